Background: an optimization exercise with open tools, aiming at small area. Do not read the settings as production practice.
RTL that was checked went through simulation tests only; none was proved equivalent to the original.
Order is by start time. A run may have started before the one above it ended, and the first run may already hold edits.
The series may have gaps, and a smaller design here may also do less where the tests do not look.
No functional check of the RTL was part of run 10.
Power is estimated from default activity; no workload was simulated.

==> design/flow/run.sh <==
#!/bin/bash
# synth_recipe.tcl (not shown) runs the flow's synth.tcl, then flattens the netlist and writes it again
# the make line also repeats each setting of config.mk as NAME=value (left out here)
make -C /OpenROAD-flow-scripts/flow DESIGN_CONFIG=/design/flow/config.mk WORK_HOME=/design/flow/orfs CLKGATE_MAP_FILE= SYNTH_SCRIPT=/design/flow/synth_recipe.tcl finish
==> design/flow/config.mk <==
export PLATFORM = sky130hd
export DESIGN_NAME = SnakeTop
export DESIGN_NICKNAME = SnakeTop
export VERILOG_FILES = /design/flow/design.v
export SDC_FILE = /design/flow/constraint.sdc
export NUM_CORES = 4
export LEC_CHECK = 0
export CAP_MARGIN = 40
export CORE_MARGIN = 2
export CORE_UTILIZATION = 40
export PLACE_DENSITY = 0.6
export SLEW_MARGIN = 30
==> design/flow/constraint.sdc <==
create_clock -name core_clock -period 10.0 [get_ports {clk}]
set_input_delay 2.0000 -clock core_clock [delete_from_list [all_inputs] [get_ports {clk}]]
set_output_delay 2.0000 -clock core_clock [all_outputs]
set_load 0.01 [all_outputs]
==> design/flow/design.v <==
`timescale 1ns/10ps
module FA(a, b, ci, sum, co);
  input   a, b, ci;
  output  sum, co;
  wire axb;
  assign axb = a^b;
  assign sum = axb ^ ci;
  assign co = (a&b) | (a&ci) | (b&ci); 
endmodule
`timescale 1ns/10ps
module CSA(a, b, ci, sum, co);
    parameter N=4;
    parameter K = N >> 1;
    input [N-1:0] a;
    input [N-1:0] b;
    input ci;
    output [N-1:0] sum;
    output co;
	generate
	   if (N==1) begin
	       FA fa_inst (.a(a[0]),.b(b[0]),.ci(ci),.sum(sum[0]),.co(co));
	   end else begin
	       wire [K-1:0] sum_low;
	       wire co_low;
	       wire [N-K-1:0] sum_high_0, sum_high_1;
	       wire co_high_0, co_high_1;
	       CSA #(.N(K))csa_low (.a(a[K-1:0]),.b(b[K-1:0]),.ci(ci),.sum(sum_low),.co(co_low));  
	       CSA #(.N(N-K))csa_high_0 (.a(a[N-1:K]),.b(b[N-1:K]),.ci(1'b0),.sum(sum_high_0),.co(co_high_0));  
	       CSA #(.N(N-K))csa_high_1 (.a(a[N-1:K]),.b(b[N-1:K]),.ci(1'b1),.sum(sum_high_1),.co(co_high_1));  
	       assign sum[K-1:0] = sum_low;
	       assign sum[N-1:K] = co_low ? sum_high_1 : sum_high_0;
	       assign co = co_low ? co_high_1 : co_high_0;
	       end
           endgenerate
endmodule
`timescale 1ns/10ps
module Lim_Inc(a, ci, sum, co);
    parameter L = 10;
    parameter N = $clog2(L);
    input [N-1:0] a;
    input ci;
    output [N-1:0] sum;
    output co;
    wire [N-1:0] sum_csa;
    wire co_csa;
   CSA #(.N(N)) csa_inst (
            .a(a),
            .b({N{1'b0}}),
            .ci(ci),
            .sum(sum_csa),
            .co(co_csa)
        );
    wire [N:0] result = {co_csa,sum_csa};
    assign co = (result >= L ) ? 1'b1 : 1'b0;
    assign sum = (co) ? {N{1'b0}} : sum_csa;
endmodule
`timescale 1ns/10ps
module Debouncer(clk, input_unstable, output_stable);
   input clk, input_unstable;
   output reg output_stable;
   parameter COUNTER_BITS = 7;
   reg [COUNTER_BITS-1:0] counter;  
   reg [COUNTER_BITS-1:0] prev_counter;     
   always @(posedge clk)
     begin
        prev_counter <= counter;  
        if (input_unstable == 1)
            counter <= (counter < {COUNTER_BITS{1'b1}}) ? counter  + 1 : counter;
        else
            counter <= (counter > {COUNTER_BITS{1'b0}}) ? counter  - 1 : counter;
        output_stable <= (counter == {COUNTER_BITS{1'b1}} && prev_counter != {COUNTER_BITS{1'b1}});  
     end
endmodule
module Ps2_Interface (
    input  wire       PS2Clk,       
    input  wire       clk,          
    input  wire       rstn,         
    input  wire       PS2Data,      
    output reg  [7:0] scancode,     
    output reg        keyPressed    
);
    reg  [3:0]  bit_count;       
    reg  [9:0]  shift_reg;        
    reg         got_make;         
    reg         skip_next;        
    reg         ps2_pulse;        
    wire [7:0] data_byte = shift_reg[8:1];
    reg ps2c_s1, ps2c_s2, ps2c_s3;
    reg ps2d_s1, ps2d_s2;
    always @(posedge clk) begin
        if (!rstn) begin
            ps2c_s1 <= 1'b1;
            ps2c_s2 <= 1'b1;
            ps2c_s3 <= 1'b1;
            ps2d_s1 <= 1'b1;
            ps2d_s2 <= 1'b1;
        end else begin
            ps2c_s1 <= PS2Clk;
            ps2c_s2 <= ps2c_s1;
            ps2c_s3 <= ps2c_s2;
            ps2d_s1 <= PS2Data;
            ps2d_s2 <= ps2d_s1;
        end
    end
    wire ps2_fall = ps2c_s3 & ~ps2c_s2;
    always @(posedge clk) begin
        if (!rstn) begin
            bit_count   <= 4'd0;
            shift_reg   <= 10'd0;
            got_make    <= 1'b0;
            skip_next   <= 1'b0;
            ps2_pulse   <= 1'b0;
            scancode    <= 8'd0;
        end else begin
            ps2_pulse <= 1'b0;   
            if (ps2_fall) begin
            if (bit_count == 4'd10) begin
                if      (data_byte == 8'hE0) begin
                end else if (data_byte == 8'hF0) begin
                    skip_next <= 1'b1;
                    got_make  <= 1'b0;
                end else if (skip_next) begin
                    skip_next <= 1'b0;
                end else if (!got_make || data_byte != scancode) begin
                         scancode  <= data_byte;
                         ps2_pulse <= 1'b1;
                         got_make  <= 1'b1;
                         end
                         end
            shift_reg <= { ps2d_s2, shift_reg[9:1] };
            bit_count <= (bit_count == 4'd10) ? 4'd0
                                              : bit_count + 4'd1;
            end
        end
    end
    reg sync1, sync2;
    always @(posedge clk) begin
        if (!rstn) begin
            sync1      <= 1'b0;
            sync2      <= 1'b0;
            keyPressed <= 1'b0;
        end else begin
            sync1      <= ps2_pulse;
            sync2      <= sync1;
            keyPressed <= sync1 & ~sync2;
        end
    end
endmodule
module Direction_Decoder (
    input  wire       clk,     
    input  wire       rstn,   
    input  wire [7:0] scancode,  
    input  wire       scancode_valid, 
    output reg  [1:0] direction   
);
    localparam UP    = 2'b00;
    localparam RIGHT = 2'b01;
    localparam DOWN  = 2'b10;
    localparam LEFT  = 2'b11;
    localparam SC_8 = 8'h75;
    localparam SC_6 = 8'h74;
    localparam SC_5 = 8'h73;
    localparam SC_4 = 8'h6B;
    reg [1:0] next_direction;
    always @(*) begin
        next_direction = direction;   
        if (scancode_valid) begin
            case (scancode)
                SC_8: next_direction = UP;
                SC_6: next_direction = RIGHT;
                SC_5: next_direction = DOWN;
                SC_4: next_direction = LEFT;
                default: ;
            endcase
            case (direction)
                UP:    if (next_direction == DOWN)  next_direction = direction;
                DOWN:  if (next_direction == UP)    next_direction = direction;
                LEFT:  if (next_direction == RIGHT) next_direction = direction;
                RIGHT: if (next_direction == LEFT)  next_direction = direction;
            endcase
        end
    end
    always @(posedge clk) begin
        if (!rstn)
            direction <= UP;              
        else
            direction <= next_direction;
    end
endmodule
module Game_FSM (
    input  wire       clk,
    input  wire       rstn,              
    input  wire [1:0] direction_in,      
    input  wire       food_eaten,        
    input  wire       collision,         
    output reg        frame_tick,        
    output reg        update_snake,      
    output reg        score_inc,         
    output reg        reset_game,        
    output reg [1:0]  direction_out      
);
  localparam IDLE     = 2'b00;
  localparam RUN      = 2'b01;
  localparam GAMEOVER = 2'b10;
  reg [1:0] state, next_state;
  parameter [24:0] TICKS_PER_FRAME = 25'd20_000_000;
  reg  [24:0] tick_counter;
  reg eaten_latched;
  always @(posedge clk) begin
    if (!rstn) begin
      tick_counter   <= 0;
      frame_tick     <= 0;
      eaten_latched  <= 0;
    end else begin
      if (tick_counter == TICKS_PER_FRAME-1) begin
        tick_counter <= 0;
        frame_tick   <= 1;
      end else begin
        tick_counter <= tick_counter + 1;
        frame_tick   <= 0;
      end
      if (food_eaten)
        eaten_latched <= 1;
      else if (frame_tick)
        eaten_latched <= 0;
    end
  end
  always @(posedge clk) begin
    if (!rstn)
      state <= IDLE;
    else
      state <= next_state;
  end
  always @(*) begin
    next_state    = state;
    update_snake  = 0;
    score_inc     = 0;
    reset_game    = 0;
    direction_out = direction_in;
    case (state)
      IDLE: begin
        if (rstn)
          next_state = RUN;
      end
      RUN: begin
        if (frame_tick) begin
          update_snake = 1;
          if (eaten_latched)
            score_inc = 1;
          if (collision)
            next_state = GAMEOVER;
        end
      end
      GAMEOVER: begin
        reset_game = 1;
        if (!rstn)
          next_state = IDLE;
      end
      default: next_state = IDLE;
    endcase
  end
endmodule
`timescale 1ns/1ps
module Snake_Logic #(
  parameter GRID_W   = 100,     
  parameter GRID_H   = 75,      
  parameter MAX_LEN  = 64,      
  parameter INIT_LEN = 4,       
  parameter POS_BITS = 13       
)(
  input  wire                   clk,
  input  wire                   rstn,           
  input  wire                   update_snake,   
  input  wire                   food_eaten,     
  input  wire [1:0]             direction_in,   
  output reg  [POS_BITS-1:0]    snake_head,     
  output reg  [$clog2(MAX_LEN):0] snake_length,  
  output wire [POS_BITS*MAX_LEN-1:0] snake_body_flat
);
  reg [POS_BITS-1:0] snake_body [0:MAX_LEN-1];
  reg [POS_BITS-1:0] new_head;          
  reg [6:0]          head_x, head_y;    
  reg                upd_s1, eat_s1;    
  reg                grow_req;          
  integer            i;
  always @(posedge clk) begin
    if (!rstn) begin
      head_x <= GRID_W/2;
      head_y <= GRID_H/2;
      upd_s1 <= 1'b0;
      eat_s1 <= 1'b0;
    end else begin
      upd_s1 <= update_snake;
      eat_s1 <= food_eaten;
      if (update_snake) begin
        case (direction_in)
          2'b00: head_y <= (head_y == 0        ? GRID_H-1 : head_y-1);
          2'b01: head_x <= (head_x == GRID_W-1 ? 0        : head_x+1);
          2'b10: head_y <= (head_y == GRID_H-1 ? 0        : head_y+1);
          2'b11: head_x <= (head_x == 0        ? GRID_W-1 : head_x-1);
        endcase
      end
    end
  end
  always @(posedge clk) begin
    if (!rstn) begin
      snake_length <= INIT_LEN;
      snake_head   <= (GRID_H/2)*GRID_W + (GRID_W/2);
      grow_req     <= 1'b0;
      for (i = 0; i < INIT_LEN;  i = i + 1)
        snake_body[i] <= (GRID_H/2)*GRID_W + ((GRID_W/2) - i);
      for (i = INIT_LEN; i < MAX_LEN; i = i + 1)
        snake_body[i] <= {POS_BITS{1'b0}};
    end else begin
      if      (eat_s1)    grow_req <= 1'b1;
      else if (upd_s1)    grow_req <= 1'b0;
      if (upd_s1) begin
        new_head = head_y * GRID_W + head_x;
        for (i = MAX_LEN-1; i > 0; i = i - 1)
          snake_body[i] <= snake_body[i-1];
        snake_body[0] <= new_head;
        if (grow_req && (snake_length < MAX_LEN))
          snake_length <= snake_length + 1;
        snake_head <= new_head;
      end
    end
  end
  genvar idx;
  generate
    for (idx = 0; idx < MAX_LEN; idx = idx + 1) begin : FLATTEN
      assign snake_body_flat[idx*POS_BITS +: POS_BITS] = snake_body[idx];
    end
  endgenerate
endmodule
`timescale 1ns/1ps
module Food_Generator #(
    parameter integer GRID_W     = 100,
    parameter integer GRID_H     = 75,
    parameter integer MAX_LEN    = 64,
    parameter integer POS_BITS   = 13
)(
    input  wire                         clk,
    input  wire                         rstn,
    input  wire                         food_eaten,         
    input  wire [POS_BITS*MAX_LEN-1:0]  snake_body_flat,    
    input  wire [$clog2(MAX_LEN):0]     snake_length,
    output reg  [POS_BITS-1:0]          food_pos            
);
    localparam integer TOTAL_CELLS = GRID_W * GRID_H;
    localparam S_IDLE   = 1'b0;
    localparam S_SEARCH = 1'b1;
    reg  [POS_BITS-1:0] lfsr_q;   
    wire feedback = lfsr_q[12] ^ lfsr_q[3] ^ lfsr_q[2] ^ lfsr_q[0];
    wire [POS_BITS-1:0] lfsr_nxt = {lfsr_q[11:0], feedback};
    reg state_q, state_d;
    reg [POS_BITS-1:0] cand_idx;
    function automatic collides;
        input [POS_BITS-1:0] idx;
        integer i;
        begin
            collides = 1'b0;
            for (i = 0; i < MAX_LEN; i = i + 1) begin : OCC
                if (i < snake_length) begin
                    if (snake_body_flat[i*POS_BITS +: POS_BITS] == idx)
                        collides = 1'b1;
                end
            end
        end
    endfunction
    always @(posedge clk) begin
        if (!rstn) begin
            state_q <= S_IDLE;
            lfsr_q  <= 13'h1;
            food_pos<= 0;                
        end else begin
            state_q <= state_d;
            lfsr_q  <= lfsr_nxt;
            if (state_q == S_SEARCH && state_d == S_IDLE) begin
                food_pos <= cand_idx;
            end
        end
    end
    always @* begin
        state_d  = state_q;    
        cand_idx = food_pos;   
        case (state_q)
            S_IDLE: begin
                if (food_eaten) begin
                    state_d = S_SEARCH;
                end
            end
            S_SEARCH: begin
                if (lfsr_nxt < TOTAL_CELLS && !collides(lfsr_nxt)) begin
                    cand_idx = lfsr_nxt;
                    state_d  = S_IDLE;    
                end else begin
                    state_d  = S_SEARCH;  
                end
            end
        endcase
    end
endmodule
`timescale 1ns/1ps
module Collision_Detector #(
    parameter MAX_LEN   = 64,     
    parameter POS_BITS  = 13,     
    parameter GRID_W    = 100,    
    parameter GRID_H    = 75      
)(
    input  wire [POS_BITS-1:0]        snake_head,
    input  wire [POS_BITS*MAX_LEN-1:0] snake_body_flat,
    input  wire [6:0]                 snake_length,
    input  wire [POS_BITS-1:0]        food_pos,
    input  wire [1:0]                 direction_in,
    output wire                       food_eaten,  
    output wire                       collision  
);
    assign food_eaten = (snake_head == food_pos);
    wire [6:0] head_x = snake_head % GRID_W;
    wire [6:0] head_y = snake_head / GRID_W;
    wire hit_left  = (direction_in == 2'b11) && (head_x == 0);
    wire hit_right = (direction_in == 2'b01) && (head_x == GRID_W-1);
    wire hit_up    = (direction_in == 2'b00) && (head_y == 0);
    wire hit_down  = (direction_in == 2'b10) && (head_y == GRID_H-1);
    wire wall_collision = hit_left || hit_right || hit_up || hit_down;
    reg col_self;
    integer i;
    always @(*) begin
        col_self = 0;
        for (i = 1; i < MAX_LEN; i = i + 1) begin
            if (i < snake_length) begin
                if (snake_head == snake_body_flat[i*POS_BITS +: POS_BITS]) begin
                    col_self = 1;
                end
            end
        end
    end
    assign collision = col_self || wall_collision;
endmodule
`timescale 1ns/1ps
module Score_Counter (
    input  wire        clk,         
    input  wire        rstn,        
    input  wire        score_inc,   
    output reg  [15:0] score        
);
    wire [3:0] ones_next, tens_next, hundreds_next, thousands_next;
    wire       c1, c2, c3, c4;
    Lim_Inc #(.L(10)) inc0 (
        .a   (score[3:0]),
        .ci  (score_inc),
        .sum (ones_next),
        .co  (c1)
    );
    Lim_Inc #(.L(10)) inc1 (
        .a   (score[7:4]),
        .ci  (c1),
        .sum (tens_next),
        .co  (c2)
    );
    Lim_Inc #(.L(10)) inc2 (
        .a   (score[11:8]),
        .ci  (c2),
        .sum (hundreds_next),
        .co  (c3)
    );
    Lim_Inc #(.L(10)) inc3 (
        .a   (score[15:12]),
        .ci  (c3),
        .sum (thousands_next),
        .co  (c4)
    );
    always @(posedge clk) begin
        if (!rstn)
            score <= 16'd0;
        else if (score_inc)
            score <= {thousands_next, hundreds_next, tens_next, ones_next};
    end
endmodule
`timescale 1ns/10ps
module Seg_7_Display(
	input [15:0] x,
    input clk,
    input clr,
    output reg [6:0] a_to_g,
    output reg [3:0] an,
    output wire dp 
	 );
    wire [1:0] s;	 
    reg [3:0] digit;
    reg [19:0] clkdiv;
    assign s = clkdiv[19:18];  
   assign dp = (s == 2'b10) ? 0 : 1;            
   always @(posedge clk) 
       case(s)
           0:digit = x[3:0];  
           1:digit = x[7:4];  
           2:digit = x[11:8];  
           3:digit = x[15:12];  
           default:digit = x[3:0];
       endcase
   always @(*)
       case(digit)
           0:a_to_g = 7'b1000000; 
           1:a_to_g = 7'b1111001; 
           2:a_to_g = 7'b0100100; 
           3:a_to_g = 7'b0110000; 
           4:a_to_g = 7'b0011001; 
           5:a_to_g = 7'b0010010; 
           6:a_to_g = 7'b0000010; 
           7:a_to_g = 7'b1111000; 
           8:a_to_g = 7'b0000000; 
           9:a_to_g = 7'b0010000; 
           'hA:a_to_g = 7'b0111111;  
           'hB:a_to_g = 7'b1111111;  
           'hC:a_to_g = 7'b1110111;
           default: a_to_g = 7'b0000000;  
   endcase
   always @(*)begin
       an=4'b1111;
       an[s] = 0;
   end
   always @(posedge clk) begin
       if ( clr == 1)
           clkdiv <= 0;
       else
           clkdiv <= clkdiv+1;
   end
endmodule
module VGA_Interface (
    input  wire        clk,           
    input  wire        rstn,          
    input  wire [11:0] pixel_color,  
    output reg  [3:0]  vgaRed,
    output reg  [3:0]  vgaGreen,
    output reg  [3:0]  vgaBlue,
    output reg         Hsync,
    output reg         Vsync,
    output reg  [10:0] XCoord,        
    output reg  [10:0] YCoord         
);
  localparam H_TOTAL    = 1040;
  localparam H_SYNC_START = 856;
  localparam H_SYNC_END   =  976;
  localparam H_VISIBLE  =  800;
  localparam V_TOTAL    =  666;
  localparam V_SYNC_START =  637;
  localparam V_SYNC_END   =  643;
  localparam V_VISIBLE  =  600;
  reg pix_clk_div;
  always @(posedge clk) begin
    if (!rstn)
      pix_clk_div <= 1'b0;
    else
      pix_clk_div <= ~pix_clk_div;
  end
  wire pix_en = ~pix_clk_div;
  reg [10:0] hcount;
  reg [9:0]  vcount;
  always @(posedge clk) begin
    if (!rstn) begin
      hcount <= 0;
      vcount <= 0;
    end else if (pix_en) begin
      if (hcount == H_TOTAL-1) begin
        hcount <= 0;
        if (vcount == V_TOTAL-1)
          vcount <= 0;
        else
          vcount <= vcount + 1;
      end else
        hcount <= hcount + 1;
    end
  end
  wire in_hsync = (hcount >= H_SYNC_START) && (hcount < H_SYNC_END);
  wire in_vsync = (vcount >= V_SYNC_START) && (vcount < V_SYNC_END);
  wire visible  = (hcount < H_VISIBLE)   && (vcount < V_VISIBLE);
  always @(posedge clk) begin
    if (!rstn) begin
      Hsync   <= 1'b1; 
      Vsync   <= 1'b1;
      vgaRed   <= 4'h0;
      vgaGreen <= 4'h0;
      vgaBlue  <= 4'h0;
      XCoord   <= 0;
      YCoord   <= 0;
    end else if (pix_en) begin
      Hsync <= ~in_hsync;  
      Vsync <= ~in_vsync;
      if (visible) begin
        vgaRed   <= pixel_color[11:8];
        vgaGreen <= pixel_color[7:4];
        vgaBlue  <= pixel_color[3:0];
      end else begin
        vgaRed   <= 4'h0;
        vgaGreen <= 4'h0;
        vgaBlue  <= 4'h0;
      end
      XCoord <= hcount >> 3;
      YCoord <= vcount >> 3;
    end
  end
endmodule
`timescale 1ns/1ps
module Font_ROM (
  input  wire [3:0] char_idx,    
  input  wire [2:0] row_idx,     
  output reg  [7:0] bits         
);
always @(*) begin
  case (char_idx)
    4'd0:  
      case (row_idx)
        3'd0: bits = 8'b00111100;
        3'd1: bits = 8'b01000010;
        3'd2: bits = 8'b01000000;
        3'd3: bits = 8'b01001110;
        3'd4: bits = 8'b01000010;
        3'd5: bits = 8'b01000010;
        3'd6: bits = 8'b01000110;
        3'd7: bits = 8'b00111000;
      endcase
    4'd1:  
      case (row_idx)
        3'd0: bits = 8'b00011000;
        3'd1: bits = 8'b00100100;
        3'd2: bits = 8'b01000010;
        3'd3: bits = 8'b01000010;
        3'd4: bits = 8'b01111110;
        3'd5: bits = 8'b01000010;
        3'd6: bits = 8'b01000010;
        3'd7: bits = 8'b01000010;
      endcase
    4'd2:  
      case (row_idx)
        3'd0: bits = 8'b01000010;
        3'd1: bits = 8'b01100110;
        3'd2: bits = 8'b01011010;
        3'd3: bits = 8'b01000010;
        3'd4: bits = 8'b01000010;
        3'd5: bits = 8'b01000010;
        3'd6: bits = 8'b01000010;
        3'd7: bits = 8'b01000010;
      endcase
    4'd3:  
      case (row_idx)
        3'd0: bits = 8'b01111110;
        3'd1: bits = 8'b01000000;
        3'd2: bits = 8'b01000000;
        3'd3: bits = 8'b01111100;
        3'd4: bits = 8'b01000000;
        3'd5: bits = 8'b01000000;
        3'd6: bits = 8'b01000000;
        3'd7: bits = 8'b01111110;
      endcase
    4'd4:  
      bits = 8'b00000000;
    4'd5:  
      case (row_idx)
        3'd0: bits = 8'b00111100;
        3'd1: bits = 8'b01000010;
        3'd2: bits = 8'b01000010;
        3'd3: bits = 8'b01000010;
        3'd4: bits = 8'b01000010;
        3'd5: bits = 8'b01000010;
        3'd6: bits = 8'b01000010;
        3'd7: bits = 8'b00111100;
      endcase
    4'd6:  
      case (row_idx)
        3'd0: bits = 8'b01000010;
        3'd1: bits = 8'b01000010;
        3'd2: bits = 8'b01000010;
        3'd3: bits = 8'b01000010;
        3'd4: bits = 8'b01000010;
        3'd5: bits = 8'b00100100;
        3'd6: bits = 8'b00100100;
        3'd7: bits = 8'b00011000;
      endcase
    4'd7:  
      case (row_idx)
        3'd0: bits = 8'b01111110;
        3'd1: bits = 8'b01000000;
        3'd2: bits = 8'b01000000;
        3'd3: bits = 8'b01111100;
        3'd4: bits = 8'b01000000;
        3'd5: bits = 8'b01000000;
        3'd6: bits = 8'b01000000;
        3'd7: bits = 8'b01111110;
      endcase
    4'd8:  
      case (row_idx)
        3'd0: bits = 8'b01111100;
        3'd1: bits = 8'b01000010;
        3'd2: bits = 8'b01000010;
        3'd3: bits = 8'b01111100;
        3'd4: bits = 8'b01010000;
        3'd5: bits = 8'b01001000;
        3'd6: bits = 8'b01000100;
        3'd7: bits = 8'b01000010;
      endcase
    default:
      bits = 8'b00000000;
  endcase
end
endmodule
`timescale 1ns/1ps
module Snake_Renderer #(
  parameter GRID_W    = 100,     
  parameter GRID_H    = 75,      
  parameter MAX_LEN   = 64,      
  parameter POS_BITS  = 13       
)(
  input  wire                     clk,
  input  wire                     rstn,           
  input  wire [10:0]              XCoord,          
  input  wire [10:0]              YCoord,          
  input  wire [POS_BITS*MAX_LEN-1:0] snake_body_flat,  
  input  wire [$clog2(MAX_LEN+1)-1:0] snake_length,    
  input  wire [POS_BITS-1:0]      food_pos,        
  input  wire                     game_over,       
  output reg  [3:0]               pixel_red,
  output reg  [3:0]               pixel_green,
  output reg  [3:0]               pixel_blue
);
  localparam CHAR_W     = 8;                     
  localparam CHAR_H     = 8;                     
  localparam TEXT_CHARS = 9;                     
  localparam TEXT_W     = CHAR_W * TEXT_CHARS;   
  localparam TEXT_H     = CHAR_H;                
  localparam X0         = (GRID_W - TEXT_W) / 2;  
  localparam Y0         = (GRID_H - TEXT_H) / 2;  
  localparam WIDTH = 27;
  reg [WIDTH-1:0] free_counter;
  always @(posedge clk) begin
    if (!rstn)
      free_counter <= 0;
    else
      free_counter <= free_counter + 1;
  end
    wire [3:0] fade = free_counter[26:23];
  integer i;
  reg [POS_BITS-1:0] cur_pos;
  reg snake_pixel;
  always @(*) begin
    cur_pos     = YCoord * GRID_W + XCoord;
    snake_pixel = 1'b0;
    for (i = 0; i < MAX_LEN; i = i + 1) begin
      if (i < snake_length && snake_body_flat[i*POS_BITS +: POS_BITS] == cur_pos)
        snake_pixel = 1'b1;
    end
  end
  reg [11:0] bg_color;
  reg [11:0] txt_color;
  reg  [3:0] char_idx;
  reg  [2:0] row_idx;
  reg  [2:0] bit_idx;
  wire [7:0] font_bits;
  Font_ROM font_rom (
    .char_idx(char_idx),
    .row_idx (row_idx),
    .bits    (font_bits)
  );
  always @(*) begin
    char_idx  = 4'd0;
    row_idx   = 3'd0;
    bit_idx   = 3'd0;
    txt_color = 12'h000;
    bg_color  = 12'h000;
    if (game_over) begin
        txt_color = {fade, fade, fade}; 
        bg_color  = ~txt_color;
      if (XCoord >= X0 && XCoord < X0 + TEXT_W &&
          YCoord >= Y0 && YCoord < Y0 + TEXT_H) begin
        char_idx = (XCoord - X0) / CHAR_W;
        row_idx  = (YCoord - Y0);
        bit_idx  = 3'd7 - ((XCoord - X0) % CHAR_W);
        if (font_bits[bit_idx])
          {pixel_red, pixel_green, pixel_blue} = txt_color;
        else
          {pixel_red, pixel_green, pixel_blue} = bg_color;
      end else begin
        {pixel_red, pixel_green, pixel_blue} = bg_color;
      end
    end else begin
      if (snake_pixel) begin
        pixel_red   = 4'h0;
        pixel_green = 4'hF;
        pixel_blue  = 4'h0;
      end else if (cur_pos == food_pos) begin
        pixel_red   = 4'hF;
        pixel_green = 4'h0;
        pixel_blue  = 4'h0;
      end else begin
        pixel_red   = 4'h0;
        pixel_green = 4'h0;
        pixel_blue  = 4'h0;
      end
    end
  end
endmodule
`timescale 1ns/1ps
module SnakeTop (
  input  wire        clk,        
  input  wire        btnC,       
  input  wire        PS2Clk,
  input  wire        PS2Data,
  output wire [6:0]  seg,
  output wire [3:0]  an,
  output wire        dp,
  output wire [3:0]  vgaRed,
  output wire [3:0]  vgaGreen,
  output wire [3:0]  vgaBlue,
  output wire        Hsync,
  output wire        Vsync
);
  localparam GRID_W   = 100;
  localparam GRID_H   = 75;
  localparam MAX_LEN  = 100;
  localparam POS_BITS = 13;
  wire db_btnC;
  Debouncer db_rst (
    .clk(clk),
    .input_unstable(btnC),
    .output_stable(db_btnC)
  );
  wire rstn = ~db_btnC;    
  wire [7:0]  scancode;
  wire        keyPressed;
  Ps2_Interface ps2_intf (
    .PS2Clk     (PS2Clk),
    .clk        (clk),
    .rstn       (rstn),
    .PS2Data    (PS2Data),
    .scancode   (scancode),
    .keyPressed (keyPressed)
  );
  wire [1:0] direction;
  Direction_Decoder dir_dec (
    .clk            (clk),
    .rstn           (rstn),
    .scancode       (scancode),
    .scancode_valid (keyPressed),
    .direction      (direction)
  );
  wire        collision;
  wire        food_eaten;
  wire        frame_tick;
  wire        update_snake;
  wire        score_inc;
  wire        reset_game;
  wire [1:0]  direction_out;
  Game_FSM #(
    .TICKS_PER_FRAME(25'd500)
  ) fsm (
    .clk           (clk),
    .rstn          (rstn),
    .direction_in  (direction),
    .food_eaten    (food_eaten),
    .collision     (collision),
    .frame_tick    (frame_tick),
    .update_snake  (update_snake),
    .score_inc     (score_inc),
    .reset_game    (reset_game),
    .direction_out (direction_out)
  );
  wire [POS_BITS-1:0]           snake_head;
  wire [POS_BITS*MAX_LEN-1:0]   snake_body_flat;
  wire [6:0]                    snake_length;
  Snake_Logic #(
    .GRID_W   (GRID_W),
    .GRID_H   (GRID_H),
    .MAX_LEN  (MAX_LEN),
    .INIT_LEN (4),
    .POS_BITS (POS_BITS)
  ) snake (
    .clk             (clk),
    .rstn            (rstn),
    .update_snake    (update_snake),
    .direction_in    (direction_out),
    .food_eaten      (food_eaten),
    .snake_head      (snake_head),
    .snake_body_flat (snake_body_flat),
    .snake_length    (snake_length)
  );
  wire [POS_BITS-1:0] food_pos;
  Food_Generator #(
    .GRID_W   (GRID_W),
    .GRID_H   (GRID_H),
    .MAX_LEN  (MAX_LEN),
    .POS_BITS (POS_BITS)
  ) food_gen (
    .clk             (clk),
    .rstn            (rstn),
    .food_eaten      (food_eaten),
    .snake_body_flat (snake_body_flat),
    .snake_length    (snake_length),
    .food_pos        (food_pos)
  );
  Collision_Detector #(
    .MAX_LEN  (MAX_LEN),
    .POS_BITS (POS_BITS),
    .GRID_W   (GRID_W),
    .GRID_H   (GRID_H)
  ) coll (
    .snake_head      (snake_head),
    .snake_body_flat (snake_body_flat),
    .snake_length    (snake_length),
    .food_pos        (food_pos),
    .direction_in    (direction_out),
    .food_eaten      (food_eaten),
    .collision       (collision)
  );
  wire [15:0] score;
  Score_Counter score_ctr (
    .clk       (clk),
    .rstn      (rstn),
    .score_inc (score_inc),
    .score     (score)
  );
  Seg_7_Display seg7 (
    .x   (score),
    .clk (clk),
    .clr (~rstn),
    .a_to_g(seg),
    .an  (an),
    .dp  (dp)
  );
  wire [3:0] pixel_red, pixel_green, pixel_blue;
  wire [11:0] pixel_color = {pixel_red, pixel_green, pixel_blue};
  wire        video_on;
  wire [10:0] XCoord, YCoord;
  VGA_Interface vga_if (
    .clk         (clk),
    .rstn        (rstn),
    .pixel_color (pixel_color),
    .vgaRed      (vgaRed),
    .vgaGreen    (vgaGreen),
    .vgaBlue     (vgaBlue),
    .Hsync       (Hsync),
    .Vsync       (Vsync),
    .XCoord      (XCoord),
    .YCoord      (YCoord)
  );
  Snake_Renderer #(
    .GRID_W   (GRID_W),
    .GRID_H   (GRID_H),
    .MAX_LEN  (MAX_LEN),
    .POS_BITS (POS_BITS)
  ) disp (
    .clk             (clk),
    .rstn            (rstn),
    .XCoord          (XCoord),
    .YCoord          (YCoord),
    .snake_body_flat (snake_body_flat),
    .snake_length    (snake_length),
    .food_pos        (food_pos),
    .game_over       (reset_game),
    .pixel_red       (pixel_red),
    .pixel_green     (pixel_green),
    .pixel_blue      (pixel_blue)
  );
endmodule
==> summary.md, run 1 <==
| Metric | Value |
|---|---|
| Routed len/inst | between 30 and 40 um |
| Clock sink count | roughly 1600 |
| Sequential fraction of the synthesis area | between 20% and 30% |
| Placer Congestion | 1.09 |
| Chip width | about 530 um |
| Unique cell type count in the Yosys netlist | 105 |
| Fin nets | ~12000 |
| Period utilization | 80.3% |
| Max-capacitance violation count | 0 |
| Top flop regs | snake.snake_body: 1287 flops, disp.free_counter: 27 flops, fsm.tick_counter: 25 flops |
| Layout Cells excl Fill | roughly 16000 |
| TritonCTS clock tree | done |
| Hold crit path type | reg2reg |
| Crit-path leading delay family | simple AND/OR/NAND/NOR gates |
| Critical path peak fanout | between 70 and 80 |
| CTS root buf | clkbuf_16 |
| Area growth, synth to finish | 6.97% |
| Unrepaired setup endpoints after global routing | no |
| Number of global-route vias before repair | between 80000 and 90000 |
| Number of post-CTS setup repair buffers | 0 |
| Initial antenna violation count | 25 |
| Post-Syn Area | 111000 sq um |
| # fillers | between 20000 and 30000 |
| PostCTS Resize Cnt | 0 |
| Met2 Track Usage GR | a little under half |
| Largest net degree at the start of global routing | about 180 |
| Post-route minimum period | about 8 ns |
| Power Dens Cells | 395 nW/um^2 |
| Average cell area after synthesis | around 8.4 sq um |
| Worst path cell trace | inv_1, ha_1, ha_1, inv_1, fa_1, inv_1, ha_1, a21o_1, a21oi_1, xnor2_2, nand3_1, nor3b_2, buf_4, xnor2_2, buf_12, xor2_1, nand4_1, o22ai_1, a221o_1, or3_1, nor4_1, o221ai_2, o21ai_0, o21ai_0 |
| DR iter-0 viols | around 13000 |
| Slowest cell on the critical path | xnor2_2 |
| Post-Syn Nets | 13300 |
| Placed wire-length estimate | 331 mm |
| First-pass DRT Iterations | 6 |
| Gr busiest metal | met2 |
| IO buf count | 29 |
| Vias | 94400 |
| Synth Instances | 13200 |
| Clk buf depth | 4 |
| Startpoint types | register |
| Setup_tns | 0 ns |
| H-tree levels | 4 |
| Place WS | 1.87 ns |
| Core area | about 280000 sq um |
| P_leak | 40.5 nW |
| Final setup fails | 0 |
| Drt total wl | approximately 480 mm |
| Share of layout cells above drive strength 1 | approximately 6.1% |
| Most flops, register | snake.snake_body |
| CP peak stage delay | ~0.73 ns |
| Final Max Slew Viols | 0 |
| # DRC | 0 |
| Slew Limit Headroom | around a fifth |
| Overflow left after global routing | 0 |
| Die H | between 500 and 600 um |
| Post-synth ARST share | 0% |
| Vias per cell | approximately 6.0 |
| Synthesis Warnings | 15 |
| Yosys reg bits | 1551 |
| Setup ws final | between 1.5 and 2 ns |
| Clk slew on worst S/H paths | 0.06 ns |
| Most numerous cell in the Yosys netlist | xnor2_1 |
| Post-synth top flop | dfxtp_1 |
| EDFF count, synth | 7 |
| CTS Buf Count | 191 |
| Hold buffer count at cts | 0 |
| Status | complete, no violations |
| Synth area leaders | dfxtp_1 28%, xnor2_1 17%, xor2_1 14% |
| Achievable Freq | 124 MHz |
| CP Capture Type | register |
| Max FFs per register | between 1000 and 1500 |
| Post-synth top cells | 2088 x xnor2_1, 1753 x xor2_1, 1553 x nor2_1 |
| Setup CP Type | reg2reg |
| Clock Skew | about 0.089 ns |
| Grt met3 use | ~10% |
| Peak supply drop | ~0.27 mV |
| Global Route Usage Sum | 32.8% |
| Arr. time, crit path | about 8.8 ns |
| Post-synth top area share | ~28% |
| Cell taking the most area after synthesis | dfxtp_1 |
| Routed Antenna Nets | 0 |
| Worst slew pin tran | 1.22 ns |
| Met1 GRT Util | between 40% and 50% |
| IO Pins | 30 |
| Placed cells | between 15000 and 20000 |
| First-pass GRT wire length | 673 mm |
| Worst-Skew Late Latency | slightly above 0.9 ns |
| CP Data Required Time | between 10 and 15 ns |
| Die ar. | around 280000 sq um |
| CP bufs+invs | 5 |
| Pwr Total | 46.8 mW |
| Hold Fails Final Rpt | 0 |
| # rows | just under 200 |
| Initial Utilization | around two fifths |
[layout make-up]
cell class / count / area, sq um / share of cell area, %
diodes: 24 / 60.1 / 0.0507
inverters: 215 / 808 / 0.682
multi-input cells: 9580 / 72000 / 60.8
repair buffers: 333 / 3300 / 2.78
clock buffers: 270 / 5560 / 4.69
flip-flops and latches: 1551 / 31200 / 26.4
clock inverters: 68 / 870 / 0.734
well taps: 3705 / 4640 / 3.91
[through the flow]
step                area (sq um)  util [%]  hold slack [ns]
floorplan                 111000         -            0.367
global placement          111000      40.3            0.374
detailed placement        112000      40.5            0.384
CTS                       118000      42.8            0.395
global route              118000      42.9            0.399
finish                    118000      42.9            0.389
[placed cells by master (no fill, tap or decap), drive strengths merged, types with 170 or more instances in the layout]
cell type	instances
nand2	237
nand4	574
nor3	180
a21oi	170
dfxtp	1544
nor2	1553
xnor2	2088
clkbuf	274
mux2i	1332
nor4	484
inv	219
xor2	1753
buf	292
nand3	203
[layer usage]
layer | up-vias | share of wire (%) | wire [um]
met4 | 16 | 8.7 | 41500
met3 | 1773 | 12 | 59500
met5 | - | 0.026 | 124
met2 | 6008 | 40 | 190000
met1 | 45600 | 39 | 186000
li1 | 41000 | - | -
[power by group]
part           internal, mW  switching (mW)
sequential             9.31            8.10
combinational          10.0            12.1
clock                  4.28            3.00
total                  23.6            23.2
[cell families (layout without fill, tap and decap cells)]
family | Yosys count | after routing | share of synthesized area, %
adders and majority gates | 122 | 122 | 1.43
buffers and inverters | 2086 | 886 | 7.18
and+or+nand+nor | 3552 | 3552 | 15.9
AOI/OAI and AO/OA | 691 | 691 | 4.24
xor gates and xnor gates | 3871 | 3871 | 31.0
muxes | 1344 | 1344 | 12.2
DFF | 1551 | 1551 | 28.1
other | 0 | 24 | 0
[worst paths after layout]
kind               startpoint             endpoint  slack [ns]  depth (start not counted)
min            ps2_intf.sync2  ps2_intf.keyPressed        0.39                          1
max reg2reg  vga_if.YCoord[2]   vga_if.vgaGreen[2]        1.97                         24
min reg2reg    ps2_intf.sync2  ps2_intf.keyPressed        0.39                          1
max          vga_if.YCoord[2]   vga_if.vgaGreen[2]        1.97                         24
==> run 2, diff against run 1 <==
==> design/flow/design.v (replaced) <==
`timescale 1ns/1ps
module Font_ROM (
  input  wire [3:0] char_idx,    
  input  wire [2:0] row_idx,     
  output reg  [7:0] bits         
);
always @(*) begin
  case (char_idx)
    4'd0:  
      case (row_idx)
        3'd0: bits = 8'b00111100;
        3'd1: bits = 8'b01000010;
        3'd2: bits = 8'b01000000;
        3'd3: bits = 8'b01001110;
        3'd4: bits = 8'b01000010;
        3'd5: bits = 8'b01000010;
        3'd6: bits = 8'b01000110;
        3'd7: bits = 8'b00111000;
      endcase
    4'd1:  
      case (row_idx)
        3'd0: bits = 8'b00011000;
        3'd1: bits = 8'b00100100;
        3'd2: bits = 8'b01000010;
        3'd3: bits = 8'b01000010;
        3'd4: bits = 8'b01111110;
        3'd5: bits = 8'b01000010;
        3'd6: bits = 8'b01000010;
        3'd7: bits = 8'b01000010;
      endcase
    4'd2:  
      case (row_idx)
        3'd0: bits = 8'b01000010;
        3'd1: bits = 8'b01100110;
        3'd2: bits = 8'b01011010;
        3'd3: bits = 8'b01000010;
        3'd4: bits = 8'b01000010;
        3'd5: bits = 8'b01000010;
        3'd6: bits = 8'b01000010;
        3'd7: bits = 8'b01000010;
      endcase
    4'd3:  
      case (row_idx)
        3'd0: bits = 8'b01111110;
        3'd1: bits = 8'b01000000;
        3'd2: bits = 8'b01000000;
        3'd3: bits = 8'b01111100;
        3'd4: bits = 8'b01000000;
        3'd5: bits = 8'b01000000;
        3'd6: bits = 8'b01000000;
        3'd7: bits = 8'b01111110;
      endcase
    4'd4:  
      bits = 8'b00000000;
    4'd5:  
      case (row_idx)
        3'd0: bits = 8'b00111100;
        3'd1: bits = 8'b01000010;
        3'd2: bits = 8'b01000010;
        3'd3: bits = 8'b01000010;
        3'd4: bits = 8'b01000010;
        3'd5: bits = 8'b01000010;
        3'd6: bits = 8'b01000010;
        3'd7: bits = 8'b00111100;
      endcase
    4'd6:  
      case (row_idx)
        3'd0: bits = 8'b01000010;
        3'd1: bits = 8'b01000010;
        3'd2: bits = 8'b01000010;
        3'd3: bits = 8'b01000010;
        3'd4: bits = 8'b01000010;
        3'd5: bits = 8'b00100100;
        3'd6: bits = 8'b00100100;
        3'd7: bits = 8'b00011000;
      endcase
    4'd7:  
      case (row_idx)
        3'd0: bits = 8'b01111110;
        3'd1: bits = 8'b01000000;
        3'd2: bits = 8'b01000000;
        3'd3: bits = 8'b01111100;
        3'd4: bits = 8'b01000000;
        3'd5: bits = 8'b01000000;
        3'd6: bits = 8'b01000000;
        3'd7: bits = 8'b01111110;
      endcase
    4'd8:  
      case (row_idx)
        3'd0: bits = 8'b01111100;
        3'd1: bits = 8'b01000010;
        3'd2: bits = 8'b01000010;
        3'd3: bits = 8'b01111100;
        3'd4: bits = 8'b01010000;
        3'd5: bits = 8'b01001000;
        3'd6: bits = 8'b01000100;
        3'd7: bits = 8'b01000010;
      endcase
    default:
      bits = 8'b00000000;
  endcase
end
endmodule
`timescale 1ns/1ps
module SnakeTop (
  input  wire        clk,
  input  wire        btnC,
  input  wire        PS2Clk,
  input  wire        PS2Data,
  output wire [6:0]  seg,
  output wire [3:0]  an,
  output wire        dp,
  output reg  [3:0]  vgaRed,
  output reg  [3:0]  vgaGreen,
  output reg  [3:0]  vgaBlue,
  output reg         Hsync,
  output reg         Vsync
);
  reg [6:0] db_cnt;
  reg       db_max_q;
  reg       rst;
  wire      db_max = (db_cnt == 7'h7f);
  always @(posedge clk) begin
    db_max_q <= db_max;
    if (btnC) begin
      if (!db_max) db_cnt <= db_cnt + 7'd1;
    end else begin
      if (db_cnt != 7'd0) db_cnt <= db_cnt - 7'd1;
    end
    rst <= db_max & ~db_max_q;
  end
  reg       ps2c_s1, ps2c_s2, ps2c_s3, ps2d_s1, ps2d_s2;
  always @(posedge clk) begin
    if (rst) begin
      ps2c_s1 <= 1'b1; ps2c_s2 <= 1'b1; ps2c_s3 <= 1'b1;
      ps2d_s1 <= 1'b1; ps2d_s2 <= 1'b1;
    end else begin
      ps2c_s1 <= PS2Clk; ps2c_s2 <= ps2c_s1; ps2c_s3 <= ps2c_s2;
      ps2d_s1 <= PS2Data; ps2d_s2 <= ps2d_s1;
    end
  end
  wire ps2_fall = ps2c_s3 & ~ps2c_s2;
  reg [3:0] bit_count;
  reg [9:1] shift_reg;
  reg       got_make, skip_next, ps2_pulse, sync1, keyPressed;
  reg [7:0] scancode;
  wire [7:0] data_byte = shift_reg[8:1];
  always @(posedge clk) begin
    if (rst) begin
      bit_count <= 4'd0;
      shift_reg <= 9'd0;
      got_make  <= 1'b0;
      skip_next <= 1'b0;
      ps2_pulse <= 1'b0;
      scancode  <= 8'd0;
      sync1     <= 1'b0;
      keyPressed <= 1'b0;
    end else begin
      ps2_pulse  <= 1'b0;
      sync1      <= ps2_pulse;
      keyPressed <= sync1;
      if (ps2_fall) begin
        if (bit_count == 4'd10) begin
          if (data_byte == 8'hE0) begin
          end else if (data_byte == 8'hF0) begin
            skip_next <= 1'b1;
            got_make  <= 1'b0;
          end else if (skip_next) begin
            skip_next <= 1'b0;
          end else if (!got_make || data_byte != scancode) begin
            scancode  <= data_byte;
            ps2_pulse <= 1'b1;
            got_make  <= 1'b1;
          end
        end
        shift_reg <= {ps2d_s2, shift_reg[9:2]};
        bit_count <= (bit_count == 4'd10) ? 4'd0 : bit_count + 4'd1;
      end
    end
  end
  reg [1:0] direction;
  reg [1:0] nd;
  always @(*) begin
    nd = direction;
    if (keyPressed) begin
      case (scancode)
        8'h75: nd = 2'd0;
        8'h74: nd = 2'd1;
        8'h73: nd = 2'd2;
        8'h6B: nd = 2'd3;
        default: ;
      endcase
      if (nd == (direction ^ 2'b10)) nd = direction;
    end
  end
  always @(posedge clk) begin
    if (rst) direction <= 2'd0;
    else     direction <= nd;
  end
  reg [8:0] tick;
  reg       frame_tick, eaten_latched, gameover;
  wire      food_eaten;
  wire      collision;
  wire      update = frame_tick & ~gameover;
  always @(posedge clk) begin
    if (rst) begin
      tick <= 9'd0;
      frame_tick <= 1'b0;
      eaten_latched <= 1'b0;
      gameover <= 1'b0;
    end else begin
      if (tick == 9'd499) begin
        tick <= 9'd0;
        frame_tick <= 1'b1;
      end else begin
        tick <= tick + 9'd1;
        frame_tick <= 1'b0;
      end
      if (food_eaten) eaten_latched <= 1'b1;
      else if (frame_tick) eaten_latched <= 1'b0;
      if (update & collision) gameover <= 1'b1;
    end
  end
  wire score_inc = update & eaten_latched;
  reg        upd_s1, upd_s2, eat_s1, grow_req;
  reg [6:0]  len;
  reg [12:0] snake_head;
  wire       grow = grow_req & (len != 7'd100);
  reg [6:0]  px, py;
  reg [12:0] pf;
  reg [6:0]  tx, ty;            
  reg [1:0]  D [1:99];
  wire [1:0] d99 = D[99];
  reg        walking, pass2, rowwalk, rowpend;
  reg [6:0]  k;
  reg        coll_flag;
  reg [15:0] hit;               
  wire       k_live = (k < len);
  wire       rotate = walking & (k != 7'd0);
  wire       walk_move = walking & (k != 7'd0) & k_live;
  wire       proc = walking & pass2 & k_live;
  reg [12:0] la;                
  reg [27:0] W;
  wire       la_fb = la[12] ^ la[3] ^ la[2] ^ la[0];
  wire start_walk = ~walking & ((tick == 9'd32) |
                                (rowpend & (tick >= 9'd32) & (tick <= 9'd300)));
  reg [1:0] dsel;
  always @(*) begin
    if (update)      dsel = direction;
    else if (pass2)  dsel = d99;
    else             dsel = d99 ^ 2'b10;
  end
  reg [6:0]  nx, ny;
  reg [12:0] nf;
  always @(*) begin
    nx = px; ny = py;
    case (dsel)
      2'd0: begin ny = py - 7'd1; nf = pf - 13'd100; end
      2'd1: begin nx = px + 7'd1; nf = pf + 13'd1;   end
      2'd2: begin ny = py + 7'd1; nf = pf + 13'd100; end
      default: begin nx = px - 7'd1; nf = pf - 13'd1; end
    endcase
  end
  integer i;
  always @(posedge clk) begin
    if (update | rotate) begin
      for (i = 99; i > 1; i = i - 1) D[i] <= D[i-1];
      D[1] <= update ? direction : d99;
    end
    if (rst) begin
      D[1] <= 2'd1; D[2] <= 2'd1; D[3] <= 2'd1;
    end
  end
  always @(posedge clk) begin
    if (rst) begin
      upd_s1 <= 1'b0; upd_s2 <= 1'b0; eat_s1 <= 1'b0; grow_req <= 1'b0;
      len <= 7'd4;
      snake_head <= 13'd3750;
      px <= 7'd50; py <= 7'd37; pf <= 13'd3750;
      tx <= 7'd47; ty <= 7'd37;
      walking <= 1'b0; pass2 <= 1'b0; rowwalk <= 1'b0;
      k <= 7'd0;
      coll_flag <= 1'b0;
    end else begin
      upd_s1 <= update;
      upd_s2 <= upd_s1;
      eat_s1 <= food_eaten;
      if (eat_s1) grow_req <= 1'b1;
      else if (upd_s1) grow_req <= 1'b0;
      if (upd_s1) begin
        if (grow) len <= len + 7'd1;
        snake_head <= pf;
      end
      if (update | walk_move) begin
        px <= nx; py <= ny; pf <= nf;
      end
      if (start_walk) begin
        walking <= 1'b1;
        pass2 <= 1'b0;
        k <= 7'd99;
        rowwalk <= rowpend;
        coll_flag <= 1'b0;
      end else if (walking) begin
        if (!pass2) begin
          if (k == 7'd1) begin pass2 <= 1'b1; k <= 7'd99; end
          else k <= k - 7'd1;
        end else begin
          if (k == 7'd99) begin tx <= px; ty <= py; end
          if (k == 7'd0) walking <= 1'b0;
          else k <= k - 7'd1;
          if (proc && k != 7'd0 && pf == snake_head) coll_flag <= 1'b1;
        end
      end
    end
  end
  wire hit_en = proc & ((k != len - 7'd1) | grow);
  integer j;
  always @(posedge clk) begin
    for (j = 0; j < 16; j = j + 1) begin
      if (start_walk)
        hit[(j+3)%16] <= 1'b0;
      else if ((hit_en | (tick == 9'd2)) && pf == W[27-j -: 13])
        hit[(j+3)%16] <= 1'b1;
    end
  end
  always @(posedge clk) begin
    if (rst) la <= 13'h9d3;
    else     la <= {la[11:0], la_fb};
    if (tick >= 9'd3 && tick <= 9'd30) W <= {W[26:0], la_fb};
  end
  wire wall = (direction == 2'd3 && px == 7'd0) || (direction == 2'd1 && px == 7'd99) ||
              (direction == 2'd0 && py == 7'd0) || (direction == 2'd2 && py == 7'd74);
  assign collision = coll_flag | wall;
  reg        fsearch;
  reg [12:0] food_pos;
  wire [12:0] wtop = W[27:15];
  assign food_eaten = (snake_head == food_pos);
  wire accept = fsearch & ((tick >= 9'd19) | (~hit[tick[3:0]] & (wtop < 13'd7500)));
  always @(posedge clk) begin
    if (rst) begin
      fsearch <= 1'b0;
      food_pos <= 13'd0;
    end else begin
      if (!fsearch) begin
        if (food_eaten) fsearch <= 1'b1;
      end else if (accept) begin
        fsearch <= 1'b0;
        food_pos <= wtop;
      end
    end
  end
  reg [15:0] score;
  always @(posedge clk) begin
    if (rst) score <= 16'd0;
    else if (score_inc) begin
      if (score[3:0] != 4'd9) score[3:0] <= score[3:0] + 4'd1;
      else begin
        score[3:0] <= 4'd0;
        if (score[7:4] != 4'd9) score[7:4] <= score[7:4] + 4'd1;
        else begin
          score[7:4] <= 4'd0;
          if (score[11:8] != 4'd9) score[11:8] <= score[11:8] + 4'd1;
          else begin
            score[11:8] <= 4'd0;
            if (score[15:12] != 4'd9) score[15:12] <= score[15:12] + 4'd1;
            else score[15:12] <= 4'd0;
          end
        end
      end
    end
  end
  reg [19:0] clkdiv;
  reg [3:0]  digit;
  reg [6:0]  a_to_g;
  wire [1:0] s = clkdiv[19:18];
  always @(posedge clk) begin
    if (rst) clkdiv <= 20'd0;
    else     clkdiv <= clkdiv + 20'd1;
    case (s)
      2'd0: digit <= score[3:0];
      2'd1: digit <= score[7:4];
      2'd2: digit <= score[11:8];
      default: digit <= score[15:12];
    endcase
  end
  always @(*) begin
    case (digit)
      4'd0: a_to_g = 7'b1000000;
      4'd1: a_to_g = 7'b1111001;
      4'd2: a_to_g = 7'b0100100;
      4'd3: a_to_g = 7'b0110000;
      4'd4: a_to_g = 7'b0011001;
      4'd5: a_to_g = 7'b0010010;
      4'd6: a_to_g = 7'b0000010;
      4'd7: a_to_g = 7'b1111000;
      4'd8: a_to_g = 7'b0000000;
      4'd9: a_to_g = 7'b0010000;
      4'hA: a_to_g = 7'b0111111;
      4'hB: a_to_g = 7'b1111111;
      4'hC: a_to_g = 7'b1110111;
      default: a_to_g = 7'b0000000;
    endcase
  end
  assign seg = a_to_g;
  assign an  = ~(4'b0001 << s);
  assign dp  = ~(s == 2'd2);
  reg        pix_div;
  reg [10:0] hcount;
  reg [9:0]  vcount;
  reg [7:0]  XCoord;
  reg [6:0]  YCoord;
  wire       pix_en = ~pix_div;
  wire       visible = (hcount < 11'd800) && (vcount < 10'd600);
  reg [3:0]  pr, pg, pb;
  always @(posedge clk) begin
    if (rst) begin
      pix_div <= 1'b0;
      hcount <= 11'd0; vcount <= 10'd0;
      Hsync <= 1'b1; Vsync <= 1'b1;
      vgaRed <= 4'h0; vgaGreen <= 4'h0; vgaBlue <= 4'h0;
      XCoord <= 8'd0; YCoord <= 7'd0;
    end else begin
      pix_div <= ~pix_div;
      if (pix_en) begin
        if (hcount == 11'd1039) begin
          hcount <= 11'd0;
          if (vcount == 10'd665) vcount <= 10'd0;
          else vcount <= vcount + 10'd1;
        end else
          hcount <= hcount + 11'd1;
        Hsync <= ~((hcount >= 11'd856) && (hcount < 11'd976));
        Vsync <= ~((vcount >= 10'd637) && (vcount < 10'd643));
        if (visible) begin
          vgaRed <= pr; vgaGreen <= pg; vgaBlue <= pb;
        end else begin
          vgaRed <= 4'h0; vgaGreen <= 4'h0; vgaBlue <= 4'h0;
        end
        XCoord <= hcount[10:3];
        YCoord <= vcount[9:3];
      end
    end
  end
  reg [99:0] M;           
  reg        S1;          
  reg        S0;          
  reg [6:0]  Rm;
  wire row_trig = pix_en && (hcount == 11'd799) &&
                  (((vcount[2:0] == 3'd7) && (vcount < 10'd600)) || (vcount == 10'd665));
  wire [6:0] row_tgt = (vcount == 10'd665) ? 7'd0 : (vcount[9:3] + 7'd1);
  wire       tail_clr = upd_s1 & ~grow;
  wire       wp_en  = (proc & rowwalk) | tail_clr | upd_s2;
  wire       wp_val = ~tail_clr;
  wire [6:0] wx = tail_clr ? tx : px;
  wire [6:0] wy = tail_clr ? ty : py;
  wire       w_row = wp_en & (wy == Rm);
  wire       clr_mask = start_walk & rowpend;
  always @(posedge clk) begin
    if (rst) begin
      M <= 100'd0;
      S1 <= 1'b0;
      S0 <= 1'b0;
      Rm <= 7'd0;
      rowpend <= 1'b0;
    end else begin
      if (row_trig) begin
        rowpend <= 1'b1;
        Rm <= row_tgt;
      end else if (start_walk) rowpend <= 1'b0;
      if (clr_mask) begin
        M <= 100'd0;
        S1 <= 1'b0;
        S0 <= 1'b0;
      end else begin
        for (i = 0; i < 100; i = i + 1)
          if (w_row && wx == i) M[i] <= wp_val;
        if (wp_en && wx == 7'd29 && wy == Rm + 7'd1) S1 <= wp_val;
        if (wp_en && wx == 7'd37 && wy == 7'd2) S0 <= wp_val;
      end
    end
  end
  reg [26:0] free_counter;
  always @(posedge clk) begin
    if (rst) free_counter <= 27'd0;
    else     free_counter <= free_counter + 27'd1;
  end
  wire [3:0] fade = free_counter[26:23];
  wire [12:0] cur_pos = YCoord * 7'd100 + XCoord;
  wire special = (XCoord == 8'd129);
  wire mbit = special ? ((YCoord == 7'd83) ? S0 : ((YCoord + 7'd1 == Rm) ? M[29] : S1))
                      : M[XCoord[6:0]];
  wire snake_pixel = mbit | (cur_pos == snake_head);
  wire food_pixel  = (cur_pos == food_pos);
  wire       in_text = (XCoord >= 8'd14) && (XCoord < 8'd86) && (YCoord >= 7'd33) && (YCoord < 7'd41);
  wire [7:0] xo = XCoord - 8'd14;
  wire [6:0] yo = YCoord - 7'd33;
  wire [7:0] font_bits;
  Font_ROM font_rom (
    .char_idx(in_text ? xo[6:3] : 4'd0),
    .row_idx (in_text ? yo[2:0] : 3'd0),
    .bits    (font_bits)
  );
  wire txt_on = in_text & font_bits[~xo[2:0]];
  always @(*) begin
    if (gameover) begin
      pr = txt_on ? fade : ~fade;
      pg = pr;
      pb = pr;
    end else if (snake_pixel) begin
      pr = 4'h0; pg = 4'hF; pb = 4'h0;
    end else if (food_pixel) begin
      pr = 4'hF; pg = 4'h0; pb = 4'h0;
    end else begin
      pr = 4'h0; pg = 4'h0; pb = 4'h0;
    end
  end
endmodule
==> summary.md, run 2 <==
| Metric | Value |
|---|---|
| IO buf count | 29 (unchanged) |
| Setup CP Type | reg2reg |
| Startpoint types | register |
| Unrepaired setup endpoints after global routing | no |
| Die H | 286 um (-46%) |
| Cell taking the most area after synthesis | dfxtp_1 |
| Final setup fails | 0 (unchanged) |
| R2R setup slack | 4.92 ns (+2.95 ns) |
| Hold crit path type | reg2reg |
| Synth Instances | 3217 (-76%) |
| Vias | 22600 (-76%) |
| First-pass GRT wire length | 117 mm (-83%) |
| FF+latch area | 14900 sq um (-52%) |
| # rows | 103 (-47%) |
| Arr. time, crit path | 5.61 ns (-3.18 ns) |
| Sequential fraction of the synthesis area | 46.8% (+19 points) |
| Number of post-CTS setup repair buffers | 0 (unchanged) |
| Worst-Skew Late Latency | 0.64 ns (-0.29 ns) |
| Largest net degree at the start of global routing | 103 (-44%) |
| Number of global-route vias before repair | 21300 (-76%) |
| Post-Syn Nets | 3341 (-75%) |
| Die ar. | 81800 sq um (-71%) |
| CTS root buf | clkbuf_16 |
| Routed Antenna Nets | 0 (unchanged) |
| DR iter-0 viols | 1772 (-86%) |
| Fin nets | 3302 (-72%) |
| Post-Syn Area | 31800 sq um (-71%) |
| First-pass DRT Iterations | 7 (+1) |
| Drt total wl | 71.7 mm (-85%) |
| Hold buffer count at cts | 0 (unchanged) |
| Worst slew pin tran | 0.857 ns (-0.361 ns) |
| # fillers | 7487 (-73%) |
| Setup_tns | 0 ns (unchanged) |
| Unique cell type count in the Yosys netlist | 80 (-24%) |
| Initial antenna violation count | 0 (-100%) |
| Most frequent cells in the layout | 434 x nor2_1, 400 x dfxtp_1, 227 x edfxtp_1 |
| Synthesis Warnings | 3 (-12) |
| Global Route Usage Sum | 17.4% (-15 points) |
| Worst r2r src | YCoord[2] |
| Chip width | 286 um (-46%) |
| Overflow left after global routing | 0 (unchanged) |
| Status | complete, no violations |
| Most frequent CP cell | ha_1 |
| Routed len/inst | 16.7 um (-45%) |
| Post-route minimum period | 5.08 ns (-2.95 ns) |
| H-tree levels | 3 (-1) |
| Post-synth top area share | 25.4% (-2.5 points) |
| Core area | 78900 sq um (-71%) |
| Placer Congestion | 0.887 (-19%) |
| # DRC | 0 (unchanged) |
| Most common cell after layout, fill and taps aside | nor2_1 |
| PostCTS Resize Cnt | 0 (unchanged) |
| CP Capture Type | register |
| Top flop regs | D: 198 flops, M: 100 flops, W: 28 flops |
| Critical path peak fanout | 13 (-82%) |
| Initial Utilization | 40.3% (+0.21 points) |
| Period utilization | 50.8% (-30 points) |
| CP endpoint | vgaGreen[2] |
| Clock Skew | 0.0251 ns (-0.0643 ns) |
| Post-synth ARST share | 0% (unchanged) |
| Share of layout cells above drive strength 1 | 8.60% (+2.5 points) |
| Vias per cell | 5.27 (-12%) |
| Most numerous cell in the Yosys netlist | nor2_1 |
| EDFF count, synth | 227 (+220) |
| Area of the multi-input gates | 15900 sq um (-78%) |
| R2R cell count | 18 (-25%) |
| Max-capacitance violation count | 0 (unchanged) |
| Hold Fails Final Rpt | 0 (unchanged) |
| CTS Buf Count | 71 (-63%) |
| IO Pins | 30 (unchanged) |
| Area growth, synth to finish | 12.3% |
| Worst path cell trace | inv_1, ha_1, ha_1, ha_1, inv_1, fa_1, inv_1, ha_1, nor2_1, nor2_1, nand3_1, or4_1, xor2_1, xnor2_1, or4_1, a21o_1, a21boi_0, o22ai_1 |
| CP peak stage delay | 0.53 ns (-0.20 ns) |
| RR Endpoint | vgaGreen[2] |
| Synth area leaders | dfxtp_1 25%, edfxtp_1 21%, xor2_1 6.0% |
| CP Data Required Time | 10.53 ns (-0.23 ns) |
| Clk buf depth | 3 (-1) |
| Max FFs per register | 198 (-85%) |
| Slowest cell on the critical path | dfxtp_1 |
| Achievable Freq | 197 MHz (+58%) |
| TritonCTS clock tree | done |
| Most flops, register | D |
| Post-synth top flop | dfxtp_1 |
| Post-synth top cells | 435 x nor2_1, 403 x dfxtp_1, 227 x edfxtp_1 |
| Worst Setup SP | YCoord[2] |
| Yosys reg bits | 630 (-59%) |
| Slew Limit Headroom | 41.9% (+23 points) |
| Clk slew on worst S/H paths | 0.07 ns (about the same) |
| Final Max Slew Viols | 0 (unchanged) |
| Average cell area after synthesis | 9.89 sq um (+18%) |
| Placed wire-length estimate | 46.0 mm (-86%) |
| Clock sink count | 630 (-59%) |
==> run 2: changes by cell type after synthesis, moves of 510 or more <==
cell,delta
nand4_1,-510
dfxtp_1,-1141
mux2i_1,-1270
xnor2_1,-1873
nor2_1,-1118
clkbuf_1,-1363
xor2_1,-1536
==> run 2: how the worst min path moves through the flow <==
stage	start	to	slack (ns)	cells after the start
detailed placement	db_max_q	rst	0.37	1
global placement	db_max_q	rst	0.36	1
global route	db_max_q	rst	0.38	1
finish	db_max_q	rst	0.37	1
floorplan	db_max_q	rst	0.37	1
CTS	db_max_q	rst	0.38	1
==> run 2: through the flow <==
| stage | area [sq um] | hold WS (ns) | setup slack, ns | utilization [%] | std cells |
|---|---|---|---|---|---|
| after CTS | 35600 | 0.382 | 4.99 | 45.1 | 4274 |
| after global placement | 33000 | 0.362 | 5.07 | 41.8 | 4140 |
| final | 35700 | 0.373 | 4.92 | 45.3 | 4284 |
| after global routing | 35700 | 0.383 | 4.60 | 45.3 | 4283 |
| after detailed placement | 33000 | 0.368 | 5.03 | 41.9 | 4146 |
| after floorplan | 31800 | 0.367 | 3.80 | - | 3217 |
==> run 2: per-layer routing <==
layer | part of all wire (%) | track usage, % | vias to the layer above
met3 | 4.4 | 2.46 | 101
met4 | 1.7 | 4.53 | 0
met5 | 0 | 0 | -
met1 | 50 | 25.8 | 10800
li1 | - | - | 11300
met2 | 44 | 26.5 | 443
==> run 2: layout make-up <==
class | count | area share, %
repair buffers | 83 | 2.16
clock inverters | 37 | 1.60
flip-flops and latches | 630 | 41.7
clock buffers | 91 | 5.50
multi-input cells | 2312 | 44.5
diodes | 1 | 0.00701
well taps | 1050 | 3.68
inverters | 80 | 0.841
==> run 2: kinds of logic after synthesis <==
group	after synthesis	share of synthesized area [%]
buf+inv	275	3.30
compound gates	528	11.1
simple gates	1125	17.0
mux	104	4.75
xor+xnor	435	12.1
flops	630	46.8
fa+ha+maj	120	4.91
==> run 2: worst max-delay path, delay by kind of cell (launching register included) <==
kind / cells / cell delay (ns)
xor gates and xnor gates: 2 / 0.45
DFF: 1 / 0.53
adders and majority gates: 5 / 1.96
buffers and inverters: 3 / 0.25
and+or+nand+nor: 5 / 1.22
AOI/OAI and AO/OA: 3 / 0.58
Power of run 2 is not shown: the default activity estimate is doubtful for this run.
==> run 3, diff against run 2 <==
--- a/design/flow/design.v
+++ b/design/flow/design.v
@@ -229,27 +229,39 @@
   reg [6:0]  px, py;
-  reg [12:0] pf;
-  reg [6:0]  tx, ty;            
-  reg [1:0]  D [1:99];
-  wire [1:0] d99 = D[99];
-  reg        walking, pass2, rowwalk, rowpend;
-  reg [6:0]  k;
+  wire [12:0] pf = py * 7'd100 + px;
+  reg [6:0]  tx, ty;
+  reg [1:0]  tdir;
+  reg [1:0]  Q [0:99];
+  wire [1:0] tap = Q[99];
+  reg [6:0]  kk;
+  reg        ins_pend;
+  reg [1:0]  d_pend;
+  wire       insert = ins_pend & (kk == 7'd0);
+  reg        walking, stepwalk, rowwalk, rowpend, steppend;
   reg        coll_flag;
-  reg [15:0] hit;               
-  wire       k_live = (k < len);
-  wire       rotate = walking & (k != 7'd0);
-  wire       walk_move = walking & (k != 7'd0) & k_live;
-  wire       proc = walking & pass2 & k_live;
+  reg [17:0] hit;               
+  reg [1:0]  widx;              
+  wire       k_live = (kk < len);
+  wire       proc = walking & k_live;
+  reg [12:0] lf;                
   reg [12:0] la;                
-  reg [27:0] W;
+  reg [12:0] G;                 
+  wire       lf_fb = lf[12] ^ lf[3] ^ lf[2] ^ lf[0];
   wire       la_fb = la[12] ^ la[3] ^ la[2] ^ la[0];
-  wire start_walk = ~walking & ((tick == 9'd32) |
-                                (rowpend & (tick >= 9'd32) & (tick <= 9'd300)));
+  wire [12:0] lf_nxt = {lf[11:0], lf_fb};
+  wire [17:0] E;
+  assign E[17:5] = G;
+  genvar gm;
+  generate for (gm = 0; gm < 5; gm = gm + 1) begin : EXT
+    assign E[4-gm] = E[17-gm] ^ E[8-gm] ^ E[7-gm] ^ E[5-gm];
+  end endgenerate
+  wire [12:0] G6 = {E[11:0], E[12] ^ E[3] ^ E[2] ^ E[0]};
+  wire walk_end = walking & (kk == 7'd0);
+  wire chain = walk_end & stepwalk & (widx != 2'd2);
+  wire step_go = steppend & (tick >= 9'd21);
+  wire start_walk = chain |
+                    ((kk == 7'd0) & ~ins_pend & (tick >= 9'd3) & (tick <= 9'd399) &
+                     (rowpend | step_go));
   reg [1:0] dsel;
-  always @(*) begin
-    if (update)      dsel = direction;
-    else if (pass2)  dsel = d99;
-    else             dsel = d99 ^ 2'b10;
-  end
+  always @(*) dsel = update ? direction : tap;
   reg [6:0]  nx, ny;
-  reg [12:0] nf;
   always @(*) begin
@@ -257,6 +269,6 @@
     case (dsel)
-      2'd0: begin ny = py - 7'd1; nf = pf - 13'd100; end
-      2'd1: begin nx = px + 7'd1; nf = pf + 13'd1;   end
-      2'd2: begin ny = py + 7'd1; nf = pf + 13'd100; end
-      default: begin nx = px - 7'd1; nf = pf - 13'd1; end
+      2'd0: ny = py - 7'd1;
+      2'd1: nx = px + 7'd1;
+      2'd2: ny = py + 7'd1;
+      default: nx = px - 7'd1;
     endcase
@@ -265,8 +277,6 @@
   always @(posedge clk) begin
-    if (update | rotate) begin
-      for (i = 99; i > 1; i = i - 1) D[i] <= D[i-1];
-      D[1] <= update ? direction : d99;
-    end
+    for (i = 99; i > 0; i = i - 1) Q[i] <= Q[i-1];
+    Q[0] <= insert ? d_pend : tap;
     if (rst) begin
-      D[1] <= 2'd1; D[2] <= 2'd1; D[3] <= 2'd1;
+      Q[0] <= 2'd1; Q[1] <= 2'd1; Q[2] <= 2'd1;
     end
@@ -278,6 +288,8 @@
       snake_head <= 13'd3750;
-      px <= 7'd50; py <= 7'd37; pf <= 13'd3750;
-      tx <= 7'd47; ty <= 7'd37;
-      walking <= 1'b0; pass2 <= 1'b0; rowwalk <= 1'b0;
-      k <= 7'd0;
+      px <= 7'd50; py <= 7'd37;
+      tx <= 7'd47; ty <= 7'd37; tdir <= 2'd1;
+      kk <= 7'd0;
+      ins_pend <= 1'b0;
+      walking <= 1'b0; stepwalk <= 1'b0; rowwalk <= 1'b0; steppend <= 1'b1;
+      widx <= 2'd0;
       coll_flag <= 1'b0;
@@ -289,2 +301,8 @@
       else if (upd_s1) grow_req <= 1'b0;
+      if (update) begin
+        d_pend <= direction;
+        ins_pend <= 1'b1;
+        steppend <= 1'b1;
+      end else if (insert) ins_pend <= 1'b0;
+      if (!insert) kk <= (kk == 7'd0) ? 7'd99 : kk - 7'd1;
       if (upd_s1) begin
@@ -292,22 +310,30 @@
         snake_head <= pf;
+        if (!grow) begin
+          case (tdir)
+            2'd0: ty <= ty - 7'd1;
+            2'd1: tx <= tx + 7'd1;
+            2'd2: ty <= ty + 7'd1;
+            default: tx <= tx - 7'd1;
+          endcase
+        end
       end
-      if (update | walk_move) begin
-        px <= nx; py <= ny; pf <= nf;
+      if (walking) begin
+        if (kk == len - 7'd1) tdir <= tap;
+        if (kk == 7'd0) walking <= 1'b0;
+        if (proc && kk != 7'd0 && pf == snake_head) coll_flag <= 1'b1;
       end
       if (start_walk) begin
+        px <= tx; py <= ty;
         walking <= 1'b1;
-        pass2 <= 1'b0;
-        k <= 7'd99;
-        rowwalk <= rowpend;
-        coll_flag <= 1'b0;
-      end else if (walking) begin
-        if (!pass2) begin
-          if (k == 7'd1) begin pass2 <= 1'b1; k <= 7'd99; end
-          else k <= k - 7'd1;
+        if (chain) begin
+          widx <= widx + 2'd1;
         end else begin
-          if (k == 7'd99) begin tx <= px; ty <= py; end
-          if (k == 7'd0) walking <= 1'b0;
-          else k <= k - 7'd1;
-          if (proc && k != 7'd0 && pf == snake_head) coll_flag <= 1'b1;
+          stepwalk <= step_go;
+          widx <= 2'd0;
+          if (step_go) steppend <= 1'b0;
         end
+        rowwalk <= rowpend;
+        coll_flag <= 1'b0;
+      end else if (update | (proc & (kk != 7'd0))) begin
+        px <= nx; py <= ny;
       end
@@ -315,10 +341,14 @@
   end
-  wire hit_en = proc & ((k != len - 7'd1) | grow);
+  wire hit_en = proc & stepwalk & ((kk != len - 7'd1) | grow);
+  wire [5:0] eq;
+  generate for (gm = 0; gm < 6; gm = gm + 1) begin : EQ
+    assign eq[gm] = (pf == E[17-gm -: 13]);
+  end endgenerate
   integer j;
   always @(posedge clk) begin
-    for (j = 0; j < 16; j = j + 1) begin
-      if (start_walk)
-        hit[(j+3)%16] <= 1'b0;
-      else if ((hit_en | (tick == 9'd2)) && pf == W[27-j -: 13])
-        hit[(j+3)%16] <= 1'b1;
+    for (j = 0; j < 18; j = j + 1) begin
+      if (start_walk & ~chain & step_go)
+        hit[j] <= 1'b0;
+      else if (hit_en && widx == j / 6 && eq[j % 6])
+        hit[j] <= 1'b1;
     end
@@ -326,5 +356,11 @@
   always @(posedge clk) begin
-    if (rst) la <= 13'h9d3;
-    else     la <= {la[11:0], la_fb};
-    if (tick >= 9'd3 && tick <= 9'd30) W <= {W[26:0], la_fb};
+    if (rst) begin
+      la <= 13'h1a9d;
+      lf <= 13'h1;
+    end else begin
+      la <= {la[11:0], la_fb};
+      lf <= lf_nxt;
+    end
+    if (tick == 9'd20) G <= la;
+    else if (chain | (walk_end & stepwalk)) G <= G6;
   end
@@ -335,5 +371,6 @@
   reg [12:0] food_pos;
-  wire [12:0] wtop = W[27:15];
   assign food_eaten = (snake_head == food_pos);
-  wire accept = fsearch & ((tick >= 9'd19) | (~hit[tick[3:0]] & (wtop < 13'd7500)));
+  wire [4:0] hidx = tick[4:0] - 5'd3;
+  wire accept = fsearch & (lf_nxt < 13'd7500) & (lf_nxt != snake_head) &
+                ((tick >= 9'd21) | ~hit[hidx]);
   always @(posedge clk) begin
@@ -347,3 +384,3 @@
         fsearch <= 1'b0;
-        food_pos <= wtop;
+        food_pos <= lf_nxt;
       end
@@ -371,3 +408,8 @@
   end
-  reg [19:0] clkdiv;
+  reg [26:0] free_counter;
+  always @(posedge clk) begin
+    if (rst) free_counter <= 27'd0;
+    else     free_counter <= free_counter + 27'd1;
+  end
+  wire [19:0] clkdiv = free_counter[19:0];
   reg [3:0]  digit;
@@ -376,4 +418,2 @@
   always @(posedge clk) begin
-    if (rst) clkdiv <= 20'd0;
-    else     clkdiv <= clkdiv + 20'd1;
     case (s)
@@ -406,3 +446,3 @@
   assign dp  = ~(s == 2'd2);
-  reg        pix_div;
+  wire       pix_div = free_counter[0];
   reg [10:0] hcount;
@@ -416,3 +456,2 @@
     if (rst) begin
-      pix_div <= 1'b0;
       hcount <= 11'd0; vcount <= 10'd0;
@@ -422,3 +461,2 @@
     end else begin
-      pix_div <= ~pix_div;
       if (pix_en) begin
@@ -480,7 +518,2 @@
   end
-  reg [26:0] free_counter;
-  always @(posedge clk) begin
-    if (rst) free_counter <= 27'd0;
-    else     free_counter <= free_counter + 27'd1;
-  end
   wire [3:0] fade = free_counter[26:23];
==> summary.md, run 3 <==
| Metric | Value |
|---|---|
| Status | complete, no violations |
| Post-Syn Nets | 3135 (-6.2%) |
| IO buf count | 29 (unchanged) |
| Vias | 21100 (-6.6%) |
| Most frequent CP cell | ha_1 |
| Hold Path Stages | 0 (-1) |
| Number of global-route vias before repair | 21100 (-1.1%) |
| Unrepaired setup endpoints after global routing | no |
| Number of post-CTS setup repair buffers | 0 (unchanged) |
| Clock sink count | 606 (-3.8%) |
| Hold Fails Final Rpt | 0 (unchanged) |
| Global Route Usage Sum | 17.7% (+0.29 points) |
| Most common cell after layout, fill and taps aside | dfxtp_1 |
| Critical path peak fanout | 14 (+1) |
| Core area | 70100 sq um (-11%) |
| Average cell area after synthesis | 9.52 sq um (-3.8%) |
| Sequential fraction of the synthesis area | 43.5% (-3.3 points) |
| Overflow left after global routing | 0 (unchanged) |
| Die H | 270 um (-5.4%) |
| Synth Instances | 2985 (-7.2%) |
| Crit path depth | 17 (-1) |
| Post-route minimum period | 4.77 ns (-0.306 ns) |
| Clock Skew | 0.0382 ns (+0.0132 ns) |
| Hold buffer count at cts | 0 (unchanged) |
| Arr. time, crit path | 5.31 ns (-0.30 ns) |
| Share of layout cells above drive strength 1 | 8.46% (-0.14 points) |
| CP Data Required Time | 10.54 ns (about the same) |
| Synthesis Warnings | 3 (unchanged) |
| Vias per cell | 5.33 (+1.1%) |
| IO Pins | 30 (unchanged) |
| Placed wire-length estimate | 45.6 mm (-0.92%) |
| Initial antenna violation count | 0 (unchanged) |
| Period utilization | 47.7% (-3.1 points) |
| EDFF count, synth | 22 (-90%) |
| Yosys reg bits | 606 (-3.8%) |
| Design area | 32000 sq um (-11%) |
| Routed Antenna Nets | 0 (unchanged) |
| CP peak stage delay | 0.55 ns (+0.02 ns) |
| CTS root buf | clkbuf_16 |
| Post-synth top area share | 41.2% (+16 points) |
| Most flops, register | Q |
| Setup_tns | 0 ns (unchanged) |
| Max FFs per register | 200 (+1.0%) |
| Chip width | 270 um (-5.4%) |
| Synth area leaders | dfxtp_1 41%, ha_1 5.9%, xnor2_1 5.4% |
| Clk slew on worst S/H paths | 0.06 ns (about the same) |
| Worst path cell trace | inv_1, ha_1, ha_1, ha_1, inv_1, fa_1, inv_1, ha_1, a211oi_1, nor2_1, nor2_1, a21oi_1, a2111oi_0, nand4_1, or4_1, o31a_1, o21ai_1 |
| Area of the multi-input gates | 15000 sq um (-5.5%) |
| Area growth, synth to finish | 12.5% |
| R2R cell count | 17 (-1) |
| Post-synth top cells | 584 x dfxtp_1, 275 x nor2_1, 226 x a21oi_1 |
| CP Capture Type | register |
| Final Max Slew Viols | 0 (unchanged) |
| CTS Buf Count | 67 (-5.6%) |
| Worst slew pin tran | 0.812 ns (-0.0453 ns) |
| CP bufs+invs | 3 (unchanged) |
| Post-synth top flop | dfxtp_1 |
| Most numerous cell in the Yosys netlist | dfxtp_1 |
| Placer Congestion | 0.894 (+0.79%) |
| Fin nets | 3115 (-5.7%) |
| Dpl cell area | 29600 sq um (-10%) |
| DR iter-0 viols | 1161 (-34%) |
| Unique cell type count in the Yosys netlist | 86 (+7.5%) |
| Hold crit path type | reg2reg |
| # fillers | 6632 (-11%) |
| Startpoint types | register |
| Most frequent cells in the layout | 582 x dfxtp_1, 275 x nor2_1, 226 x a21oi_1 |
| Cell taking the most area after synthesis | dfxtp_1 |
| # DRC | 0 (unchanged) |
| TritonCTS clock tree | done |
| Die ar. | 73200 sq um (-11%) |
| # rows | 97 (-5.8%) |
| Drt total wl | 65.7 mm (-8.2%) |
| Initial Utilization | 40.5% (+0.16 points) |
| Clk buf depth | 3 (unchanged) |
| Post-Syn Area | 28400 sq um (-11%) |
| Top flop regs | Q: 200 flops, M: 100 flops, free_counter: 27 flops |
| Max-capacitance violation count | 0 (unchanged) |
| N_diodes | 0 (-1) |
| FF+latch area | 12400 sq um (-17%) |
| H-tree levels | 3 (unchanged) |
| PostCTS Resize Cnt | 0 (unchanged) |
| First-pass GRT wire length | 108 mm (-7.5%) |
| Slowest cell on the critical path | dfxtp_1 |
| Slew Limit Headroom | 45.6% (+3.7 points) |
| Final setup fails | 0 (unchanged) |
| Post-synth ARST share | 0% (unchanged) |
| Final cell utilization of the core | 45.6% (+0.27 points) |
| Setup CP Type | reg2reg |
| Achievable Freq | 209 MHz (+6.4%) |
| Crit-path leading delay family | adder cells |
| Largest net degree at the start of global routing | 87 (-16%) |
| Routed len/inst | 16.6 um (-0.61%) |
| First-pass DRT Iterations | 6 (-1) |
| Worst-Skew Late Latency | 0.62 ns (-0.02 ns) |
## run 3: cell count changes after synthesis, sizes merged, moves of 23 or more
| cell | previous run | this run |
|---|---|---|
| a21oi | 129 | 227 |
| clkbuf | 158 | 109 |
| dfxtp | 403 | 584 |
| edfxtp | 227 | 22 |
| ha | 112 | 135 |
| nand4 | 64 | 38 |
| nor2 | 445 | 275 |
| nor3 | 46 | 69 |
| nor4 | 59 | 30 |
| xnor2 | 215 | 176 |
| xor2 | 217 | 149 |
## run 3: cells by family (layout without fill, tap and decap cells)
family          Yosys count  in the layout  share of synthesized area [%]
mux                     116            116                           5.60
fa+ha+maj               146            146                           6.72
flops                   606            606                           43.5
buf+inv                 258            288                           3.79
xor+xnor                333            333                           10.7
compound gates          623            623                           13.9
simple gates            903            903                           15.9
## run 3: per-layer routing
layer  global-route usage, %  wire (um)  vias to the layer above
met5                       0          0                        -
met4                    6.08       1630                        0
met3                    2.66       2920                      120
met2                    29.6      31000                      468
met1                    23.2      30200                    10100
li1                        -          -                    10400
## run 3: path summary, 6_finish.rpt
| check | slack, ns | end | start |
|---|---|---|---|
| setup / recovery | 5.23 | vgaRed[1] | YCoord[2] |
| hold / removal | 0.31 | Q[43][1] | Q[42][1] |
| setup reg to reg | 5.23 | vgaRed[1] | YCoord[2] |
| hold reg to reg | 0.31 | Q[43][1] | Q[42][1] |
## run 3: metrics by stage
stage                     worst slack [ns]  cells  hold slack, ns
final                                 5.23   3955           0.314
after global placement                5.44   3812           0.312
after floorplan                       5.79   2985           0.310
after global routing                  4.93   3955           0.323
after detailed placement              5.25   3830           0.312
after CTS                             5.24   3949           0.317
## run 3: area by class of cell
type / count / share of cell area (%)
Multi-Input combinational cell: 2121 / 47.0
Inverter: 93 / 1.09
Clock buffer: 90 / 5.96
Tap cell: 940 / 3.68
Sequential cell: 606 / 38.7
Timing Repair Buffer: 76 / 2.25
Clock inverter: 29 / 1.32
## run 3: worst reg2reg max path: stages, from the launching register on
cell and delay [ns]:
dfxtp_1 0.55, inv_1 0.16, ha_1 0.32, ha_1 0.29, ha_1 0.30, inv_1 0.06, fa_1 0.53, inv_1 0.04
ha_1 0.44, a211oi_1 0.32, nor2_1 0.10, nor2_1 0.10, a21oi_1 0.05, a2111oi_0 0.44, nand4_1 0.15, or4_1 0.42
o31a_1 0.30, o21ai_1 0.15
Power of run 3 is not shown: the default activity estimate is doubtful for this run.
==> run 4, diff against run 3 <==
--- a/design/flow/config.mk
+++ b/design/flow/config.mk
@@ -7,2 +7,3 @@
 export LEC_CHECK = 0
+export ABC_AREA = 1
 export CAP_MARGIN = 40
==> summary.md, run 4 <==
| Metric | Value |
|---|---|
| # fillers | 7045 (+6.2%) |
| Clock sink count | 606 (unchanged) |
| Number of global-route vias before repair | 21600 (+2.4%) |
| Yosys reg bits | 606 (unchanged) |
| Clock Skew | 0.0332 ns (-0.00508 ns) |
| Worst path cell trace | inv_1, ha_1, ha_1, fa_1, ha_1, nand2_1, o21ai_0, xnor2_1, nor2_1, inv_1, nor2_1, nand2_1, nand2_1, nand2_1, inv_1, nor2_1, nor4_1, nand3_1, a21oi_1 |
| Synth Instances | 3545 (+19%) |
| Place WS | 5.19 ns (-0.0515 ns) |
| DR iter-0 viols | 1580 (+36%) |
| Hold crit path type | reg2reg |
| Placer Congestion | 0.879 (-1.6%) |
| Top flop regs | Q: 200 flops, M: 100 flops, free_counter: 27 flops |
| PostCTS Resize Cnt | 0 (unchanged) |
| Unique cell type count in the Yosys netlist | 71 (-17%) |
| Gr busiest metal | met2 |
| Placed wire-length estimate | 47.6 mm (+4.4%) |
| EDFF count, synth | 22 (unchanged) |
| First-pass DRT Iterations | 6 (unchanged) |
| Startpoint types | register |
| IO Pins | 30 (unchanged) |
| Hold Fails Final Rpt | 0 (unchanged) |
| Overflow left after global routing | 0 (unchanged) |
| CP Data Required Time | 10.58 ns (+0.04 ns) |
| Slowest cell on the critical path | dfxtp_1 |
| Routed Antenna Nets | 0 (unchanged) |
| Final Max Slew Viols | 0 (unchanged) |
| Setup ws final | 5.49 ns (+0.258 ns) |
| Number of post-CTS setup repair buffers | 0 (unchanged) |
| IO buf count | 29 (unchanged) |
| Most frequent CP cell | nand2_1 |
| Fin nets | 3686 (+18%) |
| Post-synth top area share | 40.7% (-0.50 points) |
| Initial antenna violation count | 0 (unchanged) |
| Largest net degree at the start of global routing | 106 (+22%) |
| CTS Buf Count | 61 (-9.0%) |
| Final setup fails | 0 (unchanged) |
| Routed len/inst | 15.0 um (-9.5%) |
| Vias per cell | 5.03 (-5.6%) |
| Worst hold slack | 0.322 ns (+0.00796 ns) |
| Worst-Skew Late Latency | 0.66 ns (+0.04 ns) |
| First-pass GRT wire length | 113 mm (+4.2%) |
| Setup_tns | 0 ns (unchanged) |
| Initial Utilization | 40.3% (-0.20 points) |
| Most common cell after layout, fill and taps aside | dfxtp_1 |
| CP peak stage delay | 0.48 ns (-0.07 ns) |
| Grt met3 use | 2.66% (about the same) |
| Global Route Usage Sum | 18.4% (+0.68 points) |
| Achievable Freq | 221 MHz (+5.7%) |
| Status | complete, no violations |
| TritonCTS clock tree | done |
| Most flops, register | Q |
| Slew Limit Headroom | 43.0% (-2.6 points) |
| Arr. time, crit path | 5.09 ns (-0.22 ns) |
| Clk slew on worst S/H paths | 0.06 ns (about the same) |
| Synthesis Warnings | 3 (unchanged) |
| Average cell area after synthesis | 8.11 sq um (-15%) |
| Critical path peak fanout | 10 (-4) |
| Most frequent cells in the layout | 581 x dfxtp_1, 539 x nand2_1, 377 x inv_1 |
| Post-synth top flop | dfxtp_1 |
| Setup CP Type | reg2reg |
| Unrepaired setup endpoints after global routing | no |
| Worst slew pin tran | 0.855 ns (+0.0427 ns) |
| Share of layout cells above drive strength 1 | 8.80% (+0.35 points) |
| Vias | 22800 (+8.3%) |
| Period utilization | 45.1% (-2.6 points) |
| Synth area leaders | dfxtp_1 41%, nand2_1 7.0%, a21oi_1 5.9% |
| Post-synth top cells | 584 x dfxtp_1, 539 x nand2_1, 377 x inv_1 |
| # DRC | 0 (unchanged) |
| Post-synth ARST share | 0% (unchanged) |
| Max-capacitance violation count | 0 (unchanged) |
| Area growth, synth to finish | 11.5% |
| Sequential fraction of the synthesis area | 43.0% (-0.53 points) |
| Clk buf depth | 3 (unchanged) |
| Chip width | 272 um (+0.60%) |
| Cell taking the most area after synthesis | dfxtp_1 |
| Post-Syn Area | 28800 sq um (+1.2%) |
| Max FFs per register | 200 (unchanged) |
| Most numerous cell in the Yosys netlist | dfxtp_1 |
| Core area | 71400 sq um (+1.7%) |
| CP Capture Type | register |
| Post-Syn Nets | 3695 (+18%) |
| CTS root buf | clkbuf_16 |
| Hold buffer count at cts | 0 (unchanged) |
| H-tree levels | 2 (-1) |
| Die ar. | 74000 sq um (+1.2%) |
| Met1 GRT Util | 25.5% (+2.3 points) |
| N_diodes | 0 (unchanged) |
| Die H | 272 um (+0.60%) |
| Post-route minimum period | 4.51 ns (-0.258 ns) |
| Drt total wl | 68.3 mm (+3.9%) |
| # rows | 98 (+1.0%) |
| Met2 Track Usage GR | 29.8% (+0.16 points) |
run 4: cell count changes in the layout (fill, tap and decap cells not counted), sizes merged, moves of 105 or more:
cell    before  now
nand2      196  551
inv         94  396
o21ai      101  306
xnor2      176   57
a21oi      227  341
a211oi     120   14
nor3        69  174
run 4: cells by family (layout without fill, tap and decap cells):
kind of cell	count (synthesis)	in the layout	synth area share, %
AND/OR/NAND/NOR	1297	1297	21.6
AO/OA/AOI/OAI	774	774	14.9
buffers and inverters	520	564	7.30
XOR/XNOR	201	201	6.48
flip-flops	606	606	43.0
multiplexers	1	1	0.0392
adder cells (fa/ha/maj)	146	146	6.64
run 4: metrics by stage:
| step | cells | area [sq um] | utilization, % |
|---|---|---|---|
| 2_1_floorplan | 3545 | 28800 | - |
| 3_3_place_gp | 4419 | 29800 | 41.7 |
| 3_5_place_dp | 4422 | 29900 | 41.8 |
| 4_1_cts | 4538 | 32000 | 44.9 |
| 5_1_grt | 4539 | 32100 | 44.9 |
| 6_report | 4539 | 32100 | 44.9 |
run 4: worst paths after layout:
check / from / endpoint / slack (ns) / depth (start not counted)
worst max-delay path: py[3] / hit[8] / 5.49 / 19
worst min-delay path: Q[95][1] / Q[96][1] / 0.32 / 0
worst max register to register: py[3] / hit[8] / 5.49 / 19
worst min register to register: Q[95][1] / Q[96][1] / 0.32 / 0
run 4: routing by layer:
metal	vias to the layer above	part of all wire (%)
met2	451	45
met3	92	4.7
met5	-	0
li1	11800	-
met1	10500	48
met4	0	2.3
run 4: layout make-up:
cell class              instances  area [sq um]  share of cell area [%]
clock buffers                  90          1840                    5.73
clock inverters                26           334                    1.04
inverters                     398          1500                    4.68
multi-input cells            2419         14300                    44.7
flip-flops and latches        606         12400                    38.6
well taps                     950          1190                    3.71
repair buffers                 50           495                    1.55
run 4: critical path: cells and delay by family, from the launching register on:
| kind | cells | cell delay, ns |
|---|---|---|
| fa+ha+maj | 4 | 1.47 |
| simple gates | 9 | 1.43 |
| compound gates | 2 | 0.43 |
| buf+inv | 3 | 0.48 |
| flops | 1 | 0.48 |
| xor+xnor | 1 | 0.13 |
Power of run 4 is not shown: the default activity estimate is doubtful for this run.
==> run 5, diff against run 4 <==
--- a/design/flow/config.mk
+++ b/design/flow/config.mk
@@ -8,6 +8,7 @@
 export ABC_AREA = 1
-export CAP_MARGIN = 40
+export CAP_MARGIN = 10
 export CORE_MARGIN = 2
-export CORE_UTILIZATION = 40
-export PLACE_DENSITY = 0.6
-export SLEW_MARGIN = 30
+export CORE_UTILIZATION = 60
+export CTS_BUF_LIST = sky130_fd_sc_hd__clkbuf_4
+export PLACE_DENSITY = 0.75
+export SLEW_MARGIN = 10
==> summary.md, run 5 <==
| Metric | Value |
|---|---|
| Unique cell type count in the Yosys netlist | 71 (unchanged) |
| Sequential fraction of the synthesis area | 43.0% (unchanged) |
| Worst-Skew Late Latency | 1.00 ns (+0.34 ns) |
| Clock Skew | 0.0583 ns (+0.0251 ns) |
| CP Data Required Time | 10.82 ns (+0.24 ns) |
| Post-Syn Nets | 3695 (unchanged) |
| EDFF count, synth | 22 (unchanged) |
| Setup CP Type | reg2reg |
| Synth area leaders | dfxtp_1 41%, nand2_1 7.0%, a21oi_1 5.9% |
| Overflow left after global routing | 0 (unchanged) |
| Clock sink count | 606 (unchanged) |
| Clk slew on worst S/H paths | 0.07 ns (about the same) |
| H-tree levels | 4 (+2) |
| Hold Fails Final Rpt | 0 (unchanged) |
| Top flop regs | Q: 200 flops, M: 100 flops, free_counter: 27 flops |
| Final setup fails | 0 (unchanged) |
| # DRC | 0 (unchanged) |
| Post-route minimum period | 5.18 ns (+0.662 ns) |
| Hold crit path type | reg2reg |
| Synth Instances | 3545 (unchanged) |
| Most numerous cell in the Yosys netlist | dfxtp_1 |
| PostCTS Resize Cnt | 0 (unchanged) |
| Most common cell after layout, fill and taps aside | dfxtp_1 |
| DR iter-0 viols | 1918 (+21%) |
| Yosys reg bits | 606 (unchanged) |
| Average cell area after synthesis | 8.11 sq um (unchanged) |
| Hold buffer count at cts | 0 (unchanged) |
| Arr. time, crit path | 5.99 ns (+0.90 ns) |
| Vias | 24400 (+6.7%) |
| Drt total wl | 69.6 mm (+1.9%) |
| Max-capacitance violation count | 0 (unchanged) |
| Max FFs per register | 200 (unchanged) |
| Unrepaired setup endpoints after global routing | no |
| TritonCTS clock tree | done |
| Final Max Slew Viols | 0 (unchanged) |
| Most frequent cells in the layout | 582 x dfxtp_1, 539 x nand2_1, 377 x inv_1 |
| First-pass DRT Iterations | 6 (unchanged) |
| IO Pins | 30 (unchanged) |
| CP Capture Type | register |
| Number of post-CTS setup repair buffers | 0 (unchanged) |
| Cell taking the most area after synthesis | dfxtp_1 |
| Placed wire-length estimate | 48.5 mm (+1.9%) |
| CTS root buf | clkbuf_4 |
| Chip width | 223 um (-18%) |
| Placer Congestion | 0.898 (+2.2%) |
| Worst hold slack | 0.314 ns (-0.00761 ns) |
| Core area | 47500 sq um (-33%) |
| Critical path peak fanout | 102 (+92) |
| First-pass GRT wire length | 114 mm (+1.4%) |
| # rows | 80 (-18%) |
| Die H | 223 um (-18%) |
| Die ar. | 49700 sq um (-33%) |
| Startpoint types | register |
| Routed Antenna Nets | 0 (unchanged) |
| Number of global-route vias before repair | 23600 (+9.5%) |
| Routed len/inst | 16.0 um (+6.3%) |
| Post-synth top cells | 584 x dfxtp_1, 539 x nand2_1, 377 x inv_1 |
| IO buf count | 29 (unchanged) |
| Slew Limit Headroom | 16.2% (-27 points) |
| Most flops, register | Q |
| Fin nets | 3770 (+2.3%) |
| Area growth, synth to finish | 8.56% |
| # fillers | 4052 (-42%) |
| Post-synth ARST share | 0% (unchanged) |
| Share of layout cells above drive strength 1 | 11.4% (+2.6 points) |
| Setup_tns | 0 ns (unchanged) |
| Post-synth top flop | dfxtp_1 |
| Clk buf depth | 3 (unchanged) |
| Status | complete, no violations |
| Initial antenna violation count | 2 (+2) |
| CTS Buf Count | 151 (+150%) |
| Worst slew pin tran | 1.25 ns (+0.398 ns) |
| Synthesis Warnings | 3 (unchanged) |
| Initial Utilization | 60.5% (+20 points) |
| Largest net degree at the start of global routing | 103 (-2.8%) |
| Achievable Freq | 193 MHz (-13%) |
| Global Route Usage Sum | 28.0% (+9.7 points) |
| Post-synth top area share | 40.7% (unchanged) |
| Vias per cell | 5.60 (+11%) |
| Post-Syn Area | 28800 sq um (unchanged) |
| Period utilization | 51.8% (+6.6 points) |
## run 5: final timing paths
kind                  from        to  slack, ns  cells past startpoint
hold reg to reg   Q[10][0]  Q[11][0]       0.31                      0
setup / recovery    len[0]      M[2]       4.82                     18
setup reg to reg    len[0]      M[2]       4.82                     18
hold / removal    Q[10][0]  Q[11][0]       0.31                      0
## run 5: cells by family after synthesis
logic type	synth area share [%]
AOI/OAI and AO/OA	14.9
adders and majority gates	6.64
DFF	43.0
and+or+nand+nor	21.6
muxes	0.0392
buffers and inverters	7.30
xor gates and xnor gates	6.48
## run 5: area by class of cell
class                   instances  area [sq um]  share of cell area (%)
flip-flops and latches        606         12400                    39.6
clock buffers                 209          1570                    5.03
inverters                     398          1500                    4.80
multi-input cells            2419         14300                    45.9
clock inverters                55           287                   0.918
well taps                     615           769                    2.47
diodes                          5          12.5                  0.0401
repair buffers                 44           403                    1.29
## run 5: per-layer routing
layer  vias up  wire [um]  track usage [%]
met5         -          0                0
met4         0       1790             12.3
met3       136       5220             6.27
met2       882      31600             44.8
met1     11300      30900             36.5
li1      12100          -                -
## run 5: worst max-delay path: stages, from the launching register on
cell and delay [ns]:
dfxtp_1 0.35, inv_1 0.12, ha_1 0.23, nand3_2 0.12
o21ai_4 0.27, nand2_4 0.29, inv_2 0.18, buf_4 0.83
nand2_1 0.18, o21ai_0 0.19, xor2_1 0.18, inv_1 0.07
nand2_1 0.07, nor4_2 0.06, nand2_4 0.46, buf_4 0.93
nor3_2 0.09, o21ai_0 0.24, a21oi_1 0.06
## run 5: through the flow
step | cells | instance area (sq um) | worst slack [ns] | util, %
floorplan | 3545 | 28800 | 6.27 | -
global placement | 4082 | 29300 | 5.16 | 61.7
detailed placement | 4082 | 29300 | 4.95 | 61.7
CTS | 4346 | 31200 | 4.92 | 65.6
global route | 4350 | 31200 | 4.49 | 65.6
finish | 4351 | 31200 | 4.82 | 65.7
Power of run 5 is not shown: the default activity estimate is doubtful for this run.
==> run 6, diff against run 5 <==
--- a/design/flow/design.v
+++ b/design/flow/design.v
@@ -244,8 +244,6 @@
   wire       proc = walking & k_live;
-  reg [12:0] lf;                
   reg [12:0] la;                
-  reg [12:0] G;                 
-  wire       lf_fb = lf[12] ^ lf[3] ^ lf[2] ^ lf[0];
+  reg [12:0] G;
   wire       la_fb = la[12] ^ la[3] ^ la[2] ^ la[0];
-  wire [12:0] lf_nxt = {lf[11:0], lf_fb};
+  wire       G_fb = G[12] ^ G[3] ^ G[2] ^ G[0];
   wire [17:0] E;
@@ -256,3 +254,8 @@
   end endgenerate
-  wire [12:0] G6 = {E[11:0], E[12] ^ E[3] ^ E[2] ^ E[0]};
+  wire [18:0] X;
+  assign X[12:0] = G;
+  generate for (gm = 0; gm < 6; gm = gm + 1) begin : BACK
+    assign X[13+gm] = X[gm] ^ X[gm+4] ^ X[gm+3] ^ X[gm+1];
+  end endgenerate
+  wire [12:0] Gback6 = X[18:6];
   wire walk_end = walking & (kk == 7'd0);
@@ -351,3 +354,3 @@
         hit[j] <= 1'b0;
-      else if (hit_en && widx == j / 6 && eq[j % 6])
+      else if (hit_en && widx == (17 - j) / 6 && eq[j % 6])
         hit[j] <= 1'b1;
@@ -356,11 +359,7 @@
   always @(posedge clk) begin
-    if (rst) begin
-      la <= 13'h1a9d;
-      lf <= 13'h1;
-    end else begin
-      la <= {la[11:0], la_fb};
-      lf <= lf_nxt;
-    end
-    if (tick == 9'd20) G <= la;
-    else if (chain | (walk_end & stepwalk)) G <= G6;
+    if (rst) la <= 13'h9fa;
+    else     la <= {la[11:0], la_fb};
+    if (tick == 9'd21) G <= la;
+    else if (chain) G <= Gback6;
+    else if (tick >= 9'd3 && tick <= 9'd20) G <= {G[11:0], G_fb};
   end
@@ -373,3 +372,3 @@
   wire [4:0] hidx = tick[4:0] - 5'd3;
-  wire accept = fsearch & (lf_nxt < 13'd7500) & (lf_nxt != snake_head) &
+  wire accept = fsearch & (G < 13'd7500) & (G != snake_head) &
                 ((tick >= 9'd21) | ~hit[hidx]);
@@ -384,3 +383,3 @@
         fsearch <= 1'b0;
-        food_pos <= lf_nxt;
+        food_pos <= G;
       end
@@ -483,6 +482,7 @@
   reg        S0;          
-  reg [6:0]  Rm;
+  wire       hblank = (hcount >= 11'd800);
+  wire [6:0] Rm = (vcount == 10'd665 && hblank) ? 7'd0 :
+                  (vcount[9:3] + {6'd0, (vcount[2:0] == 3'd7) && hblank});
   wire row_trig = pix_en && (hcount == 11'd799) &&
                   (((vcount[2:0] == 3'd7) && (vcount < 10'd600)) || (vcount == 10'd665));
-  wire [6:0] row_tgt = (vcount == 10'd665) ? 7'd0 : (vcount[9:3] + 7'd1);
   wire       tail_clr = upd_s1 & ~grow;
@@ -499,3 +499,2 @@
       S0 <= 1'b0;
-      Rm <= 7'd0;
       rowpend <= 1'b0;
@@ -504,3 +503,2 @@
         rowpend <= 1'b1;
-        Rm <= row_tgt;
       end else if (start_walk) rowpend <= 1'b0;
@@ -521,3 +519,3 @@
   wire special = (XCoord == 8'd129);
-  wire mbit = special ? ((YCoord == 7'd83) ? S0 : ((YCoord + 7'd1 == Rm) ? M[29] : S1))
+  wire mbit = special ? ((vcount == 10'd0) ? S0 : ((vcount[2:0] == 3'd0) ? M[29] : S1))
                       : M[XCoord[6:0]];
--- a/design/flow/config.mk
+++ b/design/flow/config.mk
@@ -7,3 +7,2 @@
 export LEC_CHECK = 0
-export ABC_AREA = 1
 export CAP_MARGIN = 10
@@ -11,3 +10,5 @@
 export CORE_UTILIZATION = 60
-export CTS_BUF_LIST = sky130_fd_sc_hd__clkbuf_4
+export CTS_BUF_LIST = sky130_fd_sc_hd__clkbuf_16
+export CTS_CLUSTER_DIAMETER = 80
+export CTS_CLUSTER_SIZE = 22
 export PLACE_DENSITY = 0.75
==> summary.md, run 6 <==
| Metric | Value |
|---|---|
| Chip width | 221 um (-0.79%) |
| CTS root buf | clkbuf_16 |
| Period utilization | 51.3% (-0.48 points) |
| CP Data Required Time | 10.53 ns (-0.29 ns) |
| Initial antenna violation count | 1 (-1) |
| Worst slew pin tran | 1.28 ns (+0.0263 ns) |
| TritonCTS clock tree | done |
| # fillers | 3802 (-6.2%) |
| Synth Area in Compound Gates | 14.4% (-0.58 points) |
| Crit-path leading delay family | simple AND/OR/NAND/NOR gates |
| Main combinational cell family by area after synthesis | simple AND/OR/NAND/NOR gates |
| FF+latch area | 12000 sq um (-3.2%) |
| Most common cell after layout, fill and taps aside | dfxtp_1 |
| Initial Utilization | 60.8% (+0.29 points) |
| Simple-gate share of the synthesized area | 17.2% (-4.5 points) |
| Setup_tns | 0 ns (unchanged) |
| Design area | 29900 sq um (-4.3%) |
| Die ar. | 48900 sq um (-1.6%) |
| Post-route minimum period | 5.13 ns (-0.0476 ns) |
| Post-Synth XOR/XNOR Area | 10.6% (+4.1 points) |
| Most flops, register | Q |
| Worst path cell trace | inv_1, ha_1, ha_1, fa_1, ha_1, nor2b_1, o21a_1, or3_1, and2_1, xor2_1, xnor2_1, or3_1, nor4_1, a32o_1 |
| Worst r2r src | py[3] |
| # rows | 79 (-1.3%) |
| Worst-Skew Late Latency | 0.60 ns (-0.40 ns) |
| Sequential fraction of the synthesis area | 42.2% (-0.71 points) |
| Routed len/inst | 18.9 um (+18%) |
| Setup CP Type | reg2reg |
| Most frequent cells in the layout | 562 x dfxtp_1, 273 x nor2_1, 225 x a21oi_1 |
| Achievable Freq | 195 MHz (+0.93%) |
| Share of layout cells above drive strength 1 | 5.39% (-6.0 points) |
| Placer Congestion | 0.928 (+3.3%) |
| Unique cell type count in the Yosys netlist | 94 (+32%) |
| Overflow left after global routing | 0 (unchanged) |
| Synth area leaders | dfxtp_1 40%, ha_1 6.0%, xnor2_1 5.7% |
| Post-synth top area share | 39.9% (-0.75 points) |
| Max-capacitance violation count | 0 (unchanged) |
| First-pass GRT wire length | 111 mm (-2.9%) |
| Max FFs per register | 200 (unchanged) |
| Startpoint types | register |
| Vias per cell | 6.17 (+10%) |
| Average cell area after synthesis | 9.29 sq um (+15%) |
| CP peak stage delay | 0.82 ns (-0.11 ns) |
| Area of the multi-input gates | 15300 sq um (+6.9%) |
| Arr. time, crit path | 5.66 ns (-0.33 ns) |
| Clock Skew | 0.0207 ns (-0.0375 ns) |
| EDFF count, synth | 22 (unchanged) |
| PostCTS Resize Cnt | 0 (unchanged) |
| First-pass DRT Iterations | 8 (+2) |
| CP Capture Type | register |
| Status | complete, no violations |
| Dpl cell area | 28700 sq um (-2.1%) |
| Synthesis Warnings | 3 (unchanged) |
| Slew Limit Headroom | 13.6% (-2.6 points) |
| H-tree levels | 2 (-2) |
| Core area | 46600 sq um (-2.1%) |
| Hold buffer count at cts | 0 (unchanged) |
| Synth Instances | 3044 (-14%) |
| Slowest cell on the critical path | xor2_1 |
| Final setup fails | 0 (unchanged) |
| Placed cells | 3515 (-14%) |
| Number of global-route vias before repair | 21500 (-8.8%) |
| Min-delay src | Q[68][1] |
| Clock sink count | 586 (-3.3%) |
| Placed wire-length estimate | 46.8 mm (-3.4%) |
| Final Max Slew Viols | 0 (unchanged) |
| Post-Syn Area | 28300 sq um (-1.6%) |
| Post-synth ARST share | 0% (unchanged) |
| Worst Setup SP | py[3] |
| Critical path peak fanout | 8 (-92%) |
| IO Pins | 30 (unchanged) |
| CP bufs+invs | 1 (-4) |
| Drt total wl | 67.6 mm (-2.9%) |
| Layout Cells excl Fill | 3573 (-18%) |
| Global Route Usage Sum | 27.2% (-0.80 points) |
| Area growth, synth to finish | 5.53% |
| Hold crit path type | reg2reg |
| Fin nets | 3096 (-18%) |
| Clk slew on worst S/H paths | 0.09 ns (+0.02 ns) |
| CTS Buf Count | 36 (-76%) |
| Cell taking the most area after synthesis | dfxtp_1 |
| Post-synth top cells | 564 x dfxtp_1, 273 x nor2_1, 225 x a21oi_1 |
| Die H | 221 um (-0.79%) |
| Top flop regs | Q: 200 flops, M: 100 flops, free_counter: 27 flops |
| Largest net degree at the start of global routing | 103 (unchanged) |
| Number of post-CTS setup repair buffers | 0 (unchanged) |
| Post-Synth Adder-Cell Area | 6.75% (+0.11 points) |
| Vias | 22100 (-9.5%) |
| Unrepaired setup endpoints after global routing | no |
| N_diodes | 0 (-5) |
| Most frequent CP cell | ha_1 |
| Post-Syn Nets | 3194 (-14%) |
| Yosys reg bits | 586 (-3.3%) |
| Most numerous cell in the Yosys netlist | dfxtp_1 |
| Post-synth top flop | dfxtp_1 |
| Clk buf depth | 3 (unchanged) |
| DR iter-0 viols | 1958 (+2.1%) |
| Post-synthesis mux area share | 5.20% (+5.2 points) |
| Routed Antenna Nets | 0 (unchanged) |
| # DRC | 0 (unchanged) |
| Hold Fails Final Rpt | 0 (unchanged) |
| IO buf count | 29 (unchanged) |
-- run 6: changes by cell type after synthesis, moves of 49 or more --
cell,delta
a21oi_1,-115
clkbuf_1,+49
inv_1,-291
mux2i_1,+67
nand2_1,-362
nor3_2,-100
o21ai_0,-130
xnor2_1,+129
-- run 6: layer usage --
layer  part of all wire, %  global-route usage (%)
met1                    43                    36.1
met2                    47                    45.8
met3                   6.3                    3.47
met4                   3.0                    9.48
met5                 0.019                       0
-- run 6: metrics by stage --
stage               setup slack, ns  util [%]  hold slack [ns]
floorplan                      5.63         -            0.310
global placement               5.15      61.7            0.310
detailed placement             4.94      61.7            0.312
CTS                            4.91      64.1            0.327
global route                   4.40      64.1            0.333
finish                         4.87      64.1            0.321
-- run 6: cell families after synthesis --
logic type / count (synthesis)
adders and majority gates: 146
AOI/OAI and AO/OA: 649
muxes: 105
buffers and inverters: 265
and+or+nand+nor: 961
xor gates and xnor gates: 332
DFF: 586
-- run 6: worst register-to-register path: cells and delay by family, from the launching register on --
| kind | cells | cell delay [ns] |
|---|---|---|
| simple gates | 5 | 1.59 |
| fa+ha+maj | 4 | 1.44 |
| xor+xnor | 2 | 0.97 |
| flops | 1 | 0.53 |
| compound gates | 2 | 0.45 |
| buf+inv | 1 | 0.11 |
-- run 6: final timing paths --
kind / end / slack [ns] / cells past startpoint
hold / removal: Q[69][1] / 0.32 / 0
setup reg to reg: hit[9] / 4.87 / 14
setup / recovery: hit[9] / 4.87 / 14
hold reg to reg: Q[69][1] / 0.32 / 0
-- run 6: layout make-up --
class                   count  share of cell area (%)
multi-input cells        2193                    51.3
flip-flops and latches    586                    40.0
clock buffers              36                    3.02
well taps                 607                    2.54
repair buffers             42                    1.30
inverters                  87                    1.09
clock inverters            22                   0.717
Power of run 6 is not shown: the default activity estimate is doubtful for this run.
==> run 7, diff against run 6 <==
--- a/design/flow/config.mk
+++ b/design/flow/config.mk
@@ -7,2 +7,3 @@
 export LEC_CHECK = 0
+export ABC_CLOCK_PERIOD_IN_PS = 10000
 export CAP_MARGIN = 10
@@ -10,5 +11,2 @@
 export CORE_UTILIZATION = 60
-export CTS_BUF_LIST = sky130_fd_sc_hd__clkbuf_16
-export CTS_CLUSTER_DIAMETER = 80
-export CTS_CLUSTER_SIZE = 22
 export PLACE_DENSITY = 0.75
==> summary.md, run 7 <==
| Metric | Value |
|---|---|
| Initial antenna violation count | 2 (+1) |
| Chip width | 221 um (unchanged) |
| Critical path peak fanout | 8 (unchanged) |
| Most frequent cells in the layout | 562 x dfxtp_1, 273 x nor2_1, 225 x a21oi_1 |
| First-pass DRT Iterations | 6 (-2) |
| Cell taking the most area after synthesis | dfxtp_1 |
| R2R cell count | 14 (unchanged) |
| Synthesis Warnings | 3 (unchanged) |
| Most flops, register | Q |
| Vias per cell | 6.13 (-0.70%) |
| Routed len/inst | 19.0 um (+0.61%) |
| Vias | 22200 (+0.53%) |
| Place WS | 4.94 ns (unchanged) |
| Sw Share | 42.0% |
| Peak supply drop | between 0.2 and 0.3 mV |
| Setup_tns | 0 ns (unchanged) |
| Placer Congestion | 0.928 (unchanged) |
| Hold buffer count at cts | 0 (unchanged) |
| DRT met1 WL | 29.3 mm (+0.37%) |
| Post-synth top area share | 39.9% (unchanged) |
| Startpoint types | register |
| Number of global-route vias before repair | 21900 (+1.8%) |
| N_diodes | 0 (unchanged) |
| Routed length on met2 | 32.9 mm (+2.4%) |
| Synth Instances | 3044 (unchanged) |
| Logic pwr share | between 40% and 50% |
| Routed Antenna Nets | 0 (unchanged) |
| Final Max Slew Viols | 0 (unchanged) |
| P_leak | approximately 12 nW |
| Post-Syn Nets | 3194 (unchanged) |
| Power Dens Cells | 364 nW/um^2 |
| Hold Path Stages | 0 (unchanged) |
| Global Route Usage Sum | 27.7% (+0.42 points) |
| CTS root buf | clkbuf_16 |
| Initial Utilization | 60.8% (unchanged) |
| Average cell area after synthesis | 9.29 sq um (unchanged) |
| Core area | 46600 sq um (unchanged) |
| First-pass GRT wire length | 113 mm (+1.4%) |
| Setup ws final | 4.87 ns (-0.00383 ns) |
| Most numerous cell in the Yosys netlist | dfxtp_1 |
| Post-synth top flop | dfxtp_1 |
| Clock Skew | 0.0440 ns (+0.0233 ns) |
| Post-Syn Area | 28300 sq um (unchanged) |
| Max-capacitance violation count | 0 (unchanged) |
| Area growth, synth to finish | 8.16% |
| Clock sink count | 586 (unchanged) |
| PostCTS Resize Cnt | 0 (unchanged) |
| Setup CP Type | reg2reg |
| IO buf count | 29 (unchanged) |
| Worst slew pin tran | 1.21 ns (-0.0649 ns) |
| Hold Fails Final Rpt | 0 (unchanged) |
| Post-route minimum period | 5.13 ns (+0.00383 ns) |
| CTS Buf Count | 56 (+56%) |
| Top flop regs | Q: 200 flops, M: 100 flops, free_counter: 27 flops |
| Fin nets | 3116 (+0.65%) |
| Sequential fraction of the synthesis area | 42.2% (unchanged) |
| Achievable Freq | 195 MHz (about the same) |
| TritonCTS clock tree | done |
| Status | complete, no violations |
| Synth area leaders | dfxtp_1 40%, ha_1 6.0%, xnor2_1 5.7% |
| Post-synth top cells | 564 x dfxtp_1, 273 x nor2_1, 225 x a21oi_1 |
| Number of post-CTS setup repair buffers | 0 (unchanged) |
| Die ar. | 48900 sq um (unchanged) |
| Unrepaired setup endpoints after global routing | no |
| Hold crit path type | reg2reg |
| Cell-internal power | about 6.5 mW |
| Met3 Wirelength | 4.61 mm (+8.9%) |
| Drt total wl | 68.8 mm (+1.8%) |
| Clock power share | about a fifth |
| Max FFs per register | 200 (unchanged) |
| P_sw | 4.68 mW |
| Area of the multi-input gates | 15300 sq um (unchanged) |
| Period utilization | 51.3% (about the same) |
| DR top layer | met5 |
| Largest net degree at the start of global routing | 103 (unchanged) |
| DR iter-0 viols | 2118 (+8.2%) |
| # rows | 79 (unchanged) |
| Design area | 30600 sq um (+2.5%) |
| Overflow left after global routing | 0 (unchanged) |
| Seq pwr share | around a third |
| Die H | 221 um (unchanged) |
| Yosys reg bits | 586 (unchanged) |
| FF+latch area | 12000 sq um (unchanged) |
| # DRC | 0 (unchanged) |
| Clk slew on worst S/H paths | 0.06 ns (-0.03 ns) |
| Unique cell type count in the Yosys netlist | 94 (unchanged) |
| Dpl cell area | 28700 sq um (unchanged) |
| IO Pins | 30 (unchanged) |
| H-tree levels | 2 (unchanged) |
| EDFF count, synth | 22 (unchanged) |
| Final setup fails | 0 (unchanged) |
| Most common cell after layout, fill and taps aside | dfxtp_1 |
| Post-synth ARST share | 0% (unchanged) |
| CP Data Required Time | 10.57 ns (+0.04 ns) |
| Placed wire-length estimate | 46.8 mm (unchanged) |
| Arr. time, crit path | 5.70 ns (+0.04 ns) |
| # fillers | 3700 (-2.7%) |
| CP Capture Type | register |
| Clk buf depth | 3 (unchanged) |
| Share of layout cells above drive strength 1 | 6.71% (+1.3 points) |
| Worst-Skew Late Latency | 0.64 ns (+0.04 ns) |
| Slew Limit Headroom | 18.0% (+4.4 points) |
## run 7: cell counts after synthesis
Identical to the previous run, type by type.
## run 7: cell type report
cell class	count	area share, %
clock buffers	76	5.19
flip-flops and latches	586	39.1
multi-input cells	2193	50.0
repair buffers	42	1.27
well taps	607	2.48
clock inverters	26	0.883
inverters	87	1.07
## run 7: cells by family after synthesis
group	Yosys count	synth area share, %
simple gates	961	17.2
compound gates	649	14.4
buf+inv	265	3.67
fa+ha+maj	146	6.75
xor+xnor	332	10.6
mux	105	5.20
flops	586	42.2
## run 7: stage by stage
step                      hold slack (ns)  utilization, %  power (mW)  cells
after floorplan                     0.310               -        7.72   3044
after global placement              0.310            61.7        8.75   3515
after detailed placement            0.312            61.7        8.96   3515
after CTS                           0.324            65.7        11.1   3617
after global routing                0.325            65.7        11.9   3617
final                               0.319            65.7        11.1   3617
## run 7: worst max-delay path, stage by stage, from the launching register on
cell and delay [ns]:
dfxtp_1 0.53, inv_1 0.11, ha_1 0.31, ha_1 0.32, fa_1 0.46, ha_1 0.35, nor2b_1 0.15, o21a_1 0.17
or3_1 0.32, and2_1 0.18, xor2_1 0.79, xnor2_1 0.16, or3_1 0.38, nor4_1 0.56, a32o_1 0.28
## run 7: per-layer routing
| metal | vias to the layer above | global-route usage (%) |
|---|---|---|
| met1 | 10600 | 36.4 |
| met3 | 162 | 4.08 |
| met4 | 2 | 9.66 |
| met5 | - | 0 |
| li1 | 10600 | - |
| met2 | 801 | 46.5 |
## run 7: path summary, 6_finish.rpt
| path | start | endpoint | slack (ns) |
|---|---|---|---|
| setup reg to reg | py[3] | hit[9] | 4.87 |
| setup / recovery | py[3] | hit[9] | 4.87 |
| hold reg to reg | Q[68][1] | Q[69][1] | 0.32 |
| hold / removal | Q[68][1] | Q[69][1] | 0.32 |
## run 7: power by group through the flow
stage          Sequential [mW]  Combinational (mW)  Clock, mW
5_1_grt                   3.65                6.01       2.24
3_5_place_dp              3.62                5.34          0
6_report                  3.59                5.44       2.11
4_1_cts                   3.57                5.40       2.15
3_3_place_gp              3.59                5.16          0
2_1_floorplan             3.24                4.49          0
==> run 8, diff against run 7 <==
--- a/design/flow/config.mk
+++ b/design/flow/config.mk
@@ -7,3 +7,2 @@
 export LEC_CHECK = 0
-export ABC_CLOCK_PERIOD_IN_PS = 10000
 export CAP_MARGIN = 10
@@ -11,2 +10,5 @@
 export CORE_UTILIZATION = 60
+export CTS_BUF_LIST = sky130_fd_sc_hd__clkbuf_8
+export CTS_CLUSTER_DIAMETER = 60
+export CTS_CLUSTER_SIZE = 16
 export PLACE_DENSITY = 0.75
==> summary.md, run 8 <==
| Metric | Value |
|---|---|
| Gr busiest metal | met2 |
| Met2 Track Usage GR | 45.0% (-1.5 points) |
| Sequential fraction of the synthesis area | 42.2% (unchanged) |
| EDFF count, synth | 22 (unchanged) |
| Startpoint types | register |
| Max-capacitance violation count | 0 (unchanged) |
| # fillers | 3830 (+3.5%) |
| Synth Instances | 3044 (unchanged) |
| Share of layout cells above drive strength 1 | 5.99% (-0.72 points) |
| Final setup fails | 0 (unchanged) |
| Yosys reg bits | 586 (unchanged) |
| Number of global-route vias before repair | 21600 (-1.3%) |
| Most numerous cell in the Yosys netlist | dfxtp_1 |
| Post-synth top area share | 39.9% (unchanged) |
| Post-route minimum period | 5.16 ns (+0.0316 ns) |
| Clock sink count | 586 (unchanged) |
| # rows | 79 (unchanged) |
| Initial Utilization | 60.8% (unchanged) |
| FF+latch area | 12000 sq um (unchanged) |
| Unique cell type count in the Yosys netlist | 94 (unchanged) |
| Worst-Skew Late Latency | 0.69 ns (+0.05 ns) |
| Achievable Freq | 194 MHz (-0.61%) |
| Post-Syn Nets | 3194 (unchanged) |
| N_diodes | 0 (unchanged) |
| Crit-path leading delay family | simple AND/OR/NAND/NOR gates |
| # DRC | 0 (unchanged) |
| CP peak stage delay | 0.82 ns (+0.03 ns) |
| Vias per cell | 6.13 (about the same) |
| Hold buffer count at cts | 0 (unchanged) |
| Initial antenna violation count | 1 (-1) |
| Most flops, register | Q |
| Post-synth top cells | 564 x dfxtp_1, 273 x nor2_1, 225 x a21oi_1 |
| Most frequent CP cell | ha_1 |
| Most frequent cells in the layout | 562 x dfxtp_1, 273 x nor2_1, 225 x a21oi_1 |
| Critical path peak fanout | 8 (unchanged) |
| CTS Buf Count | 48 (-14%) |
| Unrepaired setup endpoints after global routing | no |
| Max FFs per register | 200 (unchanged) |
| Die ar. | 48900 sq um (unchanged) |
| Placed wire-length estimate | 46.8 mm (unchanged) |
| Synth area leaders | dfxtp_1 40%, ha_1 6.0%, xnor2_1 5.7% |
| Core area | 46600 sq um (unchanged) |
| Slew Limit Headroom | 20.3% (+2.3 points) |
| Post-synth top flop | dfxtp_1 |
| CTS root buf | clkbuf_8 |
| Final Max Slew Viols | 0 (unchanged) |
| Cell taking the most area after synthesis | dfxtp_1 |
| Die H | 221 um (unchanged) |
| IO Pins | 30 (unchanged) |
| Arr. time, crit path | 5.77 ns (+0.07 ns) |
| Worst slew pin tran | 1.18 ns (-0.0343 ns) |
| Slowest cell on the critical path | xor2_1 |
| H-tree levels | 2 (unchanged) |
| Average cell area after synthesis | 9.29 sq um (unchanged) |
| Period utilization | 51.6% (+0.32 points) |
| Grt met3 use | 3.93% (-0.15 points) |
| Clk buf depth | 3 (unchanged) |
| First-pass GRT wire length | 110 mm (-1.9%) |
| Placer Congestion | 0.928 (unchanged) |
| Area growth, synth to finish | 5.01% |
| Clk slew on worst S/H paths | 0.11 ns (+0.05 ns) |
| Status | complete, no violations |
| CP Data Required Time | 10.61 ns (+0.04 ns) |
| Top flop regs | Q: 200 flops, M: 100 flops, free_counter: 27 flops |
| Synthesis Warnings | 3 (unchanged) |
| Post-synth ARST share | 0% (unchanged) |
| Overflow left after global routing | 0 (unchanged) |
| Fin nets | 3108 (-0.26%) |
| Number of post-CTS setup repair buffers | 0 (unchanged) |
| Met1 GRT Util | 36.3% (-0.093 points) |
| Worst path cell trace | inv_1, ha_1, ha_1, fa_1, ha_1, nor2b_1, o21a_1, or3_1, and2_1, xor2_1, xnor2_1, or3_1, nor4_1, a32o_1 |
| Global Route Usage Sum | 27.0% (-0.62 points) |
| Hold crit path type | reg2reg |
| IO buf count | 29 (unchanged) |
| Area of the multi-input gates | 15300 sq um (unchanged) |
| Most common cell after layout, fill and taps aside | dfxtp_1 |
| CP bufs+invs | 1 (unchanged) |
| TritonCTS clock tree | done |
| Setup CP Type | reg2reg |
| DR iter-0 viols | 2103 (-0.71%) |
| Largest net degree at the start of global routing | 103 (unchanged) |
| CP Capture Type | register |
| PostCTS Resize Cnt | 0 (unchanged) |
| Post-Syn Area | 28300 sq um (unchanged) |
| Routed Antenna Nets | 0 (unchanged) |
| Chip width | 221 um (unchanged) |
| Drt total wl | 67.1 mm (-2.5%) |
| Setup_tns | 0 ns (unchanged) |
| First-pass DRT Iterations | 5 (-1) |
| Hold Fails Final Rpt | 0 (unchanged) |
| Routed len/inst | 18.7 um (-1.8%) |
| Vias | 22000 (-0.76%) |
| Clock Skew | 0.0380 ns (-0.00605 ns) |
| R2R setup slack | 4.84 ns (-0.03 ns) |
run 8: cell counts after synthesis:
No cell type changed its count.
run 8: cell families after synthesis:
logic type / after synthesis / synth area share (%)
AND/OR/NAND/NOR: 961 / 17.2
AO/OA/AOI/OAI: 649 / 14.4
flip-flops: 586 / 42.2
XOR/XNOR: 332 / 10.6
buffers and inverters: 265 / 3.67
adder cells (fa/ha/maj): 146 / 6.75
multiplexers: 105 / 5.20
run 8: area by class of cell:
class | instances | area share (%)
Clock inverter | 27 | 0.889
Tap cell | 607 | 2.56
Clock buffer | 51 | 2.36
Sequential cell | 586 | 40.2
Multi-Input combinational cell | 2193 | 51.5
Timing Repair Buffer | 42 | 1.31
Inverter | 87 | 1.10
run 8: final timing paths:
check	start	to	cells after the start
worst min-delay path	Q[56][1]	Q[57][1]	0
worst max-delay path	py[2]	hit[15]	14
worst min register to register	Q[56][1]	Q[57][1]	0
worst max register to register	py[2]	hit[15]	14
run 8: stage by stage:
stage	hold slack (ns)	cell area, sq um	util (%)	setup WS, ns	instances
finish	0.323	29700	63.8	4.84	3593
floorplan	0.310	28300	-	5.63	3044
global route	0.330	29700	63.8	4.42	3593
detailed placement	0.312	28700	61.7	4.94	3515
global placement	0.310	28700	61.7	5.15	3515
CTS	0.327	29700	63.8	4.89	3593
run 8: layer usage:
metal	vias up	wire, um
met3	137	4370
met4	0	1850
met1	10600	29300
li1	10500	-
met5	-	0
met2	770	31600
Power of run 8 is not shown: the default activity estimate is doubtful for this run.
==> run 9, diff against run 8 <==
==> design/flow/flow/run.sh (new file) <==
#!/bin/bash
# Standard ORFS layout, except that the combinational logic of the standard
# synthesis netlist is re-mapped by ABC for area (registers are untouched).
set -euo pipefail
R=orfs/results/$FLOW_PLATFORM/SnakeTop/base
LIB=$FLOW_HOME/platforms/$FLOW_PLATFORM/lib/sky130_fd_sc_hd__tt_025C_1v80.lib
bash standard.sh synth > synth.log 2>&1
cp $R/1_2_yosys.v std_synth.v
# cells the platform marks don't-use, and the register / tie cells to keep
DONT=$(grep -oE 'sky130_fd_sc_hd__(probe|probec|lpflow)_[a-z0-9_]+' $FLOW_HOME/platforms/$FLOW_PLATFORM/config.mk | sort -u | tr '\n' ' ')
KEEP=$(grep -oE '^\s*sky130_fd_sc_hd__(dfxtp|edfxtp|dfrtp|dfstp|dfbbp|sdf|dlx|conb)[a-z0-9_]*' std_synth.v | tr -d ' ' | sort -u | tr '\n' ' ')
echo "keep: $KEEP" > reopt_cells.txt
LIB=$LIB IN_V=std_synth.v OUT_V=reopt.v TOP=$FLOW_TOP KEEP_CELLS="$KEEP" DONT_USE="$DONT" \
  ABC_SCRIPT=flow/area.abc yosys -c flow/reopt.tcl > reopt.log 2>&1
cp reopt.v $R/1_2_yosys.v
rm -f $R/1_synth.odb $R/1_synth.sdc
bash standard.sh > layout.log 2>&1
==> design/flow/flow/area.abc (new file) <==
strash
ifraig
scorr
dc2
strash
dch -f
map -a
strash
dch -f
map -a
==> design/flow/flow/reopt.tcl (new file) <==
# Re-map the combinational logic of the standard synthesis netlist for area.
# Flip-flops (and tie cells) are kept as they are, with their names and cell types.
yosys -import
set lib $::env(LIB)
read_liberty -ignore_miss_func $lib
read_verilog $::env(IN_V)
hierarchy -top $::env(TOP)
set keep {}
foreach c [split $::env(KEEP_CELLS)] { if {$c ne ""} { lappend keep $c } }
foreach c $keep { setattr -mod -set keep_hierarchy 1 $c }
flatten
foreach c $keep { blackbox $c }
opt -full -purge
set dont {}
foreach c [split $::env(DONT_USE)] { if {$c ne ""} { lappend dont -dont_use $c } }
abc -script $::env(ABC_SCRIPT) -liberty $lib {*}$dont
opt_clean -purge
hilomap -singleton -hicell sky130_fd_sc_hd__conb_1 HI -locell sky130_fd_sc_hd__conb_1 LO
insbuf -buf sky130_fd_sc_hd__buf_4 A X
splitnets
opt_clean -purge
tee -o reopt_stat.txt stat -liberty $lib
write_verilog -noattr -nohex -nodec $::env(OUT_V)
==> design/flow/standard.sh (new file) <==
#!/bin/bash
# synth_recipe.tcl (not shown) runs the flow's synth.tcl, then flattens the netlist and writes it again
# the make line also repeats each setting of config.mk as NAME=value (left out here)
make -C /OpenROAD-flow-scripts/flow DESIGN_CONFIG=/design/flow/config.mk WORK_HOME=/design/flow/orfs CLKGATE_MAP_FILE= SYNTH_SCRIPT=/design/flow/synth_recipe.tcl "${@:-finish}"
removed: design/flow/run.sh
==> summary.md, run 9 <==
| Metric | Value |
|---|---|
| Status | complete, no violations |
| Post-Syn Nets | 3250 (+1.8%) |
| Chip width | 208 um (-6.1%) |
| Average cell area after synthesis | 7.67 sq um (-17%) |
| RR Endpoint | M[90] |
| Top flop regs | Q: 200 flops, M: 100 flops, free_counter: 27 flops |
| Core area | 40900 sq um (-12%) |
| Most flops, register | Q |
| First-pass GRT wire length | 108 mm (-2.3%) |
| Vias per cell | 5.88 (-3.9%) |
| Design area | 26700 sq um (-10%) |
| IO Pins | 30 (unchanged) |
| R2R cell count | 16 (+2) |
| Synth Instances | 3246 (+6.6%) |
| Drt total wl | 66.9 mm (-0.43%) |
| CP peak stage delay | 1.02 ns (+0.20 ns) |
| Number of global-route vias before repair | 21100 (-2.4%) |
| Worst Setup SP | len[0] |
| CP Data Required Time | 10.54 ns (-0.07 ns) |
| N_diodes | 0 (unchanged) |
| Startpoint types | register |
| CTS root buf | clkbuf_8 |
| Most frequent CP cell | clkinv_1 |
| Period utilization | 60.9% (+9.3 points) |
| Die ar. | 43100 sq um (-12%) |
| Setup_tns | 0 ns (unchanged) |
| Hold Fails Final Rpt | 0 (unchanged) |
| CP endpoint | M[90] |
| Worst r2r src | len[0] |
| Initial Utilization | 60.8% (about the same) |
| Post-route minimum period | 6.09 ns (+0.925 ns) |
| R2R setup slack | 3.91 ns (-0.93 ns) |
| Share of layout cells above drive strength 1 | 3.22% (-2.8 points) |
| Clk buf depth | 3 (unchanged) |
| Worst path cell trace | nor2_1, nand4_1, nand2_1, nand2_1, clkinv_1, o21ai_0, clkinv_1, xor2_1, nor3_1, nand2_1, nor2_1, clkinv_1, nor2_1, clkinv_1, o21ai_0, a21oi_1 |
| Slew Limit Headroom | 19.0% (-1.2 points) |
| Global Route Usage Sum | 30.1% (+3.1 points) |
| Slowest cell on the critical path | clkinv_1 |
| # fillers | 3582 (-6.5%) |
| Achievable Freq | 164 MHz (-15%) |
| Most common cell after layout, fill and taps aside | dfxtp_1 |
| Critical path peak fanout | 35 (+27) |
| Peak supply drop | ~0.26 mV |
| Clock Skew | 0.0470 ns (+0.00909 ns) |
| Max-capacitance violation count | 0 (unchanged) |
| CTS Buf Count | 46 (-4.2%) |
| Clock sink count | 586 (unchanged) |
| Max FFs per register | 200 (unchanged) |
| Die H | 208 um (-6.1%) |
| Area of the multi-input gates | 11200 sq um (-27%) |
| Worst-Skew Late Latency | 0.70 ns (about the same) |
| # DRC | 0 (unchanged) |
| DR iter-0 viols | 2376 (+13%) |
| H-tree levels | 2 (unchanged) |
| TritonCTS clock tree | done |
| Placer Congestion | 0.986 (+6.3%) |
| Final setup fails | 0 (unchanged) |
| Arr. time, crit path | 6.63 ns (+0.86 ns) |
| Placed wire-length estimate | 47.1 mm (+0.55%) |
| Initial antenna violation count | 0 (-1) |
| Post-Syn Area | 24900 sq um (-12%) |
| PostCTS Resize Cnt | 0 (unchanged) |
| Largest net degree at the start of global routing | 109 (+5.8%) |
| Min-delay src | Q[70][1] |
| Dpl cell area | 25900 sq um (-9.9%) |
| Power Dens Cells | around 300 nW/um^2 |
| Clk slew on worst S/H paths | 0.10 ns (about the same) |
| First-pass DRT Iterations | 6 (+1) |
| Vias | 22800 (+3.8%) |
| Synthesis Warnings | 3 (unchanged) |
| FF+latch area | 12000 sq um (about the same) |
| Routed len/inst | 17.2 um (-7.8%) |
| Routed Antenna Nets | 0 (unchanged) |
| Overflow left after global routing | 0 (unchanged) |
| P_leak | around 9.8 nW |
| Setup CP Type | reg2reg |
| Fin nets | 3331 (+7.2%) |
| Area growth, synth to finish | 7.30% |
| IO buf count | 29 (unchanged) |
| Most frequent cells in the layout | 563 x dfxtp_1, 558 x nor2_1, 435 x clkinv_1 |
| Hold buffer count at cts | 0 (unchanged) |
| # rows | 74 (-6.3%) |
| Number of post-CTS setup repair buffers | 0 (unchanged) |
| Unrepaired setup endpoints after global routing | no |
| CP Capture Type | register |
| Hold crit path type | reg2reg |
| Final Max Slew Viols | 0 (unchanged) |
| Worst slew pin tran | 1.21 ns (+0.0297 ns) |
[run 9: cell count changes in the layout (fill, tap and decap cells not counted), sizes merged, moves of 33 or more]
cell / previous run / this run
o21ai: 186 / 310
ha: 135 / 0
nand3: 156 / 72
a22oi: 7 / 42
xnor2: 185 / 26
mux2i: 67 / 0
a21oi: 227 / 303
inv: 98 / 15
o22ai: 4 / 59
nand2: 178 / 415
nor2: 274 / 560
mux4: 33 / 0
clkinv: 10 / 440
nor2b: 45 / 0
[run 9: power breakdown]
group | total (mW) | switching (mW) | internal (mW)
Sequential | 3.25 | 0.461 | 2.79
Clock | 1.25 | 0.778 | 0.476
Combinational | 3.52 | 2.38 | 1.13
[run 9: stage by stage]
stage / util, % / power, mW / instances / hold WS (ns) / setup slack [ns]
after floorplan: - / 5.69 / 3246 / 0.310 / 4.22
after global placement: 63.3 / 6.59 / 3811 / 0.310 / 4.42
after detailed placement: 63.3 / 6.69 / 3811 / 0.312 / 4.19
after CTS: 65.3 / 7.94 / 3881 / 0.314 / 4.17
after global routing: 65.3 / 8.54 / 3881 / 0.311 / 3.32
final: 65.3 / 8.02 / 3881 / 0.305 / 3.91
[run 9: how the worst min path moves through the flow]
stage	endpoint	cells past startpoint
finish	Q[71][1]	0
global route	Q[12][1]	0
CTS	Q[19][1]	0
detailed placement	Q[63][1]	0
global placement	Q[11][0]	0
floorplan	Q[10][0]	0
[run 9: final cells by class]
class | instances | share of cell area [%]
multi-input combinational | 2211 | 42.0
clock buffer | 47 | 2.42
timing repair buffer | 46 | 1.56
clock inverter | 23 | 0.656
inverter | 436 | 6.13
sequential | 586 | 44.7
tap | 532 | 2.49
[run 9: worst max-delay path: cells and delay by family (launching register included)]
kind,cells,cell delay (ns)
xor gates and xnor gates,1,0.21
buffers and inverters,4,2.02
DFF,1,0.40
AOI/OAI and AO/OA,3,1.05
and+or+nand+nor,8,2.24
[run 9: per-layer routing]
layer  vias to the layer above  global-route usage (%)  wire length, um
met5                         -                       0                0
met4                         0                    13.5             2830
met3                       201                    4.28             5150
met2                       911                    48.0            29700
met1                     10600                    40.9            29100
li1                      11200                       -                -
==> run 10, diff against run 9 <==
--- a/design/flow/design.v
+++ b/design/flow/design.v
@@ -115,4 +115,4 @@
   output reg  [3:0]  vgaBlue,
-  output reg         Hsync,
-  output reg         Vsync
+  output wire        Hsync,
+  output wire        Vsync
 );
@@ -451,2 +451,5 @@
   wire       pix_en = ~pix_div;
+  assign Hsync = ~((hcount >= 11'd857) && (hcount <= 11'd976));
+  assign Vsync = ~((hcount == 11'd0) ? ((vcount >= 10'd638) && (vcount <= 10'd643))
+                                     : ((vcount >= 10'd637) && (vcount <= 10'd642)));
   wire       visible = (hcount < 11'd800) && (vcount < 10'd600);
@@ -456,3 +459,2 @@
       hcount <= 11'd0; vcount <= 10'd0;
-      Hsync <= 1'b1; Vsync <= 1'b1;
       vgaRed <= 4'h0; vgaGreen <= 4'h0; vgaBlue <= 4'h0;
@@ -467,4 +469,2 @@
           hcount <= hcount + 11'd1;
-        Hsync <= ~((hcount >= 11'd856) && (hcount < 11'd976));
-        Vsync <= ~((vcount >= 10'd637) && (vcount < 10'd643));
         if (visible) begin
==> design/flow/flow/run.sh (replaced) <==
#!/bin/bash
# Standard ORFS layout, except that:
#  - the combinational logic of the standard synthesis netlist is re-mapped by
#    ABC for area; registers (names and cell types) are left as they are, and
#    the result is proven equivalent to the standard netlist (registers cut)
#    before it is used;
#  - CTS inserts no dummy loads and uses clkbuf_8 sink clusters;
#  - port buffers are buf_1.
set -euo pipefail
R=orfs/results/$FLOW_PLATFORM/SnakeTop/base
LIB=$FLOW_HOME/platforms/$FLOW_PLATFORM/lib/sky130_fd_sc_hd__tt_025C_1v80.lib
bash standard.sh synth > synth.log 2>&1
cp $R/1_2_yosys.v std_synth.v
DONT=$(grep -oE 'sky130_fd_sc_hd__(probe|probec|lpflow)_[a-z0-9_]+' $FLOW_HOME/platforms/$FLOW_PLATFORM/config.mk | sort -u | tr '\n' ' ')
REGS=$(grep -oE '^\s*sky130_fd_sc_hd__(dfxtp|edfxtp|dfxbp|dfrtp|dfrbp|dfstp|dfsbp|dfbbp|dfbbn|sdf|sedf|dlx|dlrtp)[a-z0-9_]*' std_synth.v | tr -d ' ' | sort -u | tr '\n' ' ')
KEEP="$REGS sky130_fd_sc_hd__conb_1"
echo "registers: $REGS" > reopt_cells.txt
ok=0
if LIB=$LIB IN_V=std_synth.v OUT_V=reopt.v TOP=$FLOW_TOP KEEP_CELLS="$KEEP" DONT_USE="$DONT" \
     ABC_SCRIPT=flow/area.abc yosys -c flow/reopt.tcl > reopt.log 2>&1; then
  python3 flow/cut.py std_synth.v std_cut.v "$REGS" > cut.log 2>&1
  python3 flow/cut.py reopt.v reopt_cut.v "$REGS" >> cut.log 2>&1
  if LIB=$LIB GOLD_V=std_cut.v GATE_V=reopt_cut.v TOP=$FLOW_TOP \
       yosys -c flow/eqv.tcl > eqv.log 2>&1; then
    ok=1
  fi
fi
if [[ $ok == 1 ]]; then
  echo "using the re-mapped netlist" > netlist_choice.txt
  cp reopt.v $R/1_2_yosys.v
  rm -f $R/1_synth.odb $R/1_synth.sdc
else
  echo "re-mapping failed or not proven equivalent; using the standard netlist" > netlist_choice.txt
fi
CTS_ARGS="-sink_clustering_enable -repair_clock_nets -dont_use_dummy_load -sink_clustering_size 16 -sink_clustering_max_diameter 60 -buf_list sky130_fd_sc_hd__clkbuf_8"
bash standard.sh "CTS_ARGS=$CTS_ARGS" "BUFFER_PORTS_ARGS=-buffer_cell sky130_fd_sc_hd__buf_1" finish > layout.log 2>&1
==> design/flow/flow/area.abc (replaced) <==
strash
ifraig
scorr
dc2
strash
dch -f
amap
strash
dch -f
amap
==> design/flow/flow/cut.py (new file) <==
# Turn every register instance of a netlist into cut points: its Q becomes a
# primary input and its data/enable inputs become primary outputs, so that two
# netlists with the same registers can be compared combinationally.
import re, sys
src, dst, cells = sys.argv[1], sys.argv[2], sys.argv[3].split()
s = open(src).read()
m = re.search(r'module\s+(\S+)\s*\((.*?)\);', s, re.S)
ports = [p.strip() for p in m.group(2).split(',') if p.strip()]
newports, decls = [], []
def repl(mm):
    typ, name, body = mm.group(1), mm.group(2), mm.group(3)
    if typ not in cells: return mm.group(0)
    pins = dict((p, v.strip()) for p, v in re.findall(r'\.(\w+)\(([^()]*)\)', body))
    key = re.sub(r'[^A-Za-z0-9_]', '_', name)
    out = []
    for p, v in pins.items():
        if p in ('CLK',): continue
        if p in ('Q', 'Q_N'):
            n = 'cutq_%s_%s' % (key, p); newports.append(n); decls.append('  input %s;' % n)
            out.append('  assign %s = %s ;' % (v, n))
        else:
            n = 'cutd_%s_%s' % (key, p); newports.append(n); decls.append('  output %s;' % n)
            out.append('  assign %s = %s ;' % (n, v))
    return '\n'.join(out)
body = re.sub(r'^\s*(sky130_fd_sc_hd__\w+)\s+(\S+)\s*\((.*?)\);', repl, s[m.end():], flags=re.S | re.M)
hdr = 'module %s(%s);\n' % (m.group(1), ', '.join(ports + newports)) + '\n'.join(decls) + '\n'
open(dst, 'w').write(s[:m.start()] + hdr + body)
==> design/flow/flow/eqv.tcl (new file) <==
yosys -import
read_liberty -ignore_miss_func $::env(LIB)
read_verilog $::env(GOLD_V)
yosys rename $::env(TOP) gold
read_verilog $::env(GATE_V)
yosys rename $::env(TOP) gate
hierarchy -check
flatten gold gate
opt_clean
miter -equiv -flatten -make_assert -ignore_gold_x gold gate miter
hierarchy -top miter
sat -verify -prove-asserts -show-ports miter
--- a/design/flow/flow/reopt.tcl
+++ b/design/flow/flow/reopt.tcl
@@ -12,2 +12,3 @@
 foreach c $keep { blackbox $c }
+yosys rename -hide w:*.*
 opt -full -purge
@@ -16,2 +17,3 @@
 abc -script $::env(ABC_SCRIPT) -liberty $lib {*}$dont
+splitnets
 opt_clean -purge
@@ -19,4 +21,4 @@
 insbuf -buf sky130_fd_sc_hd__buf_4 A X
-splitnets
 opt_clean -purge
+select -assert-none t:$*
 tee -o reopt_stat.txt stat -liberty $lib
==> summary.md, run 10 <==
| Metric | Value |
|---|---|
| Status | complete, no violations |
| Achievable Freq | 166 MHz (+1.1%) |
| Final cell utilization of the core | 64.8% (-0.49 points) |
| Period utilization | 60.2% (-0.68 points) |
| Design area | 25700 sq um (-3.9%) |
| Arr. time, crit path | 6.44 ns (-0.19 ns) |
| Max-capacitance violation count | 0 (unchanged) |
| P_leak | 8.69 nW (-12%) |
| Met3 Wirelength | 5.89 mm (+14%) |
| Post-Syn Area | 24100 sq um (-3.3%) |
| Core area | 39600 sq um (-3.1%) |
| Critical path peak fanout | 28 (-20%) |
| Layout Cells excl Fill | 3585 (-7.6%) |
| Chip width | 204 um (-1.6%) |
| Placed wire-length estimate | 46.5 mm (-1.2%) |
| Routed length on met2 | 29.7 mm (about the same) |
| Number of global-route vias before repair | 20900 (-1.2%) |
| Hold buffer count at cts | 0 (unchanged) |
| # rows | 73 (-1.4%) |
| Most common cell after layout, fill and taps aside | nor2_1 |
| Worst slew pin tran | 1.21 ns (-0.00393 ns) |
| Worst Setup SP | upd_s1 |
| DRT met1 WL | 28.3 mm (-2.8%) |
| Place WS | 4.24 ns (+0.0577 ns) |
| Routed len/inst | 18.5 um (+7.4%) |
| Placed cells | 3538 (-7.2%) |
| Max FFs per register | 200 (unchanged) |
| Dpl cell area | 25000 sq um (-3.3%) |
| Power Dens Cells | 325 nW/um^2 (+8.3%) |
| IO buf count | 29 (unchanged) |
| Vias per cell | 6.32 (+7.4%) |
| Synthesis Warnings | 3 (unchanged) |
| IO Pins | 30 (unchanged) |
| Peak supply drop | 0.244 mV (-6.0%) |
| Worst r2r src | upd_s1 |
| Setup ws final | 3.98 ns (+0.0682 ns) |
| Final setup fails | 0 (unchanged) |
| Unrepaired setup endpoints after global routing | no |
| Worst-Skew Late Latency | 0.66 ns (-0.04 ns) |
| Min-delay src | Q[21][1] |
| Initial antenna violation count | 2 (+2) |
| Fin nets | 3065 (-8.0%) |
| Synth Instances | 2960 (-8.8%) |
| CTS Buf Count | 46 (unchanged) |
| H-tree levels | 2 (unchanged) |
| Final Max Slew Viols | 0 (unchanged) |
| CTS root buf | clkbuf_8 |
| Overflow left after global routing | 0 (unchanged) |
| CP Data Required Time | 10.42 ns (-0.12 ns) |
| Average cell area after synthesis | 8.13 sq um (+6.1%) |
| Initial Utilization | 60.7% (-0.094 points) |
| CP Capture Type | register |
| Area growth, synth to finish | 6.65% |
| Die H | 204 um (-1.6%) |
| Routed Antenna Nets | 0 (unchanged) |
| DR iter-0 viols | 2669 (+12%) |
| # DRC | 0 (unchanged) |
| Clk slew on worst S/H paths | 0.09 ns (about the same) |
| Global Route Usage Sum | 31.2% (+1.1 points) |
| Clock Skew | 0.0853 ns (+0.0383 ns) |
| Hold crit path type | reg2reg |
| TritonCTS clock tree | done |
| Clock sink count | 584 (-0.34%) |
| Largest net degree at the start of global routing | 100 (-8.3%) |
| Placer Congestion | 0.984 (-0.26%) |
| Share of layout cells above drive strength 1 | 2.45% (-0.77 points) |
| Slew Limit Headroom | 19.2% (+0.21 points) |
| DR top layer | met4 |
| Worst hold slack | 0.326 ns (+0.0217 ns) |
| Setup_tns | 0 ns (unchanged) |
| Post-Syn Nets | 2964 (-8.8%) |
| Most frequent cells in the layout | 625 x nor2_1, 561 x dfxtp_1, 324 x clkinv_1 |
| Number of post-CTS setup repair buffers | 0 (unchanged) |
| Pwr Total | 8.35 mW (+4.1%) |
| Vias | 22700 (-0.77%) |
| First-pass GRT wire length | 106 mm (-1.4%) |
| Top flop regs | Q: 200 flops, M: 100 flops, free_counter: 27 flops |
| Most flops, register | Q |
| Startpoint types | register |
| PostCTS Resize Cnt | 0 (unchanged) |
| Die ar. | 41700 sq um (-3.2%) |
| Drt total wl | 66.3 mm (-0.81%) |
| Setup CP Type | reg2reg |
| Clk buf depth | 3 (unchanged) |
| First-pass DRT Iterations | 8 (+2) |
| Hold Fails Final Rpt | 0 (unchanged) |
| Post-route minimum period | 6.02 ns (-0.0682 ns) |
[run 10: per-layer routing]
metal,global-route usage (%),vias up
li1,-,10900
met1,42.2,10500
met2,49.5,1070
met3,5.71,196
met4,12.6,0
met5,0,-
[run 10: worst max-delay path: stages (launching register included)]
cell      delay (ns)
dfxtp_1         0.62
clkinv_1        0.58
nor2_1          0.23
buf_4           0.30
clkinv_1        0.67
o22ai_1         0.59
clkinv_1        0.17
nor2_1          0.13
a22oi_1         0.07
or4_1           0.68
nor4_1          0.41
clkinv_1        0.73
o21ai_0         0.39
o21a_1          0.16
nor2_1          0.03
[run 10: area by class of cell]
| cell class | instances | area (sq um) |
|---|---|---|
| fill | 3435 | 14000 |
| sequential | 584 | 11900 |
| multi-input combinational | 2051 | 11000 |
| inverter | 324 | 1220 |
| tap | 525 | 657 |
| clock buffer | 46 | 633 |
| timing repair buffer | 54 | 297 |
| antenna | 1 | 2.50 |
[run 10: where the power goes]
group / total, mW / internal, mW / switching, mW / leakage, nW
Clock: 1.13 / 0.412 / 0.716 / 0.331
Combinational: 3.82 / 1.27 / 2.55 / 3.54
Sequential: 3.40 / 2.91 / 0.491 / 4.82
[run 10: path summary, 6_finish.rpt]
kind,to,slack (ns),cells past startpoint
worst max-delay path,M[12],3.98,14
worst min-delay path,Q[22][1],0.33,0
worst max register to register,M[12],3.98,14
worst min register to register,Q[22][1],0.33,0
==> run 11, diff against run 10 <==
--- a/design/flow/design.v
+++ b/design/flow/design.v
@@ -448,4 +448,8 @@
   reg [9:0]  vcount;
-  reg [7:0]  XCoord;
-  reg [6:0]  YCoord;
+  reg        fresh;               
+  wire [7:0] hc_m1 = hcount[10:3] - {7'd0, hcount[2:0] == 3'd0};
+  wire [6:0] vc_m1 = vcount[9:3] - {6'd0, vcount[2:0] == 3'd0};
+  wire [7:0] XCoord = fresh ? 8'd0 : (hcount == 11'd0) ? 8'd129 : hc_m1;
+  wire [6:0] YCoord = fresh ? 7'd0 :
+                      (hcount == 11'd0) ? ((vcount == 10'd0) ? 7'd83 : vc_m1) : vcount[9:3];
   wire       pix_en = ~pix_div;
@@ -456,2 +460,3 @@
   reg [3:0]  pr, pg, pb;
+  always @(posedge clk) fresh <= rst;
   always @(posedge clk) begin
@@ -460,3 +465,2 @@
       vgaRed <= 4'h0; vgaGreen <= 4'h0; vgaBlue <= 4'h0;
-      XCoord <= 8'd0; YCoord <= 7'd0;
     end else begin
@@ -474,4 +478,2 @@
         end
-        XCoord <= hcount[10:3];
-        YCoord <= vcount[9:3];
       end
==> summary.md, run 11 <==
| Metric | Value |
|---|---|
| Clk slew on worst S/H paths | 0.10 ns (about the same) |
| Peak supply drop | 0.241 mV (-1.1%) |
| Initial antenna violation count | 0 (-2) |
| TritonCTS clock tree | done |
| Worst hold endpoint | Q[56][1] |
| Worst r2r src | hcount[0] |
| Hold buffer count at cts | 0 (unchanged) |
| Post-Syn Nets | 2990 (+0.88%) |
| Vias per cell | 6.38 (+0.84%) |
| R2R cell count | 35 (+21) |
| PostCTS Resize Cnt | 0 (unchanged) |
| Clock sink count | 570 (-2.4%) |
| IO Pins | 30 (unchanged) |
| Synthesis Warnings | 3 (unchanged) |
| Crit-path leading delay family | simple AND/OR/NAND/NOR gates |
| Fin nets | 3094 (+0.95%) |
| Largest net degree at the start of global routing | 97 (-3.0%) |
| Most frequent cells in the layout | 594 x nor2_1, 547 x dfxtp_1, 346 x clkinv_1 |
| Worst-Skew Late Latency | 0.68 ns (+0.02 ns) |
| Routed Antenna Nets | 0 (unchanged) |
| Most common cell after layout, fill and taps aside | nor2_1 |
| Max-capacitance violation count | 0 (unchanged) |
| Global Route Usage Sum | 31.9% (+0.69 points) |
| Core area | 39600 sq um (unchanged) |
| CP bufs+invs | 7 (+2) |
| CP Capture Type | register |
| Post-route minimum period | 8.15 ns (+2.13 ns) |
| Critical path peak fanout | 14 (-50%) |
| P_leak | 9.06 nW (+4.3%) |
| Die H | 204 um (about the same) |
| Crit path depth | 35 (+21) |
| Synth Instances | 2986 (+0.88%) |
| Clock Skew | 0.0999 ns (+0.0146 ns) |
| # rows | 73 (unchanged) |
| Dpl cell area | 25100 sq um (+0.10%) |
| Min-delay src | Q[55][1] |
| Routed len/inst | 18.7 um (+0.89%) |
| CTS Buf Count | 47 (+2.2%) |
| Hold Path Stages | 0 (unchanged) |
| H-tree levels | 2 (unchanged) |
| Vias | 23000 (+1.6%) |
| Setup_tns | 0 ns (unchanged) |
| IO buf count | 29 (unchanged) |
| CP Data Required Time | 10.49 ns (+0.07 ns) |
| Post-Syn Area | 24100 sq um (about the same) |
| Chip width | 204 um (about the same) |
| Slew Limit Headroom | 20.1% (+0.81 points) |
| Most frequent CP cell | nor2_1 |
| Unrepaired setup endpoints after global routing | no |
| Final Max Slew Viols | 0 (unchanged) |
| # fillers | 3444 (+0.26%) |
| First-pass DRT Iterations | 6 (-2) |
| Number of post-CTS setup repair buffers | 0 (unchanged) |
| First-pass GRT wire length | 109 mm (+2.2%) |
| RR Endpoint | vgaRed[1] |
| Drt total wl | 67.4 mm (+1.7%) |
| Hold Fails Final Rpt | 0 (unchanged) |
| CP peak stage delay | 0.67 ns (-0.06 ns) |
| Max FFs per register | 200 (unchanged) |
| Average cell area after synthesis | 8.06 sq um (-0.85%) |
| Startpoint types | register |
| Worst slew pin tran | 1.19 ns (-0.0194 ns) |
| Area growth, synth to finish | 6.78% |
| Most flops, register | Q |
| Final setup fails | 0 (unchanged) |
| R2R setup slack | 1.85 ns (-2.13 ns) |
| Overflow left after global routing | 0 (unchanged) |
| Achievable Freq | 123 MHz (-26%) |
| Period utilization | 81.5% (+21 points) |
| Slowest cell on the critical path | nor2b_1 |
| Power Dens Cells | 320 nW/um^2 (-1.6%) |
| Design area | 25700 sq um (+0.14%) |
| Placed wire-length estimate | 47.7 mm (+2.6%) |
| Die ar. | 41800 sq um (about the same) |
| Share of layout cells above drive strength 1 | 2.56% (+0.11 points) |
| Placer Congestion | 0.966 (-1.8%) |
| Status | complete, no violations |
| Top flop regs | Q: 200 flops, M: 100 flops, free_counter: 27 flops |
| Number of global-route vias before repair | 21500 (+3.1%) |
| Hold crit path type | reg2reg |
| Initial Utilization | 60.8% (about the same) |
| Setup CP Type | reg2reg |
| # DRC | 0 (unchanged) |
| Clk buf depth | 3 (unchanged) |
| Arr. time, crit path | 8.64 ns (+2.20 ns) |
| CTS root buf | clkbuf_8 |
| DR iter-0 viols | 2407 (-9.8%) |
| N_diodes | 0 (-1) |
[run 11: cell types whose count changed in the layout (fill, tap and decap cells not counted), sizes merged, moves of 12 or more]
| cell | delta |
|---|---|
| nand2 | +15 |
| dfxtp | -14 |
| o32ai | +31 |
| or2 | -18 |
| o22ai | -54 |
| a21oi | +150 |
| clkinv | +22 |
| nor3 | -78 |
| o21a | -12 |
| nor2 | -32 |
| a211oi | +24 |
[run 11: per-layer routing]
| metal | track usage (%) | routed length, um | vias to the layer above |
|---|---|---|---|
| met2 | 52.7 | 31000 | 1054 |
| met4 | 14.5 | 3070 | 0 |
| met5 | 0 | 0 | - |
| met1 | 41.1 | 28200 | 10600 |
| met3 | 5.10 | 5130 | 239 |
| li1 | - | - | 11100 |
[run 11: area by class of cell]
cell class | instances | area (sq um) | area share [%]
flip-flops and latches | 570 | 11600 | 45.2
multi-input cells | 2068 | 11200 | 43.4
well taps | 525 | 657 | 2.55
inverters | 347 | 1300 | 5.07
clock buffers | 47 | 647 | 2.52
repair buffers | 56 | 312 | 1.21
[run 11: per-stage QoR]
step / power (mW) / hold WS [ns] / setup WS, ns / cells / utilization (%)
after floorplan: 5.81 / 0.310 / 1.12 / 2986 / -
after CTS: 8.11 / 0.295 / 1.97 / 3613 / 64.9
final: 8.23 / 0.296 / 1.85 / 3613 / 64.9
after global routing: 8.72 / 0.296 / 0.714 / 3613 / 64.9
after detailed placement: 7.00 / 0.312 / 2.05 / 3566 / 63.2
after global placement: 6.88 / 0.311 / 2.27 / 3566 / 63.2
[run 11: report_power, final]
group | leakage [nW] | internal (mW) | switching (mW) | total (mW)
combinational | 4.02 | 1.24 | 2.54 | 3.79
clock | 0.338 | 0.419 | 0.702 | 1.12
sequential | 4.70 | 2.83 | 0.486 | 3.32
[run 11: worst max path at each step]
stage	from	to	slack, ns
global placement	hcount[0]	vgaRed[3]	2.27
detailed placement	hcount[0]	vgaRed[1]	2.05
CTS	hcount[0]	vgaRed[1]	1.97
global route	hcount[0]	vgaRed[1]	0.71
finish	hcount[0]	vgaRed[1]	1.85
floorplan	rst	M[21]	1.12
==> run 12, diff against run 11 <==
--- a/design/flow/design.v
+++ b/design/flow/design.v
@@ -112,5 +112,5 @@
   output wire        dp,
-  output reg  [3:0]  vgaRed,
-  output reg  [3:0]  vgaGreen,
-  output reg  [3:0]  vgaBlue,
+  output wire [3:0]  vgaRed,
+  output wire [3:0]  vgaGreen,
+  output wire [3:0]  vgaBlue,
   output wire        Hsync,
@@ -200,3 +200,5 @@
   reg [8:0] tick;
-  reg       frame_tick, eaten_latched, gameover;
+  reg       fresh;               
+  reg       eaten_latched, gameover;
+  wire      frame_tick = (tick == 9'd0) & ~fresh;
   wire      food_eaten;
@@ -207,3 +209,2 @@
       tick <= 9'd0;
-      frame_tick <= 1'b0;
       eaten_latched <= 1'b0;
@@ -211,9 +212,3 @@
     end else begin
-      if (tick == 9'd499) begin
-        tick <= 9'd0;
-        frame_tick <= 1'b1;
-      end else begin
-        tick <= tick + 9'd1;
-        frame_tick <= 1'b0;
-      end
+      tick <= (tick == 9'd499) ? 9'd0 : tick + 9'd1;
       if (food_eaten) eaten_latched <= 1'b1;
@@ -448,3 +443,2 @@
   reg [9:0]  vcount;
-  reg        fresh;               
   wire [7:0] hc_m1 = hcount[10:3] - {7'd0, hcount[2:0] == 3'd0};
@@ -459,3 +453,10 @@
   wire       visible = (hcount < 11'd800) && (vcount < 10'd600);
-  reg [3:0]  pr, pg, pb;
+  reg        c_grey, c_r, c_g;
+  reg [3:0]  c_v;
+  wire       txt_on;
+  wire       snake_pixel, food_pixel;
+  wire [3:0] fade;
+  assign vgaRed   = c_grey ? c_v : {4{c_r}};
+  assign vgaGreen = c_grey ? c_v : {4{c_g}};
+  assign vgaBlue  = c_grey ? c_v : 4'h0;
   always @(posedge clk) fresh <= rst;
@@ -464,3 +465,3 @@
       hcount <= 11'd0; vcount <= 10'd0;
-      vgaRed <= 4'h0; vgaGreen <= 4'h0; vgaBlue <= 4'h0;
+      c_grey <= 1'b0; c_r <= 1'b0; c_g <= 1'b0;
     end else begin
@@ -473,7 +474,6 @@
           hcount <= hcount + 11'd1;
-        if (visible) begin
-          vgaRed <= pr; vgaGreen <= pg; vgaBlue <= pb;
-        end else begin
-          vgaRed <= 4'h0; vgaGreen <= 4'h0; vgaBlue <= 4'h0;
-        end
+        c_grey <= visible & gameover;
+        c_g    <= visible & ~gameover & snake_pixel;
+        c_r    <= visible & ~gameover & ~snake_pixel & food_pixel;
+        c_v    <= txt_on ? fade : ~fade;
       end
@@ -518,3 +518,3 @@
   end
-  wire [3:0] fade = free_counter[26:23];
+  assign fade = free_counter[26:23];
   wire [12:0] cur_pos = YCoord * 7'd100 + XCoord;
@@ -523,4 +523,4 @@
                       : M[XCoord[6:0]];
-  wire snake_pixel = mbit | (cur_pos == snake_head);
-  wire food_pixel  = (cur_pos == food_pos);
+  assign snake_pixel = mbit | (cur_pos == snake_head);
+  assign food_pixel  = (cur_pos == food_pos);
   wire       in_text = (XCoord >= 8'd14) && (XCoord < 8'd86) && (YCoord >= 7'd33) && (YCoord < 7'd41);
@@ -534,16 +534,3 @@
   );
-  wire txt_on = in_text & font_bits[~xo[2:0]];
-  always @(*) begin
-    if (gameover) begin
-      pr = txt_on ? fade : ~fade;
-      pg = pr;
-      pb = pr;
-    end else if (snake_pixel) begin
-      pr = 4'h0; pg = 4'hF; pb = 4'h0;
-    end else if (food_pixel) begin
-      pr = 4'hF; pg = 4'h0; pb = 4'h0;
-    end else begin
-      pr = 4'h0; pg = 4'h0; pb = 4'h0;
-    end
-  end
+  assign txt_on = in_text & font_bits[~xo[2:0]];
 endmodule
==> summary.md, run 12 <==
| Metric | Value |
|---|---|
| Clk buf depth | 3 (unchanged) |
| Most common cell after layout, fill and taps aside | nor2_1 |
| Setup_tns | 0 ns (unchanged) |
| Startpoint types | register |
| CP Data Required Time | 10.33 ns (-0.16 ns) |
| Achievable Freq | 150 MHz (+22%) |
| Core area | 39600 sq um (unchanged) |
| Placed cells | 3459 (-3.0%) |
| Max FFs per register | 200 (unchanged) |
| Placer Congestion | 0.974 (+0.84%) |
| Post-Syn Nets | 2880 (-3.7%) |
| Share of layout cells above drive strength 1 | 2.95% (+0.39 points) |
| IO Pins | 30 (unchanged) |
| Worst r2r src | hcount[8] |
| Setup CP Type | reg2reg |
| Clock Skew | 0.0975 ns (-0.00245 ns) |
| Critical path peak fanout | 15 (+1) |
| Largest net degree at the start of global routing | 86 (-11%) |
| # DRC | 0 (unchanged) |
| Post-Syn Area | 24000 sq um (-0.18%) |
| Worst slew pin tran | 1.05 ns (-0.140 ns) |
| Die H | 204 um (about the same) |
| P_leak | 8.93 nW (-1.5%) |
| Die ar. | 41700 sq um (-0.18%) |
| Final Max Slew Viols | 0 (unchanged) |
| Hold Fails Final Rpt | 0 (unchanged) |
| Worst Setup SP | hcount[8] |
| Most frequent CP cell | nor2_1 |
| N_diodes | 0 (unchanged) |
| Fin nets | 2987 (-3.5%) |
| Status | complete, no violations |
| IO buf count | 29 (unchanged) |
| Clk slew on worst S/H paths | 0.10 ns (about the same) |
| Layout Cells excl Fill | 3506 (-3.0%) |
| CTS Buf Count | 47 (unchanged) |
| Unrepaired setup endpoints after global routing | no |
| Vias | 22400 (-2.6%) |
| Period utilization | 66.8% (-15 points) |
| Global Route Usage Sum | 30.9% (-1.0 points) |
| Routed Antenna Nets | 0 (unchanged) |
| Hold buffer count at cts | 0 (unchanged) |
| Placed wire-length estimate | 44.9 mm (-5.9%) |
| Worst hold endpoint | Q[7][1] |
| CP peak stage delay | 0.68 ns (about the same) |
| Initial antenna violation count | 0 (unchanged) |
| Post-route minimum period | 6.68 ns (-1.47 ns) |
| Hold Path Stages | 0 (unchanged) |
| Top flop regs | Q: 200 flops, M: 100 flops, free_counter: 27 flops |
| Number of post-CTS setup repair buffers | 0 (unchanged) |
| Slowest cell on the critical path | clkinv_1 |
| Chip width | 204 um (about the same) |
| PostCTS Resize Cnt | 0 (unchanged) |
| Initial Utilization | 60.6% (-0.11 points) |
| Synthesis Warnings | 3 (unchanged) |
| Vias per cell | 6.40 (+0.35%) |
| R2R cell count | 28 (-20%) |
| Worst-Skew Late Latency | 0.68 ns (about the same) |
| Slew Limit Headroom | 29.7% (+9.6 points) |
| First-pass GRT wire length | 106 mm (-2.8%) |
| Overflow left after global routing | 0 (unchanged) |
| Power Dens Cells | 337 nW/um^2 (+5.3%) |
| # fillers | 3407 (-1.1%) |
| RR Endpoint | c_v[0] |
| TritonCTS clock tree | done |
| Number of global-route vias before repair | 21000 (-2.2%) |
| R2R setup slack | 3.32 ns (+1.47 ns) |
| Area growth, synth to finish | 7.04% |
| Max-capacitance violation count | 0 (unchanged) |
| Synth Instances | 2876 (-3.7%) |
| Routed len/inst | 18.5 um (-0.83%) |
| CTS root buf | clkbuf_8 |
| Most flops, register | Q |
| Hold crit path type | reg2reg |
| Pwr Total | 8.67 mW (+5.3%) |
| H-tree levels | 2 (unchanged) |
| Drt total wl | 64.9 mm (-3.8%) |
| Clock sink count | 564 (-1.1%) |
| DR iter-0 viols | 2333 (-3.1%) |
| Min-delay src | Q[6][1] |
| Most frequent cells in the layout | 567 x nor2_1, 537 x dfxtp_1, 315 x clkinv_1 |
| Arr. time, crit path | 7.01 ns (-1.63 ns) |
| # rows | 73 (unchanged) |
| Average cell area after synthesis | 8.36 sq um (+3.6%) |
| Peak supply drop | 0.223 mV (-7.5%) |
| Final cell utilization of the core | 64.9% (about the same) |
| First-pass DRT Iterations | 8 (+2) |
| Final setup fails | 0 (unchanged) |
| CP Capture Type | register |
run 12: per-stage QoR:
step	instance area, sq um	hold slack (ns)	setup WS [ns]
2_1_floorplan	24000	0.310	3.48
3_3_place_gp	25100	0.311	3.61
6_report	25700	0.278	3.32
4_1_cts	25700	0.273	3.47
3_5_place_dp	25100	0.312	3.55
5_1_grt	25700	0.275	2.62
run 12: cell type report:
class	count	area, sq um	area share, %
multi-input combinational	1996	11400	44.1
tap	525	657	2.55
inverter	315	1180	4.60
clock buffer	47	647	2.51
sequential	564	11600	44.9
timing repair buffer	59	334	1.30
run 12: metal layers:
metal | share of wire, % | GRT usage (%)
met5 | 0 | 0
met4 | 4.2 | 14.2
met3 | 7.8 | 4.85
met2 | 46 | 50.6
met1 | 42 | 40.2
run 12: how the worst max path moves through the flow:
stage	slack, ns	endpoint
floorplan	3.48	M[82]
global placement	3.61	c_v[2]
finish	3.32	c_v[0]
global route	2.62	c_v[0]
CTS	3.47	c_v[0]
detailed placement	3.55	c_v[0]
run 12: power breakdown:
| part | internal (mW) | switching, mW | leakage [nW] |
|---|---|---|---|
| logic | 1.42 | 2.85 | 3.93 |
| clock network | 0.419 | 0.695 | 0.338 |
| registers | 2.79 | 0.491 | 4.66 |
| total | 4.63 | 4.04 | 8.93 |
run 12: critical path, delay by kind of cell (launching register included):
family	cells	cell delay, ns
AOI/OAI and AO/OA	7	0.91
buffers and inverters	6	1.72
and+or+nand+nor	15	3.27
DFF	1	0.49
==> run 13, diff against run 12 <==
==> design/flow/config.mk (replaced) <==
export PLATFORM = sky130hd
export DESIGN_NAME = SnakeTop
export DESIGN_NICKNAME = SnakeTop
export VERILOG_FILES = /design/flow/design.v
export SDC_FILE = /design/flow/constraint.sdc
export NUM_CORES = 4
export LEC_CHECK = 0
export CAP_MARGIN = 10
export CORE_MARGIN = 2
export CORE_UTILIZATION = 75
export PLACE_DENSITY = 0.9
export SLEW_MARGIN = 10
==> summary.md, run 13 <==
| Metric | Value |
|---|---|
| Fin nets | 2983 (-0.13%) |
| R2R setup slack | 3.26 ns (-0.07 ns) |
| CTS root buf | clkbuf_8 |
| Peak supply drop | 0.323 mV (+45%) |
| FF+latch area | 11600 sq um (unchanged) |
| Initial Utilization | 76.2% (+16 points) |
| Average cell area after synthesis | 8.36 sq um (unchanged) |
| Hold Fails Final Rpt | 0 (unchanged) |
| Most frequent CP cell | nor2_1 |
| Clock sink count | 564 (unchanged) |
| Overflow left after global routing | 0 (unchanged) |
| Clk buf depth | 3 (unchanged) |
| Power Dens Cells | 354 nW/um^2 (+5.1%) |
| Startpoint types | register |
| Chip width | 183 um (-10%) |
| Drt total wl | 79.2 mm (+22%) |
| IO buf count | 29 (unchanged) |
| Vias per cell | 7.40 (+16%) |
| Worst-Skew Late Latency | 0.64 ns (-0.04 ns) |
| Slowest cell on the critical path | o21ai_0 |
| Max-capacitance violation count | 0 (unchanged) |
| Die ar. | 33500 sq um (-20%) |
| Period utilization | 67.4% (+0.66 points) |
| Die H | 183 um (-10%) |
| IO Pins | 30 (unchanged) |
| Final Max Slew Viols | 0 (unchanged) |
| H-tree levels | 2 (unchanged) |
| Clock Skew | 0.0946 ns (-0.00291 ns) |
| PostCTS Resize Cnt | 0 (unchanged) |
| Routed Antenna Nets | 0 (unchanged) |
| Slew Limit Headroom | 15.4% (-14 points) |
| Global Route Usage Sum | 46.6% (+16 points) |
| Setup_tns | 0 ns (unchanged) |
| DR iter-0 viols | 4512 (+93%) |
| Initial antenna violation count | 8 (+8) |
| Achievable Freq | 148 MHz (-0.97%) |
| Area growth, synth to finish | 6.24% |
| Max FFs per register | 200 (unchanged) |
| Setup CP Type | reg2reg |
| Share of layout cells above drive strength 1 | 2.79% (-0.16 points) |
| CP Data Required Time | 10.31 ns (-0.02 ns) |
| CP Capture Type | register |
| Post-Syn Area | 24000 sq um (unchanged) |
| Clk slew on worst S/H paths | 0.10 ns (about the same) |
| Top flop regs | Q: 200 flops, M: 100 flops, free_counter: 27 flops |
| Placed wire-length estimate | 51.7 mm (+15%) |
| Routed len/inst | 23.4 um (+26%) |
| # fillers | 1875 (-45%) |
| Worst slew pin tran | 1.26 ns (+0.210 ns) |
| Number of global-route vias before repair | 24200 (+15%) |
| Synthesis Warnings | 3 (unchanged) |
| Synth Instances | 2876 (unchanged) |
| # rows | 65 (-11%) |
| Most common cell after layout, fill and taps aside | nor2_1 |
| Final setup fails | 0 (unchanged) |
| Area of the multi-input gates | 11400 sq um (about the same) |
| First-pass DRT Iterations | 17 (+9) |
| Hold buffer count at cts | 0 (unchanged) |
| Most flops, register | Q |
| Most frequent cells in the layout | 568 x nor2_1, 537 x dfxtp_1, 315 x clkinv_1 |
| Post-route minimum period | 6.74 ns (+0.0656 ns) |
| Worst hold slack | 0.312 ns (+0.0339 ns) |
| Placer Congestion | 1.00 (+2.9%) |
| CP peak stage delay | 0.52 ns (-0.16 ns) |
| TritonCTS clock tree | done |
| Number of post-CTS setup repair buffers | 0 (unchanged) |
| Final cell utilization of the core | 80.9% (+16 points) |
| Status | complete, no violations |
| CTS Buf Count | 43 (-8.5%) |
| First-pass GRT wire length | 126 mm (+19%) |
| Arr. time, crit path | 7.05 ns (+0.04 ns) |
| Largest net degree at the start of global routing | 92 (+7.0%) |
| Core area | 31600 sq um (-20%) |
| Critical path peak fanout | 7 (-8) |
| Vias | 25100 (+12%) |
| Hold crit path type | reg2reg |
| Unrepaired setup endpoints after global routing | no |
| P_leak | 8.90 nW (-0.30%) |
| Post-Syn Nets | 2880 (unchanged) |
| # DRC | 0 (unchanged) |
## run 13: cell type report
cell class                 instances  area share (%)
sequential                       564            45.2
multi-input combinational       1996            44.5
inverter                         315            4.63
clock buffer                      43            2.32
tap                              402            1.97
timing repair buffer              59            1.31
antenna                            6          0.0588
## run 13: path summary, 6_finish.rpt
kind,from,end,depth (start not counted)
worst max-delay path,hcount[2],c_v[1],32
worst min-delay path,Q[83][1],Q[84][1],0
worst max register to register,hcount[2],c_v[1],32
worst min register to register,Q[83][1],Q[84][1],0
## run 13: through the flow
step	area, sq um	setup WS, ns	power, mW	cells
3_5_place_dp	24900	3.59	7.58	3336
3_3_place_gp	24900	3.70	7.31	3336
5_1_grt	25500	2.52	9.44	3379
2_1_floorplan	24000	3.48	6.21	2876
6_report	25500	3.26	9.04	3385
4_1_cts	25500	3.51	8.72	3379
## run 13: worst max-delay path: cells and delay by family, from the launching register on
| kind | cells | cell delay (ns) |
|---|---|---|
| AND/OR/NAND/NOR | 19 | 3.24 |
| AO/OA/AOI/OAI | 9 | 2.09 |
| flip-flops | 1 | 0.35 |
| buffers and inverters | 4 | 0.75 |
## run 13: where the power goes
part / total [mW] / internal (mW) / switching, mW
sequential: 3.36 / 2.79 / 0.570
combinational: 4.57 / 1.42 / 3.15
clock: 1.11 / 0.386 / 0.724
## run 13: per-layer routing
metal  track usage [%]  share of wire, %  vias to the layer above  wire [um]
li1                  -                 -                    10900          -
met1              53.4                34                    11200      27300
met2              75.2                44                     2256      35300
met3              11.6                12                      727       9420
met4              35.8               9.1                        0       7240
met5                 0                 0                        -          0

==> static timing again, ports no longer ideal <==
The flow's constraints put no driver on any port. The routed layouts listed below were extracted and timed again, unchanged, in two steps.
Step 1 (the two cells are an assumption about what drives the block):
set clk [get_ports {clk}]
set_driving_cell -lib_cell sky130_fd_sc_hd__clkbuf_16 $clk
set_driving_cell -lib_cell sky130_fd_sc_hd__buf_2 [delete_from_list [all_inputs] $clk]
Step 2, shift: input delay + t, output delay - t, t = (earliest + latest rising clock arrival at the registers) / 2. This alone moves slack from input paths to output paths.
Three values: no drivers, after step 1, after step 2; two values: the first two.
| run | t, ns | setup slack, ns | clock arrival spread, ns | slew at the worst register clock pin (ns) |
|---|---|---|---|---|
| run 1 | 0.986 | 1.966 / 1.966 / 1.966 | 0.104 / 0.104 | 0.07 / 0.07 |
| run 2 | 0.685 | 4.921 / 4.921 / 4.921 | 0.031 / 0.031 | 0.07 / 0.07 |
| run 3 | 0.667 | 5.227 / 5.227 / 5.227 | 0.038 / 0.038 | 0.06 / 0.06 |
| run 4 | 0.710 | 5.485 / 5.485 / 5.485 | 0.035 / 0.035 | 0.07 / 0.07 |
| run 5 | 1.026 | 4.823 / 4.823 / 4.823 | 0.059 / 0.059 | 0.08 / 0.08 |
| run 6 | 0.649 | 4.871 / 4.871 / 4.871 | 0.022 / 0.023 | 0.09 / 0.09 |
| run 7 | 0.684 | 4.867 / 4.867 / 4.867 | 0.045 / 0.045 | 0.07 / 0.07 |
| run 8 | 0.728 | 4.835 / 4.835 / 4.835 | 0.039 / 0.039 | 0.11 / 0.11 |
| run 9 | 0.726 | 3.910 / 3.910 / 3.910 | 0.051 / 0.051 | 0.10 / 0.10 |
| run 10 | 0.671 | 3.978 / 3.978 / 3.978 | 0.085 / 0.085 | 0.10 / 0.10 |
| run 11 | 0.681 | 1.851 / 1.851 / 1.851 | 0.099 / 0.100 | 0.11 / 0.11 |
| run 12 | 0.686 | 3.322 / 3.322 / 3.322 | 0.098 / 0.097 | 0.11 / 0.11 |
| run 13 | 0.648 | 3.256 / 3.256 / 3.256 | 0.106 / 0.107 | 0.12 / 0.12 |
After both steps every run listed still meets setup and hold.
